This is an optimization exercise on Yosys and OpenROAD, whose aim is small area and a short achievable clock period, not a production implementation.
Function was checked by simulation only, so behaviour that the tests miss may differ from the original.
Runs are listed by start time; runs that overlapped did not see each other's results, and the first one shown may already differ from the original design.
Some runs may be left out. An edit can pass the tests and still lose a function that they never use.
Power and IR drop assume default switching activity.

--- design/flow/design.v ---
module schoolbook(clk, rst, a, b, c);
input clk;
input rst;
input [282:0] a;
input [282:0] b;
output [565:0] c;
reg  [282:0] areg;
reg  [282:0] hi;
reg  [282:0] lo;
reg  [8:0]   count;
reg          first;
reg          done;
wire [282:0] addend = lo[0] ? areg : 283'd0;
wire [283:0] s      = {1'b0, hi} + {1'b0, addend};
wire [283:0] s0     = {1'b0, b[0] ? a : 283'd0};
wire [283:0] sn     = first ? s0 : s;
assign c = {hi, lo};
always @(posedge clk) begin
	areg <= a;
	if (rst == 1'b0) begin
		count <= 9'd0;
		first <= 1'b1;
		done  <= 1'b0;
	end
	else begin
		first <= 1'b0;
		if (!done) count <= count + 9'd1;
		if (count == 9'd282) done <= 1'b1;
	end
	if (!done) begin
		hi <= sn[283:1];
		lo <= first ? {sn[0], b[282:1]} : {sn[0], lo[282:1]};
	end
end
endmodule
--- design/flow/run.sh ---
#!/bin/bash
# synth_recipe.tcl (not shown) runs the flow's synth.tcl, then flattens the netlist and writes it again
# the make line also repeats each setting of config.mk as NAME=value (left out here)
make -C /OpenROAD-flow-scripts/flow DESIGN_CONFIG=/design/flow/config.mk WORK_HOME=/design/flow/orfs CLKGATE_MAP_FILE= SYNTH_SCRIPT=/design/flow/synth_recipe.tcl finish
--- design/flow/config.mk ---
export PLATFORM = sky130hd
export DESIGN_NAME = schoolbook
export DESIGN_NICKNAME = schoolbook
export VERILOG_FILES = /design/flow/design.v
export SDC_FILE = /design/flow/constraint.sdc
export NUM_CORES = 4
export LEC_CHECK = 0
export CAP_MARGIN = 20
export CORE_MARGIN = 2
export CORE_UTILIZATION = 25
export PLACE_DENSITY = 0.4
export SLEW_MARGIN = 20
--- design/flow/constraint.sdc ---
create_clock -name core_clock -period 14.0 [get_ports {clk}]
set_input_delay 2.8000 -clock core_clock [delete_from_list [all_inputs] [get_ports {clk}]]
set_output_delay 2.8000 -clock core_clock [all_outputs]
set_load 0.01 [all_outputs]
==> results of run 1 <==
==> placed cells by master (no fill, tap or decap), types with 107 or more instances in the layout <==
cell type and count:
and2_1 284, nand4_1 158, clkdlybuf4s50_1 1133, nand2_1 717
clkbuf_16 112, ha_1 285, xor2_1 108, mux2_2 282
a21oi_1 563, xnor2_1 173, inv_1 107, edfxtp_1 566
dfxtp_1 293, nor2_1 341, o21ai_0 617, a21o_1 126
==> per-layer routing <==
layer / GRT usage / up-vias
met4: 0.143 / 100
met3: 0.0668 / 507
met5: 0 / -
li1: - / 22400
met1: 0.290 / 23500
met2: 0.448 / 1576
==> power breakdown <==
group          switching (uW)  internal (uW)  leakage, uW  total, uW
Clock                    1270           1820      0.00188       3090
Combinational            2980           1930       0.0153       4910
Sequential                422           3240      0.00868       3660
Total                    4670           6990       0.0259      11700
==> sequential cells by signal, indices dropped and copies added, names as in the netlist <==
register / count
done: 1
count: 9
lo: 283
hi: 283
areg: 283
first: 1
==> metrics by stage <==
| step | std cells | hold slack [ns] |
|---|---|---|
| 2_1_floorplan | 5548 | 0.471 |
| 3_3_place_gp | 9161 | 0.499 |
| 3_5_place_dp | 9161 | 0.498 |
| 4_1_cts | 9372 | 0.516 |
| 5_1_grt | 9390 | 0.559 |
| 6_report | 9411 | 0.512 |
==> logic make-up (layout without fill, tap and decap cells) <==
logic type / after synthesis / after routing / synth area share
adders and majority gates: 286 / 286 / 0.0693
muxes: 284 / 284 / 0.0617
AOI/OAI and AO/OA: 1686 / 1686 / 0.190
and+or+nand+nor: 1780 / 1780 / 0.162
other: 0 / 39 / 0
DFF: 860 / 860 / 0.442
xor gates and xnor gates: 281 / 281 / 0.0476
buffers and inverters: 371 / 1491 / 0.0269
==> worst reg2reg max path: stages (launching register included) <==
cell       delay (ns)
edfxtp_1         0.32
buf_4            0.71
buf_4            0.81
buf_4            0.49
buf_4            0.59
and2_1           0.29
ha_1             0.30
nand2_1          0.11
nor2_1           0.27
nand2_1          0.19
nor4_1           0.58
nand3_1          0.18
a2111oi_1        0.68
nor3_1           0.28
o31ai_1          0.49
a21oi_1          0.20
o21ai_1          0.46
nand2_1          0.14
o21ai_0          0.22
xnor2_1          0.14
o21ai_0          0.08
==> area by class of cell <==
cell class / count / area, sq um / share of cell area
diodes: 39 / 97.6 / 0.00140
clock buffers: 166 / 3230 / 0.0462
clock inverters: 45 / 674 / 0.00966
inverters: 108 / 413 / 0.00591
multi-input cells: 4317 / 27500 / 0.394
flip-flops and latches: 860 / 22900 / 0.328
well taps: 2704 / 3380 / 0.0485
repair buffers: 1172 / 11700 / 0.167
==> final timing paths <==
kind	startpoint	to
worst max-delay path	lo[0]$_DFFE_PN_	hi[280]$_DFFE_PN_
worst min-delay path	count[8]$_SDFFE_PN0N_	count[8]$_SDFFE_PN0N_
worst max register to register	lo[0]$_DFFE_PN_	hi[280]$_DFFE_PN_
worst min register to register	count[8]$_SDFFE_PN0N_	count[8]$_SDFFE_PN0N_
==> summary.md, run 1 <==
| Metric | Value |
|---|---|
| Outcome | `complete, no violations` |
| Setup ws final | `6.15 ns` |
| Cell depth of the worst hold path | `2` |
| CP Capture Type | `flip-flop` |
| Ys flop type | `edfxtp_1` |
| Max_slew headroom | `0.200` |
| Final Instance Area | `69800 sq um` |
| Yosys cell types | `81` |
| First-pass GRT wire length | `389000 microns` |
| Final Core Density | `0.338` |
| Leak | `0.0259 uW` |
| Crit Path Max Fanout | `100` |
| Area Growth Syn to Fin | `34.9%` |
| Yosys warns | `1` |
| Worst Hold Class | `reg2reg` |
| CTS Sinks | `860` |
| Grt total ovfl | `0` |
| Cell area after synthesis | `51800 sq um` |
| Pwr dens | `167 nW/um^2` |
| Die span in y | `459 microns` |
| GRT Util Overall | `0.259` |
| DRC viols | `0` |
| Final GP Congestion | `0.978` |
| Arrival time worst endpoint | `8.33 ns` |
| Largest cells by area after synthesis | `edfxtp_1, dfxtp_1, ha_1, mux2_2, o21ai_0` |
| Largest net degree at the start of global routing | `148` |
| H-tree levels | `3` |
| NumNets Final | `7424` |
| CTS tree | `done` |
| Sequential share of the synthesized area | `0.442` |
| Setup TNS | `0 ns` |
| Initial antenna violation count | `110` |
| Post-synth EDFFs | `566` |
| Synthesized netlist cell count | `5548` |
| Via count | `48000` |
| Top layer in use | `met5` |
| Tot Pwr | `11700 uW` |
| Final setup vio count | `0` |
| Routed metal-1 wirelength | `109000 microns` |
| Crit path kind | `reg2reg` |
| Worst-path cell chain | `buf_4 > buf_4 > buf_4 > buf_4 > and2_1 > ha_1 > nand2_1 > nor2_1 > nand2_1 > nor4_1 > nand3_1 > a2111oi_1 > nor3_1 > o31ai_1 > a21oi_1 > o21ai_1 > nand2_1 > o21ai_0 > xnor2_1 > o21ai_0` |
| Worst VDD drop | `0.103 mV` |
| Met3 routed WL | `17800 microns` |
| Clk root buf | `clkbuf_16` |
| CP peak stage delay | `0.77 ns` |
| Slew @ Worst Pin | `1.20 ns` |
| DRT iter0 DRCs | `3566` |
| Area post-placement | `65800 sq um` |
| Clock skew | `0.0652 ns` |
| CTS Buf Count | `111` |
| Startpoint type of the worst setup path | `flip-flop` |
| Clk latency of the worst-skew pair | `0.81 ns` |
| FMAX | `127 MHz` |
| Post-DP HPWL | `236000 microns` |
| Pre-CTS setup slack | `5.95 ns` |
| Post-Route WL | `284000 microns` |
| Num rows | `167` |
| Layout cells sized above 1 | `0.0801` |
| Worst-case reg-to-reg path depth | `20` |
| CP required | `14.47 ns` |
| Post-DRT Antenna Nets | `0` |
| Setup Fix Bufs, Post-CTS | `0` |
| Placeable Area | `206000 sq um` |
| Synth top area share | `0.328` |
| Max-cap check violation count | `0` |
| Commonest cells in the netlist | `nand2_1, o21ai_0, edfxtp_1` |
| Vias in the first global route | `49200` |
| PortBufs | `1133` |
| DRT Pass-1 Iters | `6` |
| Buffers & Inverters on Critical Path | `4` |
| Initial Util | `0.251` |
| Async set-or-reset flop fraction in the synthesized netlist | `0` |
| Post-CTS Resized | `0` |
| Final period util | `0.561` |
| RSZ-0062 raised after global routing | `no` |
| Clk buf depth | `3` |
| Die area | `211000 sq um` |
| Fill count | `21500` |
| Drt wl/cell | `30.1 microns` |
| # hold bufs at CTS | `0` |
| Die X | `459 microns` |
| Most frequent cell after synthesis | `nand2_1` |
| Shortest period the worst path allows | `7.85 ns` |
| Average size of a mapped cell | `9.33 sq um` |
| Syn_nets | `6402` |
| Slowest CP cell | `buf_4` |
| FF-to-FF setup slack | `6.15 ns` |
| Via density per instance | `5.10` |
| Number of I/O pins | `1134` |
| Final Hold Viols | `0` |
| Max Slew Vio Count | `0` |
| Yosys top cell by area | `edfxtp_1` |
| WP depth | `20` |
| #FFs+latches synth | `860` |
| Clock slew at reported path FFs | `0.06 ns` |
| Top delay family on crit path | `buffers and inverters` |
| Critical path's most frequent cell | `buf_4` |
| Met2 wire length | `139000 microns` |
==> run 2, diff against run 1 <==
--- a/design/flow/design.v
+++ b/design/flow/design.v
@@ -6,3 +6,3 @@
 output [565:0] c;
-reg  [282:0] areg;
+reg  [282:0] am;
 reg  [282:0] hi;
@@ -12,9 +12,8 @@
 reg          done;
-wire [282:0] addend = lo[0] ? areg : 283'd0;
-wire [283:0] s      = {1'b0, hi} + {1'b0, addend};
-wire [283:0] s0     = {1'b0, b[0] ? a : 283'd0};
-wire [283:0] sn     = first ? s0 : s;
+wire         bn = first ? b[1] : lo[1];
+wire [283:0] s  = {1'b0, hi} + {1'b0, am};
+wire [283:0] sn = first ? {1'b0, b[0] ? a : 283'd0} : s;
 assign c = {hi, lo};
 always @(posedge clk) begin
-	areg <= a;
+	am <= bn ? a : 283'd0;
 	if (rst == 1'b0) begin
==> design/flow/flow/run.sh (new file) <==
#!/bin/bash
set -euo pipefail
bash standard.sh SETUP_SLACK_MARGIN=9 finish > standard.log 2>&1
==> design/flow/standard.sh (new file) <==
#!/bin/bash
# synth_recipe.tcl (not shown) runs the flow's synth.tcl, then flattens the netlist and writes it again
# the make line also repeats each setting of config.mk as NAME=value (left out here)
make -C /OpenROAD-flow-scripts/flow DESIGN_CONFIG=/design/flow/config.mk WORK_HOME=/design/flow/orfs CLKGATE_MAP_FILE= SYNTH_SCRIPT=/design/flow/synth_recipe.tcl "${@:-finish}"
--- a/design/flow/config.mk
+++ b/design/flow/config.mk
@@ -9,4 +9,4 @@
 export CORE_MARGIN = 2
-export CORE_UTILIZATION = 25
-export PLACE_DENSITY = 0.4
+export CORE_UTILIZATION = 50
+export PLACE_DENSITY = 0.6
 export SLEW_MARGIN = 20
removed: design/flow/run.sh
==> run 2 against run 1 <==
Against the previous run: sequential share of layout area up 0.14 points; fmax rose by 54%; non-clock buffer count increased by 46; via count grew 11%; setup slack better by 2.8 ns; die area shrank 49%.
==> summary.md, run 2 <==
| Metric | Value |
|---|---|
| Startpoint type of the worst setup path | `flip-flop` |
| Via count | `53100` |
| Worst Hold Class | `reg2reg` |
| Yosys top cell by area | `edfxtp_1` |
| Max-cap check violation count | `0` |
| FMAX | `197 MHz` |
| Shortest period the worst path allows | `5.09 ns` |
| Average size of a mapped cell | `9.31 sq um` |
| Fill count | `8320` |
| GRT Util Overall | `0.494` |
| # hold bufs at CTS | `0` |
| Pwr dens | `168 nW/um^2` |
| Leak | `0.0262 uW` |
| Drt wl/cell | `34.1 microns` |
| Ys flop type | `edfxtp_1` |
| Area post-placement | `64500 sq um` |
| Register area | `22900 sq um` |
| Initial Util | `0.505` |
| Synth Area in Compound Gates | `0.191` |
| NumNets Final | `7508` |
| CP endpoint | `hi[253]$_DFFE_PN_` |
| Most common cell after layout, fill and taps aside | `clkdlybuf4s50_1` |
| CP Capture Type | `flip-flop` |
| R2r startpoint | `hi[0]$_DFFE_PN_` |
| Hold slack | `0.507 ns` |
| Most frequent cell after synthesis | `nand2_1` |
| Yosys warns | `1` |
| Arrival time worst endpoint | `5.52 ns` |
| Commonest cells in the netlist | `nand2_1, o21ai_0, a21oi_1` |
| Final Instance Area | `69500 sq um` |
| CTS Sinks | `860` |
| CTS Buf Count | `93` |
| Post-synth EDFFs | `566` |
| Worst-case reg-to-reg path depth | `18` |
| Multi-input logic area | `29100 sq um` |
| Final setup vio count | `0` |
| Vias in the first global route | `49300` |
| Max_slew headroom | `0.192` |
| Clock slew at reported path FFs | `0.06 ns` |
| Clk latency of the worst-skew pair | `0.72 ns` |
| DRT Pass-1 Iters | `6` |
| Via density per instance | `6.52` |
| Die X | `328 microns` |
| Layout cells sized above 1 | `0.103` |
| Leading cell types in the layout, fill and taps excluded | `clkdlybuf4s50_1, nand2_1, o21ai_0` |
| Clk root buf | `clkbuf_16` |
| Largest cells by area after synthesis | `edfxtp_1, dfxtp_1, ha_1, mux2_2, o21ai_0` |
| Placeable Area | `104000 sq um` |
| Final GP Congestion | `1.19` |
| Syn_nets | `6477` |
| Biggest regs | `am (283), hi (283), lo (283)` |
| Final Hold Viols | `0` |
| Clock skew | `0.0338 ns` |
| Post-DP HPWL | `228000 microns` |
| Number of I/O pins | `1134` |
| CP required | `14.43 ns` |
| Slew @ Worst Pin | `1.21 ns` |
| Mux cell area share after synthesis | `0.0611` |
| Sequential share of the synthesized area | `0.437` |
| Area Growth Syn to Fin | `32.9%` |
| Synthesized netlist cell count | `5623` |
| Setup TNS | `0 ns` |
| Post-Synth Adder-Cell Area | `0.0685` |
| FF-to-FF setup slack | `8.91 ns` |
| First-pass GRT wire length | `374000 microns` |
| Worst r2r dst | `hi[253]$_DFFE_PN_` |
| Xor/xnor cell area share of the yosys netlist | `0.0464` |
| Crit path from | `hi[0]$_DFFE_PN_` |
| Grt total ovfl | `0` |
| Simple-Gate Fraction of Synth Area | `0.167` |
| Worst VDD drop | `0.120 mV` |
| Largest family of logic cells by synthesized area | `compound AO/OA/AOI/OAI gates` |
| DRC viols | `0` |
| Largest net degree at the start of global routing | `197` |
| Yosys cell types | `82` |
| CTS tree | `done` |
| Post-Route WL | `278000 microns` |
| H-tree levels | `3` |
| Crit path kind | `reg2reg` |
| Post-DRT Antenna Nets | `0` |
| Initial antenna violation count | `54` |
| Max Slew Vio Count | `0` |
| Async set-or-reset flop fraction in the synthesized netlist | `0` |
| Die area | `107000 sq um` |
| Num rows | `118` |
| RSZ-0062 raised after global routing | `yes` |
| Crit Path Max Fanout | `4` |
| Die span in y | `328 microns` |
| PortBufs | `1133` |
| Outcome | `complete, no violations` |
| #FFs+latches synth | `860` |
| Final period util | `0.363` |
| Clk buf depth | `3` |
| Cell area after synthesis | `52300 sq um` |
| DRT iter0 DRCs | `7375` |
| Synth top area share | `0.325` |
==> run 2: layout make-up <==
cell class	instances	area share
tap	1380	0.0248
multi-input combinational	4382	0.418
timing repair buffer	1218	0.173
clock inverter	47	0.00900
antenna	38	0.00137
inverter	99	0.00540
clock buffer	128	0.0387
sequential	860	0.329
==> run 2: logic make-up after synthesis <==
| group | after synthesis |
|---|---|
| multiplexers | 284 |
| adder cells (fa/ha/maj) | 286 |
| AND/OR/NAND/NOR | 1838 |
| flip-flops | 860 |
| buffers and inverters | 382 |
| XOR/XNOR | 277 |
| AO/OA/AOI/OAI | 1696 |
==> run 2: worst max-delay path: stages (launching register included) <==
cell       delay (ns)
edfxtp_1         0.39
ha_4             0.16
inv_1            0.05
fa_2             0.37
nor2b_4          0.18
o2111ai_4        0.16
a21o_1           0.27
a2111o_1         0.50
a311oi_4         0.46
nor3_4           0.08
o21ai_2          0.23
a31o_4           0.24
a41o_4           0.26
a41oi_4          0.17
o21a_4           0.31
o31a_1           0.29
o41ai_2          0.39
xnor2_1          0.19
o21ai_1          0.10
==> run 2: repair_timing <==
action,in CTS,in global routing
buffers inserted,17,43
endpoints found under the setup margin,213,160
gates resized for setup,94,111
cloned,1,0
pin swaps,17,39
endpoints found under the hold margin,0,0
==> run 2: metal layers <==
layer | share of wire | global-route usage
met4 | 0.089 | 0.350
met2 | 0.40 | 0.687
met5 | 0.0019 | 0.0169
met1 | 0.36 | 0.595
met3 | 0.16 | 0.239
==> run 2: worst min path at each step <==
stage                                     start                    end  slack [ns]  depth (start not counted)
after global placement    count[8]$_SDFFE_PN0N_  count[8]$_SDFFE_PN0N_        0.46                          2
after CTS                 count[8]$_SDFFE_PN0N_  count[8]$_SDFFE_PN0N_        0.51                          2
after floorplan           count[8]$_SDFFE_PN0N_  count[8]$_SDFFE_PN0N_        0.45                          2
final                     count[8]$_SDFFE_PN0N_  count[8]$_SDFFE_PN0N_        0.51                          2
after detailed placement  count[8]$_SDFFE_PN0N_  count[8]$_SDFFE_PN0N_        0.50                          2
after global routing      count[8]$_SDFFE_PN0N_  count[8]$_SDFFE_PN0N_        0.52                          2
==> run 2: per-stage QoR <==
stage | util | setup slack (ns) | cells | total power, uW
4_1_cts | 0.660 | 8.94 | 8071 | 11200
3_5_place_dp | 0.623 | 7.69 | 7878 | 8520
5_1_grt | 0.671 | 8.89 | 8146 | 11900
3_3_place_gp | 0.623 | 7.73 | 7878 | 8480
6_report | 0.671 | 8.91 | 8152 | 11700
2_1_floorplan | - | 4.50 | 5623 | 6090
==> run 2: power by group <==
part	switching, uW	leakage [uW]	total, uW	internal [uW]
combinational	3230	0.0160	5260	2040
clock	1150	0.00161	2680	1530
sequential	459	0.00865	3710	3260
--- run 3: outline of the changes from run 2 ---
design/flow/design.v: 34 -> 2543 lines; modules unchanged: 0
  schoolbook: edited, 34 -> 2543 lines, shown in part
==> module schoolbook, changes in run 3, first 50 of 2514 lines <==
@@ -13,3 +13,2512 @@
 wire         bn = first ? b[1] : lo[1];
-wire [283:0] s  = {1'b0, hi} + {1'b0, am};
+wire [282:0] g0 = hi & am;
+wire [282:0] p0 = hi ^ am;
+wire g1_1 = g0[1] | (p0[1] & g0[0]);
+wire p1_1 = p0[1] & p0[0];
+wire g1_3 = g0[3] | (p0[3] & g0[2]);
+wire p1_3 = p0[3] & p0[2];
+wire g1_5 = g0[5] | (p0[5] & g0[4]);
+wire p1_5 = p0[5] & p0[4];
+wire g1_7 = g0[7] | (p0[7] & g0[6]);
+wire p1_7 = p0[7] & p0[6];
+wire g1_9 = g0[9] | (p0[9] & g0[8]);
+wire p1_9 = p0[9] & p0[8];
+wire g1_11 = g0[11] | (p0[11] & g0[10]);
+wire p1_11 = p0[11] & p0[10];
+wire g1_13 = g0[13] | (p0[13] & g0[12]);
+wire p1_13 = p0[13] & p0[12];
+wire g1_15 = g0[15] | (p0[15] & g0[14]);
+wire p1_15 = p0[15] & p0[14];
+wire g1_17 = g0[17] | (p0[17] & g0[16]);
+wire p1_17 = p0[17] & p0[16];
+wire g1_19 = g0[19] | (p0[19] & g0[18]);
+wire p1_19 = p0[19] & p0[18];
+wire g1_21 = g0[21] | (p0[21] & g0[20]);
+wire p1_21 = p0[21] & p0[20];
+wire g1_23 = g0[23] | (p0[23] & g0[22]);
+wire p1_23 = p0[23] & p0[22];
+wire g1_25 = g0[25] | (p0[25] & g0[24]);
+wire p1_25 = p0[25] & p0[24];
+wire g1_27 = g0[27] | (p0[27] & g0[26]);
+wire p1_27 = p0[27] & p0[26];
+wire g1_29 = g0[29] | (p0[29] & g0[28]);
+wire p1_29 = p0[29] & p0[28];
+wire g1_31 = g0[31] | (p0[31] & g0[30]);
+wire p1_31 = p0[31] & p0[30];
+wire g1_33 = g0[33] | (p0[33] & g0[32]);
+wire p1_33 = p0[33] & p0[32];
+wire g1_35 = g0[35] | (p0[35] & g0[34]);
+wire p1_35 = p0[35] & p0[34];
+wire g1_37 = g0[37] | (p0[37] & g0[36]);
+wire p1_37 = p0[37] & p0[36];
+wire g1_39 = g0[39] | (p0[39] & g0[38]);
+wire p1_39 = p0[39] & p0[38];
+wire g1_41 = g0[41] | (p0[41] & g0[40]);
+wire p1_41 = p0[41] & p0[40];
+wire g1_43 = g0[43] | (p0[43] & g0[42]);
+wire p1_43 = p0[43] & p0[42];
+wire g1_45 = g0[45] | (p0[45] & g0[44]);
==> design/flow/flow/run.sh (replaced) <==
#!/bin/bash
set -euo pipefail
bash standard.sh SETUP_SLACK_MARGIN=9 BUFFER_PORTS_ARGS="-buffer_cell sky130_fd_sc_hd__buf_1" finish > standard.log 2>&1
--- a/design/flow/config.mk
+++ b/design/flow/config.mk
@@ -11,2 +11,2 @@
 export PLACE_DENSITY = 0.6
-export SLEW_MARGIN = 20
+export SLEW_MARGIN = 40
==> run 3 against run 2 <==
Against the previous run: the flow now stops in 3_2_place_iop; area after synthesis decreased by 19%; synthesized cell count decreased by 35%.
==> summary.md, run 3 <==
| Metric | Value |
|---|---|
| Commonest cells in the netlist | `edfxtp_1, nand2_1, o21ai_0` |
| First error | `[ERROR PPL-0024] Number of IO pins (1134) exceeds maximum number of available positions (1068). Increase the die perimeter from 1183.96um to 1542.24um.` |
| Sequential share of the synthesized area | `0.537` |
| Yosys cell types | `74` |
| Post-synth EDFFs | `566` |
| Synth top area share | `0.399` |
| Yosys warns | `1` |
| Synth Area in Compound Gates | `0.118` |
| Syn_nets | `4513` |
| Average size of a mapped cell | `11.7 sq um` |
| Ys flop type | `edfxtp_1` |
| Simple-Gate Fraction of Synth Area | `0.109` |
| Xor/xnor cell area share of the yosys netlist | `0.0559` |
| #FFs+latches synth | `860` |
| Synthesized netlist cell count | `3652` |
| Halt Stage | `3_2_place_iop` |
| Largest cells by area after synthesis | `edfxtp_1, dfxtp_1, ha_1, mux2_2, and2_1` |
| Num rows | `107` |
| Die X | `296 microns` |
| Post-Synth Adder-Cell Area | `0.0876` |
| Initial Util | `0.502` |
| Outcome | `stopped before the end` |
| Yosys top cell by area | `edfxtp_1` |
| Async set-or-reset flop fraction in the synthesized netlist | `0` |
| Die span in y | `296 microns` |
| Cell area after synthesis | `42600 sq um` |
| Most frequent cell after synthesis | `edfxtp_1` |
| Mux cell area share after synthesis | `0.0745` |
| Largest family of logic cells by synthesized area | `compound AO/OA/AOI/OAI gates` |
[run 3: cell count changes after synthesis, sizes merged, moves of 113 or more]
cell	before	now
o21ai	618	338
nor2	344	89
nand2	726	349
nand4	164	46
clkbuf	240	127
a21oi	569	202
[run 3: cell families after synthesis]
logic type / after synthesis
XOR/XNOR: 272
adder cells (fa/ha/maj): 293
flip-flops: 860
multiplexers: 282
AO/OA/AOI/OAI: 823
buffers and inverters: 204
AND/OR/NAND/NOR: 918
==> run 4, diff against run 3 <==
==> design/flow/design.v (replaced) <==
module schoolbook(clk, rst, a, b, c);
input clk;
input rst;
input [282:0] a;
input [282:0] b;
output [565:0] c;
reg  [282:0] am;
reg  [282:0] hi;
reg  [282:0] lo;
reg  [8:0]   count;
reg          first;
reg          done;
wire         bn = first ? b[1] : lo[1];
wire [282:0] g0 = hi & am;
wire [282:0] p0 = hi ^ am;
wire g1_1 = g0[1] | (p0[1] & g0[0]);
wire p1_1 = p0[1] & p0[0];
wire g1_3 = g0[3] | (p0[3] & g0[2]);
wire p1_3 = p0[3] & p0[2];
wire g1_5 = g0[5] | (p0[5] & g0[4]);
wire p1_5 = p0[5] & p0[4];
wire g1_7 = g0[7] | (p0[7] & g0[6]);
wire p1_7 = p0[7] & p0[6];
wire g1_9 = g0[9] | (p0[9] & g0[8]);
wire p1_9 = p0[9] & p0[8];
wire g1_11 = g0[11] | (p0[11] & g0[10]);
wire p1_11 = p0[11] & p0[10];
wire g1_13 = g0[13] | (p0[13] & g0[12]);
wire p1_13 = p0[13] & p0[12];
wire g1_15 = g0[15] | (p0[15] & g0[14]);
wire p1_15 = p0[15] & p0[14];
wire g1_17 = g0[17] | (p0[17] & g0[16]);
wire p1_17 = p0[17] & p0[16];
wire g1_19 = g0[19] | (p0[19] & g0[18]);
wire p1_19 = p0[19] & p0[18];
wire g1_21 = g0[21] | (p0[21] & g0[20]);
wire p1_21 = p0[21] & p0[20];
wire g1_23 = g0[23] | (p0[23] & g0[22]);
wire p1_23 = p0[23] & p0[22];
wire g1_25 = g0[25] | (p0[25] & g0[24]);
wire p1_25 = p0[25] & p0[24];
wire g1_27 = g0[27] | (p0[27] & g0[26]);
wire p1_27 = p0[27] & p0[26];
wire g1_29 = g0[29] | (p0[29] & g0[28]);
wire p1_29 = p0[29] & p0[28];
wire g1_31 = g0[31] | (p0[31] & g0[30]);
wire p1_31 = p0[31] & p0[30];
wire g1_33 = g0[33] | (p0[33] & g0[32]);
wire p1_33 = p0[33] & p0[32];
wire g1_35 = g0[35] | (p0[35] & g0[34]);
wire p1_35 = p0[35] & p0[34];
wire g1_37 = g0[37] | (p0[37] & g0[36]);
wire p1_37 = p0[37] & p0[36];
wire g1_39 = g0[39] | (p0[39] & g0[38]);
wire p1_39 = p0[39] & p0[38];
wire g1_41 = g0[41] | (p0[41] & g0[40]);
wire p1_41 = p0[41] & p0[40];
wire g1_43 = g0[43] | (p0[43] & g0[42]);
wire p1_43 = p0[43] & p0[42];
wire g1_45 = g0[45] | (p0[45] & g0[44]);
wire p1_45 = p0[45] & p0[44];
wire g1_47 = g0[47] | (p0[47] & g0[46]);
wire p1_47 = p0[47] & p0[46];
wire g1_49 = g0[49] | (p0[49] & g0[48]);
wire p1_49 = p0[49] & p0[48];
wire g1_51 = g0[51] | (p0[51] & g0[50]);
wire p1_51 = p0[51] & p0[50];
wire g1_53 = g0[53] | (p0[53] & g0[52]);
wire p1_53 = p0[53] & p0[52];
wire g1_55 = g0[55] | (p0[55] & g0[54]);
wire p1_55 = p0[55] & p0[54];
wire g1_57 = g0[57] | (p0[57] & g0[56]);
wire p1_57 = p0[57] & p0[56];
wire g1_59 = g0[59] | (p0[59] & g0[58]);
wire p1_59 = p0[59] & p0[58];
wire g1_61 = g0[61] | (p0[61] & g0[60]);
wire p1_61 = p0[61] & p0[60];
wire g1_63 = g0[63] | (p0[63] & g0[62]);
wire p1_63 = p0[63] & p0[62];
wire g1_65 = g0[65] | (p0[65] & g0[64]);
wire p1_65 = p0[65] & p0[64];
wire g1_67 = g0[67] | (p0[67] & g0[66]);
wire p1_67 = p0[67] & p0[66];
wire g1_69 = g0[69] | (p0[69] & g0[68]);
wire p1_69 = p0[69] & p0[68];
wire g1_71 = g0[71] | (p0[71] & g0[70]);
wire p1_71 = p0[71] & p0[70];
wire g1_73 = g0[73] | (p0[73] & g0[72]);
wire p1_73 = p0[73] & p0[72];
wire g1_75 = g0[75] | (p0[75] & g0[74]);
wire p1_75 = p0[75] & p0[74];
wire g1_77 = g0[77] | (p0[77] & g0[76]);
wire p1_77 = p0[77] & p0[76];
wire g1_79 = g0[79] | (p0[79] & g0[78]);
wire p1_79 = p0[79] & p0[78];
wire g1_81 = g0[81] | (p0[81] & g0[80]);
wire p1_81 = p0[81] & p0[80];
wire g1_83 = g0[83] | (p0[83] & g0[82]);
wire p1_83 = p0[83] & p0[82];
wire g1_85 = g0[85] | (p0[85] & g0[84]);
wire p1_85 = p0[85] & p0[84];
wire g1_87 = g0[87] | (p0[87] & g0[86]);
wire p1_87 = p0[87] & p0[86];
wire g1_89 = g0[89] | (p0[89] & g0[88]);
wire p1_89 = p0[89] & p0[88];
wire g1_91 = g0[91] | (p0[91] & g0[90]);
wire p1_91 = p0[91] & p0[90];
wire g1_93 = g0[93] | (p0[93] & g0[92]);
wire p1_93 = p0[93] & p0[92];
wire g1_95 = g0[95] | (p0[95] & g0[94]);
wire p1_95 = p0[95] & p0[94];
wire g1_97 = g0[97] | (p0[97] & g0[96]);
wire p1_97 = p0[97] & p0[96];
wire g1_99 = g0[99] | (p0[99] & g0[98]);
wire p1_99 = p0[99] & p0[98];
wire g1_101 = g0[101] | (p0[101] & g0[100]);
wire p1_101 = p0[101] & p0[100];
wire g1_103 = g0[103] | (p0[103] & g0[102]);
wire p1_103 = p0[103] & p0[102];
wire g1_105 = g0[105] | (p0[105] & g0[104]);
wire p1_105 = p0[105] & p0[104];
wire g1_107 = g0[107] | (p0[107] & g0[106]);
wire p1_107 = p0[107] & p0[106];
wire g1_109 = g0[109] | (p0[109] & g0[108]);
wire p1_109 = p0[109] & p0[108];
wire g1_111 = g0[111] | (p0[111] & g0[110]);
wire p1_111 = p0[111] & p0[110];
wire g1_113 = g0[113] | (p0[113] & g0[112]);
wire p1_113 = p0[113] & p0[112];
wire g1_115 = g0[115] | (p0[115] & g0[114]);
wire p1_115 = p0[115] & p0[114];
wire g1_117 = g0[117] | (p0[117] & g0[116]);
wire p1_117 = p0[117] & p0[116];
wire g1_119 = g0[119] | (p0[119] & g0[118]);
wire p1_119 = p0[119] & p0[118];
wire g1_121 = g0[121] | (p0[121] & g0[120]);
wire p1_121 = p0[121] & p0[120];
wire g1_123 = g0[123] | (p0[123] & g0[122]);
wire p1_123 = p0[123] & p0[122];
wire g1_125 = g0[125] | (p0[125] & g0[124]);
wire p1_125 = p0[125] & p0[124];
wire g1_127 = g0[127] | (p0[127] & g0[126]);
wire p1_127 = p0[127] & p0[126];
wire g1_129 = g0[129] | (p0[129] & g0[128]);
wire p1_129 = p0[129] & p0[128];
wire g1_131 = g0[131] | (p0[131] & g0[130]);
wire p1_131 = p0[131] & p0[130];
wire g1_133 = g0[133] | (p0[133] & g0[132]);
wire p1_133 = p0[133] & p0[132];
wire g1_135 = g0[135] | (p0[135] & g0[134]);
wire p1_135 = p0[135] & p0[134];
wire g1_137 = g0[137] | (p0[137] & g0[136]);
wire p1_137 = p0[137] & p0[136];
wire g1_139 = g0[139] | (p0[139] & g0[138]);
wire p1_139 = p0[139] & p0[138];
wire g1_141 = g0[141] | (p0[141] & g0[140]);
wire p1_141 = p0[141] & p0[140];
wire g1_143 = g0[143] | (p0[143] & g0[142]);
wire p1_143 = p0[143] & p0[142];
wire g1_145 = g0[145] | (p0[145] & g0[144]);
wire p1_145 = p0[145] & p0[144];
wire g1_147 = g0[147] | (p0[147] & g0[146]);
wire p1_147 = p0[147] & p0[146];
wire g1_149 = g0[149] | (p0[149] & g0[148]);
wire p1_149 = p0[149] & p0[148];
wire g1_151 = g0[151] | (p0[151] & g0[150]);
wire p1_151 = p0[151] & p0[150];
wire g1_153 = g0[153] | (p0[153] & g0[152]);
wire p1_153 = p0[153] & p0[152];
wire g1_155 = g0[155] | (p0[155] & g0[154]);
wire p1_155 = p0[155] & p0[154];
wire g1_157 = g0[157] | (p0[157] & g0[156]);
wire p1_157 = p0[157] & p0[156];
wire g1_159 = g0[159] | (p0[159] & g0[158]);
wire p1_159 = p0[159] & p0[158];
wire g1_161 = g0[161] | (p0[161] & g0[160]);
wire p1_161 = p0[161] & p0[160];
wire g1_163 = g0[163] | (p0[163] & g0[162]);
wire p1_163 = p0[163] & p0[162];
wire g1_165 = g0[165] | (p0[165] & g0[164]);
wire p1_165 = p0[165] & p0[164];
wire g1_167 = g0[167] | (p0[167] & g0[166]);
wire p1_167 = p0[167] & p0[166];
wire g1_169 = g0[169] | (p0[169] & g0[168]);
wire p1_169 = p0[169] & p0[168];
wire g1_171 = g0[171] | (p0[171] & g0[170]);
wire p1_171 = p0[171] & p0[170];
wire g1_173 = g0[173] | (p0[173] & g0[172]);
wire p1_173 = p0[173] & p0[172];
wire g1_175 = g0[175] | (p0[175] & g0[174]);
wire p1_175 = p0[175] & p0[174];
wire g1_177 = g0[177] | (p0[177] & g0[176]);
wire p1_177 = p0[177] & p0[176];
wire g1_179 = g0[179] | (p0[179] & g0[178]);
wire p1_179 = p0[179] & p0[178];
wire g1_181 = g0[181] | (p0[181] & g0[180]);
wire p1_181 = p0[181] & p0[180];
wire g1_183 = g0[183] | (p0[183] & g0[182]);
wire p1_183 = p0[183] & p0[182];
wire g1_185 = g0[185] | (p0[185] & g0[184]);
wire p1_185 = p0[185] & p0[184];
wire g1_187 = g0[187] | (p0[187] & g0[186]);
wire p1_187 = p0[187] & p0[186];
wire g1_189 = g0[189] | (p0[189] & g0[188]);
wire p1_189 = p0[189] & p0[188];
wire g1_191 = g0[191] | (p0[191] & g0[190]);
wire p1_191 = p0[191] & p0[190];
wire g1_193 = g0[193] | (p0[193] & g0[192]);
wire p1_193 = p0[193] & p0[192];
wire g1_195 = g0[195] | (p0[195] & g0[194]);
wire p1_195 = p0[195] & p0[194];
wire g1_197 = g0[197] | (p0[197] & g0[196]);
wire p1_197 = p0[197] & p0[196];
wire g1_199 = g0[199] | (p0[199] & g0[198]);
wire p1_199 = p0[199] & p0[198];
wire g1_201 = g0[201] | (p0[201] & g0[200]);
wire p1_201 = p0[201] & p0[200];
wire g1_203 = g0[203] | (p0[203] & g0[202]);
wire p1_203 = p0[203] & p0[202];
wire g1_205 = g0[205] | (p0[205] & g0[204]);
wire p1_205 = p0[205] & p0[204];
wire g1_207 = g0[207] | (p0[207] & g0[206]);
wire p1_207 = p0[207] & p0[206];
wire g1_209 = g0[209] | (p0[209] & g0[208]);
wire p1_209 = p0[209] & p0[208];
wire g1_211 = g0[211] | (p0[211] & g0[210]);
wire p1_211 = p0[211] & p0[210];
wire g1_213 = g0[213] | (p0[213] & g0[212]);
wire p1_213 = p0[213] & p0[212];
wire g1_215 = g0[215] | (p0[215] & g0[214]);
wire p1_215 = p0[215] & p0[214];
wire g1_217 = g0[217] | (p0[217] & g0[216]);
wire p1_217 = p0[217] & p0[216];
wire g1_219 = g0[219] | (p0[219] & g0[218]);
wire p1_219 = p0[219] & p0[218];
wire g1_221 = g0[221] | (p0[221] & g0[220]);
wire p1_221 = p0[221] & p0[220];
wire g1_223 = g0[223] | (p0[223] & g0[222]);
wire p1_223 = p0[223] & p0[222];
wire g1_225 = g0[225] | (p0[225] & g0[224]);
wire p1_225 = p0[225] & p0[224];
wire g1_227 = g0[227] | (p0[227] & g0[226]);
wire p1_227 = p0[227] & p0[226];
wire g1_229 = g0[229] | (p0[229] & g0[228]);
wire p1_229 = p0[229] & p0[228];
wire g1_231 = g0[231] | (p0[231] & g0[230]);
wire p1_231 = p0[231] & p0[230];
wire g1_233 = g0[233] | (p0[233] & g0[232]);
wire p1_233 = p0[233] & p0[232];
wire g1_235 = g0[235] | (p0[235] & g0[234]);
wire p1_235 = p0[235] & p0[234];
wire g1_237 = g0[237] | (p0[237] & g0[236]);
wire p1_237 = p0[237] & p0[236];
wire g1_239 = g0[239] | (p0[239] & g0[238]);
wire p1_239 = p0[239] & p0[238];
wire g1_241 = g0[241] | (p0[241] & g0[240]);
wire p1_241 = p0[241] & p0[240];
wire g1_243 = g0[243] | (p0[243] & g0[242]);
wire p1_243 = p0[243] & p0[242];
wire g1_245 = g0[245] | (p0[245] & g0[244]);
wire p1_245 = p0[245] & p0[244];
wire g1_247 = g0[247] | (p0[247] & g0[246]);
wire p1_247 = p0[247] & p0[246];
wire g1_249 = g0[249] | (p0[249] & g0[248]);
wire p1_249 = p0[249] & p0[248];
wire g1_251 = g0[251] | (p0[251] & g0[250]);
wire p1_251 = p0[251] & p0[250];
wire g1_253 = g0[253] | (p0[253] & g0[252]);
wire p1_253 = p0[253] & p0[252];
wire g1_255 = g0[255] | (p0[255] & g0[254]);
wire p1_255 = p0[255] & p0[254];
wire g1_257 = g0[257] | (p0[257] & g0[256]);
wire p1_257 = p0[257] & p0[256];
wire g1_259 = g0[259] | (p0[259] & g0[258]);
wire p1_259 = p0[259] & p0[258];
wire g1_261 = g0[261] | (p0[261] & g0[260]);
wire p1_261 = p0[261] & p0[260];
wire g1_263 = g0[263] | (p0[263] & g0[262]);
wire p1_263 = p0[263] & p0[262];
wire g1_265 = g0[265] | (p0[265] & g0[264]);
wire p1_265 = p0[265] & p0[264];
wire g1_267 = g0[267] | (p0[267] & g0[266]);
wire p1_267 = p0[267] & p0[266];
wire g1_269 = g0[269] | (p0[269] & g0[268]);
wire p1_269 = p0[269] & p0[268];
wire g1_271 = g0[271] | (p0[271] & g0[270]);
wire p1_271 = p0[271] & p0[270];
wire g1_273 = g0[273] | (p0[273] & g0[272]);
wire p1_273 = p0[273] & p0[272];
wire g1_275 = g0[275] | (p0[275] & g0[274]);
wire p1_275 = p0[275] & p0[274];
wire g1_277 = g0[277] | (p0[277] & g0[276]);
wire p1_277 = p0[277] & p0[276];
wire g1_279 = g0[279] | (p0[279] & g0[278]);
wire p1_279 = p0[279] & p0[278];
wire g1_281 = g0[281] | (p0[281] & g0[280]);
wire p1_281 = p0[281] & p0[280];
wire g2_3 = g1_3 | (p1_3 & g1_1);
wire p2_3 = p1_3 & p1_1;
wire g2_7 = g1_7 | (p1_7 & g1_5);
wire p2_7 = p1_7 & p1_5;
wire g2_11 = g1_11 | (p1_11 & g1_9);
wire p2_11 = p1_11 & p1_9;
wire g2_15 = g1_15 | (p1_15 & g1_13);
wire p2_15 = p1_15 & p1_13;
wire g2_19 = g1_19 | (p1_19 & g1_17);
wire p2_19 = p1_19 & p1_17;
wire g2_23 = g1_23 | (p1_23 & g1_21);
wire p2_23 = p1_23 & p1_21;
wire g2_27 = g1_27 | (p1_27 & g1_25);
wire p2_27 = p1_27 & p1_25;
wire g2_31 = g1_31 | (p1_31 & g1_29);
wire p2_31 = p1_31 & p1_29;
wire g2_35 = g1_35 | (p1_35 & g1_33);
wire p2_35 = p1_35 & p1_33;
wire g2_39 = g1_39 | (p1_39 & g1_37);
wire p2_39 = p1_39 & p1_37;
wire g2_43 = g1_43 | (p1_43 & g1_41);
wire p2_43 = p1_43 & p1_41;
wire g2_47 = g1_47 | (p1_47 & g1_45);
wire p2_47 = p1_47 & p1_45;
wire g2_51 = g1_51 | (p1_51 & g1_49);
wire p2_51 = p1_51 & p1_49;
wire g2_55 = g1_55 | (p1_55 & g1_53);
wire p2_55 = p1_55 & p1_53;
wire g2_59 = g1_59 | (p1_59 & g1_57);
wire p2_59 = p1_59 & p1_57;
wire g2_63 = g1_63 | (p1_63 & g1_61);
wire p2_63 = p1_63 & p1_61;
wire g2_67 = g1_67 | (p1_67 & g1_65);
wire p2_67 = p1_67 & p1_65;
wire g2_71 = g1_71 | (p1_71 & g1_69);
wire p2_71 = p1_71 & p1_69;
wire g2_75 = g1_75 | (p1_75 & g1_73);
wire p2_75 = p1_75 & p1_73;
wire g2_79 = g1_79 | (p1_79 & g1_77);
wire p2_79 = p1_79 & p1_77;
wire g2_83 = g1_83 | (p1_83 & g1_81);
wire p2_83 = p1_83 & p1_81;
wire g2_87 = g1_87 | (p1_87 & g1_85);
wire p2_87 = p1_87 & p1_85;
wire g2_91 = g1_91 | (p1_91 & g1_89);
wire p2_91 = p1_91 & p1_89;
wire g2_95 = g1_95 | (p1_95 & g1_93);
wire p2_95 = p1_95 & p1_93;
wire g2_99 = g1_99 | (p1_99 & g1_97);
wire p2_99 = p1_99 & p1_97;
wire g2_103 = g1_103 | (p1_103 & g1_101);
wire p2_103 = p1_103 & p1_101;
wire g2_107 = g1_107 | (p1_107 & g1_105);
wire p2_107 = p1_107 & p1_105;
wire g2_111 = g1_111 | (p1_111 & g1_109);
wire p2_111 = p1_111 & p1_109;
wire g2_115 = g1_115 | (p1_115 & g1_113);
wire p2_115 = p1_115 & p1_113;
wire g2_119 = g1_119 | (p1_119 & g1_117);
wire p2_119 = p1_119 & p1_117;
wire g2_123 = g1_123 | (p1_123 & g1_121);
wire p2_123 = p1_123 & p1_121;
wire g2_127 = g1_127 | (p1_127 & g1_125);
wire p2_127 = p1_127 & p1_125;
wire g2_131 = g1_131 | (p1_131 & g1_129);
wire p2_131 = p1_131 & p1_129;
wire g2_135 = g1_135 | (p1_135 & g1_133);
wire p2_135 = p1_135 & p1_133;
wire g2_139 = g1_139 | (p1_139 & g1_137);
wire p2_139 = p1_139 & p1_137;
wire g2_143 = g1_143 | (p1_143 & g1_141);
wire p2_143 = p1_143 & p1_141;
wire g2_147 = g1_147 | (p1_147 & g1_145);
wire p2_147 = p1_147 & p1_145;
wire g2_151 = g1_151 | (p1_151 & g1_149);
wire p2_151 = p1_151 & p1_149;
wire g2_155 = g1_155 | (p1_155 & g1_153);
wire p2_155 = p1_155 & p1_153;
wire g2_159 = g1_159 | (p1_159 & g1_157);
wire p2_159 = p1_159 & p1_157;
wire g2_163 = g1_163 | (p1_163 & g1_161);
wire p2_163 = p1_163 & p1_161;
wire g2_167 = g1_167 | (p1_167 & g1_165);
wire p2_167 = p1_167 & p1_165;
wire g2_171 = g1_171 | (p1_171 & g1_169);
wire p2_171 = p1_171 & p1_169;
wire g2_175 = g1_175 | (p1_175 & g1_173);
wire p2_175 = p1_175 & p1_173;
wire g2_179 = g1_179 | (p1_179 & g1_177);
wire p2_179 = p1_179 & p1_177;
wire g2_183 = g1_183 | (p1_183 & g1_181);
wire p2_183 = p1_183 & p1_181;
wire g2_187 = g1_187 | (p1_187 & g1_185);
wire p2_187 = p1_187 & p1_185;
wire g2_191 = g1_191 | (p1_191 & g1_189);
wire p2_191 = p1_191 & p1_189;
wire g2_195 = g1_195 | (p1_195 & g1_193);
wire p2_195 = p1_195 & p1_193;
wire g2_199 = g1_199 | (p1_199 & g1_197);
wire p2_199 = p1_199 & p1_197;
wire g2_203 = g1_203 | (p1_203 & g1_201);
wire p2_203 = p1_203 & p1_201;
wire g2_207 = g1_207 | (p1_207 & g1_205);
wire p2_207 = p1_207 & p1_205;
wire g2_211 = g1_211 | (p1_211 & g1_209);
wire p2_211 = p1_211 & p1_209;
wire g2_215 = g1_215 | (p1_215 & g1_213);
wire p2_215 = p1_215 & p1_213;
wire g2_219 = g1_219 | (p1_219 & g1_217);
wire p2_219 = p1_219 & p1_217;
wire g2_223 = g1_223 | (p1_223 & g1_221);
wire p2_223 = p1_223 & p1_221;
wire g2_227 = g1_227 | (p1_227 & g1_225);
wire p2_227 = p1_227 & p1_225;
wire g2_231 = g1_231 | (p1_231 & g1_229);
wire p2_231 = p1_231 & p1_229;
wire g2_235 = g1_235 | (p1_235 & g1_233);
wire p2_235 = p1_235 & p1_233;
wire g2_239 = g1_239 | (p1_239 & g1_237);
wire p2_239 = p1_239 & p1_237;
wire g2_243 = g1_243 | (p1_243 & g1_241);
wire p2_243 = p1_243 & p1_241;
wire g2_247 = g1_247 | (p1_247 & g1_245);
wire p2_247 = p1_247 & p1_245;
wire g2_251 = g1_251 | (p1_251 & g1_249);
wire p2_251 = p1_251 & p1_249;
wire g2_255 = g1_255 | (p1_255 & g1_253);
wire p2_255 = p1_255 & p1_253;
wire g2_259 = g1_259 | (p1_259 & g1_257);
wire p2_259 = p1_259 & p1_257;
wire g2_263 = g1_263 | (p1_263 & g1_261);
wire p2_263 = p1_263 & p1_261;
wire g2_267 = g1_267 | (p1_267 & g1_265);
wire p2_267 = p1_267 & p1_265;
wire g2_271 = g1_271 | (p1_271 & g1_269);
wire p2_271 = p1_271 & p1_269;
wire g2_275 = g1_275 | (p1_275 & g1_273);
wire p2_275 = p1_275 & p1_273;
wire g2_279 = g1_279 | (p1_279 & g1_277);
wire p2_279 = p1_279 & p1_277;
wire g3_7 = g2_7 | (p2_7 & g2_3);
wire p3_7 = p2_7 & p2_3;
wire g3_15 = g2_15 | (p2_15 & g2_11);
wire p3_15 = p2_15 & p2_11;
wire g3_23 = g2_23 | (p2_23 & g2_19);
wire p3_23 = p2_23 & p2_19;
wire g3_31 = g2_31 | (p2_31 & g2_27);
wire p3_31 = p2_31 & p2_27;
wire g3_39 = g2_39 | (p2_39 & g2_35);
wire p3_39 = p2_39 & p2_35;
wire g3_47 = g2_47 | (p2_47 & g2_43);
wire p3_47 = p2_47 & p2_43;
wire g3_55 = g2_55 | (p2_55 & g2_51);
wire p3_55 = p2_55 & p2_51;
wire g3_63 = g2_63 | (p2_63 & g2_59);
wire p3_63 = p2_63 & p2_59;
wire g3_71 = g2_71 | (p2_71 & g2_67);
wire p3_71 = p2_71 & p2_67;
wire g3_79 = g2_79 | (p2_79 & g2_75);
wire p3_79 = p2_79 & p2_75;
wire g3_87 = g2_87 | (p2_87 & g2_83);
wire p3_87 = p2_87 & p2_83;
wire g3_95 = g2_95 | (p2_95 & g2_91);
wire p3_95 = p2_95 & p2_91;
wire g3_103 = g2_103 | (p2_103 & g2_99);
wire p3_103 = p2_103 & p2_99;
wire g3_111 = g2_111 | (p2_111 & g2_107);
wire p3_111 = p2_111 & p2_107;
wire g3_119 = g2_119 | (p2_119 & g2_115);
wire p3_119 = p2_119 & p2_115;
wire g3_127 = g2_127 | (p2_127 & g2_123);
wire p3_127 = p2_127 & p2_123;
wire g3_135 = g2_135 | (p2_135 & g2_131);
wire p3_135 = p2_135 & p2_131;
wire g3_143 = g2_143 | (p2_143 & g2_139);
wire p3_143 = p2_143 & p2_139;
wire g3_151 = g2_151 | (p2_151 & g2_147);
wire p3_151 = p2_151 & p2_147;
wire g3_159 = g2_159 | (p2_159 & g2_155);
wire p3_159 = p2_159 & p2_155;
wire g3_167 = g2_167 | (p2_167 & g2_163);
wire p3_167 = p2_167 & p2_163;
wire g3_175 = g2_175 | (p2_175 & g2_171);
wire p3_175 = p2_175 & p2_171;
wire g3_183 = g2_183 | (p2_183 & g2_179);
wire p3_183 = p2_183 & p2_179;
wire g3_191 = g2_191 | (p2_191 & g2_187);
wire p3_191 = p2_191 & p2_187;
wire g3_199 = g2_199 | (p2_199 & g2_195);
wire p3_199 = p2_199 & p2_195;
wire g3_207 = g2_207 | (p2_207 & g2_203);
wire p3_207 = p2_207 & p2_203;
wire g3_215 = g2_215 | (p2_215 & g2_211);
wire p3_215 = p2_215 & p2_211;
wire g3_223 = g2_223 | (p2_223 & g2_219);
wire p3_223 = p2_223 & p2_219;
wire g3_231 = g2_231 | (p2_231 & g2_227);
wire p3_231 = p2_231 & p2_227;
wire g3_239 = g2_239 | (p2_239 & g2_235);
wire p3_239 = p2_239 & p2_235;
wire g3_247 = g2_247 | (p2_247 & g2_243);
wire p3_247 = p2_247 & p2_243;
wire g3_255 = g2_255 | (p2_255 & g2_251);
wire p3_255 = p2_255 & p2_251;
wire g3_263 = g2_263 | (p2_263 & g2_259);
wire p3_263 = p2_263 & p2_259;
wire g3_271 = g2_271 | (p2_271 & g2_267);
wire p3_271 = p2_271 & p2_267;
wire g3_279 = g2_279 | (p2_279 & g2_275);
wire p3_279 = p2_279 & p2_275;
wire g4_15 = g3_15 | (p3_15 & g3_7);
wire p4_15 = p3_15 & p3_7;
wire g4_31 = g3_31 | (p3_31 & g3_23);
wire p4_31 = p3_31 & p3_23;
wire g4_47 = g3_47 | (p3_47 & g3_39);
wire p4_47 = p3_47 & p3_39;
wire g4_63 = g3_63 | (p3_63 & g3_55);
wire p4_63 = p3_63 & p3_55;
wire g4_79 = g3_79 | (p3_79 & g3_71);
wire p4_79 = p3_79 & p3_71;
wire g4_95 = g3_95 | (p3_95 & g3_87);
wire p4_95 = p3_95 & p3_87;
wire g4_111 = g3_111 | (p3_111 & g3_103);
wire p4_111 = p3_111 & p3_103;
wire g4_127 = g3_127 | (p3_127 & g3_119);
wire p4_127 = p3_127 & p3_119;
wire g4_143 = g3_143 | (p3_143 & g3_135);
wire p4_143 = p3_143 & p3_135;
wire g4_159 = g3_159 | (p3_159 & g3_151);
wire p4_159 = p3_159 & p3_151;
wire g4_175 = g3_175 | (p3_175 & g3_167);
wire p4_175 = p3_175 & p3_167;
wire g4_191 = g3_191 | (p3_191 & g3_183);
wire p4_191 = p3_191 & p3_183;
wire g4_207 = g3_207 | (p3_207 & g3_199);
wire p4_207 = p3_207 & p3_199;
wire g4_223 = g3_223 | (p3_223 & g3_215);
wire p4_223 = p3_223 & p3_215;
wire g4_239 = g3_239 | (p3_239 & g3_231);
wire p4_239 = p3_239 & p3_231;
wire g4_255 = g3_255 | (p3_255 & g3_247);
wire p4_255 = p3_255 & p3_247;
wire g4_271 = g3_271 | (p3_271 & g3_263);
wire p4_271 = p3_271 & p3_263;
wire g5_31 = g4_31 | (p4_31 & g4_15);
wire p5_31 = p4_31 & p4_15;
wire g5_63 = g4_63 | (p4_63 & g4_47);
wire p5_63 = p4_63 & p4_47;
wire g5_95 = g4_95 | (p4_95 & g4_79);
wire p5_95 = p4_95 & p4_79;
wire g5_127 = g4_127 | (p4_127 & g4_111);
wire p5_127 = p4_127 & p4_111;
wire g5_159 = g4_159 | (p4_159 & g4_143);
wire p5_159 = p4_159 & p4_143;
wire g5_191 = g4_191 | (p4_191 & g4_175);
wire p5_191 = p4_191 & p4_175;
wire g5_223 = g4_223 | (p4_223 & g4_207);
wire p5_223 = p4_223 & p4_207;
wire g5_255 = g4_255 | (p4_255 & g4_239);
wire p5_255 = p4_255 & p4_239;
wire g6_63 = g5_63 | (p5_63 & g5_31);
wire p6_63 = p5_63 & p5_31;
wire g6_127 = g5_127 | (p5_127 & g5_95);
wire p6_127 = p5_127 & p5_95;
wire g6_191 = g5_191 | (p5_191 & g5_159);
wire p6_191 = p5_191 & p5_159;
wire g6_255 = g5_255 | (p5_255 & g5_223);
wire p6_255 = p5_255 & p5_223;
wire g7_127 = g6_127 | (p6_127 & g6_63);
wire p7_127 = p6_127 & p6_63;
wire g7_255 = g6_255 | (p6_255 & g6_191);
wire p7_255 = p6_255 & p6_191;
wire g8_255 = g7_255 | (p7_255 & g7_127);
wire p8_255 = p7_255 & p7_127;
wire g9_191 = g6_191 | (p6_191 & g7_127);
wire p9_191 = p6_191 & p7_127;
wire g10_95 = g5_95 | (p5_95 & g6_63);
wire p10_95 = p5_95 & p6_63;
wire g10_159 = g5_159 | (p5_159 & g7_127);
wire p10_159 = p5_159 & p7_127;
wire g10_223 = g5_223 | (p5_223 & g9_191);
wire p10_223 = p5_223 & p9_191;
wire g11_47 = g4_47 | (p4_47 & g5_31);
wire p11_47 = p4_47 & p5_31;
wire g11_79 = g4_79 | (p4_79 & g6_63);
wire p11_79 = p4_79 & p6_63;
wire g11_111 = g4_111 | (p4_111 & g10_95);
wire p11_111 = p4_111 & p10_95;
wire g11_143 = g4_143 | (p4_143 & g7_127);
wire p11_143 = p4_143 & p7_127;
wire g11_175 = g4_175 | (p4_175 & g10_159);
wire p11_175 = p4_175 & p10_159;
wire g11_207 = g4_207 | (p4_207 & g9_191);
wire p11_207 = p4_207 & p9_191;
wire g11_239 = g4_239 | (p4_239 & g10_223);
wire p11_239 = p4_239 & p10_223;
wire g11_271 = g4_271 | (p4_271 & g8_255);
wire p11_271 = p4_271 & p8_255;
wire g12_23 = g3_23 | (p3_23 & g4_15);
wire p12_23 = p3_23 & p4_15;
wire g12_39 = g3_39 | (p3_39 & g5_31);
wire p12_39 = p3_39 & p5_31;
wire g12_55 = g3_55 | (p3_55 & g11_47);
wire p12_55 = p3_55 & p11_47;
wire g12_71 = g3_71 | (p3_71 & g6_63);
wire p12_71 = p3_71 & p6_63;
wire g12_87 = g3_87 | (p3_87 & g11_79);
wire p12_87 = p3_87 & p11_79;
wire g12_103 = g3_103 | (p3_103 & g10_95);
wire p12_103 = p3_103 & p10_95;
wire g12_119 = g3_119 | (p3_119 & g11_111);
wire p12_119 = p3_119 & p11_111;
wire g12_135 = g3_135 | (p3_135 & g7_127);
wire p12_135 = p3_135 & p7_127;
wire g12_151 = g3_151 | (p3_151 & g11_143);
wire p12_151 = p3_151 & p11_143;
wire g12_167 = g3_167 | (p3_167 & g10_159);
wire p12_167 = p3_167 & p10_159;
wire g12_183 = g3_183 | (p3_183 & g11_175);
wire p12_183 = p3_183 & p11_175;
wire g12_199 = g3_199 | (p3_199 & g9_191);
wire p12_199 = p3_199 & p9_191;
wire g12_215 = g3_215 | (p3_215 & g11_207);
wire p12_215 = p3_215 & p11_207;
wire g12_231 = g3_231 | (p3_231 & g10_223);
wire p12_231 = p3_231 & p10_223;
wire g12_247 = g3_247 | (p3_247 & g11_239);
wire p12_247 = p3_247 & p11_239;
wire g12_263 = g3_263 | (p3_263 & g8_255);
wire p12_263 = p3_263 & p8_255;
wire g12_279 = g3_279 | (p3_279 & g11_271);
wire p12_279 = p3_279 & p11_271;
wire g13_11 = g2_11 | (p2_11 & g3_7);
wire p13_11 = p2_11 & p3_7;
wire g13_19 = g2_19 | (p2_19 & g4_15);
wire p13_19 = p2_19 & p4_15;
wire g13_27 = g2_27 | (p2_27 & g12_23);
wire p13_27 = p2_27 & p12_23;
wire g13_35 = g2_35 | (p2_35 & g5_31);
wire p13_35 = p2_35 & p5_31;
wire g13_43 = g2_43 | (p2_43 & g12_39);
wire p13_43 = p2_43 & p12_39;
wire g13_51 = g2_51 | (p2_51 & g11_47);
wire p13_51 = p2_51 & p11_47;
wire g13_59 = g2_59 | (p2_59 & g12_55);
wire p13_59 = p2_59 & p12_55;
wire g13_67 = g2_67 | (p2_67 & g6_63);
wire p13_67 = p2_67 & p6_63;
wire g13_75 = g2_75 | (p2_75 & g12_71);
wire p13_75 = p2_75 & p12_71;
wire g13_83 = g2_83 | (p2_83 & g11_79);
wire p13_83 = p2_83 & p11_79;
wire g13_91 = g2_91 | (p2_91 & g12_87);
wire p13_91 = p2_91 & p12_87;
wire g13_99 = g2_99 | (p2_99 & g10_95);
wire p13_99 = p2_99 & p10_95;
wire g13_107 = g2_107 | (p2_107 & g12_103);
wire p13_107 = p2_107 & p12_103;
wire g13_115 = g2_115 | (p2_115 & g11_111);
wire p13_115 = p2_115 & p11_111;
wire g13_123 = g2_123 | (p2_123 & g12_119);
wire p13_123 = p2_123 & p12_119;
wire g13_131 = g2_131 | (p2_131 & g7_127);
wire p13_131 = p2_131 & p7_127;
wire g13_139 = g2_139 | (p2_139 & g12_135);
wire p13_139 = p2_139 & p12_135;
wire g13_147 = g2_147 | (p2_147 & g11_143);
wire p13_147 = p2_147 & p11_143;
wire g13_155 = g2_155 | (p2_155 & g12_151);
wire p13_155 = p2_155 & p12_151;
wire g13_163 = g2_163 | (p2_163 & g10_159);
wire p13_163 = p2_163 & p10_159;
wire g13_171 = g2_171 | (p2_171 & g12_167);
wire p13_171 = p2_171 & p12_167;
wire g13_179 = g2_179 | (p2_179 & g11_175);
wire p13_179 = p2_179 & p11_175;
wire g13_187 = g2_187 | (p2_187 & g12_183);
wire p13_187 = p2_187 & p12_183;
wire g13_195 = g2_195 | (p2_195 & g9_191);
wire p13_195 = p2_195 & p9_191;
wire g13_203 = g2_203 | (p2_203 & g12_199);
wire p13_203 = p2_203 & p12_199;
wire g13_211 = g2_211 | (p2_211 & g11_207);
wire p13_211 = p2_211 & p11_207;
wire g13_219 = g2_219 | (p2_219 & g12_215);
wire p13_219 = p2_219 & p12_215;
wire g13_227 = g2_227 | (p2_227 & g10_223);
wire p13_227 = p2_227 & p10_223;
wire g13_235 = g2_235 | (p2_235 & g12_231);
wire p13_235 = p2_235 & p12_231;
wire g13_243 = g2_243 | (p2_243 & g11_239);
wire p13_243 = p2_243 & p11_239;
wire g13_251 = g2_251 | (p2_251 & g12_247);
wire p13_251 = p2_251 & p12_247;
wire g13_259 = g2_259 | (p2_259 & g8_255);
wire p13_259 = p2_259 & p8_255;
wire g13_267 = g2_267 | (p2_267 & g12_263);
wire p13_267 = p2_267 & p12_263;
wire g13_275 = g2_275 | (p2_275 & g11_271);
wire p13_275 = p2_275 & p11_271;
wire g14_5 = g1_5 | (p1_5 & g2_3);
wire p14_5 = p1_5 & p2_3;
wire g14_9 = g1_9 | (p1_9 & g3_7);
wire p14_9 = p1_9 & p3_7;
wire g14_13 = g1_13 | (p1_13 & g13_11);
wire p14_13 = p1_13 & p13_11;
wire g14_17 = g1_17 | (p1_17 & g4_15);
wire p14_17 = p1_17 & p4_15;
wire g14_21 = g1_21 | (p1_21 & g13_19);
wire p14_21 = p1_21 & p13_19;
wire g14_25 = g1_25 | (p1_25 & g12_23);
wire p14_25 = p1_25 & p12_23;
wire g14_29 = g1_29 | (p1_29 & g13_27);
wire p14_29 = p1_29 & p13_27;
wire g14_33 = g1_33 | (p1_33 & g5_31);
wire p14_33 = p1_33 & p5_31;
wire g14_37 = g1_37 | (p1_37 & g13_35);
wire p14_37 = p1_37 & p13_35;
wire g14_41 = g1_41 | (p1_41 & g12_39);
wire p14_41 = p1_41 & p12_39;
wire g14_45 = g1_45 | (p1_45 & g13_43);
wire p14_45 = p1_45 & p13_43;
wire g14_49 = g1_49 | (p1_49 & g11_47);
wire p14_49 = p1_49 & p11_47;
wire g14_53 = g1_53 | (p1_53 & g13_51);
wire p14_53 = p1_53 & p13_51;
wire g14_57 = g1_57 | (p1_57 & g12_55);
wire p14_57 = p1_57 & p12_55;
wire g14_61 = g1_61 | (p1_61 & g13_59);
wire p14_61 = p1_61 & p13_59;
wire g14_65 = g1_65 | (p1_65 & g6_63);
wire p14_65 = p1_65 & p6_63;
wire g14_69 = g1_69 | (p1_69 & g13_67);
wire p14_69 = p1_69 & p13_67;
wire g14_73 = g1_73 | (p1_73 & g12_71);
wire p14_73 = p1_73 & p12_71;
wire g14_77 = g1_77 | (p1_77 & g13_75);
wire p14_77 = p1_77 & p13_75;
wire g14_81 = g1_81 | (p1_81 & g11_79);
wire p14_81 = p1_81 & p11_79;
wire g14_85 = g1_85 | (p1_85 & g13_83);
wire p14_85 = p1_85 & p13_83;
wire g14_89 = g1_89 | (p1_89 & g12_87);
wire p14_89 = p1_89 & p12_87;
wire g14_93 = g1_93 | (p1_93 & g13_91);
wire p14_93 = p1_93 & p13_91;
wire g14_97 = g1_97 | (p1_97 & g10_95);
wire p14_97 = p1_97 & p10_95;
wire g14_101 = g1_101 | (p1_101 & g13_99);
wire p14_101 = p1_101 & p13_99;
wire g14_105 = g1_105 | (p1_105 & g12_103);
wire p14_105 = p1_105 & p12_103;
wire g14_109 = g1_109 | (p1_109 & g13_107);
wire p14_109 = p1_109 & p13_107;
wire g14_113 = g1_113 | (p1_113 & g11_111);
wire p14_113 = p1_113 & p11_111;
wire g14_117 = g1_117 | (p1_117 & g13_115);
wire p14_117 = p1_117 & p13_115;
wire g14_121 = g1_121 | (p1_121 & g12_119);
wire p14_121 = p1_121 & p12_119;
wire g14_125 = g1_125 | (p1_125 & g13_123);
wire p14_125 = p1_125 & p13_123;
wire g14_129 = g1_129 | (p1_129 & g7_127);
wire p14_129 = p1_129 & p7_127;
wire g14_133 = g1_133 | (p1_133 & g13_131);
wire p14_133 = p1_133 & p13_131;
wire g14_137 = g1_137 | (p1_137 & g12_135);
wire p14_137 = p1_137 & p12_135;
wire g14_141 = g1_141 | (p1_141 & g13_139);
wire p14_141 = p1_141 & p13_139;
wire g14_145 = g1_145 | (p1_145 & g11_143);
wire p14_145 = p1_145 & p11_143;
wire g14_149 = g1_149 | (p1_149 & g13_147);
wire p14_149 = p1_149 & p13_147;
wire g14_153 = g1_153 | (p1_153 & g12_151);
wire p14_153 = p1_153 & p12_151;
wire g14_157 = g1_157 | (p1_157 & g13_155);
wire p14_157 = p1_157 & p13_155;
wire g14_161 = g1_161 | (p1_161 & g10_159);
wire p14_161 = p1_161 & p10_159;
wire g14_165 = g1_165 | (p1_165 & g13_163);
wire p14_165 = p1_165 & p13_163;
wire g14_169 = g1_169 | (p1_169 & g12_167);
wire p14_169 = p1_169 & p12_167;
wire g14_173 = g1_173 | (p1_173 & g13_171);
wire p14_173 = p1_173 & p13_171;
wire g14_177 = g1_177 | (p1_177 & g11_175);
wire p14_177 = p1_177 & p11_175;
wire g14_181 = g1_181 | (p1_181 & g13_179);
wire p14_181 = p1_181 & p13_179;
wire g14_185 = g1_185 | (p1_185 & g12_183);
wire p14_185 = p1_185 & p12_183;
wire g14_189 = g1_189 | (p1_189 & g13_187);
wire p14_189 = p1_189 & p13_187;
wire g14_193 = g1_193 | (p1_193 & g9_191);
wire p14_193 = p1_193 & p9_191;
wire g14_197 = g1_197 | (p1_197 & g13_195);
wire p14_197 = p1_197 & p13_195;
wire g14_201 = g1_201 | (p1_201 & g12_199);
wire p14_201 = p1_201 & p12_199;
wire g14_205 = g1_205 | (p1_205 & g13_203);
wire p14_205 = p1_205 & p13_203;
wire g14_209 = g1_209 | (p1_209 & g11_207);
wire p14_209 = p1_209 & p11_207;
wire g14_213 = g1_213 | (p1_213 & g13_211);
wire p14_213 = p1_213 & p13_211;
wire g14_217 = g1_217 | (p1_217 & g12_215);
wire p14_217 = p1_217 & p12_215;
wire g14_221 = g1_221 | (p1_221 & g13_219);
wire p14_221 = p1_221 & p13_219;
wire g14_225 = g1_225 | (p1_225 & g10_223);
wire p14_225 = p1_225 & p10_223;
wire g14_229 = g1_229 | (p1_229 & g13_227);
wire p14_229 = p1_229 & p13_227;
wire g14_233 = g1_233 | (p1_233 & g12_231);
wire p14_233 = p1_233 & p12_231;
wire g14_237 = g1_237 | (p1_237 & g13_235);
wire p14_237 = p1_237 & p13_235;
wire g14_241 = g1_241 | (p1_241 & g11_239);
wire p14_241 = p1_241 & p11_239;
wire g14_245 = g1_245 | (p1_245 & g13_243);
wire p14_245 = p1_245 & p13_243;
wire g14_249 = g1_249 | (p1_249 & g12_247);
wire p14_249 = p1_249 & p12_247;
wire g14_253 = g1_253 | (p1_253 & g13_251);
wire p14_253 = p1_253 & p13_251;
wire g14_257 = g1_257 | (p1_257 & g8_255);
wire p14_257 = p1_257 & p8_255;
wire g14_261 = g1_261 | (p1_261 & g13_259);
wire p14_261 = p1_261 & p13_259;
wire g14_265 = g1_265 | (p1_265 & g12_263);
wire p14_265 = p1_265 & p12_263;
wire g14_269 = g1_269 | (p1_269 & g13_267);
wire p14_269 = p1_269 & p13_267;
wire g14_273 = g1_273 | (p1_273 & g11_271);
wire p14_273 = p1_273 & p11_271;
wire g14_277 = g1_277 | (p1_277 & g13_275);
wire p14_277 = p1_277 & p13_275;
wire g14_281 = g1_281 | (p1_281 & g12_279);
wire p14_281 = p1_281 & p12_279;
wire g15_2 = g0[2] | (p0[2] & g1_1);
wire p15_2 = p0[2] & p1_1;
wire g15_4 = g0[4] | (p0[4] & g2_3);
wire p15_4 = p0[4] & p2_3;
wire g15_6 = g0[6] | (p0[6] & g14_5);
wire p15_6 = p0[6] & p14_5;
wire g15_8 = g0[8] | (p0[8] & g3_7);
wire p15_8 = p0[8] & p3_7;
wire g15_10 = g0[10] | (p0[10] & g14_9);
wire p15_10 = p0[10] & p14_9;
wire g15_12 = g0[12] | (p0[12] & g13_11);
wire p15_12 = p0[12] & p13_11;
wire g15_14 = g0[14] | (p0[14] & g14_13);
wire p15_14 = p0[14] & p14_13;
wire g15_16 = g0[16] | (p0[16] & g4_15);
wire p15_16 = p0[16] & p4_15;
wire g15_18 = g0[18] | (p0[18] & g14_17);
wire p15_18 = p0[18] & p14_17;
wire g15_20 = g0[20] | (p0[20] & g13_19);
wire p15_20 = p0[20] & p13_19;
wire g15_22 = g0[22] | (p0[22] & g14_21);
wire p15_22 = p0[22] & p14_21;
wire g15_24 = g0[24] | (p0[24] & g12_23);
wire p15_24 = p0[24] & p12_23;
wire g15_26 = g0[26] | (p0[26] & g14_25);
wire p15_26 = p0[26] & p14_25;
wire g15_28 = g0[28] | (p0[28] & g13_27);
wire p15_28 = p0[28] & p13_27;
wire g15_30 = g0[30] | (p0[30] & g14_29);
wire p15_30 = p0[30] & p14_29;
wire g15_32 = g0[32] | (p0[32] & g5_31);
wire p15_32 = p0[32] & p5_31;
wire g15_34 = g0[34] | (p0[34] & g14_33);
wire p15_34 = p0[34] & p14_33;
wire g15_36 = g0[36] | (p0[36] & g13_35);
wire p15_36 = p0[36] & p13_35;
wire g15_38 = g0[38] | (p0[38] & g14_37);
wire p15_38 = p0[38] & p14_37;
wire g15_40 = g0[40] | (p0[40] & g12_39);
wire p15_40 = p0[40] & p12_39;
wire g15_42 = g0[42] | (p0[42] & g14_41);
wire p15_42 = p0[42] & p14_41;
wire g15_44 = g0[44] | (p0[44] & g13_43);
wire p15_44 = p0[44] & p13_43;
wire g15_46 = g0[46] | (p0[46] & g14_45);
wire p15_46 = p0[46] & p14_45;
wire g15_48 = g0[48] | (p0[48] & g11_47);
wire p15_48 = p0[48] & p11_47;
wire g15_50 = g0[50] | (p0[50] & g14_49);
wire p15_50 = p0[50] & p14_49;
wire g15_52 = g0[52] | (p0[52] & g13_51);
wire p15_52 = p0[52] & p13_51;
wire g15_54 = g0[54] | (p0[54] & g14_53);
wire p15_54 = p0[54] & p14_53;
wire g15_56 = g0[56] | (p0[56] & g12_55);
wire p15_56 = p0[56] & p12_55;
wire g15_58 = g0[58] | (p0[58] & g14_57);
wire p15_58 = p0[58] & p14_57;
wire g15_60 = g0[60] | (p0[60] & g13_59);
wire p15_60 = p0[60] & p13_59;
wire g15_62 = g0[62] | (p0[62] & g14_61);
wire p15_62 = p0[62] & p14_61;
wire g15_64 = g0[64] | (p0[64] & g6_63);
wire p15_64 = p0[64] & p6_63;
wire g15_66 = g0[66] | (p0[66] & g14_65);
wire p15_66 = p0[66] & p14_65;
wire g15_68 = g0[68] | (p0[68] & g13_67);
wire p15_68 = p0[68] & p13_67;
wire g15_70 = g0[70] | (p0[70] & g14_69);
wire p15_70 = p0[70] & p14_69;
wire g15_72 = g0[72] | (p0[72] & g12_71);
wire p15_72 = p0[72] & p12_71;
wire g15_74 = g0[74] | (p0[74] & g14_73);
wire p15_74 = p0[74] & p14_73;
wire g15_76 = g0[76] | (p0[76] & g13_75);
wire p15_76 = p0[76] & p13_75;
wire g15_78 = g0[78] | (p0[78] & g14_77);
wire p15_78 = p0[78] & p14_77;
wire g15_80 = g0[80] | (p0[80] & g11_79);
wire p15_80 = p0[80] & p11_79;
wire g15_82 = g0[82] | (p0[82] & g14_81);
wire p15_82 = p0[82] & p14_81;
wire g15_84 = g0[84] | (p0[84] & g13_83);
wire p15_84 = p0[84] & p13_83;
wire g15_86 = g0[86] | (p0[86] & g14_85);
wire p15_86 = p0[86] & p14_85;
wire g15_88 = g0[88] | (p0[88] & g12_87);
wire p15_88 = p0[88] & p12_87;
wire g15_90 = g0[90] | (p0[90] & g14_89);
wire p15_90 = p0[90] & p14_89;
wire g15_92 = g0[92] | (p0[92] & g13_91);
wire p15_92 = p0[92] & p13_91;
wire g15_94 = g0[94] | (p0[94] & g14_93);
wire p15_94 = p0[94] & p14_93;
wire g15_96 = g0[96] | (p0[96] & g10_95);
wire p15_96 = p0[96] & p10_95;
wire g15_98 = g0[98] | (p0[98] & g14_97);
wire p15_98 = p0[98] & p14_97;
wire g15_100 = g0[100] | (p0[100] & g13_99);
wire p15_100 = p0[100] & p13_99;
wire g15_102 = g0[102] | (p0[102] & g14_101);
wire p15_102 = p0[102] & p14_101;
wire g15_104 = g0[104] | (p0[104] & g12_103);
wire p15_104 = p0[104] & p12_103;
wire g15_106 = g0[106] | (p0[106] & g14_105);
wire p15_106 = p0[106] & p14_105;
wire g15_108 = g0[108] | (p0[108] & g13_107);
wire p15_108 = p0[108] & p13_107;
wire g15_110 = g0[110] | (p0[110] & g14_109);
wire p15_110 = p0[110] & p14_109;
wire g15_112 = g0[112] | (p0[112] & g11_111);
wire p15_112 = p0[112] & p11_111;
wire g15_114 = g0[114] | (p0[114] & g14_113);
wire p15_114 = p0[114] & p14_113;
wire g15_116 = g0[116] | (p0[116] & g13_115);
wire p15_116 = p0[116] & p13_115;
wire g15_118 = g0[118] | (p0[118] & g14_117);
wire p15_118 = p0[118] & p14_117;
wire g15_120 = g0[120] | (p0[120] & g12_119);
wire p15_120 = p0[120] & p12_119;
wire g15_122 = g0[122] | (p0[122] & g14_121);
wire p15_122 = p0[122] & p14_121;
wire g15_124 = g0[124] | (p0[124] & g13_123);
wire p15_124 = p0[124] & p13_123;
wire g15_126 = g0[126] | (p0[126] & g14_125);
wire p15_126 = p0[126] & p14_125;
wire g15_128 = g0[128] | (p0[128] & g7_127);
wire p15_128 = p0[128] & p7_127;
wire g15_130 = g0[130] | (p0[130] & g14_129);
wire p15_130 = p0[130] & p14_129;
wire g15_132 = g0[132] | (p0[132] & g13_131);
wire p15_132 = p0[132] & p13_131;
wire g15_134 = g0[134] | (p0[134] & g14_133);
wire p15_134 = p0[134] & p14_133;
wire g15_136 = g0[136] | (p0[136] & g12_135);
wire p15_136 = p0[136] & p12_135;
wire g15_138 = g0[138] | (p0[138] & g14_137);
wire p15_138 = p0[138] & p14_137;
wire g15_140 = g0[140] | (p0[140] & g13_139);
wire p15_140 = p0[140] & p13_139;
wire g15_142 = g0[142] | (p0[142] & g14_141);
wire p15_142 = p0[142] & p14_141;
wire g15_144 = g0[144] | (p0[144] & g11_143);
wire p15_144 = p0[144] & p11_143;
wire g15_146 = g0[146] | (p0[146] & g14_145);
wire p15_146 = p0[146] & p14_145;
wire g15_148 = g0[148] | (p0[148] & g13_147);
wire p15_148 = p0[148] & p13_147;
wire g15_150 = g0[150] | (p0[150] & g14_149);
wire p15_150 = p0[150] & p14_149;
wire g15_152 = g0[152] | (p0[152] & g12_151);
wire p15_152 = p0[152] & p12_151;
wire g15_154 = g0[154] | (p0[154] & g14_153);
wire p15_154 = p0[154] & p14_153;
wire g15_156 = g0[156] | (p0[156] & g13_155);
wire p15_156 = p0[156] & p13_155;
wire g15_158 = g0[158] | (p0[158] & g14_157);
wire p15_158 = p0[158] & p14_157;
wire g15_160 = g0[160] | (p0[160] & g10_159);
wire p15_160 = p0[160] & p10_159;
wire g15_162 = g0[162] | (p0[162] & g14_161);
wire p15_162 = p0[162] & p14_161;
wire g15_164 = g0[164] | (p0[164] & g13_163);
wire p15_164 = p0[164] & p13_163;
wire g15_166 = g0[166] | (p0[166] & g14_165);
wire p15_166 = p0[166] & p14_165;
wire g15_168 = g0[168] | (p0[168] & g12_167);
wire p15_168 = p0[168] & p12_167;
wire g15_170 = g0[170] | (p0[170] & g14_169);
wire p15_170 = p0[170] & p14_169;
wire g15_172 = g0[172] | (p0[172] & g13_171);
wire p15_172 = p0[172] & p13_171;
wire g15_174 = g0[174] | (p0[174] & g14_173);
wire p15_174 = p0[174] & p14_173;
wire g15_176 = g0[176] | (p0[176] & g11_175);
wire p15_176 = p0[176] & p11_175;
wire g15_178 = g0[178] | (p0[178] & g14_177);
wire p15_178 = p0[178] & p14_177;
wire g15_180 = g0[180] | (p0[180] & g13_179);
wire p15_180 = p0[180] & p13_179;
wire g15_182 = g0[182] | (p0[182] & g14_181);
wire p15_182 = p0[182] & p14_181;
wire g15_184 = g0[184] | (p0[184] & g12_183);
wire p15_184 = p0[184] & p12_183;
wire g15_186 = g0[186] | (p0[186] & g14_185);
wire p15_186 = p0[186] & p14_185;
wire g15_188 = g0[188] | (p0[188] & g13_187);
wire p15_188 = p0[188] & p13_187;
wire g15_190 = g0[190] | (p0[190] & g14_189);
wire p15_190 = p0[190] & p14_189;
wire g15_192 = g0[192] | (p0[192] & g9_191);
wire p15_192 = p0[192] & p9_191;
wire g15_194 = g0[194] | (p0[194] & g14_193);
wire p15_194 = p0[194] & p14_193;
wire g15_196 = g0[196] | (p0[196] & g13_195);
wire p15_196 = p0[196] & p13_195;
wire g15_198 = g0[198] | (p0[198] & g14_197);
wire p15_198 = p0[198] & p14_197;
wire g15_200 = g0[200] | (p0[200] & g12_199);
wire p15_200 = p0[200] & p12_199;
wire g15_202 = g0[202] | (p0[202] & g14_201);
wire p15_202 = p0[202] & p14_201;
wire g15_204 = g0[204] | (p0[204] & g13_203);
wire p15_204 = p0[204] & p13_203;
wire g15_206 = g0[206] | (p0[206] & g14_205);
wire p15_206 = p0[206] & p14_205;
wire g15_208 = g0[208] | (p0[208] & g11_207);
wire p15_208 = p0[208] & p11_207;
wire g15_210 = g0[210] | (p0[210] & g14_209);
wire p15_210 = p0[210] & p14_209;
wire g15_212 = g0[212] | (p0[212] & g13_211);
wire p15_212 = p0[212] & p13_211;
wire g15_214 = g0[214] | (p0[214] & g14_213);
wire p15_214 = p0[214] & p14_213;
wire g15_216 = g0[216] | (p0[216] & g12_215);
wire p15_216 = p0[216] & p12_215;
wire g15_218 = g0[218] | (p0[218] & g14_217);
wire p15_218 = p0[218] & p14_217;
wire g15_220 = g0[220] | (p0[220] & g13_219);
wire p15_220 = p0[220] & p13_219;
wire g15_222 = g0[222] | (p0[222] & g14_221);
wire p15_222 = p0[222] & p14_221;
wire g15_224 = g0[224] | (p0[224] & g10_223);
wire p15_224 = p0[224] & p10_223;
wire g15_226 = g0[226] | (p0[226] & g14_225);
wire p15_226 = p0[226] & p14_225;
wire g15_228 = g0[228] | (p0[228] & g13_227);
wire p15_228 = p0[228] & p13_227;
wire g15_230 = g0[230] | (p0[230] & g14_229);
wire p15_230 = p0[230] & p14_229;
wire g15_232 = g0[232] | (p0[232] & g12_231);
wire p15_232 = p0[232] & p12_231;
wire g15_234 = g0[234] | (p0[234] & g14_233);
wire p15_234 = p0[234] & p14_233;
wire g15_236 = g0[236] | (p0[236] & g13_235);
wire p15_236 = p0[236] & p13_235;
wire g15_238 = g0[238] | (p0[238] & g14_237);
wire p15_238 = p0[238] & p14_237;
wire g15_240 = g0[240] | (p0[240] & g11_239);
wire p15_240 = p0[240] & p11_239;
wire g15_242 = g0[242] | (p0[242] & g14_241);
wire p15_242 = p0[242] & p14_241;
wire g15_244 = g0[244] | (p0[244] & g13_243);
wire p15_244 = p0[244] & p13_243;
wire g15_246 = g0[246] | (p0[246] & g14_245);
wire p15_246 = p0[246] & p14_245;
wire g15_248 = g0[248] | (p0[248] & g12_247);
wire p15_248 = p0[248] & p12_247;
wire g15_250 = g0[250] | (p0[250] & g14_249);
wire p15_250 = p0[250] & p14_249;
wire g15_252 = g0[252] | (p0[252] & g13_251);
wire p15_252 = p0[252] & p13_251;
wire g15_254 = g0[254] | (p0[254] & g14_253);
wire p15_254 = p0[254] & p14_253;
wire g15_256 = g0[256] | (p0[256] & g8_255);
wire p15_256 = p0[256] & p8_255;
wire g15_258 = g0[258] | (p0[258] & g14_257);
wire p15_258 = p0[258] & p14_257;
wire g15_260 = g0[260] | (p0[260] & g13_259);
wire p15_260 = p0[260] & p13_259;
wire g15_262 = g0[262] | (p0[262] & g14_261);
wire p15_262 = p0[262] & p14_261;
wire g15_264 = g0[264] | (p0[264] & g12_263);
wire p15_264 = p0[264] & p12_263;
wire g15_266 = g0[266] | (p0[266] & g14_265);
wire p15_266 = p0[266] & p14_265;
wire g15_268 = g0[268] | (p0[268] & g13_267);
wire p15_268 = p0[268] & p13_267;
wire g15_270 = g0[270] | (p0[270] & g14_269);
wire p15_270 = p0[270] & p14_269;
wire g15_272 = g0[272] | (p0[272] & g11_271);
wire p15_272 = p0[272] & p11_271;
wire g15_274 = g0[274] | (p0[274] & g14_273);
wire p15_274 = p0[274] & p14_273;
wire g15_276 = g0[276] | (p0[276] & g13_275);
wire p15_276 = p0[276] & p13_275;
wire g15_278 = g0[278] | (p0[278] & g14_277);
wire p15_278 = p0[278] & p14_277;
wire g15_280 = g0[280] | (p0[280] & g12_279);
wire p15_280 = p0[280] & p12_279;
wire g15_282 = g0[282] | (p0[282] & g14_281);
wire p15_282 = p0[282] & p14_281;
wire [283:0] cy;
assign cy[0] = 1'b0;
assign cy[1] = g0[0];
assign cy[2] = g1_1;
assign cy[3] = g15_2;
assign cy[4] = g2_3;
assign cy[5] = g15_4;
assign cy[6] = g14_5;
assign cy[7] = g15_6;
assign cy[8] = g3_7;
assign cy[9] = g15_8;
assign cy[10] = g14_9;
assign cy[11] = g15_10;
assign cy[12] = g13_11;
assign cy[13] = g15_12;
assign cy[14] = g14_13;
assign cy[15] = g15_14;
assign cy[16] = g4_15;
assign cy[17] = g15_16;
assign cy[18] = g14_17;
assign cy[19] = g15_18;
assign cy[20] = g13_19;
assign cy[21] = g15_20;
assign cy[22] = g14_21;
assign cy[23] = g15_22;
assign cy[24] = g12_23;
assign cy[25] = g15_24;
assign cy[26] = g14_25;
assign cy[27] = g15_26;
assign cy[28] = g13_27;
assign cy[29] = g15_28;
assign cy[30] = g14_29;
assign cy[31] = g15_30;
assign cy[32] = g5_31;
assign cy[33] = g15_32;
assign cy[34] = g14_33;
assign cy[35] = g15_34;
assign cy[36] = g13_35;
assign cy[37] = g15_36;
assign cy[38] = g14_37;
assign cy[39] = g15_38;
assign cy[40] = g12_39;
assign cy[41] = g15_40;
assign cy[42] = g14_41;
assign cy[43] = g15_42;
assign cy[44] = g13_43;
assign cy[45] = g15_44;
assign cy[46] = g14_45;
assign cy[47] = g15_46;
assign cy[48] = g11_47;
assign cy[49] = g15_48;
assign cy[50] = g14_49;
assign cy[51] = g15_50;
assign cy[52] = g13_51;
assign cy[53] = g15_52;
assign cy[54] = g14_53;
assign cy[55] = g15_54;
assign cy[56] = g12_55;
assign cy[57] = g15_56;
assign cy[58] = g14_57;
assign cy[59] = g15_58;
assign cy[60] = g13_59;
assign cy[61] = g15_60;
assign cy[62] = g14_61;
assign cy[63] = g15_62;
assign cy[64] = g6_63;
assign cy[65] = g15_64;
assign cy[66] = g14_65;
assign cy[67] = g15_66;
assign cy[68] = g13_67;
assign cy[69] = g15_68;
assign cy[70] = g14_69;
assign cy[71] = g15_70;
assign cy[72] = g12_71;
assign cy[73] = g15_72;
assign cy[74] = g14_73;
assign cy[75] = g15_74;
assign cy[76] = g13_75;
assign cy[77] = g15_76;
assign cy[78] = g14_77;
assign cy[79] = g15_78;
assign cy[80] = g11_79;
assign cy[81] = g15_80;
assign cy[82] = g14_81;
assign cy[83] = g15_82;
assign cy[84] = g13_83;
assign cy[85] = g15_84;
assign cy[86] = g14_85;
assign cy[87] = g15_86;
assign cy[88] = g12_87;
assign cy[89] = g15_88;
assign cy[90] = g14_89;
assign cy[91] = g15_90;
assign cy[92] = g13_91;
assign cy[93] = g15_92;
assign cy[94] = g14_93;
assign cy[95] = g15_94;
assign cy[96] = g10_95;
assign cy[97] = g15_96;
assign cy[98] = g14_97;
assign cy[99] = g15_98;
assign cy[100] = g13_99;
assign cy[101] = g15_100;
assign cy[102] = g14_101;
assign cy[103] = g15_102;
assign cy[104] = g12_103;
assign cy[105] = g15_104;
assign cy[106] = g14_105;
assign cy[107] = g15_106;
assign cy[108] = g13_107;
assign cy[109] = g15_108;
assign cy[110] = g14_109;
assign cy[111] = g15_110;
assign cy[112] = g11_111;
assign cy[113] = g15_112;
assign cy[114] = g14_113;
assign cy[115] = g15_114;
assign cy[116] = g13_115;
assign cy[117] = g15_116;
assign cy[118] = g14_117;
assign cy[119] = g15_118;
assign cy[120] = g12_119;
assign cy[121] = g15_120;
assign cy[122] = g14_121;
assign cy[123] = g15_122;
assign cy[124] = g13_123;
assign cy[125] = g15_124;
assign cy[126] = g14_125;
assign cy[127] = g15_126;
assign cy[128] = g7_127;
assign cy[129] = g15_128;
assign cy[130] = g14_129;
assign cy[131] = g15_130;
assign cy[132] = g13_131;
assign cy[133] = g15_132;
assign cy[134] = g14_133;
assign cy[135] = g15_134;
assign cy[136] = g12_135;
assign cy[137] = g15_136;
assign cy[138] = g14_137;
assign cy[139] = g15_138;
assign cy[140] = g13_139;
assign cy[141] = g15_140;
assign cy[142] = g14_141;
assign cy[143] = g15_142;
assign cy[144] = g11_143;
assign cy[145] = g15_144;
assign cy[146] = g14_145;
assign cy[147] = g15_146;
assign cy[148] = g13_147;
assign cy[149] = g15_148;
assign cy[150] = g14_149;
assign cy[151] = g15_150;
assign cy[152] = g12_151;
assign cy[153] = g15_152;
assign cy[154] = g14_153;
assign cy[155] = g15_154;
assign cy[156] = g13_155;
assign cy[157] = g15_156;
assign cy[158] = g14_157;
assign cy[159] = g15_158;
assign cy[160] = g10_159;
assign cy[161] = g15_160;
assign cy[162] = g14_161;
assign cy[163] = g15_162;
assign cy[164] = g13_163;
assign cy[165] = g15_164;
assign cy[166] = g14_165;
assign cy[167] = g15_166;
assign cy[168] = g12_167;
assign cy[169] = g15_168;
assign cy[170] = g14_169;
assign cy[171] = g15_170;
assign cy[172] = g13_171;
assign cy[173] = g15_172;
assign cy[174] = g14_173;
assign cy[175] = g15_174;
assign cy[176] = g11_175;
assign cy[177] = g15_176;
assign cy[178] = g14_177;
assign cy[179] = g15_178;
assign cy[180] = g13_179;
assign cy[181] = g15_180;
assign cy[182] = g14_181;
assign cy[183] = g15_182;
assign cy[184] = g12_183;
assign cy[185] = g15_184;
assign cy[186] = g14_185;
assign cy[187] = g15_186;
assign cy[188] = g13_187;
assign cy[189] = g15_188;
assign cy[190] = g14_189;
assign cy[191] = g15_190;
assign cy[192] = g9_191;
assign cy[193] = g15_192;
assign cy[194] = g14_193;
assign cy[195] = g15_194;
assign cy[196] = g13_195;
assign cy[197] = g15_196;
assign cy[198] = g14_197;
assign cy[199] = g15_198;
assign cy[200] = g12_199;
assign cy[201] = g15_200;
assign cy[202] = g14_201;
assign cy[203] = g15_202;
assign cy[204] = g13_203;
assign cy[205] = g15_204;
assign cy[206] = g14_205;
assign cy[207] = g15_206;
assign cy[208] = g11_207;
assign cy[209] = g15_208;
assign cy[210] = g14_209;
assign cy[211] = g15_210;
assign cy[212] = g13_211;
assign cy[213] = g15_212;
assign cy[214] = g14_213;
assign cy[215] = g15_214;
assign cy[216] = g12_215;
assign cy[217] = g15_216;
assign cy[218] = g14_217;
assign cy[219] = g15_218;
assign cy[220] = g13_219;
assign cy[221] = g15_220;
assign cy[222] = g14_221;
assign cy[223] = g15_222;
assign cy[224] = g10_223;
assign cy[225] = g15_224;
assign cy[226] = g14_225;
assign cy[227] = g15_226;
assign cy[228] = g13_227;
assign cy[229] = g15_228;
assign cy[230] = g14_229;
assign cy[231] = g15_230;
assign cy[232] = g12_231;
assign cy[233] = g15_232;
assign cy[234] = g14_233;
assign cy[235] = g15_234;
assign cy[236] = g13_235;
assign cy[237] = g15_236;
assign cy[238] = g14_237;
assign cy[239] = g15_238;
assign cy[240] = g11_239;
assign cy[241] = g15_240;
assign cy[242] = g14_241;
assign cy[243] = g15_242;
assign cy[244] = g13_243;
assign cy[245] = g15_244;
assign cy[246] = g14_245;
assign cy[247] = g15_246;
assign cy[248] = g12_247;
assign cy[249] = g15_248;
assign cy[250] = g14_249;
assign cy[251] = g15_250;
assign cy[252] = g13_251;
assign cy[253] = g15_252;
assign cy[254] = g14_253;
assign cy[255] = g15_254;
assign cy[256] = g8_255;
assign cy[257] = g15_256;
assign cy[258] = g14_257;
assign cy[259] = g15_258;
assign cy[260] = g13_259;
assign cy[261] = g15_260;
assign cy[262] = g14_261;
assign cy[263] = g15_262;
assign cy[264] = g12_263;
assign cy[265] = g15_264;
assign cy[266] = g14_265;
assign cy[267] = g15_266;
assign cy[268] = g13_267;
assign cy[269] = g15_268;
assign cy[270] = g14_269;
assign cy[271] = g15_270;
assign cy[272] = g11_271;
assign cy[273] = g15_272;
assign cy[274] = g14_273;
assign cy[275] = g15_274;
assign cy[276] = g13_275;
assign cy[277] = g15_276;
assign cy[278] = g14_277;
assign cy[279] = g15_278;
assign cy[280] = g12_279;
assign cy[281] = g15_280;
assign cy[282] = g14_281;
assign cy[283] = g15_282;
wire [283:0] s = {cy[283], p0 ^ cy[282:0]};
wire [283:0] sn = first ? {1'b0, b[0] ? a : 283'd0} : s;
assign c = {hi, lo};
always @(posedge clk) begin
	am <= bn ? a : 283'd0;
	if (rst == 1'b0) begin
		count <= 9'd0;
		first <= 1'b1;
		done  <= 1'b0;
	end
	else begin
		first <= 1'b0;
		if (!done) count <= count + 9'd1;
		if (count == 9'd282) done <= 1'b1;
	end
	if (!done) begin
		hi <= sn[283:1];
		lo <= first ? {sn[0], b[282:1]} : {sn[0], lo[282:1]};
	end
end
endmodule
==> run 4 against run 3 <==
Against the previous run: the flow again stops in 3_2_place_iop; synthesized cell count rose by 0.14%; area after synthesis rose by 2.4%.
==> summary.md, run 4 <==
| Metric | Value |
|---|---|
| Outcome | `stopped before the end` |
| Halt Stage | `3_2_place_iop` |
| First error | `[ERROR PPL-0024] Number of IO pins (1134) exceeds maximum number of available positions (1080). Increase the die perimeter from 1198.08um to 1542.24um.` |
| Sequential share of the synthesized area | `0.524` |
| Initial Util | `0.504` |
| Yosys top cell by area | `edfxtp_1` |
| Synth Area in Compound Gates | `0.0962` |
| Xor/xnor cell area share of the yosys netlist | `0.0291` |
| Mux cell area share after synthesis | `0.0727` |
| Ys flop type | `edfxtp_1` |
| Simple-Gate Fraction of Synth Area | `0.101` |
| #FFs+latches synth | `860` |
| Die X | `300 microns` |
| Average size of a mapped cell | `11.9 sq um` |
| Num rows | `108` |
| Largest family of logic cells by synthesized area | `adder cells` |
| Async set-or-reset flop fraction in the synthesized netlist | `0` |
| Post-synth EDFFs | `566` |
| Synth top area share | `0.389` |
| Cell area after synthesis | `43700 sq um` |
| Yosys warns | `1` |
| Syn_nets | `4650` |
| Synthesized netlist cell count | `3657` |
| Yosys cell types | `70` |
| Die span in y | `300 microns` |
| Largest cells by area after synthesis | `edfxtp_1, dfxtp_1, ha_1, mux2_2, fa_1` |
| Commonest cells in the netlist | `edfxtp_1, nand2_1, o21ai_0` |
| Most frequent cell after synthesis | `edfxtp_1` |
| Post-Synth Adder-Cell Area | `0.146` |
[run 4: cell families after synthesis]
kind of cell               after synthesis
and+or+nand+nor                        879
DFF                                    860
AOI/OAI and AO/OA                      704
adders and majority gates              425
buffers and inverters                  362
muxes                                  282
xor gates and xnor gates               145
==> run 5, diff against run 4 <==
==> design/flow/design.v: back to that of run 3 <==
--- a/design/flow/config.mk
+++ b/design/flow/config.mk
@@ -8,4 +8,4 @@
 export CAP_MARGIN = 20
-export CORE_MARGIN = 2
-export CORE_UTILIZATION = 50
+export CORE_AREA = 5 5 395 395
+export DIE_AREA = 0 0 400 400
 export PLACE_DENSITY = 0.6
==> run 5 against run 4 <==
Against the previous run: now clean on timing, DRC and antenna; area after synthesis is 2.4% lower; synthesized cell count is 0.14% lower.
==> summary.md, run 5 <==
| Metric | Value |
|---|---|
| Largest cells by area after synthesis | `edfxtp_1, dfxtp_1, ha_1, mux2_2, and2_1` |
| Biggest regs | `am (283), hi (283), lo (283)` |
| Tot Pwr | `9100 uW` |
| Cell total after placement | `6707` |
| Worst VDD drop | `0.117 mV` |
| Setup TNS | `0 ns` |
| Clk root buf | `clkbuf_16` |
| Clock skew | `0.0856 ns` |
| Routed metal-1 wirelength | `72600 microns` |
| Max-cap check violation count | `0` |
| First-pass GRT wire length | `264000 microns` |
| Clock slew at reported path FFs | `0.06 ns` |
| Worst-path cell chain | `buf_1` |
| Largest net degree at the start of global routing | `155` |
| Leak | `0.0206 uW` |
| Vias in the first global route | `33600` |
| NumNets Final | `5644` |
| Ys flop type | `edfxtp_1` |
| Slew @ Worst Pin | `1.02 ns` |
| Most frequent cell after synthesis | `edfxtp_1` |
| Yosys warns | `1` |
| H-tree levels | `3` |
| Worst Hold Class | `reg2reg` |
| Die X | `400 microns` |
| Crit Path Max Fanout | `2` |
| Grt total ovfl | `0` |
| Sequential share of the synthesized area | `0.537` |
| CTS Buf Count | `101` |
| Post-Route WL | `199000 microns` |
| Layout cells sized above 1 | `0.104` |
| CTS tree | `done` |
| Die span in y | `400 microns` |
| Via count | `34700` |
| Drt wl/cell | `28.7 microns` |
| GRT Util Overall | `0.236` |
| Pwr dens | `172 nW/um^2` |
| DRC viols | `0` |
| Initial Util | `0.281` |
| Yosys cell types | `74` |
| Clk buf depth | `3` |
| #FFs+latches synth | `860` |
| Yosys top cell by area | `edfxtp_1` |
| Most common cell after layout, fill and taps aside | `buf_1` |
| Non-filler cells, final | `6956` |
| Final period util | `0.337` |
| Average size of a mapped cell | `11.7 sq um` |
| Cell area after synthesis | `42600 sq um` |
| Commonest cells in the netlist | `edfxtp_1, nand2_1, o21ai_0` |
| CTS Sinks | `860` |
| CP required | `11.20 ns` |
| Num rows | `143` |
| Clk latency of the worst-skew pair | `0.73 ns` |
| Final GP Congestion | `0.982` |
| PortBufs | `1133` |
| CP Capture Type | `primary output` |
| Top delay family on crit path | `buffers and inverters` |
| Shortest period the worst path allows | `4.71 ns` |
| Post-synth EDFFs | `566` |
| RSZ-0062 raised after global routing | `no` |
| Max Slew Vio Count | `0` |
| Buffers & Inverters on Critical Path | `1` |
| Top layer in use | `met5` |
| Via density per instance | `4.98` |
| Async set-or-reset flop fraction in the synthesized netlist | `0` |
| Placeable Area | `152000 sq um` |
| Area Growth Syn to Fin | `24.3%` |
| Number of I/O pins | `1134` |
| Post-DP HPWL | `161000 microns` |
| Crit path kind | `reg2out` |
| Arrival time worst endpoint | `1.91 ns` |
| Synth top area share | `0.399` |
| Final Hold Viols | `0` |
| Startpoint type of the worst setup path | `flip-flop` |
| Die area | `160000 sq um` |
| Synthesized netlist cell count | `3652` |
| FMAX | `212 MHz` |
| Slowest CP cell | `buf_1` |
| Max_slew headroom | `0.320` |
| CP peak stage delay | `0.69 ns` |
| Outcome | `complete, no violations` |
| DRT Pass-1 Iters | `6` |
| Leading cell types in the layout, fill and taps excluded | `buf_1, edfxtp_1, nand2_1` |
| Final setup vio count | `0` |
| Initial antenna violation count | `86` |
| Syn_nets | `4513` |
| Post-DRT Antenna Nets | `0` |
| Met3 routed WL | `24900 microns` |
| DRT iter0 DRCs | `3121` |
| Met2 wire length | `88700 microns` |
[run 5: cell families (layout without fill, tap and decap cells)]
family                   after synthesis  count (layout)  synth area share
AO/OA/AOI/OAI                        823             823             0.118
buffers and inverters                204            1424            0.0180
flip-flops                           860             860             0.537
multiplexers                         282             282            0.0745
XOR/XNOR                             272             272            0.0559
other                                  0              54                 0
AND/OR/NAND/NOR                      918             918             0.109
adder cells (fa/ha/maj)              293             293            0.0876
[run 5: worst paths after layout]
check | cells after the start | start | slack, ns | endpoint
min reg2reg | 2 | count[8]$_SDFFE_PN0N_ | 0.51 | count[8]$_SDFFE_PN0N_
min | 2 | count[8]$_SDFFE_PN0N_ | 0.51 | count[8]$_SDFFE_PN0N_
max reg2reg | 15 | hi[110]$_DFFE_PN_ | 9.29 | hi[174]$_DFFE_PN_
max | 1 | lo[2]$_DFFE_PN_ | 9.29 | c[2]
[run 5: area by class of cell]
cell class,count,area [sq um]
fillers,15500,98600
flip-flops and latches,860,22900
multi-input cells,2588,19000
repair buffers,1156,4630
clock buffers,136,2890
well taps,2030,2540
clock inverters,56,577
inverters,76,292
diodes,54,135
[run 5: worst register-to-register path, stage by stage, from the launching register on]
cell and delay (ns):
edfxtp_1 0.40, ha_1 0.39, nand4_1 0.19, nor4_2 0.67
nand2_1 0.11, a21oi_1 0.44, o2111ai_1 0.20, o211ai_1 0.13
buf_4 0.22, nor2_2 0.13, o31ai_2 0.57, a21o_1 0.28
a221o_1 0.26, a41oi_1 0.15, xor2_1 0.16, o21ai_0 0.09
[run 5: what timing repair did]
action | CTS | global route
setup endpoints to repair | 54 | 18
pin swaps | 1 | 0
resized for setup | 3 | 6
setup buffers | 1 | 0
hold buffers | 0 | 0
[run 5: stage by stage]
stage / area [sq um] / worst slack, ns / utilization / hold WS [ns]
after floorplan: 42600 / 4.72 / - / 0.453
after global placement: 49200 / 8.48 / 0.324 / 0.468
after detailed placement: 49300 / 8.60 / 0.325 / 0.504
after CTS: 52800 / 9.14 / 0.348 / 0.512
after global routing: 52900 / 9.02 / 0.349 / 0.555
final: 53000 / 9.29 / 0.350 / 0.512
[run 5: where the power goes]
part,leakage [uW],internal (uW),switching [uW]
Clock,0.00171,1610,1170
Sequential,0.00865,3240,357
Combinational,0.0102,1040,1690
[run 5: per-layer routing]
metal / track usage / up-vias
li1: - / 15700
met5: 0.0385 / -
met1: 0.259 / 16900
met3: 0.122 / 444
met2: 0.361 / 1606
met4: 0.136 / 64
==> run 6, diff against run 5 <==
==> design/flow/design.v: back to that of run 4 <==
==> run 6 against run 5 <==
Against the previous run: die area stayed put; flip-flop and latch count did not move; total power decreased by 0.87%; critical endpoint is now hi[166]$_DFFE_PN_; utilization increased by 0.80 points; clock skew down 0.029 ns; largest cell class unchanged; register-to-register slack got worse by 0.06 ns; setup slack got worse by 0.056 ns; via count fell by 2.7%; first-iteration DRC count is 22% lower.
==> summary.md, run 6 <==
| Metric | Value |
|---|---|
| NumNets Final | `5793` |
| Placeable Area | `152000 sq um` |
| CP peak stage delay | `0.44 ns` |
| Final Hold Viols | `0` |
| Worst Hold Class | `reg2reg` |
| Yosys warns | `1` |
| H-tree levels | `3` |
| Initial antenna violation count | `62` |
| Max-cap check violation count | `0` |
| Die area | `160000 sq um` |
| Arrival time worst endpoint | `5.19 ns` |
| Commonest cells in the netlist | `edfxtp_1, nand2_1, o21ai_0` |
| Average size of a mapped cell | `11.9 sq um` |
| Final setup vio count | `0` |
| Yosys cell types | `70` |
| FMAX | `210 MHz` |
| Clk root buf | `clkbuf_16` |
| PortBufs | `1133` |
| Worst-path cell chain | `ha_1 > fa_1 > a211oi_2 > o211a_1 > or4b_1 > nand3_2 > o2111ai_4 > a2111oi_4 > buf_4 > buf_4 > o21a_2 > a21oi_1 > o21bai_1 > a31o_2 > fa_1 > xnor2_1 > o21ai_0` |
| GR Util met2 | `0.374` |
| Clk buf depth | `3` |
| WP depth | `17` |
| Ys flop type | `edfxtp_1` |
| Most frequent cell after synthesis | `edfxtp_1` |
| Async set-or-reset flop fraction in the synthesized netlist | `0` |
| Largest cells by area after synthesis | `edfxtp_1, dfxtp_1, ha_1, mux2_2, fa_1` |
| FF-to-FF setup slack | `9.23 ns` |
| Vias in the first global route | `33600` |
| CTS Sinks | `860` |
| Clock slew at reported path FFs | `0.06 ns` |
| Crit Path Max Fanout | `6` |
| CP required | `14.42 ns` |
| Via count | `33700` |
| CTS Buf Count | `104` |
| #FFs+latches synth | `860` |
| Leading cell types in the layout, fill and taps excluded | `buf_1, edfxtp_1, nand2_1` |
| Synth Area in Compound Gates | `0.0962` |
| Final period util | `0.341` |
| Post-synth EDFFs | `566` |
| Number of I/O pins | `1134` |
| Startpoint type of the worst setup path | `flip-flop` |
| Sequential share of the synthesized area | `0.524` |
| First-pass GRT wire length | `248000 microns` |
| DRT Pass-1 Iters | `9` |
| Largest family of logic cells by synthesized area | `adder cells` |
| Slew @ Worst Pin | `1.06 ns` |
| # hold bufs at CTS | `0` |
| Final GP Congestion | `0.926` |
| Initial Util | `0.288` |
| Max Slew Vio Count | `0` |
| DRC viols | `0` |
| Top delay family on crit path | `compound AO/OA/AOI/OAI gates` |
| Cell area after synthesis | `43700 sq um` |
| Pwr dens | `166 nW/um^2` |
| Worst-case reg-to-reg path depth | `17` |
| Post-Route WL | `182000 microns` |
| Crit path kind | `reg2reg` |
| GRT Util Overall | `0.216` |
| Shortest period the worst path allows | `4.77 ns` |
| Leak | `0.0213 uW` |
| Met3 usage | `0.0864` |
| Most common cell after layout, fill and taps aside | `buf_1` |
| Largest net degree at the start of global routing | `149` |
| Num rows | `143` |
| Clock skew | `0.0566 ns` |
| Grt total ovfl | `0` |
| Synthesized netlist cell count | `3657` |
| Die X | `400 microns` |
| Post-Synth Adder-Cell Area | `0.146` |
| Slowest CP cell | `fa_1` |
| GR peak layer | `met2` |
| Mux cell area share after synthesis | `0.0727` |
| Post-DRT Antenna Nets | `0` |
| Outcome | `complete, no violations` |
| Setup TNS | `0 ns` |
| Cell depth of the worst hold path | `2` |
| DRT iter0 DRCs | `2426` |
| CP Capture Type | `flip-flop` |
| Die span in y | `400 microns` |
| Post-DP HPWL | `146000 microns` |
| CTS tree | `done` |
| Drt wl/cell | `26.1 microns` |
| Area Growth Syn to Fin | `24.1%` |
| Worst VDD drop | `0.124 mV` |
| Xor/xnor cell area share of the yosys netlist | `0.0291` |
| Synth top area share | `0.389` |
| Grt met1 use | `0.232` |
| Buffers & Inverters on Critical Path | `2` |
| Via density per instance | `4.85` |
| Tot Pwr | `9020 uW` |
| Yosys top cell by area | `edfxtp_1` |
| Layout cells sized above 1 | `0.106` |
| Simple-Gate Fraction of Synth Area | `0.101` |
| Clk latency of the worst-skew pair | `0.73 ns` |
| Biggest regs | `am (283), hi (283), lo (283)` |
| Syn_nets | `4650` |
| RSZ-0062 raised after global routing | `no` |
| Max_slew headroom | `0.297` |
-- run 6: cell count changes in the layout (fill, tap and decap cells not counted), moves of 16 or more --
cell / previous run / this run
nand3_1: 44 / 24
fa_1: 9 / 142
nor2_1: 87 / 64
inv_1: 74 / 233
diode_2: 54 / 37
xnor2_1: 149 / 92
a21oi_1: 198 / 129
nand2_1: 349 / 377
xor2_1: 123 / 53
a22o_1: 24 / 0
o21ai_0: 332 / 348
-- run 6: repair_timing --
| action | in CTS | in global routing |
|---|---|---|
| resized for setup | 6 | 18 |
| pin swaps | 2 | 2 |
| gates cloned | 0 | 0 |
| setup buffers | 5 | 4 |
| endpoints found under the setup margin | 49 | 71 |
-- run 6: area by class of cell --
cell class,instances,area [sq um]
sequential,860,22900
clock inverter,50,626
fill,15300,97300
clock buffer,142,2930
inverter,235,886
antenna,37,92.6
timing repair buffer,1164,4650
multi-input combinational,2435,19600
tap,2030,2540
-- run 6: logic make-up after synthesis --
group | after synthesis
simple gates | 879
mux | 282
fa+ha+maj | 425
compound gates | 704
flops | 860
xor+xnor | 145
buf+inv | 362
-- run 6: per-stage QoR --
step | cells | worst slack [ns] | hold WS (ns) | instance area (sq um) | util
final | 6953 | 9.23 | 0.487 | 54200 | 0.358
after global routing | 6926 | 9.02 | 0.534 | 54100 | 0.357
after CTS | 6911 | 9.04 | 0.487 | 53900 | 0.356
after detailed placement | 6714 | 8.44 | 0.479 | 50300 | 0.332
after global placement | 6712 | 8.49 | 0.475 | 50200 | 0.331
after floorplan | 3657 | 4.72 | 0.458 | 43700 | -
-- run 6: worst min-delay path, stage by stage, from the launching register on --
cell	delay (ns)
dfxtp_1	0.31
o21ai_0	0.07
a21oi_1	0.06
-- run 6: final timing paths --
path,start,endpoint
worst min register to register,count[8]$_SDFFE_PN0N_,count[8]$_SDFFE_PN0N_
worst max-delay path,hi[0]$_DFFE_PN_,hi[166]$_DFFE_PN_
worst min-delay path,count[8]$_SDFFE_PN0N_,count[8]$_SDFFE_PN0N_
worst max register to register,hi[0]$_DFFE_PN_,hi[166]$_DFFE_PN_
-- run 6: per-layer routing --
layer / routed length [microns] / share of wire
met4: 9420 / 0.052
met2: 89600 / 0.49
met5: 313 / 0.0017
met3: 18000 / 0.099
met1: 64400 / 0.35
-- run 6: power by group --
group          internal (uW)  leakage [uW]  switching [uW]
Sequential              3240       0.00865             378
Combinational            991        0.0110            1590
Clock                   1660       0.00172            1160
==> run 7, diff against run 6 <==
==> design/flow/design.v: back to that of run 3 <==
==> design/flow/flow/run.sh (replaced) <==
#!/bin/bash
set -euo pipefail
bash standard.sh SETUP_SLACK_MARGIN=10 BUFFER_PORTS_ARGS="-buffer_cell sky130_fd_sc_hd__buf_1" finish > standard.log 2>&1
==> run 7 against run 6 <==
Against the previous run: non-clock buffer count is 482 higher; still clean; combinational power is 48% higher; clock power is 3% lower; critical path type is now reg2out; via count is 9.3% higher.
==> summary.md, run 7 <==
| Metric | Value |
|---|---|
| Outcome | `complete, no violations` |
| Commonest cells in the netlist | `edfxtp_1, nand2_1, o21ai_0` |
| CP Capture Type | `primary output` |
| Num rows | `143` |
| Post-Route WL | `206000 microns` |
| Hold slack | `0.487 ns` |
| Slew @ Worst Pin | `1.02 ns` |
| Yosys cell types | `74` |
| Area Growth Syn to Fin | `44.4%` |
| CTS Buf Count | `102` |
| Crit Path Max Fanout | `2` |
| DRT Pass-1 Iters | `8` |
| Drt wl/cell | `27.6 microns` |
| CTS tree | `done` |
| Final setup vio count | `0` |
| Worst r2r dst | `hi[281]$_DFFE_PN_` |
| Syn_nets | `4513` |
| First-pass GRT wire length | `268000 microns` |
| Number of I/O pins | `1134` |
| Clk root buf | `clkbuf_16` |
| Clock slew at reported path FFs | `0.06 ns` |
| Initial Util | `0.281` |
| Area post-placement | `49300 sq um` |
| Worst-case reg-to-reg path depth | `14` |
| Async set-or-reset flop fraction in the synthesized netlist | `0` |
| Worst VDD drop | `0.110 mV` |
| Grt total ovfl | `0` |
| Slowest CP cell | `edfxtp_1` |
| Max-cap check violation count | `0` |
| Post-synth EDFFs | `566` |
| Clock skew | `0.0530 ns` |
| Arrival time worst endpoint | `1.55 ns` |
| Largest net degree at the start of global routing | `159` |
| #FFs+latches synth | `860` |
| Pwr dens | `165 nW/um^2` |
| Post-DP HPWL | `159000 microns` |
| Clk latency of the worst-skew pair | `0.73 ns` |
| Tot Pwr | `10200 uW` |
| Worst-path cell chain | `clkbuf_2` |
| Buffers & Inverters on Critical Path | `1` |
| Leading cell types in the layout, fill and taps excluded | `buf_1, edfxtp_1, buf_4` |
| WP depth | `1` |
| Max_slew headroom | `0.318` |
| Leak | `0.0256 uW` |
| Max Slew Vio Count | `0` |
| Final Hold Viols | `0` |
| Startpoint type of the worst setup path | `flip-flop` |
| Clk buf depth | `3` |
| FF-to-FF setup slack | `9.77 ns` |
| Most frequent cell after synthesis | `edfxtp_1` |
| Top delay family on crit path | `flip-flops` |
| Most common cell after layout, fill and taps aside | `buf_1` |
| Initial antenna violation count | `84` |
| DRT iter0 DRCs | `3273` |
| Placeable Area | `152000 sq um` |
| NumNets Final | `6137` |
| Vias in the first global route | `35000` |
| Die area | `160000 sq um` |
| Yosys warns | `1` |
| Hold path start | `count[8]$_SDFFE_PN0N_` |
| Setup TNS | `0 ns` |
| Layout cells sized above 1 | `0.333` |
| Final GP Congestion | `1.01` |
| R2r startpoint | `hi[210]$_DFFE_PN_` |
| Average size of a mapped cell | `11.7 sq um` |
| Shortest period the worst path allows | `4.35 ns` |
| Die X | `400 microns` |
| Cell area after synthesis | `42600 sq um` |
| Post-DRT Antenna Nets | `0` |
| GRT Util Overall | `0.238` |
| RSZ-0062 raised after global routing | `yes` |
| WHS Endpoint | `count[8]$_SDFFE_PN0N_` |
| DRC viols | `0` |
| Biggest regs | `am (283), hi (283), lo (283)` |
| Via count | `36900` |
| Worst Hold Class | `reg2reg` |
| H-tree levels | `3` |
| Synth top area share | `0.399` |
| Via density per instance | `4.95` |
| # hold bufs at CTS | `0` |
| Final Instance Area | `61500 sq um` |
| Cell depth of the worst hold path | `2` |
| Largest cells by area after synthesis | `edfxtp_1, dfxtp_1, ha_1, mux2_2, and2_1` |
| PortBufs | `1133` |
| Crit path kind | `reg2out` |
| FMAX | `230 MHz` |
| CTS Sinks | `860` |
| Final period util | `0.311` |
| CP peak stage delay | `0.59 ns` |
| Synthesized netlist cell count | `3652` |
| CP required | `11.20 ns` |
| Ys flop type | `edfxtp_1` |
| Yosys top cell by area | `edfxtp_1` |
| Die span in y | `400 microns` |
| Sequential share of the synthesized area | `0.537` |
run 7: per-stage QoR:
| step | setup WS (ns) | util | std cells |
|---|---|---|---|
| floorplan | 4.72 | - | 3652 |
| global placement | 8.47 | 0.324 | 6706 |
| detailed placement | 8.51 | 0.325 | 6711 |
| CTS | 9.61 | 0.382 | 7226 |
| global route | 9.65 | 0.406 | 7428 |
| finish | 9.65 | 0.406 | 7453 |
run 7: repair_timing:
action / 4_1_cts / 5_1_grt
buffers inserted: 318 / 169
resized for setup: 1033 / 653
cloned: 3 / 0
setup endpoints to repair: 828 / 737
pin swaps: 29 / 215
run 7: power breakdown:
part | switching (uW) | total [uW] | leakage [uW] | internal, uW
sequential | 363 | 3600 | 0.00865 | 3240
combinational | 1970 | 3830 | 0.0153 | 1850
clock | 1180 | 2730 | 0.00166 | 1560
total | 3510 | 10200 | 0.0256 | 6650
run 7: worst max path at each step:
stage                 startpoint                 to  slack, ns
6_report       lo[256]$_DFFE_PN_             c[256]       9.65
5_1_grt         hi[15]$_DFFE_PN_  hi[254]$_DFFE_PN_       9.65
4_1_cts        lo[233]$_DFFE_PN_             c[233]       9.61
3_5_place_dp     hi[0]$_DFFE_PN_  hi[266]$_DFFE_PN_       8.51
3_3_place_gp     hi[0]$_DFFE_PN_  hi[266]$_DFFE_PN_       8.47
2_1_floorplan  done$_SDFFE_PN0N_    hi[0]$_DFFE_PN_       4.72
run 7: logic make-up after synthesis:
kind of cell	share of synthesized area
xor gates and xnor gates	0.0559
and+or+nand+nor	0.109
buffers and inverters	0.0180
adders and majority gates	0.0876
muxes	0.0745
AOI/OAI and AO/OA	0.118
DFF	0.537
run 7: area by class of cell:
type / instances / area [sq um]
timing repair buffer: 1646 / 11300
antenna: 57 / 143
inverter: 76 / 292
clock buffer: 138 / 2830
multi-input combinational: 2590 / 21000
fill: 14600 / 90000
sequential: 860 / 22900
tap: 2030 / 2540
clock inverter: 56 / 562
run 7: per-layer routing:
layer	vias up	global-route usage	wire length [microns]
met3	467	0.115	25000
met1	17900	0.260	72600
li1	16700	-	-
met2	1702	0.369	92700
met4	66	0.144	14100
met5	-	0.0406	1330
==> run 8, diff against run 7 <==
--- a/design/flow/config.mk
+++ b/design/flow/config.mk
@@ -9,2 +9,4 @@
 export CORE_AREA = 5 5 395 395
+export CTS_CLUSTER_DIAMETER = 60
+export CTS_CLUSTER_SIZE = 30
 export DIE_AREA = 0 0 400 400
==> run 8 against run 7 <==
Against the previous run: sequential power about the same; worst hold slack about the same; cell count decreased by 0.11%; clock skew increased by 0.0054 ns; final area decreased by 0.18%; utilization decreased by 0.074 points; clock power hardly changed; total power decreased by 0.12%; critical endpoint is now c[233].
==> summary.md, run 8 <==
| Metric | Value |
|---|---|
| Outcome | `complete, no violations` |
| Ys flop type | `edfxtp_1` |
| Biggest regs | `am (283), hi (283), lo (283)` |
| Leak | `0.0256 uW` |
| CTS tree | `done` |
| Startpoint type of the worst setup path | `flip-flop` |
| Shortest period the worst path allows | `4.45 ns` |
| Drt wl/cell | `27.5 microns` |
| Yosys warns | `1` |
| Yosys cell types | `74` |
| Cell area after synthesis | `42600 sq um` |
| CTS Buf Count | `96` |
| Placeable Area | `152000 sq um` |
| Leading cell types in the layout, fill and taps excluded | `buf_1, edfxtp_1, buf_4` |
| # hold bufs at CTS | `0` |
| Clock slew at reported path FFs | `0.08 ns` |
| CTS Sinks | `860` |
| Number of I/O pins | `1134` |
| Via density per instance | `4.99` |
| Post-DP HPWL | `159000 microns` |
| Synth top area share | `0.399` |
| Largest net degree at the start of global routing | `159` |
| Non-filler cells, final | `7445` |
| WP depth | `1` |
| #FFs+latches synth | `860` |
| CP peak stage delay | `0.67 ns` |
| Pre-CTS setup slack | `8.51 ns` |
| Async set-or-reset flop fraction in the synthesized netlist | `0` |
| Most common cell after layout, fill and taps aside | `buf_1` |
| Max Slew Vio Count | `0` |
| Final GP Congestion | `1.01` |
| Sequential share of the synthesized area | `0.537` |
| Die area | `160000 sq um` |
| Worst-case reg-to-reg path depth | `19` |
| Commonest cells in the netlist | `edfxtp_1, nand2_1, o21ai_0` |
| Cell depth of the worst hold path | `2` |
| Synthesized netlist cell count | `3652` |
| Final setup vio count | `0` |
| Arrival time worst endpoint | `1.65 ns` |
| Worst Hold Class | `reg2reg` |
| DRT Pass-1 Iters | `6` |
| Top delay family on crit path | `flip-flops` |
| FF-to-FF setup slack | `9.72 ns` |
| Average size of a mapped cell | `11.7 sq um` |
| Crit Path Max Fanout | `2` |
| Slowest CP cell | `edfxtp_1` |
| Initial antenna violation count | `85` |
| Cell total after placement | `6711` |
| FMAX | `225 MHz` |
| Post-synth EDFFs | `566` |
| Worst-path cell chain | `buf_2` |
| Clk latency of the worst-skew pair | `0.75 ns` |
| Crit path kind | `reg2out` |
| Syn_nets | `4513` |
| Max-cap check violation count | `0` |
| Layout cells sized above 1 | `0.337` |
| Slew @ Worst Pin | `1.17 ns` |
| RSZ-0062 raised after global routing | `yes` |
| Worst VDD drop | `0.109 mV` |
| Yosys top cell by area | `edfxtp_1` |
| Initial Util | `0.281` |
| Vias in the first global route | `35000` |
| Clock skew | `0.0584 ns` |
| Clk root buf | `clkbuf_16` |
| Pwr dens | `165 nW/um^2` |
| Via count | `37100` |
| Die span in y | `400 microns` |
| Grt total ovfl | `0` |
| Die X | `400 microns` |
| GRT Util Overall | `0.237` |
| Post-DRT Antenna Nets | `0` |
| Final Hold Viols | `0` |
| Area Growth Syn to Fin | `44.1%` |
| Most frequent cell after synthesis | `edfxtp_1` |
| Num rows | `143` |
| CP Capture Type | `primary output` |
| CP required | `11.20 ns` |
| Setup TNS | `0 ns` |
| H-tree levels | `3` |
| DRT iter0 DRCs | `3325` |
| Final period util | `0.318` |
| Buffers & Inverters on Critical Path | `1` |
| Max_slew headroom | `0.218` |
| First-pass GRT wire length | `267000 microns` |
| Post-Route WL | `205000 microns` |
| NumNets Final | `6127` |
| Clk buf depth | `3` |
| PortBufs | `1133` |
| Largest cells by area after synthesis | `edfxtp_1, dfxtp_1, ha_1, mux2_2, and2_1` |
| DRC viols | `0` |
| Setup ws final | `9.55 ns` |
[run 8: cell counts after synthesis]
No cell type changed its count.
[run 8: layout make-up]
type                            count  area (sq um)
Inverter                           76           292
Timing Repair Buffer             1641         11200
Fill cell                       14500         90100
Antenna cell                       65           163
Tap cell                         2030          2540
Clock buffer                      104          2520
Sequential cell                   860         22900
Multi-Input combinational cell   2591         20900
Clock inverter                     78           933
[run 8: timing repair]
| item | 4_1_cts | 5_1_grt |
|---|---|---|
| pin swaps | 46 | 196 |
| setup buffers | 322 | 160 |
| endpoints found under the setup margin | 828 | 755 |
| resized for setup | 1035 | 644 |
| gates cloned | 4 | 0 |
| endpoints found under the hold margin | 0 | 0 |
[run 8: logic make-up (layout without fill, tap and decap cells)]
logic type | Yosys count | after routing | synth area share
AND/OR/NAND/NOR | 918 | 920 | 0.109
other | 0 | 65 | 0
adder cells (fa/ha/maj) | 293 | 293 | 0.0876
multiplexers | 282 | 282 | 0.0745
AO/OA/AOI/OAI | 823 | 824 | 0.118
buffers and inverters | 204 | 1899 | 0.0180
XOR/XNOR | 272 | 272 | 0.0559
flip-flops | 860 | 860 | 0.537
[run 8: layer usage]
metal	global-route usage	vias up	share of wire	routed length, microns
met5	0.0409	-	0.0048	977
met4	0.141	64	0.066	13600
met3	0.113	470	0.12	24100
met2	0.370	1756	0.45	93300
met1	0.260	18200	0.36	73100
li1	-	16700	-	-
[run 8: stage by stage]
stage | utilization | total power (uW) | area (sq um) | hold slack [ns]
finish | 0.405 | 10100 | 61400 | 0.487
global route | 0.405 | 10600 | 61400 | 0.534
CTS | 0.383 | 9710 | 58000 | 0.489
detailed placement | 0.325 | 6310 | 49300 | 0.476
global placement | 0.324 | 6270 | 49200 | 0.466
floorplan | - | 5200 | 42600 | 0.453
[run 8: power breakdown]
part	total, uW	switching [uW]	leakage (uW)	internal (uW)
logic	3800	1980	0.0153	1820
registers	3590	356	0.00865	3240
clock network	2750	1290	0.00165	1460
total	10100	3630	0.0256	6520
[run 8: path summary, 6_finish.rpt]
| path | startpoint | to |
|---|---|---|
| worst min-delay path | count[8]$_SDFFE_PN0N_ | count[8]$_SDFFE_PN0N_ |
| worst min register to register | count[8]$_SDFFE_PN0N_ | count[8]$_SDFFE_PN0N_ |
| worst max-delay path | lo[233]$_DFFE_PN_ | c[233] |
| worst max register to register | hi[11]$_DFFE_PN_ | hi[225]$_DFFE_PN_ |
==> run 9, diff against run 8 <==
==> design/flow/flow/run.sh (replaced) <==
#!/bin/bash
set -euo pipefail
bash standard.sh SETUP_SLACK_MARGIN=9.5 BUFFER_PORTS_ARGS="-buffer_cell sky130_fd_sc_hd__buf_1" finish > standard.log 2>&1
--- a/design/flow/config.mk
+++ b/design/flow/config.mk
@@ -9,4 +9,2 @@
 export CORE_AREA = 5 5 395 395
-export CTS_CLUSTER_DIAMETER = 60
-export CTS_CLUSTER_SIZE = 30
 export DIE_AREA = 0 0 400 400
==> run 9 against run 8 <==
Against the previous run: register-to-register slack worse by 0.20 ns; non-clock buffer count is 471 lower; critical path type unchanged; synthesized cell count stayed put.
==> summary.md, run 9 <==
| Metric | Value |
|---|---|
| Outcome | `complete, no violations` |
| FF-to-FF setup slack | `9.52 ns` |
| Setup ws final | `9.49 ns` |
| DRC viols | `0` |
| Post-DP HPWL | `161000 microns` |
| Layout cells sized above 1 | `0.117` |
| Vias in the first global route | `33700` |
| Yosys cell types | `74` |
| Final GP Congestion | `0.982` |
| First-pass GRT wire length | `265000 microns` |
| Clock skew | `0.0861 ns` |
| Hold slack | `0.505 ns` |
| Logic pwr share | `0.303` |
| Leading cell types in the layout, fill and taps excluded | `buf_1, edfxtp_1, nand2_1` |
| #FFs+latches synth | `860` |
| Clk latency of the worst-skew pair | `0.73 ns` |
| Drt wl/cell | `28.7 microns` |
| Setup TNS | `0 ns` |
| Yosys top cell by area | `edfxtp_1` |
| Clk root buf | `clkbuf_16` |
| CP Capture Type | `primary output` |
| Multi-input logic area | `19300 sq um` |
| Most frequent cell after synthesis | `edfxtp_1` |
| Leak | `0.0208 uW` |
| Number of I/O pins | `1134` |
| Internal power | `5900 uW` |
| DRT Pass-1 Iters | `7` |
| Average size of a mapped cell | `11.7 sq um` |
| Crit Path Max Fanout | `2` |
| Commonest cells in the netlist | `edfxtp_1, nand2_1, o21ai_0` |
| Async set-or-reset flop fraction in the synthesized netlist | `0` |
| Crit path kind | `reg2out` |
| Register area | `22900 sq um` |
| Area Growth Syn to Fin | `25.2%` |
| Worst-path cell chain | `buf_1` |
| Power share of the sequential group | `0.393` |
| Clock slew at reported path FFs | `0.07 ns` |
| CTS Sinks | `860` |
| Crit path from | `lo[207]$_DFFE_PN_` |
| CP required | `11.20 ns` |
| Arrival time worst endpoint | `1.71 ns` |
| Max Slew Vio Count | `0` |
| Initial Util | `0.281` |
| Top delay family on crit path | `buffers and inverters` |
| Cell area after synthesis | `42600 sq um` |
| R2r startpoint | `hi[139]$_DFFE_PN_` |
| Syn_nets | `4513` |
| Die span in y | `400 microns` |
| Initial antenna violation count | `86` |
| Final period util | `0.322` |
| Cell depth of the worst hold path | `2` |
| GRT Util Overall | `0.236` |
| Buffers & Inverters on Critical Path | `1` |
| Clock power frac | `0.304` |
| Worst r2r dst | `hi[281]$_DFFE_PN_` |
| Die X | `400 microns` |
| Grt total ovfl | `0` |
| Synthesized netlist cell count | `3652` |
| Synth top area share | `0.399` |
| Largest cells by area after synthesis | `edfxtp_1, dfxtp_1, ha_1, mux2_2, and2_1` |
| Num rows | `143` |
| Final Hold Viols | `0` |
| RSZ-0062 raised after global routing | `yes` |
| Max_slew headroom | `0.339` |
| Post-synth EDFFs | `566` |
| Biggest regs | `am (283), hi (283), lo (283)` |
| Via density per instance | `5.03` |
| CTS Buf Count | `101` |
| Via count | `35000` |
| Pwr dens | `171 nW/um^2` |
| Tot Pwr | `9140 uW` |
| Fill count | `15400` |
| Max-cap check violation count | `0` |
| Clk buf depth | `3` |
| Final setup vio count | `0` |
| Net Switching | `3240 uW` |
| Shortest period the worst path allows | `4.51 ns` |
| Hold path start | `count[8]$_SDFFE_PN0N_` |
| # hold bufs at CTS | `0` |
| WHS Endpoint | `count[8]$_SDFFE_PN0N_` |
| Sequential share of the synthesized area | `0.537` |
| Post-DRT Antenna Nets | `0` |
| Startpoint type of the worst setup path | `flip-flop` |
| NumNets Final | `5659` |
| Largest net degree at the start of global routing | `155` |
| DRT iter0 DRCs | `3132` |
| Yosys warns | `1` |
| Worst VDD drop | `0.116 mV` |
| CTS tree | `done` |
| PortBufs | `1133` |
| FMAX | `222 MHz` |
| H-tree levels | `3` |
| Worst Hold Class | `reg2reg` |
| Pre-CTS setup slack | `8.60 ns` |
| CP peak stage delay | `0.63 ns` |
| Post-Route WL | `200000 microns` |
| Switching Fraction | `0.355` |
| Placeable Area | `152000 sq um` |
| Ys flop type | `edfxtp_1` |
| Die area | `160000 sq um` |
| Most common cell after layout, fill and taps aside | `buf_1` |
| Slew @ Worst Pin | `0.992 ns` |
| Slowest CP cell | `buf_1` |
| Final Core Density | `0.352` |
| Worst-case reg-to-reg path depth | `14` |
## run 9: worst max-delay path by stage
stage	end	slack [ns]	depth (start not counted)
after global routing	hi[174]$_DFFE_PN_	9.40	16
after global placement	hi[253]$_DFFE_PN_	8.48	14
final	c[207]	9.49	1
after detailed placement	hi[266]$_DFFE_PN_	8.60	15
after CTS	hi[245]$_DFFE_PN_	9.43	17
after floorplan	hi[0]$_DFFE_PN_	4.72	1
## run 9: layer usage
metal | global-route usage | part of all wire
met5 | 0.0311 | 0.0058
met1 | 0.262 | 0.36
met4 | 0.129 | 0.062
met2 | 0.366 | 0.45
met3 | 0.118 | 0.13
## run 9: through the flow
step,std cells,area (sq um)
final,6965,53400
after global routing,6934,53300
after CTS,6906,52900
after detailed placement,6707,49300
after global placement,6704,49200
after floorplan,3652,42600
## run 9: what timing repair did
action                     in CTS  in global routing
setup endpoints to repair     160                 82
pin swaps                       5                 10
setup buffers                   7                  8
gates cloned                    0                  1
gates resized for setup        49                 35
## run 9: power by group through the flow
| stage | Sequential, uW | Clock, uW | Combinational, uW |
|---|---|---|---|
| CTS | 3580 | 2820 | 2730 |
| global route | 3620 | 2930 | 3010 |
| floorplan | 3660 | 0 | 1530 |
| detailed placement | 3630 | 0 | 2700 |
| global placement | 3620 | 0 | 2660 |
| finish | 3590 | 2780 | 2770 |
## run 9: cells by family (layout without fill, tap and decap cells)
family	Yosys count	in the layout	synth area share
AO/OA/AOI/OAI	823	824	0.118
XOR/XNOR	272	272	0.0559
adder cells (fa/ha/maj)	293	293	0.0876
buffers and inverters	204	1438	0.0180
flip-flops	860	860	0.537
multiplexers	282	282	0.0745
other	0	48	0
AND/OR/NAND/NOR	918	918	0.109
## run 9: final cells by class
class | instances | share of cell area
Tap cell | 2030 | 0.0476
Inverter | 76 | 0.00546
Clock inverter | 56 | 0.0108
Clock buffer | 136 | 0.0542
Timing Repair Buffer | 1170 | 0.0897
Multi-Input combinational cell | 2589 | 0.361
Sequential cell | 860 | 0.429
Antenna cell | 48 | 0.00225
==> run 10, diff against run 9 <==
==> design/flow/flow/run.sh (replaced) <==
#!/bin/bash
set -euo pipefail
bash standard.sh SETUP_SLACK_MARGIN=9.75 BUFFER_PORTS_ARGS="-buffer_cell sky130_fd_sc_hd__buf_1" finish > standard.log 2>&1
==> run 10 against run 9 <==
Against the previous run: clock power hardly changed; clock skew is 0.0013 ns lower; register-to-register slack better by 0.29 ns; total power is 2.3% higher; worst hold slack better by 0.0058 ns; flip-flop and latch count stayed put; critical path type unchanged; largest cell class unchanged; largest power group unchanged.
==> summary.md, run 10 <==
| Metric | Value |
|---|---|
| R2r startpoint | `hi[167]$_DFFE_PN_` |
| DRC viols | `0` |
| Yosys top cell by area | `edfxtp_1` |
| Die span in y | `400 microns` |
| #FFs+latches synth | `860` |
| Final period util | `0.313` |
| CP required | `11.20 ns` |
| Vias in the first global route | `34000` |
| Commonest cells in the netlist | `edfxtp_1, nand2_1, o21ai_0` |
| FF-to-FF setup slack | `9.81 ns` |
| Initial Util | `0.281` |
| Final setup vio count | `0` |
| Yosys cell types | `74` |
| Met3 usage | `0.123` |
| GR Util met2 | `0.366` |
| Cell area after synthesis | `42600 sq um` |
| DRT iter0 DRCs | `2985` |
| Sequential share of the synthesized area | `0.537` |
| RSZ-0062 raised after global routing | `yes` |
| Clock skew | `0.0848 ns` |
| CTS Sinks | `860` |
| GR peak layer | `met2` |
| Setup TNS | `0 ns` |
| Die area | `160000 sq um` |
| CTS tree | `done` |
| Worst-case reg-to-reg path depth | `14` |
| Non-filler cells, final | `7048` |
| GRT Util Overall | `0.237` |
| Top delay family on crit path | `flip-flops` |
| Multi-input logic area | `19800 sq um` |
| Final Core Density | `0.363` |
| Worst-path cell chain | `buf_2` |
| Cell total after placement | `6707` |
| Grt met1 use | `0.261` |
| Largest cells by area after synthesis | `edfxtp_1, dfxtp_1, ha_1, mux2_2, and2_1` |
| Drt wl/cell | `28.7 microns` |
| First-pass GRT wire length | `266000 microns` |
| Tot Pwr | `9350 uW` |
| Die X | `400 microns` |
| Synthesized netlist cell count | `3652` |
| Post-DP HPWL | `161000 microns` |
| Worst Hold Class | `reg2reg` |
| WHS Endpoint | `count[8]$_SDFFE_PN0N_` |
| CTS Buf Count | `101` |
| Worst VDD drop | `0.116 mV` |
| Most frequent cell after synthesis | `edfxtp_1` |
| Most common cell after layout, fill and taps aside | `buf_1` |
| Area Growth Syn to Fin | `29.1%` |
| Final GP Congestion | `0.982` |
| Fill count | `15300` |
| Syn_nets | `4513` |
| Clk latency of the worst-skew pair | `0.73 ns` |
| # hold bufs at CTS | `0` |
| Max Slew Vio Count | `0` |
| Crit Path Max Fanout | `2` |
| Via density per instance | `5.00` |
| Clk buf depth | `3` |
| Worst r2r dst | `hi[281]$_DFFE_PN_` |
| Initial antenna violation count | `86` |
| CP peak stage delay | `0.62 ns` |
| Placeable Area | `152000 sq um` |
| Leak | `0.0218 uW` |
| Shortest period the worst path allows | `4.38 ns` |
| NumNets Final | `5745` |
| Clock slew at reported path FFs | `0.06 ns` |
| PortBufs | `1133` |
| Async set-or-reset flop fraction in the synthesized netlist | `0` |
| Clk root buf | `clkbuf_16` |
| CP Capture Type | `primary output` |
| Startpoint type of the worst setup path | `flip-flop` |
| Number of I/O pins | `1134` |
| DRT Pass-1 Iters | `6` |
| Max_slew headroom | `0.357` |
| Max-cap check violation count | `0` |
| Grt total ovfl | `0` |
| Post-Route WL | `202000 microns` |
| Synth top area share | `0.399` |
| Largest net degree at the start of global routing | `155` |
| Pwr dens | `170 nW/um^2` |
| Yosys warns | `1` |
| Post-DRT Antenna Nets | `0` |
| Outcome | `complete, no violations` |
| Num rows | `143` |
| Via count | `35300` |
| Average size of a mapped cell | `11.7 sq um` |
| Buffers & Inverters on Critical Path | `1` |
| Hold path start | `count[8]$_SDFFE_PN0N_` |
| Crit path kind | `reg2out` |
| Post-synth EDFFs | `566` |
| Register area | `22900 sq um` |
| H-tree levels | `3` |
| Cell depth of the worst hold path | `2` |
| Final Hold Viols | `0` |
| Biggest regs | `am (283), hi (283), lo (283)` |
| Arrival time worst endpoint | `1.58 ns` |
| Slowest CP cell | `edfxtp_1` |
| Leading cell types in the layout, fill and taps excluded | `buf_1, edfxtp_1, nand2_1` |
| Slew @ Worst Pin | `0.964 ns` |
| Layout cells sized above 1 | `0.175` |
| Ys flop type | `edfxtp_1` |
| FMAX | `228 MHz` |
==> run 10: cell counts after synthesis <==
No cell type changed its count.
==> run 10: per-layer routing <==
metal  up-vias  part of all wire
li1      15900                 -
met1     17200              0.36
met2      1640              0.45
met3       451              0.13
met4        70             0.063
met5         -            0.0060
==> run 10: final cells by class <==
type	count	area share
Antenna cell	45	0.00205
Timing Repair Buffer	1255	0.108
Clock buffer	136	0.0526
Tap cell	2030	0.0462
Clock inverter	56	0.0105
Inverter	76	0.00530
Sequential cell	860	0.416
Multi-Input combinational cell	2590	0.360
==> run 10: through the flow <==
stage          worst slack (ns)  hold WS (ns)  area, sq um
6_report                   9.62         0.511        55000
5_1_grt                    9.65         0.555        55000
4_1_cts                    9.65         0.512        54000
3_5_place_dp               8.60         0.504        49300
3_3_place_gp               8.48         0.468        49200
2_1_floorplan              4.72         0.453        42600
==> run 10: how the worst max path moves through the flow <==
stage | from | to | slack, ns | cells after the start
3_5_place_dp | hi[0]$_DFFE_PN_ | hi[266]$_DFFE_PN_ | 8.60 | 15
2_1_floorplan | done$_SDFFE_PN0N_ | hi[0]$_DFFE_PN_ | 4.72 | 1
6_report | lo[244]$_DFFE_PN_ | c[244] | 9.62 | 1
5_1_grt | hi[109]$_DFFE_PN_ | hi[250]$_DFFE_PN_ | 9.65 | 17
4_1_cts | lo[280]$_DFFE_PN_ | c[280] | 9.65 | 1
3_3_place_gp | hi[110]$_DFFE_PN_ | hi[253]$_DFFE_PN_ | 8.48 | 14
==> run 10: cell families after synthesis <==
logic type,share of synthesized area
AO/OA/AOI/OAI,0.118
XOR/XNOR,0.0559
adder cells (fa/ha/maj),0.0876
buffers and inverters,0.0180
flip-flops,0.537
multiplexers,0.0745
AND/OR/NAND/NOR,0.109
==> run 10: where the power goes <==
part           switching, uW  internal (uW)
logic                   1780           1210
registers                341           3240
clock network           1170           1610
==> run 10: timing repair <==
| item | in CTS | in global routing |
|---|---|---|
| endpoints found under the hold margin | 0 | 0 |
| pin swaps | 17 | 61 |
| gates cloned | 1 | 2 |
| endpoints found under the setup margin | 364 | 167 |
| gates resized for setup | 296 | 124 |
| setup buffers | 65 | 34 |
==> run 11, diff against run 10 <==
==> design/flow/flow/run.sh (replaced) <==
#!/bin/bash
set -euo pipefail
bash standard.sh SETUP_SLACK_MARGIN=9.5 BUFFER_PORTS_ARGS="-buffer_cell sky130_fd_sc_hd__buf_1" finish > standard.log 2>&1
--- a/design/flow/config.mk
+++ b/design/flow/config.mk
@@ -9,2 +9,3 @@
 export CORE_AREA = 5 5 395 395
+export CTS_BUF_LIST = sky130_fd_sc_hd__clkbuf_8
 export DIE_AREA = 0 0 400 400
==> run 11 against run 10 <==
Against the previous run: clock power shrank 8.6%; die area did not move; setup slack lost 0.16 ns; combinational power shrank 3%; non-clock buffer count shrank 39; critical path depth did not move; register-to-register slack got worse by 0.25 ns; sequential share of layout area grew 0.71 points; area after synthesis unchanged; sequential power hardly changed; utilization is 0.61 points lower; critical path type unchanged; largest power group unchanged; highest routed layer unchanged.
==> summary.md, run 11 <==
| Metric | Value |
|---|---|
| Sequential share of the synthesized area | `0.537` |
| Commonest cells in the netlist | `edfxtp_1, nand2_1, o21ai_0` |
| Via density per instance | `4.98` |
| Via count | `35500` |
| Clk root buf | `clkbuf_8` |
| Worst VDD drop | `0.0886 mV` |
| Most common cell after layout, fill and taps aside | `buf_1` |
| Number of I/O pins | `1134` |
| Slew @ Worst Pin | `1.06 ns` |
| Final period util | `0.324` |
| R2r startpoint | `hi[81]$_DFFE_PN_` |
| Synthesized netlist cell count | `3652` |
| Top delay family on crit path | `flip-flops` |
| Crit path kind | `reg2out` |
| H-tree levels | `4` |
| CTS tree | `done` |
| Clock skew | `0.0620 ns` |
| CTS Buf Count | `162` |
| Setup ws final | `9.47 ns` |
| Die area | `160000 sq um` |
| Initial antenna violation count | `87` |
| Leak | `0.0216 uW` |
| Worst r2r dst | `hi[281]$_DFFE_PN_` |
| CP required | `11.20 ns` |
| Synth top area share | `0.399` |
| Layout cells sized above 1 | `0.159` |
| Most frequent cell after synthesis | `edfxtp_1` |
| CP Capture Type | `primary output` |
| First-pass GRT wire length | `266000 microns` |
| Shortest period the worst path allows | `4.53 ns` |
| DRT iter0 DRCs | `3000` |
| Outcome | `complete, no violations` |
| Initial Util | `0.281` |
| DRT Pass-1 Iters | `8` |
| Clk latency of the worst-skew pair | `0.90 ns` |
| Arrival time worst endpoint | `1.73 ns` |
| Ys flop type | `edfxtp_1` |
| DRC viols | `0` |
| PortBufs | `1133` |
| Syn_nets | `4513` |
| Die span in y | `400 microns` |
| Hold path start | `count[8]$_SDFFE_PN0N_` |
| Clock slew at reported path FFs | `0.06 ns` |
| Clk buf depth | `3` |
| Vias in the first global route | `34300` |
| GRT Util Overall | `0.238` |
| #FFs+latches synth | `860` |
| Yosys top cell by area | `edfxtp_1` |
| Buffers & Inverters on Critical Path | `1` |
| Post-DP HPWL | `161000 microns` |
| Area Growth Syn to Fin | `26.9%` |
| Placeable Area | `152000 sq um` |
| Startpoint type of the worst setup path | `flip-flop` |
| Average size of a mapped cell | `11.7 sq um` |
| Biggest regs | `am (283), hi (283), lo (283)` |
| Post-DRT Antenna Nets | `0` |
| Worst Hold Class | `reg2reg` |
| Final setup vio count | `0` |
| Max-cap check violation count | `0` |
| Pwr dens | `167 nW/um^2` |
| Final Hold Viols | `0` |
| Crit Path Max Fanout | `2` |
| CP peak stage delay | `0.63 ns` |
| Leading cell types in the layout, fill and taps excluded | `buf_1, edfxtp_1, nand2_1` |
| Worst-path cell chain | `buf_2` |
| Post-Route WL | `202000 microns` |
| Cell area after synthesis | `42600 sq um` |
| Async set-or-reset flop fraction in the synthesized netlist | `0` |
| Max Slew Vio Count | `0` |
| Grt total ovfl | `0` |
| Die X | `400 microns` |
| Drt wl/cell | `28.3 microns` |
| Largest net degree at the start of global routing | `155` |
| RSZ-0062 raised after global routing | `yes` |
| Post-synth EDFFs | `566` |
| Yosys cell types | `74` |
| Cell depth of the worst hold path | `2` |
| Num rows | `143` |
| Final GP Congestion | `0.982` |
| Max_slew headroom | `0.295` |
| WHS Endpoint | `count[8]$_SDFFE_PN0N_` |
| Yosys warns | `1` |
| FF-to-FF setup slack | `9.56 ns` |
| Largest cells by area after synthesis | `edfxtp_1, dfxtp_1, ha_1, mux2_2, and2_1` |
| NumNets Final | `5765` |
| Setup TNS | `0 ns` |
| Pre-CTS setup slack | `8.60 ns` |
| CTS Sinks | `860` |
| Tot Pwr | `9020 uW` |
| Slowest CP cell | `edfxtp_1` |
| FMAX | `221 MHz` |
| Worst-case reg-to-reg path depth | `17` |
==> run 11: logic make-up after synthesis <==
kind of cell | synth area share
XOR/XNOR | 0.0559
buffers and inverters | 0.0180
multiplexers | 0.0745
AO/OA/AOI/OAI | 0.118
adder cells (fa/ha/maj) | 0.0876
AND/OR/NAND/NOR | 0.109
flip-flops | 0.537
==> run 11: tightest hold or removal path: cells and delay by family, from the launching register on <==
family             cells  cell delay [ns]
AOI/OAI and AO/OA      2             0.13
DFF                    1             0.32
==> run 11: what timing repair did <==
| item | CTS | global route |
|---|---|---|
| resized for setup | 190 | 73 |
| hold buffers | 0 | 0 |
| endpoints found under the setup margin | 255 | 83 |
| cloned | 0 | 0 |
| buffers inserted | 43 | 17 |
| pin swaps | 10 | 23 |
==> run 11: worst max path at each step <==
| stage | from | to | slack, ns | depth (start not counted) |
|---|---|---|---|---|
| after floorplan | done$_SDFFE_PN0N_ | hi[0]$_DFFE_PN_ | 4.72 | 1 |
| after CTS | lo[2]$_DFFE_PN_ | c[2] | 9.41 | 1 |
| after detailed placement | hi[0]$_DFFE_PN_ | hi[266]$_DFFE_PN_ | 8.60 | 15 |
| final | lo[280]$_DFFE_PN_ | c[280] | 9.47 | 1 |
| after global routing | lo[280]$_DFFE_PN_ | c[280] | 9.39 | 1 |
| after global placement | hi[110]$_DFFE_PN_ | hi[253]$_DFFE_PN_ | 8.48 | 14 |
==> run 11: final cells by class <==
class,instances,area [sq um]
inverter,76,292
timing repair buffer,1216,5410
sequential,860,22900
multi-input combinational,2588,19500
fill,15400,97500
antenna,61,153
clock buffer,189,2600
tap,2030,2540
clock inverter,111,683
==> run 11: metrics by stage <==
step,hold slack [ns],cells,area (sq um),utilization
global route,0.555,7101,54000,0.356
global placement,0.468,6704,49200,0.324
detailed placement,0.504,6707,49300,0.325
finish,0.509,7131,54100,0.357
CTS,0.512,7050,53300,0.352
floorplan,0.453,3652,42600,-
==> run 11: power by group <==
| part | total [uW] | leakage (uW) | switching (uW) | internal, uW |
|---|---|---|---|---|
| logic | 2900 | 0.0110 | 1760 | 1140 |
| registers | 3580 | 0.00865 | 337 | 3240 |
| clock network | 2540 | 0.00195 | 1200 | 1350 |
| total | 9020 | 0.0216 | 3290 | 5730 |
==> run 11: metal layers <==
metal / part of all wire / track usage / vias to the layer above
met3: 0.13 / 0.130 / 451
met4: 0.062 / 0.131 / 64
met1: 0.36 / 0.260 / 17300
li1: - / - / 16000
met5: 0.0056 / 0.0357 / -
met2: 0.45 / 0.365 / 1725
==> run 12, diff against run 11 <==
==> design/flow/flow/run.sh (replaced) <==
#!/bin/bash
set -euo pipefail
bash standard.sh SETUP_SLACK_MARGIN=9.75 BUFFER_PORTS_ARGS="-buffer_cell sky130_fd_sc_hd__buf_1" finish > standard.log 2>&1
--- a/design/flow/config.mk
+++ b/design/flow/config.mk
@@ -9,5 +9,4 @@
 export CORE_AREA = 5 5 395 395
-export CTS_BUF_LIST = sky130_fd_sc_hd__clkbuf_8
 export DIE_AREA = 0 0 400 400
-export PLACE_DENSITY = 0.6
+export PLACE_DENSITY = 0.35
 export SLEW_MARGIN = 40
==> run 12 against run 11 <==
Against the previous run: utilization rose by 0.47 points; cell count is 1.3% lower; clock skew decreased by 0.043 ns; combinational power up 3%; clock power rose by 7%; still clean; fmax up 6.2%; non-clock buffer count is 25 higher; sequential power about the same.
==> summary.md, run 12 <==
| Metric | Value |
|---|---|
| Met3 usage | `0.0923` |
| Clock skew | `0.0188 ns` |
| Crit path kind | `reg2out` |
| Yosys cell types | `74` |
| Setup TNS | `0 ns` |
| Grt total ovfl | `0` |
| CP peak stage delay | `0.55 ns` |
| Post-DP HPWL | `160000 microns` |
| Hold slack | `0.490 ns` |
| Clk latency of the worst-skew pair | `0.71 ns` |
| Pwr dens | `169 nW/um^2` |
| CTS Buf Count | `109` |
| Leading cell types in the layout, fill and taps excluded | `buf_1, edfxtp_1, nand2_1` |
| CTS tree | `done` |
| DRT Pass-1 Iters | `5` |
| Final period util | `0.305` |
| Final Hold Viols | `0` |
| Drt wl/cell | `28.8 microns` |
| Top delay family on crit path | `flip-flops` |
| Slew @ Worst Pin | `0.846 ns` |
| Die area | `160000 sq um` |
| #FFs+latches synth | `860` |
| Num rows | `143` |
| Initial Util | `0.281` |
| Startpoint type of the worst setup path | `flip-flop` |
| Most frequent cell after synthesis | `edfxtp_1` |
| Async set-or-reset flop fraction in the synthesized netlist | `0` |
| Post-Route WL | `203000 microns` |
| First-pass GRT wire length | `270000 microns` |
| DRT iter0 DRCs | `2102` |
| Worst VDD drop | `0.0916 mV` |
| Worst-path cell chain | `buf_6` |
| Post-DRT Antenna Nets | `0` |
| Layout cells sized above 1 | `0.174` |
| Clk root buf | `clkbuf_16` |
| Die span in y | `400 microns` |
| CP required | `11.20 ns` |
| Buffers & Inverters on Critical Path | `1` |
| Slowest CP cell | `edfxtp_1` |
| # hold bufs at CTS | `0` |
| Final setup vio count | `0` |
| Synth top area share | `0.399` |
| Max Slew Vio Count | `0` |
| Area Growth Syn to Fin | `28.6%` |
| Largest cells by area after synthesis | `edfxtp_1, dfxtp_1, ha_1, mux2_2, and2_1` |
| Worst Hold Class | `reg2reg` |
| GR peak layer | `met2` |
| Sequential share of the synthesized area | `0.537` |
| Max-cap check violation count | `0` |
| Ys flop type | `edfxtp_1` |
| Synthesized netlist cell count | `3652` |
| DRC viols | `0` |
| Cell area after synthesis | `42600 sq um` |
| Via density per instance | `4.79` |
| Placeable Area | `152000 sq um` |
| PortBufs | `1133` |
| H-tree levels | `3` |
| Shortest period the worst path allows | `4.27 ns` |
| Outcome | `complete, no violations` |
| Average size of a mapped cell | `11.7 sq um` |
| Number of I/O pins | `1134` |
| Grt met1 use | `0.277` |
| Yosys top cell by area | `edfxtp_1` |
| Max_slew headroom | `0.436` |
| Crit Path Max Fanout | `2` |
| Via count | `33700` |
| Syn_nets | `4513` |
| Clock slew at reported path FFs | `0.06 ns` |
| RSZ-0062 raised after global routing | `yes` |
| CTS Sinks | `860` |
| CP Capture Type | `primary output` |
| Initial antenna violation count | `105` |
| Post-synth EDFFs | `566` |
| Vias in the first global route | `34100` |
| GRT Util Overall | `0.240` |
| GR Util met2 | `0.404` |
| Commonest cells in the netlist | `edfxtp_1, nand2_1, o21ai_0` |
| Biggest regs | `am (283), hi (283), lo (283)` |
| Final GP Congestion | `0.911` |
| Yosys warns | `1` |
| Largest net degree at the start of global routing | `121` |
| NumNets Final | `5739` |
| Die X | `400 microns` |
| Clk buf depth | `3` |
| Arrival time worst endpoint | `1.47 ns` |
| Leak | `0.0217 uW` |
| FMAX | `234 MHz` |
| Most common cell after layout, fill and taps aside | `buf_1` |
-- run 12: cell count changes in the layout (fill, tap and decap cells not counted), sizes merged --
cell      change
and2          +2
buf          +19
bufinv        -4
clkbuf       -13
clkinv        -1
clkinvlp      -2
diode        -19
inv          -75
-- run 12: layer usage --
layer  wire length (microns)  up-vias
met5                     362        -
met3                   17400      323
met2                   97200     1074
met4                    8970       54
met1                   78900    16400
li1                        -    15900
-- run 12: power by group --
part / internal, uW / switching, uW
Clock: 1540 / 1180
Sequential: 3240 / 322
Combinational: 1210 / 1770
Total: 5990 / 3280
-- run 12: path summary, 6_finish.rpt --
kind / startpoint / endpoint / slack, ns / cells past startpoint
worst max-delay path: hi[244]$_DFFE_PN_ / c[527] / 9.73 / 1
worst min-delay path: count[8]$_SDFFE_PN0N_ / count[8]$_SDFFE_PN0N_ / 0.49 / 2
worst max register to register: hi[58]$_DFFE_PN_ / hi[281]$_DFFE_PN_ / 9.86 / 15
worst min register to register: count[8]$_SDFFE_PN0N_ / count[8]$_SDFFE_PN0N_ / 0.49 / 2
-- run 12: stage by stage --
step	total power (uW)	std cells	utilization	instance area, sq um	setup WS (ns)
floorplan	5200	3652	-	42600	4.72
global placement	6400	6709	0.325	49200	8.68
detailed placement	6380	6716	0.326	49400	8.58
CTS	9300	6958	0.355	53900	9.65
global route	9790	7004	0.361	54700	9.66
finish	9270	7038	0.362	54800	9.73
-- run 12: repair_timing --
item	CTS	global route
endpoints found under the setup margin	427	175
pin swaps	27	46
gates resized for setup	325	97
gates cloned	0	2
buffers inserted	43	35
-- run 12: logic make-up after synthesis --
family | after synthesis | synth area share
fa+ha+maj | 293 | 0.0876
flops | 860 | 0.537
simple gates | 918 | 0.109
xor+xnor | 272 | 0.0559
compound gates | 823 | 0.118
mux | 282 | 0.0745
buf+inv | 204 | 0.0180
-- run 12: worst reg2reg max path, delay by kind of cell (launching register included) --
kind | cells | cell delay, ns
DFF | 1 | 0.43
buffers and inverters | 1 | 0.14
and+or+nand+nor | 3 | 0.79
AOI/OAI and AO/OA | 10 | 2.24
adders and majority gates | 1 | 0.28
-- run 12: cell type report --
type                       count  area [sq um]
sequential                   860         22900
inverter                      76           289
antenna                       42           105
clock buffer                 170          3080
timing repair buffer        1241          5770
fill                       15600         96700
multi-input combinational   2590         19900
clock inverter                29           244
tap                         2030          2540
==> run 13, diff against run 12 <==
--- a/design/flow/config.mk
+++ b/design/flow/config.mk
@@ -10,3 +10,3 @@
 export DIE_AREA = 0 0 400 400
-export PLACE_DENSITY = 0.35
+export PLACE_DENSITY = 0.45
 export SLEW_MARGIN = 40
==> run 13 against run 12 <==
Against the previous run: area after synthesis is the same; total power grew 2.5%; flip-flop and latch count is the same; worst hold slack gained 0.0022 ns; critical endpoint is now c[528]; cell count is essentially flat; non-clock buffer count grew 19; largest cell class unchanged.
==> summary.md, run 13 <==
| Metric | Value |
|---|---|
| Outcome | `complete, no violations` |
| Max-cap check violation count | `0` |
| H-tree levels | `3` |
| Post-Synth Adder-Cell Area | `0.0876` |
| Routed metal-1 wirelength | `78900 microns` |
| FF-to-FF setup slack | `9.77 ns` |
| Non-filler cells, final | `7042` |
| Yosys cell types | `74` |
| Layout cells sized above 1 | `0.188` |
| Crit path kind | `reg2out` |
| #FFs+latches synth | `860` |
| Sequential share of the synthesized area | `0.537` |
| GRT Util Overall | `0.234` |
| Buffers & Inverters on Critical Path | `1` |
| Met3 routed WL | `15000 microns` |
| RSZ-0062 raised after global routing | `yes` |
| Leading cell types in the layout, fill and taps excluded | `buf_1, edfxtp_1, nand2_1` |
| Async set-or-reset flop fraction in the synthesized netlist | `0` |
| CP endpoint | `c[528]` |
| Most frequent cell after synthesis | `edfxtp_1` |
| Post-DP HPWL | `157000 microns` |
| Synth top area share | `0.399` |
| CP peak stage delay | `0.55 ns` |
| DRC viols | `0` |
| Top delay family on crit path | `flip-flops` |
| Simple-Gate Fraction of Synth Area | `0.109` |
| Post-DRT Antenna Nets | `0` |
| Synthesized netlist cell count | `3652` |
| Placeable Area | `152000 sq um` |
| Drt wl/cell | `28.2 microns` |
| Worst-path cell chain | `buf_6` |
| Crit Path Max Fanout | `2` |
| DRT Pass-1 Iters | `7` |
| Leak | `0.0221 uW` |
| Num rows | `143` |
| Via density per instance | `4.87` |
| Worst VDD drop | `0.105 mV` |
| NumNets Final | `5756` |
| Arrival time worst endpoint | `1.48 ns` |
| Worst-case reg-to-reg path depth | `14` |
| Area Growth Syn to Fin | `30.4%` |
| Largest family of logic cells by synthesized area | `compound AO/OA/AOI/OAI gates` |
| Die span in y | `400 microns` |
| First-pass GRT wire length | `265000 microns` |
| Most common cell after layout, fill and taps aside | `buf_1` |
| Final period util | `0.306` |
| Slowest CP cell | `edfxtp_1` |
| Shortest period the worst path allows | `4.28 ns` |
| Average size of a mapped cell | `11.7 sq um` |
| Syn_nets | `4513` |
| Yosys top cell by area | `edfxtp_1` |
| Post-Route WL | `198000 microns` |
| CTS Sinks | `860` |
| CP required | `11.20 ns` |
| Initial antenna violation count | `72` |
| DRT iter0 DRCs | `2333` |
| Clk buf depth | `3` |
| WP depth | `1` |
| Die X | `400 microns` |
| Clock skew | `0.0518 ns` |
| Mux cell area share after synthesis | `0.0745` |
| Slew @ Worst Pin | `0.817 ns` |
| Ys flop type | `edfxtp_1` |
| CTS tree | `done` |
| CP Capture Type | `primary output` |
| Final Hold Viols | `0` |
| Final GP Congestion | `0.922` |
| Final setup vio count | `0` |
| Clock slew at reported path FFs | `0.06 ns` |
| Xor/xnor cell area share of the yosys netlist | `0.0559` |
| CTS Buf Count | `107` |
| Clk root buf | `clkbuf_16` |
| Final Core Density | `0.367` |
| Met2 wire length | `94100 microns` |
| Largest net degree at the start of global routing | `166` |
| PortBufs | `1133` |
| Synth Area in Compound Gates | `0.118` |
| Max_slew headroom | `0.455` |
| Worst Hold Class | `reg2reg` |
| Post-synth EDFFs | `566` |
| Startpoint type of the worst setup path | `flip-flop` |
| Setup TNS | `0 ns` |
| Die area | `160000 sq um` |
| Number of I/O pins | `1134` |
| Cell depth of the worst hold path | `2` |
| Top layer in use | `met5` |
| Grt total ovfl | `0` |
| Max Slew Vio Count | `0` |
| Pwr dens | `171 nW/um^2` |
| Cell total after placement | `6712` |
| Biggest regs | `am (283), hi (283), lo (283)` |
| Initial Util | `0.281` |
| Clk latency of the worst-skew pair | `0.74 ns` |
| Vias in the first global route | `33900` |
| Largest cells by area after synthesis | `edfxtp_1, dfxtp_1, ha_1, mux2_2, and2_1` |
| R2r startpoint | `hi[213]$_DFFE_PN_` |
| Cell area after synthesis | `42600 sq um` |
| Commonest cells in the netlist | `edfxtp_1, nand2_1, o21ai_0` |
| Yosys warns | `1` |
| FMAX | `234 MHz` |
| Crit path from | `hi[245]$_DFFE_PN_` |
| Worst r2r dst | `hi[281]$_DFFE_PN_` |
| Via count | `34300` |
[run 13: cell counts after synthesis]
Identical to the previous run, type by type.
[run 13: kinds of logic after synthesis]
family / after synthesis
compound gates: 823
xor+xnor: 272
fa+ha+maj: 293
buf+inv: 204
flops: 860
mux: 282
simple gates: 918
[run 13: where the power goes]
group,switching (uW),internal (uW)
Sequential,349,3240
Combinational,1770,1250
Clock,1190,1710
[run 13: routing by layer]
layer | vias to the layer above | global-route usage
met3 | 330 | 0.0696
li1 | 15900 | -
met4 | 48 | 0.108
met2 | 1132 | 0.386
met1 | 16900 | 0.281
met5 | - | 0
[run 13: worst reg2reg max path, stage by stage (launching register included)]
cell and delay, ns:
edfxtp_1 0.46, ha_4 0.27, and3_1 0.19, and2_1 0.18, a221o_1 0.37, a221o_1 0.36, a221oi_4 0.38, nand3_2 0.17
nand3b_1 0.29, a31oi_4 0.27, buf_12 0.13, o21ai_4 0.05, o311a_1 0.30, or3_1 0.32, a32o_1 0.25
[run 13: area by class of cell]
type | count | area [sq um]
Clock inverter | 57 | 672
Antenna cell | 27 | 67.6
Multi-Input combinational cell | 2590 | 19900
Inverter | 76 | 292
Timing Repair Buffer | 1260 | 6190
Tap cell | 2030 | 2540
Fill cell | 15500 | 96000
Clock buffer | 142 | 3000
Sequential cell | 860 | 22900
[run 13: worst min-delay path by stage]
stage	start	end	slack, ns
after detailed placement	count[8]$_SDFFE_PN0N_	count[8]$_SDFFE_PN0N_	0.48
final	count[8]$_SDFFE_PN0N_	count[8]$_SDFFE_PN0N_	0.49
after global placement	count[8]$_SDFFE_PN0N_	count[8]$_SDFFE_PN0N_	0.47
after CTS	count[8]$_SDFFE_PN0N_	count[8]$_SDFFE_PN0N_	0.50
after floorplan	count[8]$_SDFFE_PN0N_	count[8]$_SDFFE_PN0N_	0.45
after global routing	count[7]$_SDFFE_PN0N_	count[7]$_SDFFE_PN0N_	0.56
[run 13: metrics by stage]
step                      hold slack (ns)  area [sq um]  total power, uW  setup slack [ns]
after floorplan                     0.453         42600             5200              4.72
after global placement              0.472         49200             6350              8.58
after detailed placement            0.481         49300             6350              8.52
after CTS                           0.496         54700             9490              9.65
after global routing                0.555         55500             9970              9.64
final                               0.493         55600             9500              9.72
[run 13: repair_timing]
action | in CTS | in global routing
gates cloned | 2 | 0
resized for setup | 381 | 121
endpoints found under the hold margin | 0 | 0
setup buffers | 74 | 26
hold buffers | 0 | 0
pin swaps | 29 | 41
setup endpoints to repair | 489 | 184
==> run 14, diff against run 13 <==
--- a/design/flow/config.mk
+++ b/design/flow/config.mk
@@ -10,3 +10,3 @@
 export DIE_AREA = 0 0 400 400
-export PLACE_DENSITY = 0.45
+export PLACE_DENSITY = 0.28
 export SLEW_MARGIN = 40
==> run 14 against run 13 <==
Against the previous run: global-route usage is 0.47 points higher; critical path depth is 1 higher; clock-buffer cell count is 23 higher; total power is 1.1% lower; highest routed layer unchanged; clock power hardly changed; first-iteration DRC count is 24% lower; fmax is 0.22% higher; final area is 1.2% lower; setup slack better by 0.0093 ns; cell count stayed put.
==> summary.md, run 14 <==
| Metric | Value |
|---|---|
| Outcome | `complete, no violations` |
| Clock skew | `0.0386 ns` |
| Most frequent cell after synthesis | `edfxtp_1` |
| First-pass GRT wire length | `268000 microns` |
| Shortest period the worst path allows | `4.27 ns` |
| Via density per instance | `4.76` |
| Worst r2r dst | `hi[281]$_DFFE_PN_` |
| Top delay family on crit path | `flip-flops` |
| Hold path start | `count[8]$_SDFFE_PN0N_` |
| DRC viols | `0` |
| Final setup vio count | `0` |
| Post-DRT Antenna Nets | `0` |
| Max_slew headroom | `0.429` |
| Post-DP HPWL | `158000 microns` |
| Ys flop type | `edfxtp_1` |
| Internal power | `6100 uW` |
| Slowest CP cell | `edfxtp_1` |
| Area Growth Syn to Fin | `28.8%` |
| DRT Pass-1 Iters | `5` |
| Yosys warns | `1` |
| GRT Util Overall | `0.239` |
| Final Hold Viols | `0` |
| CTS tree | `done` |
| #FFs+latches synth | `860` |
| R2r startpoint | `hi[217]$_DFFE_PN_` |
| Leak | `0.0219 uW` |
| Worst-case reg-to-reg path depth | `15` |
| Routed metal-1 wirelength | `78100 microns` |
| Sequential share of the synthesized area | `0.537` |
| Largest net degree at the start of global routing | `132` |
| Power share of the sequential group | `0.375` |
| Worst-path cell chain | `buf_6 > buf_6` |
| DRT iter0 DRCs | `1784` |
| Clk root buf | `clkbuf_16` |
| Worst VDD drop | `0.104 mV` |
| Hold slack | `0.496 ns` |
| Drt wl/cell | `28.6 microns` |
| Yosys cell types | `74` |
| Pre-CTS setup slack | `8.42 ns` |
| Net Switching | `3300 uW` |
| Leading cell types in the layout, fill and taps excluded | `buf_1, edfxtp_1, nand2_1` |
| Met2 wire length | `99600 microns` |
| Die span in y | `400 microns` |
| PortBufs | `1133` |
| Post-synth EDFFs | `566` |
| Worst Hold Class | `reg2reg` |
| WHS Endpoint | `count[8]$_SDFFE_PN0N_` |
| Top layer in use | `met5` |
| Average size of a mapped cell | `11.7 sq um` |
| Startpoint type of the worst setup path | `flip-flop` |
| Vias in the first global route | `34000` |
| Cell depth of the worst hold path | `2` |
| Initial antenna violation count | `114` |
| Max Slew Vio Count | `0` |
| Commonest cells in the netlist | `edfxtp_1, nand2_1, o21ai_0` |
| Met3 routed WL | `16100 microns` |
| FMAX | `234 MHz` |
| Multi-input logic area | `19700 sq um` |
| Clock slew at reported path FFs | `0.06 ns` |
| Clk buf depth | `3` |
| CP peak stage delay | `0.48 ns` |
| Clock power frac | `0.308` |
| Largest cells by area after synthesis | `edfxtp_1, dfxtp_1, ha_1, mux2_2, and2_1` |
| Pwr dens | `171 nW/um^2` |
| Register area | `22900 sq um` |
| Setup ws final | `9.73 ns` |
| CP Capture Type | `primary output` |
| Synth top area share | `0.399` |
| Placeable Area | `152000 sq um` |
| Post-Route WL | `202000 microns` |
| Cell area after synthesis | `42600 sq um` |
| Arrival time worst endpoint | `1.47 ns` |
| Num rows | `143` |
| Fill count | `15700` |
| NumNets Final | `5746` |
| Synthesized netlist cell count | `3652` |
| Max-cap check violation count | `0` |
| Setup TNS | `0 ns` |
| Clk latency of the worst-skew pair | `0.74 ns` |
| Syn_nets | `4513` |
| Grt total ovfl | `0` |
| Slew @ Worst Pin | `0.857 ns` |
| H-tree levels | `3` |
| Layout cells sized above 1 | `0.178` |
| RSZ-0062 raised after global routing | `yes` |
| CTS Buf Count | `113` |
| Buffers & Inverters on Critical Path | `2` |
| Die area | `160000 sq um` |
| FF-to-FF setup slack | `9.78 ns` |
| Crit path kind | `reg2out` |
| CP required | `11.20 ns` |
| CTS Sinks | `860` |
| Async set-or-reset flop fraction in the synthesized netlist | `0` |
| Yosys top cell by area | `edfxtp_1` |
| Most common cell after layout, fill and taps aside | `buf_1` |
| Switching Fraction | `0.351` |
| Initial Util | `0.281` |
| Final period util | `0.305` |
| Die X | `400 microns` |
| Biggest regs | `am (283), hi (283), lo (283)` |
| Final GP Congestion | `0.846` |
| Number of I/O pins | `1134` |
| Via count | `33500` |
| Logic pwr share | `0.317` |
| Crit Path Max Fanout | `2` |
| Critical path's most frequent cell | `buf_6` |
==> run 14: cell counts after synthesis <==
Identical to the previous run, type by type.
==> run 14: power groups by stage <==
stage / Sequential, uW / Clock (uW) / Combinational (uW)
CTS: 3540 / 2990 / 2960
finish: 3530 / 2900 / 2980
global route: 3580 / 3090 / 3270
detailed placement: 3590 / 0 / 2780
global placement: 3590 / 0 / 2810
floorplan: 3660 / 0 / 1530
==> run 14: how the worst max path moves through the flow <==
stage                      start                 to  depth (start not counted)
2_1_floorplan  done$_SDFFE_PN0N_    hi[0]$_DFFE_PN_                          1
3_3_place_gp                b[0]  hi[237]$_DFFE_PN_                          5
3_5_place_dp    hi[17]$_DFFE_PN_  hi[266]$_DFFE_PN_                         14
4_1_cts        hi[214]$_DFFE_PN_             c[497]                          2
5_1_grt        hi[165]$_DFFE_PN_  hi[281]$_DFFE_PN_                         14
6_report       hi[214]$_DFFE_PN_             c[497]                          2
==> run 14: cells by family after synthesis <==
| logic type | Yosys count | share of synthesized area |
|---|---|---|
| compound gates | 823 | 0.118 |
| mux | 282 | 0.0745 |
| buf+inv | 204 | 0.0180 |
| xor+xnor | 272 | 0.0559 |
| flops | 860 | 0.537 |
| simple gates | 918 | 0.109 |
| fa+ha+maj | 293 | 0.0876 |
==> run 14: worst register-to-register path: cells and delay by family (launching register included) <==
family	cells	cell delay (ns)
DFF	1	0.46
and+or+nand+nor	3	0.75
AOI/OAI and AO/OA	10	2.30
buffers and inverters	1	0.18
adders and majority gates	1	0.29
==> run 14: final cells by class <==
cell class                      count  area share
Tap cell                         2030      0.0462
Multi-Input combinational cell   2591       0.359
Clock buffer                      165      0.0580
Antenna cell                       29     0.00132
Inverter                           76     0.00526
Sequential cell                   860       0.417
Clock inverter                     48     0.00806
Timing Repair Buffer             1243       0.105
==> run 14: per-stage QoR <==
step | cells | util | power [uW] | instance area [sq um]
floorplan | 3652 | - | 5200 | 42600
global placement | 6711 | 0.324 | 6400 | 49200
detailed placement | 6715 | 0.325 | 6370 | 49300
CTS | 6979 | 0.359 | 9500 | 54300
global route | 7020 | 0.362 | 9940 | 54900
finish | 7042 | 0.362 | 9400 | 54900
==> run 14: timing repair <==
item / CTS / global route
hold buffers: 0 / 0
setup buffers: 51 / 31
cloned: 0 / 3
resized for setup: 353 / 85
endpoints found under the setup margin: 464 / 155
pin swaps: 30 / 34
==> run 14: layer usage <==
metal,vias to the layer above,GRT usage
li1,15900,-
met1,16200,0.275
met2,999,0.418
met3,363,0.0825
met4,56,0.0724
met5,-,0
==> run 15, diff against run 14 <==
==> design/flow/flow/run.sh (replaced) <==
#!/bin/bash
set -euo pipefail
bash standard.sh SETUP_SLACK_MARGIN=9.75 BUFFER_PORTS_ARGS="-buffer_cell sky130_fd_sc_hd__buf_1" CTS_ARGS="-sink_clustering_enable -repair_clock_nets -dont_use_dummy_load" finish > standard.log 2>&1
--- a/design/flow/config.mk
+++ b/design/flow/config.mk
@@ -10,3 +10,3 @@
 export DIE_AREA = 0 0 400 400
-export PLACE_DENSITY = 0.28
+export PLACE_DENSITY = 0.35
 export SLEW_MARGIN = 40
==> run 15 against run 14 <==
Against the previous run: still clean on timing, DRC and antenna; flip-flop and latch count is the same; total power decreased by 5.1%; via count shrank 0.47%; sequential share of layout area increased by 0.86 points; clock power fell by 16%; clock skew grew 0.0039 ns; die area stayed put; sequential power about the same; global-route usage grew 0.20 points.
==> summary.md, run 15 <==
| Metric | Value |
|---|---|
| Max Slew Vio Count | `0` |
| Clock slew at reported path FFs | `0.06 ns` |
| DRC viols | `0` |
| Num rows | `143` |
| Post-DRT Antenna Nets | `0` |
| Commonest cells in the netlist | `edfxtp_1, nand2_1, o21ai_0` |
| Grt total ovfl | `0` |
| Synth top area share | `0.399` |
| Post-Route WL | `202000 microns` |
| PortBufs | `1133` |
| Die span in y | `400 microns` |
| Worst Hold Class | `reg2reg` |
| Crit path kind | `reg2out` |
| Max_slew headroom | `0.425` |
| Largest net degree at the start of global routing | `121` |
| Drt wl/cell | `29.2 microns` |
| Post-synth EDFFs | `566` |
| Final Hold Viols | `0` |
| Syn_nets | `4513` |
| Initial Util | `0.281` |
| Setup TNS | `0 ns` |
| RSZ-0062 raised after global routing | `yes` |
| Die X | `400 microns` |
| DRT Pass-1 Iters | `5` |
| First-pass GRT wire length | `270000 microns` |
| Final setup vio count | `0` |
| Clk buf depth | `3` |
| # hold bufs at CTS | `0` |
| CTS Sinks | `860` |
| Slowest CP cell | `edfxtp_1` |
| Final GP Congestion | `0.911` |
| Cell area after synthesis | `42600 sq um` |
| Vias in the first global route | `33900` |
| Biggest regs | `am (283), hi (283), lo (283)` |
| Layout cells sized above 1 | `0.159` |
| Yosys top cell by area | `edfxtp_1` |
| Pwr dens | `166 nW/um^2` |
| Final Core Density | `0.355` |
| Yosys warns | `1` |
| Via density per instance | `4.82` |
| Worst-path cell chain | `buf_4 > buf_2` |
| Clk latency of the worst-skew pair | `0.72 ns` |
| Average size of a mapped cell | `11.7 sq um` |
| Leading cell types in the layout, fill and taps excluded | `buf_1, edfxtp_1, nand2_1` |
| Via count | `33400` |
| Yosys cell types | `74` |
| Die area | `160000 sq um` |
| Post-DP HPWL | `160000 microns` |
| NumNets Final | `5721` |
| Async set-or-reset flop fraction in the synthesized netlist | `0` |
| CP Capture Type | `primary output` |
| FMAX | `235 MHz` |
| Crit Path Max Fanout | `2` |
| Sequential share of the synthesized area | `0.537` |
| CTS tree | `done` |
| Final period util | `0.303` |
| DRT iter0 DRCs | `1955` |
| Largest cells by area after synthesis | `edfxtp_1, dfxtp_1, ha_1, mux2_2, and2_1` |
| Ys flop type | `edfxtp_1` |
| Final Instance Area | `53800 sq um` |
| Most common cell after layout, fill and taps aside | `buf_1` |
| Arrival time worst endpoint | `1.45 ns` |
| H-tree levels | `3` |
| Outcome | `complete, no violations` |
| Area Growth Syn to Fin | `26.2%` |
| Clock skew | `0.0425 ns` |
| Max-cap check violation count | `0` |
| CP peak stage delay | `0.44 ns` |
| Slew @ Worst Pin | `0.862 ns` |
| Most frequent cell after synthesis | `edfxtp_1` |
| CTS Buf Count | `109` |
| #FFs+latches synth | `860` |
| Synthesized netlist cell count | `3652` |
| CP required | `11.20 ns` |
| Startpoint type of the worst setup path | `flip-flop` |
| Shortest period the worst path allows | `4.25 ns` |
| Clk root buf | `clkbuf_16` |
| Leak | `0.0212 uW` |
| Initial antenna violation count | `101` |
| Worst VDD drop | `0.0914 mV` |
| Area post-placement | `49400 sq um` |
| GRT Util Overall | `0.241` |
| Placeable Area | `152000 sq um` |
| Number of I/O pins | `1134` |
-- run 15: changes by cell type in the layout (fill, tap and decap cells not counted), moves of 14 or more --
cell,before,now
clkbuf_8,14,0
clkbuf_1,37,0
buf_2,158,137
clkinv_2,17,0
buf_1,910,954
clkinv_1,18,0
buf_4,101,83
-- run 15: final timing paths --
check                             start                     to  slack, ns  depth (start not counted)
hold / removal    count[8]$_SDFFE_PN0N_  count[8]$_SDFFE_PN0N_       0.49                          2
hold reg to reg   count[8]$_SDFFE_PN0N_  count[8]$_SDFFE_PN0N_       0.49                          2
setup / recovery      hi[115]$_DFFE_PN_                 c[398]       9.75                          2
setup reg to reg      hi[117]$_DFFE_PN_      hi[281]$_DFFE_PN_       9.87                         14
-- run 15: timing repair --
item	in CTS	in global routing
gates cloned	2	0
setup buffers	33	27
gates resized for setup	277	79
pin swaps	20	37
setup endpoints to repair	412	154
-- run 15: worst max-delay path, delay by kind of cell, from the launching register on --
family,cells,cell delay (ns)
flops,1,0.44
buf+inv,2,0.33
-- run 15: cell type report --
cell class | instances | area [sq um]
diodes | 37 | 92.6
clock buffers | 109 | 2730
fillers | 15600 | 97700
inverters | 76 | 289
multi-input cells | 2590 | 19800
flip-flops and latches | 860 | 22900
well taps | 2030 | 2540
repair buffers | 1223 | 5530
-- run 15: cell families after synthesis --
family                   count (synthesis)  synth area share
AND/OR/NAND/NOR                        918             0.109
flip-flops                             860             0.537
AO/OA/AOI/OAI                          823             0.118
adder cells (fa/ha/maj)                293            0.0876
multiplexers                           282            0.0745
XOR/XNOR                               272            0.0559
buffers and inverters                  204            0.0180
-- run 15: layer usage --
layer | wire, microns | vias to the layer above | GRT usage
met4 | 9210 | 52 | 0.0934
met2 | 96500 | 1023 | 0.404
met1 | 79200 | 16200 | 0.282
met5 | 361 | - | 0
met3 | 16900 | 320 | 0.0866
li1 | - | 15700 | -
-- run 15: report_power, final --
| group | leakage, uW | internal [uW] | total (uW) | switching [uW] |
|---|---|---|---|---|
| sequential | 0.00865 | 3240 | 3560 | 319 |
| combinational | 0.0112 | 1170 | 2940 | 1760 |
| clock | 0.00134 | 1350 | 2430 | 1080 |
| total | 0.0212 | 5760 | 8930 | 3160 |
-- run 15: stage by stage --
stage / hold slack [ns] / setup WS, ns / total power, uW / std cells
final: 0.489 / 9.75 / 8930 / 6925
after global routing: 0.546 / 9.66 / 9430 / 6894
after CTS: 0.486 / 9.67 / 8980 / 6860
after detailed placement: 0.479 / 8.58 / 6380 / 6716
after global placement: 0.474 / 8.68 / 6400 / 6709
after floorplan: 0.453 / 4.72 / 5200 / 3652
## Run 16: large edit since run 15, in outline
design/flow/design.v: 2543 -> 2631 lines; modules unchanged: 0
  schoolbook: edited, 2543 -> 2631 lines, shown in part
==> module schoolbook, changes in run 16, first 53 of 4122 lines <==
@@ -297,1942 +297,2030 @@
 wire p1_281 = p0[281] & p0[280];
-wire g2_2 = g0[2] | (p0[2] & g1_1);
-wire p2_2 = p0[2] & p1_1;
 wire g2_3 = g1_3 | (p1_3 & g1_1);
 wire p2_3 = p1_3 & p1_1;
-wire g2_6 = g0[6] | (p0[6] & g1_5);
-wire p2_6 = p0[6] & p1_5;
+wire g2_5 = g1_5 | (p1_5 & g1_3);
+wire p2_5 = p1_5 & p1_3;
 wire g2_7 = g1_7 | (p1_7 & g1_5);
 wire p2_7 = p1_7 & p1_5;
-wire g2_10 = g0[10] | (p0[10] & g1_9);
-wire p2_10 = p0[10] & p1_9;
+wire g2_9 = g1_9 | (p1_9 & g1_7);
+wire p2_9 = p1_9 & p1_7;
 wire g2_11 = g1_11 | (p1_11 & g1_9);
 wire p2_11 = p1_11 & p1_9;
-wire g2_14 = g0[14] | (p0[14] & g1_13);
-wire p2_14 = p0[14] & p1_13;
+wire g2_13 = g1_13 | (p1_13 & g1_11);
+wire p2_13 = p1_13 & p1_11;
 wire g2_15 = g1_15 | (p1_15 & g1_13);
 wire p2_15 = p1_15 & p1_13;
-wire g2_18 = g0[18] | (p0[18] & g1_17);
-wire p2_18 = p0[18] & p1_17;
+wire g2_17 = g1_17 | (p1_17 & g1_15);
+wire p2_17 = p1_17 & p1_15;
 wire g2_19 = g1_19 | (p1_19 & g1_17);
 wire p2_19 = p1_19 & p1_17;
-wire g2_22 = g0[22] | (p0[22] & g1_21);
-wire p2_22 = p0[22] & p1_21;
+wire g2_21 = g1_21 | (p1_21 & g1_19);
+wire p2_21 = p1_21 & p1_19;
 wire g2_23 = g1_23 | (p1_23 & g1_21);
 wire p2_23 = p1_23 & p1_21;
-wire g2_26 = g0[26] | (p0[26] & g1_25);
-wire p2_26 = p0[26] & p1_25;
+wire g2_25 = g1_25 | (p1_25 & g1_23);
+wire p2_25 = p1_25 & p1_23;
 wire g2_27 = g1_27 | (p1_27 & g1_25);
 wire p2_27 = p1_27 & p1_25;
-wire g2_30 = g0[30] | (p0[30] & g1_29);
-wire p2_30 = p0[30] & p1_29;
+wire g2_29 = g1_29 | (p1_29 & g1_27);
+wire p2_29 = p1_29 & p1_27;
 wire g2_31 = g1_31 | (p1_31 & g1_29);
 wire p2_31 = p1_31 & p1_29;
-wire g2_34 = g0[34] | (p0[34] & g1_33);
-wire p2_34 = p0[34] & p1_33;
+wire g2_33 = g1_33 | (p1_33 & g1_31);
+wire p2_33 = p1_33 & p1_31;
 wire g2_35 = g1_35 | (p1_35 & g1_33);
==> design/flow/flow/run.sh (replaced) <==
#!/bin/bash
set -euo pipefail
bash standard.sh SETUP_SLACK_MARGIN=9.75 BUFFER_PORTS_ARGS="-buffer_cell sky130_fd_sc_hd__buf_1" finish > standard.log 2>&1
==> run 16 against run 15 <==
Against the previous run: first-iteration DRC count up 24%; still clean on timing, DRC and antenna; highest routed layer unchanged; sequential power up 1%; cell count up 12%; critical path depth up 17; critical endpoint is now hi[279]$_DFFE_PN_; worst hold slack better by 0.019 ns; sequential share of layout area down 5.0 points.
==> summary.md, run 16 <==
| Metric | Value |
|---|---|
| Outcome | `complete, no violations` |
| Largest family of logic cells by synthesized area | `adder cells` |
| Tot Pwr | `9990 uW` |
| Post-DRT Antenna Nets | `0` |
| Worst Hold Class | `reg2reg` |
| Synth top area share | `0.363` |
| #FFs+latches synth | `860` |
| Xor/xnor cell area share of the yosys netlist | `0.0277` |
| WHS Endpoint | `count[8]$_SDFFE_PN0N_` |
| Crit path kind | `reg2reg` |
| Async set-or-reset flop fraction in the synthesized netlist | `0` |
| Initial Util | `0.309` |
| DRC viols | `0` |
| Shortest period the worst path allows | `4.49 ns` |
| Synth Area in Compound Gates | `0.119` |
| Clk buf depth | `3` |
| Post-Route WL | `218000 microns` |
| DRT iter0 DRCs | `2425` |
| Cell total after placement | `7381` |
| Max-cap check violation count | `0` |
| Post-DP HPWL | `173000 microns` |
| Grt met1 use | `0.326` |
| CP required | `14.44 ns` |
| RSZ-0062 raised after global routing | `yes` |
| Largest net degree at the start of global routing | `130` |
| Yosys top cell by area | `edfxtp_1` |
| Simple-Gate Fraction of Synth Area | `0.127` |
| Via count | `38600` |
| CTS Buf Count | `111` |
| H-tree levels | `3` |
| Setup TNS | `0 ns` |
| NumNets Final | `6631` |
| PortBufs | `1133` |
| First-pass GRT wire length | `298000 microns` |
| Yosys cell types | `76` |
| Startpoint type of the worst setup path | `flip-flop` |
| Layout cells sized above 1 | `0.202` |
| Syn_nets | `5312` |
| Worst-case reg-to-reg path depth | `19` |
| GR Util met2 | `0.437` |
| Leading cell types in the layout, fill and taps excluded | `buf_1, edfxtp_1, nand2_1` |
| Post-synth EDFFs | `566` |
| Fill count | `15300` |
| Max_slew headroom | `0.413` |
| Slew @ Worst Pin | `0.874 ns` |
| Max Slew Vio Count | `0` |
| Final Hold Viols | `0` |
| Num rows | `143` |
| Die area | `160000 sq um` |
| Hold slack | `0.509 ns` |
| Final GP Congestion | `0.872` |
| Die X | `400 microns` |
| Clock skew | `0.0204 ns` |
| DRT Pass-1 Iters | `5` |
| FF-to-FF setup slack | `9.51 ns` |
| Area post-placement | `53600 sq um` |
| Arrival time worst endpoint | `4.93 ns` |
| Leak | `0.0236 uW` |
| Clk root buf | `clkbuf_16` |
| Cell depth of the worst hold path | `2` |
| GR peak layer | `met2` |
| Met3 usage | `0.0743` |
| Yosys warns | `1` |
| GRT Util Overall | `0.261` |
| FMAX | `223 MHz` |
| Final setup vio count | `0` |
| Placeable Area | `152000 sq um` |
| Non-filler cells, final | `7788` |
| Register area | `22900 sq um` |
| Final Instance Area | `60900 sq um` |
| Synthesized netlist cell count | `4319` |
| Area Growth Syn to Fin | `30.0%` |
| Multi-input logic area | `24300 sq um` |
| Biggest regs | `am (283), hi (283), lo (283)` |
| Worst r2r dst | `hi[279]$_DFFE_PN_` |
| Most common cell after layout, fill and taps aside | `buf_1` |
| Die span in y | `400 microns` |
| Pwr dens | `164 nW/um^2` |
| Worst VDD drop | `0.107 mV` |
| Hold path start | `count[8]$_SDFFE_PN0N_` |
| Vias in the first global route | `39300` |
| Clk latency of the worst-skew pair | `0.73 ns` |
| R2r startpoint | `hi[0]$_DFFE_PN_` |
| Post-Synth Adder-Cell Area | `0.136` |
| Clock slew at reported path FFs | `0.06 ns` |
| Sequential share of the synthesized area | `0.488` |
| Initial antenna violation count | `96` |
| Final period util | `0.321` |
| Cell area after synthesis | `46800 sq um` |
| Largest cells by area after synthesis | `edfxtp_1, dfxtp_1, ha_1, mux2_2, fa_1` |
| # hold bufs at CTS | `0` |
| Grt total ovfl | `0` |
| Commonest cells in the netlist | `edfxtp_1, nand2_1, o21ai_0` |
| Crit Path Max Fanout | `3` |
| CTS tree | `done` |
| Mux cell area share after synthesis | `0.0678` |
| CP Capture Type | `flip-flop` |
| Most frequent cell after synthesis | `edfxtp_1` |
| Drt wl/cell | `28.0 microns` |
| Via density per instance | `4.95` |
| Average size of a mapped cell | `10.8 sq um` |
| Ys flop type | `edfxtp_1` |
| CTS Sinks | `860` |
| Number of I/O pins | `1134` |
==> run 16: repair_timing <==
item / CTS / global route
gates resized for setup: 500 / 247
pin swaps: 112 / 100
setup endpoints to repair: 368 / 177
buffers inserted: 116 / 57
==> run 16: worst max-delay path, stage by stage, from the launching register on <==
cell       delay, ns
edfxtp_1        0.35
ha_2            0.18
inv_2           0.04
fa_2            0.33
nand2b_4        0.15
a21o_1          0.22
a311o_2         0.41
a2111oi_4       0.35
buf_4           0.18
o311ai_4        0.11
a21oi_2         0.17
buf_6           0.14
o2111ai_4       0.18
o21ai_4         0.15
a31oi_4         0.14
a211oi_4        0.33
a221o_1         0.21
fa_1            0.40
inv_1           0.05
o21ai_0         0.07
==> run 16: layer usage <==
metal	wire length (microns)	vias to the layer above
met5	375	-
met1	89400	18900
li1	-	18100
met4	7840	56
met2	104000	1176
met3	16300	376
==> run 16: worst max-delay path by stage <==
stage                            from           endpoint  slack [ns]  cells past startpoint
finish                hi[0]$_DFFE_PN_  hi[279]$_DFFE_PN_        9.51                     19
global route          hi[0]$_DFFE_PN_  hi[211]$_DFFE_PN_        9.32                     21
CTS                   hi[0]$_DFFE_PN_  hi[275]$_DFFE_PN_        9.47                     20
detailed placement   hi[69]$_DFFE_PN_  hi[275]$_DFFE_PN_        8.49                     15
global placement                 b[1]  am[58]$_SDFF_PN0_        8.13                      5
floorplan           done$_SDFFE_PN0N_    hi[0]$_DFFE_PN_        4.73                      1
==> run 16: final cells by class <==
cell class / count / share of cell area
multi-input cells: 3043 / 0.399
flip-flops and latches: 860 / 0.376
repair buffers: 1336 / 0.108
clock buffers: 164 / 0.0502
well taps: 2030 / 0.0417
inverters: 286 / 0.0178
clock inverters: 45 / 0.00692
diodes: 24 / 0.000986
==> run 16: kinds of logic after synthesis <==
| kind of cell | after synthesis |
|---|---|
| AND/OR/NAND/NOR | 1231 |
| AO/OA/AOI/OAI | 957 |
| flip-flops | 860 |
| adder cells (fa/ha/maj) | 425 |
| buffers and inverters | 416 |
| multiplexers | 282 |
| XOR/XNOR | 148 |
==> run 16: metrics by stage <==
step	worst slack, ns	utilization
global route	9.32	0.402
detailed placement	8.49	0.353
finish	9.51	0.402
global placement	8.13	0.352
CTS	9.47	0.393
floorplan	4.73	-
==> run 16: report_power, final <==
part / leakage, uW / internal (uW) / total (uW) / switching (uW)
clock network: 0.00168 / 1620 / 2850 / 1230
registers: 0.00865 / 3240 / 3600 / 355
logic: 0.0132 / 1380 / 3550 / 2170
==> run 17: too many edits to list; what changed since run 16 <==
design/flow/design.v: 2631 -> 4393 lines; modules unchanged: 0
  schoolbook: edited, 2631 -> 4393 lines, shown in part
==> module schoolbook, changes in run 17, first 51 of 4780 lines <==
@@ -17,2310 +17,4072 @@
 wire p1_1 = p0[1] & p0[0];
+wire g1_2 = g0[2] | (p0[2] & g0[1]);
+wire p1_2 = p0[2] & p0[1];
 wire g1_3 = g0[3] | (p0[3] & g0[2]);
 wire p1_3 = p0[3] & p0[2];
+wire g1_4 = g0[4] | (p0[4] & g0[3]);
+wire p1_4 = p0[4] & p0[3];
 wire g1_5 = g0[5] | (p0[5] & g0[4]);
 wire p1_5 = p0[5] & p0[4];
+wire g1_6 = g0[6] | (p0[6] & g0[5]);
+wire p1_6 = p0[6] & p0[5];
 wire g1_7 = g0[7] | (p0[7] & g0[6]);
 wire p1_7 = p0[7] & p0[6];
+wire g1_8 = g0[8] | (p0[8] & g0[7]);
+wire p1_8 = p0[8] & p0[7];
 wire g1_9 = g0[9] | (p0[9] & g0[8]);
 wire p1_9 = p0[9] & p0[8];
+wire g1_10 = g0[10] | (p0[10] & g0[9]);
+wire p1_10 = p0[10] & p0[9];
 wire g1_11 = g0[11] | (p0[11] & g0[10]);
 wire p1_11 = p0[11] & p0[10];
+wire g1_12 = g0[12] | (p0[12] & g0[11]);
+wire p1_12 = p0[12] & p0[11];
 wire g1_13 = g0[13] | (p0[13] & g0[12]);
 wire p1_13 = p0[13] & p0[12];
+wire g1_14 = g0[14] | (p0[14] & g0[13]);
+wire p1_14 = p0[14] & p0[13];
 wire g1_15 = g0[15] | (p0[15] & g0[14]);
 wire p1_15 = p0[15] & p0[14];
+wire g1_16 = g0[16] | (p0[16] & g0[15]);
+wire p1_16 = p0[16] & p0[15];
 wire g1_17 = g0[17] | (p0[17] & g0[16]);
 wire p1_17 = p0[17] & p0[16];
+wire g1_18 = g0[18] | (p0[18] & g0[17]);
+wire p1_18 = p0[18] & p0[17];
 wire g1_19 = g0[19] | (p0[19] & g0[18]);
 wire p1_19 = p0[19] & p0[18];
+wire g1_20 = g0[20] | (p0[20] & g0[19]);
+wire p1_20 = p0[20] & p0[19];
 wire g1_21 = g0[21] | (p0[21] & g0[20]);
 wire p1_21 = p0[21] & p0[20];
+wire g1_22 = g0[22] | (p0[22] & g0[21]);
+wire p1_22 = p0[22] & p0[21];
 wire g1_23 = g0[23] | (p0[23] & g0[22]);
 wire p1_23 = p0[23] & p0[22];
+wire g1_24 = g0[24] | (p0[24] & g0[23]);
+wire p1_24 = p0[24] & p0[23];
 wire g1_25 = g0[25] | (p0[25] & g0[24]);
 wire p1_25 = p0[25] & p0[24];
+wire g1_26 = g0[26] | (p0[26] & g0[25]);
==> design/flow/flow/run.sh (replaced) <==
#!/bin/bash
set -euo pipefail
bash standard.sh SETUP_SLACK_MARGIN=9.75 BUFFER_PORTS_ARGS="-buffer_cell sky130_fd_sc_hd__buf_1" CTS_ARGS="-sink_clustering_enable -repair_clock_nets -dont_use_dummy_load" finish > standard.log 2>&1
==> run 17 against run 16 <==
Against the previous run: area after synthesis is 13% higher; worst hold slack better by 0.0043 ns; critical endpoint is now hi[229]$_DFFE_PN_; fmax is 2.2% higher; critical path type unchanged; clock power is 18% lower; flip-flop and latch count stayed put.
==> summary.md, run 17 <==
| Metric | Value |
|---|---|
| Outcome | `complete, no violations` |
| Shortest period the worst path allows | `4.40 ns` |
| Via density per instance | `5.73` |
| Layout cells sized above 1 | `0.184` |
| Pre-CTS setup slack | `8.10 ns` |
| Yosys cell types | `86` |
| Initial Util | `0.348` |
| Crit Path Max Fanout | `7` |
| Worst VDD drop | `0.104 mV` |
| Average size of a mapped cell | `9.26 sq um` |
| Worst Hold Class | `reg2reg` |
| CTS Sinks | `860` |
| Clock slew at reported path FFs | `0.06 ns` |
| Async set-or-reset flop fraction in the synthesized netlist | `0` |
| Cell total after placement | `8599` |
| Largest net degree at the start of global routing | `156` |
| Post-synth EDFFs | `566` |
| Die area | `160000 sq um` |
| Xor/xnor cell area share of the yosys netlist | `0.0465` |
| DRT iter0 DRCs | `4917` |
| Clock skew | `0.117 ns` |
| Max-cap check violation count | `0` |
| # hold bufs at CTS | `0` |
| Largest cells by area after synthesis | `edfxtp_1, dfxtp_1, ha_1, mux2_2, o21ai_0` |
| Clk buf depth | `3` |
| Pwr dens | `166 nW/um^2` |
| H-tree levels | `3` |
| Ys flop type | `edfxtp_1` |
| Slowest CP cell | `a311o_2` |
| Simple-Gate Fraction of Synth Area | `0.170` |
| Initial antenna violation count | `68` |
| NumNets Final | `7743` |
| CTS Buf Count | `104` |
| CP Capture Type | `flip-flop` |
| Syn_nets | `6550` |
| Final period util | `0.314` |
| Post-Route WL | `295000 microns` |
| Clk latency of the worst-skew pair | `0.76 ns` |
| Die X | `400 microns` |
| Final GP Congestion | `1.02` |
| Max Slew Vio Count | `0` |
| Mux cell area share after synthesis | `0.0606` |
| Arrival time worst endpoint | `4.80 ns` |
| Most frequent cell after synthesis | `nand2_1` |
| Cell area after synthesis | `52800 sq um` |
| GRT Util Overall | `0.349` |
| Post-DP HPWL | `244000 microns` |
| FMAX | `228 MHz` |
| Vias in the first global route | `50000` |
| Post-DRT Antenna Nets | `0` |
| DRT Pass-1 Iters | `8` |
| Leading cell types in the layout, fill and taps excluded | `buf_1, nand2_1, edfxtp_1` |
| Yosys top cell by area | `edfxtp_1` |
| Leak | `0.0245 uW` |
| Final setup vio count | `0` |
| Setup TNS | `0 ns` |
| CTS tree | `done` |
| Setup ws final | `9.60 ns` |
| Via count | `51200` |
| Num rows | `143` |
| Area Growth Syn to Fin | `26.5%` |
| Number of I/O pins | `1134` |
| Crit path kind | `reg2reg` |
| Worst-path cell chain | `ha_1 > nand4_1 > nor2_2 > nand2_1 > nor3_2 > o211ai_1 > buf_4 > a311o_2 > nand2_4 > a21oi_4 > buf_8 > buf_6 > o41ai_4 > a21oi_2 > xor2_1 > o21ai_1` |
| Biggest regs | `am (283), hi (283), lo (283)` |
| Tot Pwr | `11100 uW` |
| Placeable Area | `152000 sq um` |
| Max_slew headroom | `0.370` |
| CP required | `14.41 ns` |
| Top delay family on crit path | `compound AO/OA/AOI/OAI gates` |
| Sequential share of the synthesized area | `0.434` |
| Non-filler cells, final | `8935` |
| DRC viols | `0` |
| RSZ-0062 raised after global routing | `yes` |
| Slew @ Worst Pin | `0.936 ns` |
| Grt total ovfl | `0` |
| Post-Synth Adder-Cell Area | `0.0680` |
| Final Hold Viols | `0` |
| Commonest cells in the netlist | `nand2_1, o21ai_0, a21oi_1` |
| First-pass GRT wire length | `396000 microns` |
| Synth Area in Compound Gates | `0.191` |
| Largest family of logic cells by synthesized area | `compound AO/OA/AOI/OAI gates` |
| Synth top area share | `0.322` |
| PortBufs | `1133` |
| Yosys warns | `1` |
| #FFs+latches synth | `860` |
| Most common cell after layout, fill and taps aside | `buf_1` |
| CP peak stage delay | `0.50 ns` |
| Drt wl/cell | `33.0 microns` |
| Synthesized netlist cell count | `5696` |
| Clk root buf | `clkbuf_16` |
| Startpoint type of the worst setup path | `flip-flop` |
| Die span in y | `400 microns` |
| Buffers & Inverters on Critical Path | `3` |
==> run 17: final timing paths <==
check | startpoint | end | slack [ns] | depth (start not counted)
setup / recovery | hi[91]$_DFFE_PN_ | hi[229]$_DFFE_PN_ | 9.60 | 16
hold / removal | count[8]$_SDFFE_PN0N_ | count[8]$_SDFFE_PN0N_ | 0.51 | 2
setup reg to reg | hi[91]$_DFFE_PN_ | hi[229]$_DFFE_PN_ | 9.60 | 16
hold reg to reg | count[8]$_SDFFE_PN0N_ | count[8]$_SDFFE_PN0N_ | 0.51 | 2
==> run 17: report_power, final <==
group	internal [uW]	switching (uW)
Sequential	3260	342
Clock	1290	1050
Combinational	1790	3360
Total	6330	4750
==> run 17: what timing repair did <==
action,in CTS,in global routing
endpoints found under the hold margin,0,0
pin swaps,112,122
buffers inserted,148,65
gates resized for setup,665,256
cloned,0,0
setup endpoints to repair,454,233
==> run 17: stage by stage <==
| stage | hold WS (ns) | utilization | area [sq um] |
|---|---|---|---|
| floorplan | 0.471 | - | 52800 |
| global placement | 0.495 | 0.387 | 58700 |
| detailed placement | 0.505 | 0.389 | 58900 |
| CTS | 0.520 | 0.429 | 65100 |
| global route | 0.539 | 0.440 | 66700 |
| finish | 0.513 | 0.440 | 66700 |
==> run 17: cells by family after synthesis <==
kind of cell,Yosys count
compound gates,1716
xor+xnor,280
fa+ha+maj,286
buf+inv,405
flops,860
mux,284
simple gates,1865
==> run 17: worst register-to-register path: stages, from the launching register on <==
cell and delay, ns:
edfxtp_1 0.40, ha_1 0.47, nand4_1 0.31, nor2_2 0.32, nand2_1 0.14, nor3_2 0.34, o211ai_1 0.14, buf_4 0.19
a311o_2 0.50, nand2_4 0.15, a21oi_4 0.07, buf_8 0.17, buf_6 0.13, o41ai_4 0.38, a21oi_2 0.14, xor2_1 0.19
o21ai_1 0.07
==> run 17: final cells by class <==
| cell class | count | area, sq um |
|---|---|---|
| diodes | 18 | 45.0 |
| clock buffers | 104 | 2600 |
| repair buffers | 1385 | 7140 |
| fillers | 15500 | 84800 |
| inverters | 107 | 405 |
| well taps | 2030 | 2540 |
| multi-input cells | 4431 | 31100 |
| flip-flops and latches | 860 | 22900 |
==> run 17: per-layer routing <==
| metal | track usage | vias up | routed length (microns) | part of all wire |
|---|---|---|---|---|
| li1 | - | 23200 | - | - |
| met1 | 0.453 | 25200 | 121000 | 0.41 |
| met2 | 0.545 | 2200 | 130000 | 0.44 |
| met3 | 0.106 | 483 | 28500 | 0.097 |
| met4 | 0.136 | 44 | 14300 | 0.049 |
| met5 | 0 | - | 266 | 0.00090 |
==> run 18, diff against run 17 <==
==> design/flow/design.v: back to that of run 3 <==
==> design/flow/flow/run.sh (replaced) <==
#!/bin/bash
set -euo pipefail
bash standard.sh SETUP_SLACK_MARGIN=9.85 BUFFER_PORTS_ARGS="-buffer_cell sky130_fd_sc_hd__buf_1" CTS_ARGS="-sink_clustering_enable -repair_clock_nets -dont_use_dummy_load" finish > standard.log 2>&1
==> run 18 against run 17 <==
Against the previous run: first-iteration DRC count fell by 59%; fmax rose by 3.4%; highest routed layer unchanged; flip-flop and latch count did not move; non-clock buffer count rose by 4; still clean.
==> summary.md, run 18 <==
| Metric | Value |
|---|---|
| Outcome | `complete, no violations` |
| Most common cell after layout, fill and taps aside | `buf_1` |
| H-tree levels | `3` |
| Final Core Density | `0.375` |
| Max_slew headroom | `0.386` |
| Crit Path Max Fanout | `2` |
| Leak | `0.0231 uW` |
| Number of I/O pins | `1134` |
| Top delay family on crit path | `flip-flops` |
| Worst Hold Class | `reg2reg` |
| Buffers & Inverters on Critical Path | `1` |
| Num rows | `143` |
| Setup TNS | `0 ns` |
| Worst VDD drop | `0.0915 mV` |
| Biggest regs | `am (283), hi (283), lo (283)` |
| Commonest cells in the netlist | `edfxtp_1, nand2_1, o21ai_0` |
| Die span in y | `400 microns` |
| Slew @ Worst Pin | `0.913 ns` |
| Largest cells by area after synthesis | `edfxtp_1, dfxtp_1, ha_1, mux2_2, and2_1` |
| Clk root buf | `clkbuf_16` |
| Synth top area share | `0.399` |
| Post-DP HPWL | `160000 microns` |
| Met3 usage | `0.0853` |
| CP peak stage delay | `0.54 ns` |
| Crit path kind | `reg2out` |
| First-pass GRT wire length | `272000 microns` |
| Yosys top cell by area | `edfxtp_1` |
| GR peak layer | `met2` |
| Worst-case reg-to-reg path depth | `14` |
| Synthesized netlist cell count | `3652` |
| Grt met1 use | `0.282` |
| Placeable Area | `152000 sq um` |
| PortBufs | `1133` |
| Initial antenna violation count | `101` |
| WHS Endpoint | `count[8]$_SDFFE_PN0N_` |
| Clock skew | `0.0396 ns` |
| Via density per instance | `4.79` |
| Grt total ovfl | `0` |
| GRT Util Overall | `0.242` |
| Startpoint type of the worst setup path | `flip-flop` |
| R2r startpoint | `hi[217]$_DFFE_PN_` |
| Layout cells sized above 1 | `0.233` |
| Clk buf depth | `3` |
| CP required | `11.20 ns` |
| Area post-placement | `49400 sq um` |
| DRT iter0 DRCs | `1994` |
| Vias in the first global route | `34500` |
| Final period util | `0.304` |
| Average size of a mapped cell | `11.7 sq um` |
| Final GP Congestion | `0.911` |
| Post-DRT Antenna Nets | `0` |
| Pwr dens | `163 nW/um^2` |
| Initial Util | `0.281` |
| DRC viols | `0` |
| RSZ-0062 raised after global routing | `yes` |
| Largest net degree at the start of global routing | `121` |
| Clock slew at reported path FFs | `0.05 ns` |
| CTS tree | `done` |
| CP Capture Type | `primary output` |
| Via count | `34000` |
| Area Growth Syn to Fin | `33.4%` |
| Tot Pwr | `9280 uW` |
| Max Slew Vio Count | `0` |
| Post-Route WL | `203000 microns` |
| Drt wl/cell | `28.6 microns` |
| GR Util met2 | `0.401` |
| Sequential share of the synthesized area | `0.537` |
| Shortest period the worst path allows | `4.25 ns` |
| Final Instance Area | `56900 sq um` |
| Worst r2r dst | `hi[281]$_DFFE_PN_` |
| Worst-path cell chain | `buf_6` |
| Cell area after synthesis | `42600 sq um` |
| Syn_nets | `4513` |
| Ys flop type | `edfxtp_1` |
| Most frequent cell after synthesis | `edfxtp_1` |
| Post-synth EDFFs | `566` |
| DRT Pass-1 Iters | `5` |
| Die area | `160000 sq um` |
| Arrival time worst endpoint | `1.45 ns` |
| Hold path start | `count[8]$_SDFFE_PN0N_` |
| Clk latency of the worst-skew pair | `0.72 ns` |
| FF-to-FF setup slack | `9.86 ns` |
| NumNets Final | `5887` |
| Max-cap check violation count | `0` |
| Final Hold Viols | `0` |
| Async set-or-reset flop fraction in the synthesized netlist | `0` |
| Yosys warns | `1` |
| CTS Buf Count | `109` |
| Final setup vio count | `0` |
| FMAX | `235 MHz` |
| #FFs+latches synth | `860` |
| Cell depth of the worst hold path | `2` |
| Die X | `400 microns` |
| Slowest CP cell | `edfxtp_1` |
| Leading cell types in the layout, fill and taps excluded | `buf_1, edfxtp_1, nand2_1` |
| Yosys cell types | `74` |
| CTS Sinks | `860` |
==> run 18: cell types whose count changed in the layout (fill, tap and decap cells not counted), moves of 37 or more <==
cell	before	now
nor2_1	321	81
o21bai_1	95	33
buf_1	938	762
nand4_1	197	46
clkbuf_2	9	48
nor3_1	61	12
o21a_1	45	8
ha_1	185	245
buf_6	74	225
a21oi_1	536	183
ha_2	56	8
nand2_1	696	348
o21ai_0	542	302
==> run 18: cell families (layout without fill, tap and decap cells) <==
family | count (synthesis) | after routing | synth area share
fa+ha+maj | 293 | 293 | 0.0876
mux | 282 | 282 | 0.0745
flops | 860 | 860 | 0.537
simple gates | 918 | 920 | 0.109
other cells | 0 | 45 | 0
compound gates | 823 | 823 | 0.118
xor+xnor | 272 | 272 | 0.0559
buf+inv | 204 | 1574 | 0.0180
==> run 18: worst max-delay path by stage <==
stage / start / endpoint / depth (start not counted)
2_1_floorplan: done$_SDFFE_PN0N_ / hi[0]$_DFFE_PN_ / 1
3_3_place_gp: hi[0]$_DFFE_PN_ / hi[266]$_DFFE_PN_ / 15
3_5_place_dp: hi[0]$_DFFE_PN_ / hi[266]$_DFFE_PN_ / 15
4_1_cts: hi[245]$_DFFE_PN_ / c[528] / 1
5_1_grt: hi[244]$_DFFE_PN_ / c[527] / 1
6_report: hi[249]$_DFFE_PN_ / c[532] / 1
==> run 18: power by group <==
group / switching [uW] / internal, uW / leakage (uW)
Combinational: 1830 / 1460 / 0.0131
Sequential: 324 / 3240 / 0.00865
Clock: 1090 / 1350 / 0.00134
Total: 3240 / 6050 / 0.0231
==> run 18: layout make-up <==
cell class / instances / area [sq um]
inverter: 76 / 289
fill: 15400 / 94700
clock buffer: 109 / 2730
multi-input combinational: 2590 / 20100
antenna: 45 / 113
timing repair buffer: 1389 / 8250
tap: 2030 / 2540
sequential: 860 / 22900
==> run 18: through the flow <==
step	cells	worst slack (ns)	hold WS (ns)
after floorplan	3652	4.72	0.453
after global placement	6709	8.68	0.474
after detailed placement	6716	8.58	0.479
after CTS	6980	9.67	0.486
after global routing	7074	9.68	0.546
final	7099	9.75	0.489
==> run 18: layer usage <==
metal,vias to the layer above,routed length [microns]
li1,16100,-
met1,16500,79200
met2,1052,96400
met3,332,17000
met4,50,10400
met5,-,343
==> run 18: worst min-delay path, delay by kind of cell, from the launching register on <==
family          cells  cell delay, ns
compound gates      2            0.13
flops               1            0.31
==> run 18: repair_timing <==
action                                  in CTS  in global routing
cloned                                       2                  0
endpoints found under the hold margin        0                  0
pin swaps                                   28                 57
hold buffers                                 0                  0
gates resized for setup                    773                221
endpoints found under the setup margin     629                348
setup buffers                              153                 72
==> run 19, diff against run 18 <==
==> design/flow/flow/run.sh (replaced) <==
#!/bin/bash
set -euo pipefail
bash standard.sh SETUP_SLACK_MARGIN=9.75 BUFFER_PORTS_ARGS="-buffer_cell sky130_fd_sc_hd__buf_1" CTS_ARGS="-sink_clustering_enable -repair_clock_nets -dont_use_dummy_load" finish > standard.log 2>&1
--- a/design/flow/config.mk
+++ b/design/flow/config.mk
@@ -11,2 +11,2 @@
 export PLACE_DENSITY = 0.35
-export SLEW_MARGIN = 40
+export SLEW_MARGIN = 20
==> run 19 against run 18 <==
Against the previous run: still clean on timing, DRC and antenna; fmax rose by 0.10%; critical path depth unchanged; register-to-register slack worse by 0.09 ns; global-route usage is 0.17 points lower; area after synthesis unchanged; worst hold slack lost 0.0019 ns; sequential share of layout area is 2.4 points higher; non-clock buffer count down 166; clock-buffer cell count rose by 1; flip-flop and latch count did not move; synthesized cell count unchanged; cell count is 2.4% lower.
==> summary.md, run 19 <==
| Metric | Value |
|---|---|
| WHS Endpoint | `count[8]$_SDFFE_PN0N_` |
| Synthesized netlist cell count | `3652` |
| Cell area after synthesis | `42600 sq um` |
| Die X | `400 microns` |
| DRT Pass-1 Iters | `6` |
| Pre-CTS setup slack | `8.62 ns` |
| Via density per instance | `4.82` |
| DRC viols | `0` |
| Hold path start | `count[8]$_SDFFE_PN0N_` |
| Final GP Congestion | `0.911` |
| RSZ-0062 raised after global routing | `yes` |
| Async set-or-reset flop fraction in the synthesized netlist | `0` |
| Grt total ovfl | `0` |
| Clk buf depth | `3` |
| Layout cells sized above 1 | `0.158` |
| Post-DRT Antenna Nets | `0` |
| Worst VDD drop | `0.109 mV` |
| Vias in the first global route | `33700` |
| Area Growth Syn to Fin | `25.8%` |
| CTS Sinks | `860` |
| Post-DP HPWL | `159000 microns` |
| Yosys cell types | `74` |
| Arrival time worst endpoint | `1.45 ns` |
| Yosys top cell by area | `edfxtp_1` |
| Clk root buf | `clkbuf_16` |
| CTS Buf Count | `110` |
| Leak | `0.0212 uW` |
| Synth top area share | `0.399` |
| PortBufs | `1133` |
| Max Slew Vio Count | `0` |
| Biggest regs | `am (283), hi (283), lo (283)` |
| Sequential share of the synthesized area | `0.537` |
| Final period util | `0.303` |
| Buffers & Inverters on Critical Path | `1` |
| CP required | `11.20 ns` |
| Top delay family on crit path | `flip-flops` |
| First-pass GRT wire length | `270000 microns` |
| Crit path kind | `reg2out` |
| Average size of a mapped cell | `11.7 sq um` |
| Post-synth EDFFs | `566` |
| Setup ws final | `9.75 ns` |
| FMAX | `236 MHz` |
| Worst r2r dst | `hi[281]$_DFFE_PN_` |
| Initial Util | `0.281` |
| CP peak stage delay | `0.54 ns` |
| Initial antenna violation count | `92` |
| Clock skew | `0.0512 ns` |
| Largest net degree at the start of global routing | `182` |
| R2r startpoint | `hi[19]$_DFFE_PN_` |
| Worst-case reg-to-reg path depth | `15` |
| Pwr dens | `166 nW/um^2` |
| Num rows | `143` |
| FF-to-FF setup slack | `9.77 ns` |
| H-tree levels | `3` |
| Syn_nets | `4513` |
| Max_slew headroom | `0.274` |
| Final Hold Viols | `0` |
| Worst Hold Class | `reg2reg` |
| Ys flop type | `edfxtp_1` |
| Clock slew at reported path FFs | `0.05 ns` |
| Outcome | `complete, no violations` |
| Worst-path cell chain | `buf_6` |
| Crit Path Max Fanout | `2` |
| Largest cells by area after synthesis | `edfxtp_1, dfxtp_1, ha_1, mux2_2, and2_1` |
| Setup TNS | `0 ns` |
| Most frequent cell after synthesis | `edfxtp_1` |
| Cell depth of the worst hold path | `2` |
| CP Capture Type | `primary output` |
| Startpoint type of the worst setup path | `flip-flop` |
| Slew @ Worst Pin | `1.09 ns` |
| CTS tree | `done` |
| Die area | `160000 sq um` |
| GRT Util Overall | `0.240` |
| Number of I/O pins | `1134` |
| Placeable Area | `152000 sq um` |
| Register area | `22900 sq um` |
| Clk latency of the worst-skew pair | `0.73 ns` |
| Leading cell types in the layout, fill and taps excluded | `buf_1, edfxtp_1, nand2_1` |
| Slowest CP cell | `edfxtp_1` |
| Shortest period the worst path allows | `4.25 ns` |
| Final setup vio count | `0` |
| DRT iter0 DRCs | `1951` |
| Multi-input logic area | `19700 sq um` |
| Drt wl/cell | `29.2 microns` |
| Via count | `33400` |
| # hold bufs at CTS | `0` |
| Yosys warns | `1` |
| #FFs+latches synth | `860` |
| Die span in y | `400 microns` |
| NumNets Final | `5722` |
| Most common cell after layout, fill and taps aside | `buf_1` |
| Commonest cells in the netlist | `edfxtp_1, nand2_1, o21ai_0` |
| Fill count | `15600` |
| Max-cap check violation count | `0` |
| Post-Route WL | `202000 microns` |
-- run 19: cell counts after synthesis --
No cell type changed its count.
-- run 19: cells by family (layout without fill, tap and decap cells) --
family | after synthesis | count (layout) | synth area share
muxes | 282 | 282 | 0.0745
AOI/OAI and AO/OA | 823 | 823 | 0.118
and+or+nand+nor | 918 | 920 | 0.109
xor gates and xnor gates | 272 | 272 | 0.0559
DFF | 860 | 860 | 0.537
other | 0 | 38 | 0
adders and majority gates | 293 | 293 | 0.0876
buffers and inverters | 204 | 1409 | 0.0180
-- run 19: metrics by stage --
| step | power, uW | cells | cell area, sq um | hold slack [ns] | utilization |
|---|---|---|---|---|---|
| global route | 9430 | 6895 | 53600 | 0.545 | 0.353 |
| CTS | 8980 | 6857 | 52900 | 0.487 | 0.349 |
| floorplan | 5200 | 3652 | 42600 | 0.453 | - |
| global placement | 6400 | 6709 | 49200 | 0.474 | 0.325 |
| detailed placement | 6380 | 6709 | 49200 | 0.481 | 0.325 |
| finish | 8920 | 6927 | 53600 | 0.487 | 0.354 |
-- run 19: power by group --
part	total (uW)	switching, uW	internal (uW)
sequential	3550	310	3240
clock	2440	1080	1360
combinational	2930	1760	1170
total	8920	3150	5770
-- run 19: timing repair --
action                     in CTS  in global routing
cloned                          1                  2
setup endpoints to repair     424                167
pin swaps                      19                 39
gates resized for setup       280                 73
setup buffers                  37                 29
-- run 19: area by class of cell --
class,instances,area share
flip-flops and latches,860,0.427
multi-input cells,2590,0.366
repair buffers,1223,0.101
clock buffers,110,0.0513
well taps,2030,0.0473
inverters,76,0.00539
diodes,38,0.00177
-- run 19: worst max path at each step --
| stage | start | endpoint | slack, ns | cells after the start |
|---|---|---|---|---|
| 2_1_floorplan | done$_SDFFE_PN0N_ | hi[0]$_DFFE_PN_ | 4.72 | 1 |
| 3_3_place_gp | hi[0]$_DFFE_PN_ | hi[266]$_DFFE_PN_ | 8.68 | 15 |
| 3_5_place_dp | hi[0]$_DFFE_PN_ | hi[266]$_DFFE_PN_ | 8.62 | 15 |
| 4_1_cts | hi[249]$_DFFE_PN_ | c[532] | 9.68 | 1 |
| 5_1_grt | hi[12]$_DFFE_PN_ | hi[110]$_DFFE_PN_ | 9.64 | 16 |
| 6_report | hi[249]$_DFFE_PN_ | c[532] | 9.75 | 1 |
-- run 19: routing by layer --
layer / routed length [microns] / vias up / global-route usage
met3: 17400 / 345 / 0.0945
met5: 512 / - / 0.0111
li1: - / 15700 / -
met1: 78600 / 16300 / 0.274
met2: 96900 / 997 / 0.405
met4: 8750 / 58 / 0.0903
==> run 20, diff against run 19 <==
--- a/design/flow/config.mk
+++ b/design/flow/config.mk
@@ -11,2 +11,3 @@
 export PLACE_DENSITY = 0.35
-export SLEW_MARGIN = 20
+export SLEW_MARGIN = 40
+export TNS_END_PERCENT = 30
==> run 20 against run 19 <==
Against the previous run: still clean on timing, DRC and antenna; clock power about the same; cell count fell by 0.22%; routed wire length is 0.15% lower; die area stayed put; sequential share of layout area up 0.24 points; register-to-register slack better by 0.02 ns; largest power group unchanged.
==> summary.md, run 20 <==
| Metric | Value |
|---|---|
| Internal power | `5710 uW` |
| Clk buf depth | `3` |
| Via count | `33300` |
| Cell area after synthesis | `42600 sq um` |
| Final GP Congestion | `0.911` |
| Final setup vio count | `0` |
| Slew @ Worst Pin | `0.858 ns` |
| H-tree levels | `3` |
| Largest cells by area after synthesis | `edfxtp_1, dfxtp_1, ha_1, mux2_2, and2_1` |
| CP peak stage delay | `0.45 ns` |
| Net Switching | `3150 uW` |
| Cell depth of the worst hold path | `2` |
| Outcome | `complete, no violations` |
| Via density per instance | `4.82` |
| #FFs+latches synth | `860` |
| Tot Pwr | `8860 uW` |
| CTS Buf Count | `109` |
| Placeable Area | `152000 sq um` |
| Clock slew at reported path FFs | `0.05 ns` |
| WHS Endpoint | `count[8]$_SDFFE_PN0N_` |
| WP depth | `1` |
| Post-DP HPWL | `160000 microns` |
| Leading cell types in the layout, fill and taps excluded | `buf_1, edfxtp_1, nand2_1` |
| Crit path from | `lo[226]$_DFFE_PN_` |
| Synthesized netlist cell count | `3652` |
| DRT iter0 DRCs | `1972` |
| Area Growth Syn to Fin | `25.2%` |
| CTS tree | `done` |
| PortBufs | `1133` |
| Logic pwr share | `0.324` |
| Die span in y | `400 microns` |
| R2r startpoint | `hi[13]$_DFFE_PN_` |
| Largest net degree at the start of global routing | `121` |
| Average size of a mapped cell | `11.7 sq um` |
| Drt wl/cell | `29.2 microns` |
| Ys flop type | `edfxtp_1` |
| DRC viols | `0` |
| Post-DRT Antenna Nets | `0` |
| Vias in the first global route | `33800` |
| Grt total ovfl | `0` |
| Power share of the sequential group | `0.402` |
| FF-to-FF setup slack | `9.79 ns` |
| Area post-placement | `49400 sq um` |
| Die X | `400 microns` |
| Worst-case reg-to-reg path depth | `15` |
| Pwr dens | `166 nW/um^2` |
| Hold path start | `count[8]$_SDFFE_PN0N_` |
| Yosys cell types | `74` |
| Post-synth EDFFs | `566` |
| Number of I/O pins | `1134` |
| NumNets Final | `5710` |
| Worst r2r dst | `hi[281]$_DFFE_PN_` |
| FMAX | `230 MHz` |
| Max Slew Vio Count | `0` |
| Biggest regs | `am (283), hi (283), lo (283)` |
| Worst Hold Class | `reg2reg` |
| First-pass GRT wire length | `270000 microns` |
| Setup ws final | `9.66 ns` |
| Clock skew | `0.0415 ns` |
| RSZ-0062 raised after global routing | `yes` |
| Pre-CTS setup slack | `8.58 ns` |
| Initial Util | `0.281` |
| Async set-or-reset flop fraction in the synthesized netlist | `0` |
| Slowest CP cell | `buf_1` |
| Switching Fraction | `0.356` |
| Fill count | `15700` |
| CTS Sinks | `860` |
| Yosys warns | `1` |
| Final Hold Viols | `0` |
| Top delay family on crit path | `buffers and inverters` |
| Clock power frac | `0.274` |
| DRT Pass-1 Iters | `5` |
| Leak | `0.0207 uW` |
| Layout cells sized above 1 | `0.126` |
| Die area | `160000 sq um` |
| Startpoint type of the worst setup path | `flip-flop` |
| Syn_nets | `4513` |
| Arrival time worst endpoint | `1.54 ns` |
| Synth top area share | `0.399` |
| Clk root buf | `clkbuf_16` |
| Buffers & Inverters on Critical Path | `1` |
| Yosys top cell by area | `edfxtp_1` |
| Crit path kind | `reg2out` |
| Max-cap check violation count | `0` |
| Final period util | `0.310` |
| Initial antenna violation count | `100` |
| Worst VDD drop | `0.0906 mV` |
| Most frequent cell after synthesis | `edfxtp_1` |
| CP required | `11.20 ns` |
| Num rows | `143` |
| Setup TNS | `0 ns` |
| Most common cell after layout, fill and taps aside | `buf_1` |
| CP Capture Type | `primary output` |
| Crit Path Max Fanout | `2` |
| Worst-path cell chain | `buf_1` |
| Sequential share of the synthesized area | `0.537` |
| Shortest period the worst path allows | `4.34 ns` |
| GRT Util Overall | `0.241` |
| Post-Route WL | `202000 microns` |
| Commonest cells in the netlist | `edfxtp_1, nand2_1, o21ai_0` |
| Clk latency of the worst-skew pair | `0.70 ns` |
| Max_slew headroom | `0.428` |
| Final Instance Area | `53400 sq um` |
==> run 20: metal layers <==
metal | vias to the layer above | global-route usage | wire length [microns]
met5 | - | 0 | 358
met4 | 50 | 0.0917 | 9510
met3 | 320 | 0.0868 | 17000
met2 | 1073 | 0.404 | 96100
met1 | 16200 | 0.281 | 78900
li1 | 15700 | - | -
==> run 20: what timing repair did <==
action | CTS | global route
setup endpoints to repair | 412 | 289
setup buffers | 13 | 36
hold buffers | 0 | 0
gates cloned | 2 | 0
pin swaps | 18 | 29
resized for setup | 69 | 136
endpoints found under the hold margin | 0 | 0
==> run 20: cells by family after synthesis <==
| group | count (synthesis) | synth area share |
|---|---|---|
| DFF | 860 | 0.537 |
| muxes | 282 | 0.0745 |
| buffers and inverters | 204 | 0.0180 |
| adders and majority gates | 293 | 0.0876 |
| and+or+nand+nor | 918 | 0.109 |
| AOI/OAI and AO/OA | 823 | 0.118 |
| xor gates and xnor gates | 272 | 0.0559 |
==> run 20: worst max-delay path by stage <==
stage | end | slack [ns]
final | c[226] | 9.66
after floorplan | hi[0]$_DFFE_PN_ | 4.72
after detailed placement | hi[266]$_DFFE_PN_ | 8.58
after CTS | c[99] | 9.50
after global routing | hi[281]$_DFFE_PN_ | 9.58
after global placement | hi[266]$_DFFE_PN_ | 8.68
==> run 20: power by group through the flow <==
stage               combinational, uW  clock [uW]  sequential, uW
detailed placement               2770           0            3610
CTS                              2830        2520            3570
global placement                 2790           0            3610
floorplan                        1530           0            3660
finish                           2870        2430            3560
global route                     3150        2610            3600
==> run 20: through the flow <==
step / util / cells / hold slack [ns]
after floorplan: - / 3652 / 0.453
after CTS: 0.347 / 6840 / 0.486
final: 0.352 / 6912 / 0.489
after detailed placement: 0.326 / 6716 / 0.479
after global placement: 0.325 / 6709 / 0.474
after global routing: 0.352 / 6882 / 0.546
==> run 20: final cells by class <==
class,count,area [sq um],share of cell area
multi-input combinational,2590,19600,0.367
clock buffer,109,2730,0.0511
timing repair buffer,1212,5220,0.0978
antenna,35,87.6,0.00164
inverter,76,289,0.00542
tap,2030,2540,0.0476
sequential,860,22900,0.429
==> run 21, diff against run 20 <==
--- a/design/flow/config.mk
+++ b/design/flow/config.mk
@@ -10,4 +10,4 @@
 export DIE_AREA = 0 0 400 400
+export GPL_ROUTABILITY_DRIVEN = 0
 export PLACE_DENSITY = 0.35
 export SLEW_MARGIN = 40
-export TNS_END_PERCENT = 30
==> run 21 against run 20 <==
Against the previous run: clock-buffer cell count is 1 higher; utilization is 0.27 points higher; global-route usage hardly changed; flip-flop and latch count stayed put; via count hardly changed; total power is 0.70% higher; clock skew is 0.025 ns higher; worst hold slack worse by 0.0014 ns; sequential share of layout area is 0.33 points lower; combinational power is 2% higher; critical path type unchanged; critical endpoint is now c[528].
==> summary.md, run 21 <==
| Metric | Value |
|---|---|
| Outcome | `complete, no violations` |
| Async set-or-reset flop fraction in the synthesized netlist | `0` |
| Worst Hold Class | `reg2reg` |
| Max-cap check violation count | `0` |
| Leak | `0.0212 uW` |
| Post-synth EDFFs | `566` |
| Power share of the sequential group | `0.399` |
| Largest net degree at the start of global routing | `133` |
| Clock slew at reported path FFs | `0.06 ns` |
| Die span in y | `400 microns` |
| DRT Pass-1 Iters | `5` |
| Cell area after synthesis | `42600 sq um` |
| Worst-path cell chain | `buf_6` |
| Slew @ Worst Pin | `0.860 ns` |
| Hold path start | `count[8]$_SDFFE_PN0N_` |
| Slowest CP cell | `edfxtp_1` |
| H-tree levels | `3` |
| Leading cell types in the layout, fill and taps excluded | `buf_1, edfxtp_1, nand2_1` |
| Die area | `160000 sq um` |
| Ys flop type | `edfxtp_1` |
| WHS Endpoint | `count[8]$_SDFFE_PN0N_` |
| Clock skew | `0.0664 ns` |
| Biggest regs | `am (283), hi (283), lo (283)` |
| Internal power | `5770 uW` |
| Yosys cell types | `74` |
| Post-Route WL | `201000 microns` |
| Commonest cells in the netlist | `edfxtp_1, nand2_1, o21ai_0` |
| Max Slew Vio Count | `0` |
| Cell total after placement | `6714` |
| FMAX | `235 MHz` |
| Yosys top cell by area | `edfxtp_1` |
| CTS tree | `done` |
| Area Growth Syn to Fin | `26.1%` |
| Average size of a mapped cell | `11.7 sq um` |
| Top delay family on crit path | `flip-flops` |
| Grt total ovfl | `0` |
| R2r startpoint | `hi[0]$_DFFE_PN_` |
| Switching Fraction | `0.354` |
| CTS Sinks | `860` |
| DRT iter0 DRCs | `1850` |
| CP required | `11.20 ns` |
| WP depth | `1` |
| Crit Path Max Fanout | `3` |
| Clock power frac | `0.274` |
| PortBufs | `1133` |
| Via count | `33300` |
| CP peak stage delay | `0.55 ns` |
| Non-filler cells, final | `6917` |
| CTS Buf Count | `110` |
| Final period util | `0.304` |
| Clk root buf | `clkbuf_16` |
| Number of I/O pins | `1134` |
| Vias in the first global route | `33900` |
| Startpoint type of the worst setup path | `flip-flop` |
| Yosys warns | `1` |
| Pwr dens | `166 nW/um^2` |
| FF-to-FF setup slack | `9.77 ns` |
| Worst-case reg-to-reg path depth | `16` |
| Layout cells sized above 1 | `0.157` |
| Syn_nets | `4513` |
| Post-DRT Antenna Nets | `0` |
| Crit path from | `hi[245]$_DFFE_PN_` |
| Clk latency of the worst-skew pair | `0.73 ns` |
| Drt wl/cell | `29.1 microns` |
| Final setup vio count | `0` |
| Net Switching | `3160 uW` |
| Synthesized netlist cell count | `3652` |
| Setup TNS | `0 ns` |
| Initial antenna violation count | `102` |
| Post-DP HPWL | `159000 microns` |
| Die X | `400 microns` |
| DRC viols | `0` |
| Logic pwr share | `0.327` |
| Max_slew headroom | `0.421` |
| Arrival time worst endpoint | `1.45 ns` |
| Most frequent cell after synthesis | `edfxtp_1` |
| Synth top area share | `0.399` |
| Crit path kind | `reg2out` |
| #FFs+latches synth | `860` |
| Num rows | `143` |
| RSZ-0062 raised after global routing | `yes` |
| Shortest period the worst path allows | `4.25 ns` |
| CP Capture Type | `primary output` |
| NumNets Final | `5710` |
| GRT Util Overall | `0.241` |
| Via density per instance | `4.81` |
| Buffers & Inverters on Critical Path | `1` |
| Most common cell after layout, fill and taps aside | `buf_1` |
| Clk buf depth | `3` |
| Placeable Area | `152000 sq um` |
| Cell depth of the worst hold path | `2` |
| Worst r2r dst | `hi[281]$_DFFE_PN_` |
| Sequential share of the synthesized area | `0.537` |
| Initial Util | `0.281` |
| Largest cells by area after synthesis | `edfxtp_1, dfxtp_1, ha_1, mux2_2, and2_1` |
| Worst VDD drop | `0.0905 mV` |
| Final Hold Viols | `0` |
| First-pass GRT wire length | `270000 microns` |
-- run 21: cell types whose count changed in the layout (fill, tap and decap cells not counted), sizes merged --
cell / delta
and2: -1
buf: +6
clkbuf: -5
diode: +5
-- run 21: per-layer routing --
metal | share of wire | up-vias | global-route usage
met2 | 0.48 | 1053 | 0.403
met5 | 0.0020 | - | 0.00677
met4 | 0.049 | 60 | 0.103
met3 | 0.088 | 336 | 0.0949
li1 | - | 15700 | -
met1 | 0.38 | 16100 | 0.273
-- run 21: stage by stage --
stage / cell area (sq um) / util / total power, uW / worst slack, ns / hold WS (ns)
finish: 53800 / 0.355 / 8920 / 9.75 / 0.487
global route: 53700 / 0.354 / 9440 / 9.61 / 0.537
CTS: 53000 / 0.350 / 8980 / 9.59 / 0.487
detailed placement: 49400 / 0.326 / 6380 / 8.64 / 0.476
global placement: 49200 / 0.324 / 6400 / 8.70 / 0.475
floorplan: 42600 / - / 5200 / 4.72 / 0.453
-- run 21: worst max-delay path by stage --
stage	to	slack [ns]
3_3_place_gp	hi[245]$_DFFE_PN_	8.70
4_1_cts	hi[281]$_DFFE_PN_	9.59
5_1_grt	hi[281]$_DFFE_PN_	9.61
6_report	c[528]	9.75
3_5_place_dp	hi[266]$_DFFE_PN_	8.64
2_1_floorplan	hi[0]$_DFFE_PN_	4.72
-- run 21: cell families after synthesis --
| family | after synthesis | share of synthesized area |
|---|---|---|
| AO/OA/AOI/OAI | 823 | 0.118 |
| buffers and inverters | 204 | 0.0180 |
| adder cells (fa/ha/maj) | 293 | 0.0876 |
| flip-flops | 860 | 0.537 |
| XOR/XNOR | 272 | 0.0559 |
| AND/OR/NAND/NOR | 918 | 0.109 |
| multiplexers | 282 | 0.0745 |
-- run 21: timing repair --
action,CTS,global route
pin swaps,9,39
endpoints found under the setup margin,443,158
hold buffers,0,0
gates resized for setup,271,86
cloned,1,0
setup buffers,29,22
-- run 21: layout make-up --
cell class                 instances  area, sq um
multi-input combinational       2589        19700
sequential                       860        22900
fill                           15600        97800
tap                             2030         2540
antenna                           40          100
inverter                          76          289
clock buffer                     110         2750
timing repair buffer            1212         5520
-- run 21: power groups by stage --
stage | Combinational [uW] | Clock [uW] | Sequential, uW
finish | 2920 | 2450 | 3560
global route | 3210 | 2620 | 3600
CTS | 2890 | 2540 | 3560
detailed placement | 2770 | 0 | 3610
global placement | 2790 | 0 | 3610
floorplan | 1530 | 0 | 3660
==> run 22, diff against run 21 <==
--- a/design/flow/design.v
+++ b/design/flow/design.v
@@ -11,3 +11,4 @@
 reg          first;
-reg          done;
+reg          done;    
+reg          hold;    
 wire         bn = first ? b[1] : lo[1];
@@ -2526,3 +2527,3 @@
 always @(posedge clk) begin
-	am <= bn ? a : 283'd0;
+	am <= hold ? s[283:1] : (bn ? a : 283'd0);
 	if (rst == 1'b0) begin
@@ -2531,2 +2532,3 @@
 		done  <= 1'b0;
+		hold  <= 1'b0;
 	end
@@ -2536,7 +2538,7 @@
 		if (count == 9'd282) done <= 1'b1;
+		if (count == 9'd281) hold <= 1'b1;
 	end
-	if (!done) begin
-		hi <= sn[283:1];
+	hi <= sn[283:1];
+	if (!done)
 		lo <= first ? {sn[0], b[282:1]} : {sn[0], lo[282:1]};
-	end
 end
--- a/design/flow/config.mk
+++ b/design/flow/config.mk
@@ -10,3 +10,2 @@
 export DIE_AREA = 0 0 400 400
-export GPL_ROUTABILITY_DRIVEN = 0
 export PLACE_DENSITY = 0.35
==> run 22 against run 21 <==
Against the previous run: routed wire length fell by 1.0%; critical path depth rose by 18; worst hold slack improved by 0.026 ns; flip-flop and latch count rose by 1; critical path type is now reg2reg; critical endpoint is now hi[185]$_DFF_P_; largest power group unchanged; highest routed layer unchanged.
==> summary.md, run 22 <==
| Metric | Value |
|---|---|
| Via density per instance | `4.98` |
| Final GP Congestion | `0.850` |
| Ys flop type | `dfxtp_1` |
| GRT Util Overall | `0.236` |
| Clk buf depth | `3` |
| Syn_nets | `4988` |
| Simple-Gate Fraction of Synth Area | `0.110` |
| Setup TNS | `0 ns` |
| Arrival time worst endpoint | `4.89 ns` |
| Worst VDD drop | `0.0965 mV` |
| Worst r2r dst | `hi[185]$_DFF_P_` |
| Sequential share of the synthesized area | `0.475` |
| Die area | `160000 sq um` |
| Most common cell after layout, fill and taps aside | `buf_1` |
| Worst Hold Class | `reg2reg` |
| Crit Path Max Fanout | `4` |
| Post-DP HPWL | `153000 microns` |
| Worst-path cell chain | `ha_4 > fa_2 > a21o_1 > nand4_1 > a31o_1 > a211o_4 > a2111oi_4 > buf_4 > buf_6 > o21ai_4 > and2_4 > a21o_4 > buf_4 > a2111oi_4 > buf_4 > o21a_4 > o21a_1 > o21ai_2 > a32o_1` |
| Initial antenna violation count | `99` |
| Largest family of logic cells by synthesized area | `compound AO/OA/AOI/OAI gates` |
| Vias in the first global route | `36500` |
| Clock skew | `0.0501 ns` |
| Cell total after placement | `7128` |
| Worst-case reg-to-reg path depth | `19` |
| NumNets Final | `6146` |
| DRC viols | `0` |
| DRT iter0 DRCs | `1854` |
| Hold path start | `count[8]$_SDFFE_PN0N_` |
| #FFs+latches synth | `861` |
| Post-Synth Adder-Cell Area | `0.0886` |
| Pre-CTS setup slack | `8.14 ns` |
| First-pass GRT wire length | `274000 microns` |
| Non-filler cells, final | `7342` |
| CP Capture Type | `flip-flop` |
| Largest cells by area after synthesis | `dfxtp_1, edfxtp_1, ha_1, mux2_2, nand2_1` |
| Yosys top cell by area | `dfxtp_1` |
| Slew @ Worst Pin | `0.847 ns` |
| CP peak stage delay | `0.43 ns` |
| Max-cap check violation count | `0` |
| CP required | `14.61 ns` |
| Leading cell types in the layout, fill and taps excluded | `buf_1, nand2_1, dfxtp_1` |
| Synth Area in Compound Gates | `0.175` |
| Drt wl/cell | `27.2 microns` |
| Clk latency of the worst-skew pair | `0.73 ns` |
| FF-to-FF setup slack | `9.72 ns` |
| Synthesized netlist cell count | `4126` |
| H-tree levels | `3` |
| Post-synth EDFFs | `283` |
| Critical path's most frequent cell | `buf_4` |
| Clock slew at reported path FFs | `0.05 ns` |
| WHS Endpoint | `count[8]$_SDFFE_PN0N_` |
| Clk root buf | `clkbuf_16` |
| Number of I/O pins | `1134` |
| Num rows | `143` |
| Max Slew Vio Count | `0` |
| Startpoint type of the worst setup path | `flip-flop` |
| Pwr dens | `170 nW/um^2` |
| R2r startpoint | `hi[0]$_DFF_P_` |
| Top delay family on crit path | `compound AO/OA/AOI/OAI gates` |
| Average size of a mapped cell | `10.2 sq um` |
| Grt total ovfl | `0` |
| Crit path kind | `reg2reg` |
| Cell depth of the worst hold path | `2` |
| Yosys warns | `1` |
| Crit path from | `hi[0]$_DFF_P_` |
| Largest net degree at the start of global routing | `165` |
| Buffers & Inverters on Critical Path | `4` |
| Yosys cell types | `90` |
| Die X | `400 microns` |
| PortBufs | `1133` |
| Leak | `0.0213 uW` |
| Area Growth Syn to Fin | `26.1%` |
| Setup ws final | `9.72 ns` |
| Shortest period the worst path allows | `4.28 ns` |
| Slowest CP cell | `a2111oi_4` |
| Synth top area share | `0.274` |
| CTS tree | `done` |
| Final setup vio count | `0` |
| Via count | `36500` |
| Post-Route WL | `199000 microns` |
| RSZ-0062 raised after global routing | `yes` |
| Max_slew headroom | `0.430` |
| Commonest cells in the netlist | `nand2_1, dfxtp_1, o21ai_0` |
| Die span in y | `400 microns` |
| Biggest regs | `am (283), hi (283), lo (283)` |
| Post-DRT Antenna Nets | `0` |
| Xor/xnor cell area share of the yosys netlist | `0.0479` |
| DRT Pass-1 Iters | `5` |
| Most frequent cell after synthesis | `nand2_1` |
| Layout cells sized above 1 | `0.142` |
| CTS Sinks | `861` |
| Cell area after synthesis | `42300 sq um` |
| Placeable Area | `152000 sq um` |
| Mux cell area share after synthesis | `0.0777` |
| FMAX | `234 MHz` |
| Initial Util | `0.279` |
| Async set-or-reset flop fraction in the synthesized netlist | `0` |
| Final Hold Viols | `0` |
| Outcome | `complete, no violations` |
| Final period util | `0.306` |
| CTS Buf Count | `112` |
run 22: kinds of logic (layout without fill, tap and decap cells):
| kind of cell | Yosys count | count (layout) |
|---|---|---|
| XOR/XNOR | 231 | 231 |
| flip-flops | 861 | 861 |
| other | 0 | 30 |
| AO/OA/AOI/OAI | 1122 | 1122 |
| buffers and inverters | 290 | 1445 |
| AND/OR/NAND/NOR | 1036 | 1037 |
| adder cells (fa/ha/maj) | 294 | 294 |
| multiplexers | 292 | 292 |
run 22: how the worst max path moves through the flow:
stage,to,depth (start not counted),slack [ns]
after floorplan,lo[0]$_DFFE_PN_,1,9.00
after global placement,hi[233]$_DFF_P_,7,7.68
after detailed placement,hi[233]$_DFF_P_,7,8.14
after CTS,c[81],2,9.68
after global routing,hi[182]$_DFF_P_,17,9.50
final,hi[185]$_DFF_P_,19,9.72
run 22: metal layers:
layer	global-route usage	vias up	wire (microns)
met5	0	-	430
met4	0.0639	68	5990
met3	0.0772	329	15200
met2	0.415	1007	98200
met1	0.277	17600	79500
li1	-	17500	-
run 22: per-stage QoR:
step | power, uW | utilization | cell area [sq um] | hold slack, ns
2_1_floorplan | 5300 | - | 42300 | 0.470
3_3_place_gp | 6560 | 0.321 | 48600 | 0.499
3_5_place_dp | 6530 | 0.321 | 48700 | 0.498
4_1_cts | 9120 | 0.345 | 52300 | 0.511
5_1_grt | 9630 | 0.351 | 53200 | 0.545
6_report | 9080 | 0.352 | 53300 | 0.514
run 22: final cells by class:
type,count,area (sq um)
timing repair buffer,1234,5510
inverter,99,395
sequential,861,20100
fill,15900,98200
antenna,30,75.1
tap,2030,2540
multi-input combinational,2976,21900
clock buffer,112,2800
run 22: what timing repair did:
action / in CTS / in global routing
gates cloned: 1 / 0
hold buffers: 0 / 0
pin swaps: 22 / 47
setup endpoints to repair: 558 / 238
gates resized for setup: 185 / 120
setup buffers: 29 / 40
run 22: worst min-delay path, stage by stage, from the launching register on:
cell and delay [ns]:
dfxtp_1 0.33, xor2_1 0.07, nor2_1 0.07
run 22: report_power, final:
part | total, uW | internal [uW] | switching, uW
Combinational | 3270 | 1270 | 2000
Clock | 2470 | 1380 | 1090
Sequential | 3340 | 3050 | 297
==> run 23, diff against run 22 <==
--- a/design/flow/design.v
+++ b/design/flow/design.v
@@ -11,4 +11,3 @@
 reg          first;
-reg          done;    
-reg          hold;    
+reg          done;
 wire         bn = first ? b[1] : lo[1];
@@ -2527,3 +2526,3 @@
 always @(posedge clk) begin
-	am <= hold ? s[283:1] : (bn ? a : 283'd0);
+	am <= bn ? a : 283'd0;
 	if (rst == 1'b0) begin
@@ -2532,3 +2531,2 @@
 		done  <= 1'b0;
-		hold  <= 1'b0;
 	end
@@ -2538,7 +2536,7 @@
 		if (count == 9'd282) done <= 1'b1;
-		if (count == 9'd281) hold <= 1'b1;
 	end
-	hi <= sn[283:1];
-	if (!done)
+	if (!done) begin
+		hi <= sn[283:1];
 		lo <= first ? {sn[0], b[282:1]} : {sn[0], lo[282:1]};
+	end
 end
==> design/flow/run.sh (new file) <==
#!/bin/bash
# synth_recipe.tcl (not shown) runs the flow's synth.tcl, then flattens the netlist and writes it again
# the make line also repeats each setting of config.mk as NAME=value (left out here)
make -C /OpenROAD-flow-scripts/flow DESIGN_CONFIG=/design/flow/config.mk WORK_HOME=/design/flow/orfs CLKGATE_MAP_FILE= SYNTH_SCRIPT=/design/flow/synth_recipe.tcl finish
--- a/design/flow/config.mk
+++ b/design/flow/config.mk
@@ -11,2 +11,3 @@
 export PLACE_DENSITY = 0.35
+export SETUP_SLACK_MARGIN = 5
 export SLEW_MARGIN = 40
removed: design/flow/flow/run.sh
removed: design/flow/standard.sh
==> run 23 against run 22 <==
Against the previous run: routed wire length grew 4.0%; area after synthesis increased by 0.86%; sequential share of layout area rose by 0.48 points; final area rose by 13%; sequential power is 6.3% higher; setup slack lost 1.1 ns; via count fell by 9.5%; clock power increased by 12%; synthesized cell count is 11% lower; clock-buffer cell count rose by 44; cell count down 5.3%; largest cell class is now sequential cells.
==> summary.md, run 23 <==
| Metric | Value |
|---|---|
| H-tree levels | `3` |
| GRT Util Overall | `0.248` |
| Yosys warns | `1` |
| Die X | `400 microns` |
| NumNets Final | `5653` |
| Initial antenna violation count | `104` |
| Multi-input logic area | `19000 sq um` |
| Final Instance Area | `60000 sq um` |
| Clock skew | `0.0398 ns` |
| R2r startpoint | `hi[17]$_DFFE_PN_` |
| Synth top area share | `0.399` |
| Layout cells sized above 1 | `0.0996` |
| CTS tree | `done` |
| Largest cells by area after synthesis | `edfxtp_1, dfxtp_1, ha_1, mux2_2, and2_1` |
| Via density per instance | `4.75` |
| Shortest period the worst path allows | `5.36 ns` |
| Max-cap check violation count | `0` |
| Synthesized netlist cell count | `3652` |
| CP Capture Type | `flip-flop` |
| Arrival time worst endpoint | `5.80 ns` |
| Pwr dens | `160 nW/um^2` |
| Fill count | `14900` |
| Via count | `33100` |
| Syn_nets | `4513` |
| Pre-CTS setup slack | `8.60 ns` |
| Async set-or-reset flop fraction in the synthesized netlist | `0` |
| Placeable Area | `152000 sq um` |
| Largest net degree at the start of global routing | `168` |
| Die span in y | `400 microns` |
| Final Hold Viols | `0` |
| Most common cell after layout, fill and taps aside | `clkdlybuf4s50_1` |
| Logic pwr share | `0.343` |
| Hold slack | `0.488 ns` |
| Area post-placement | `56400 sq um` |
| Clk root buf | `clkbuf_16` |
| Commonest cells in the netlist | `edfxtp_1, nand2_1, o21ai_0` |
| Vias in the first global route | `33900` |
| Final Core Density | `0.396` |
| Power share of the sequential group | `0.369` |
| CTS Buf Count | `109` |
| Average size of a mapped cell | `11.7 sq um` |
| Leak | `0.0236 uW` |
| Register area | `22900 sq um` |
| Clock power frac | `0.288` |
| Crit path kind | `reg2reg` |
| Final GP Congestion | `0.890` |
| Setup Fix Bufs, Post-CTS | `0` |
| CTS Sinks | `860` |
| # hold bufs at CTS | `0` |
| Post-Route WL | `207000 microns` |
| Biggest regs | `am (283), hi (283), lo (283)` |
| Max_slew headroom | `0.439` |
| Yosys cell types | `74` |
| RSZ-0062 raised after global routing | `no` |
| Final setup vio count | `0` |
| Ys flop type | `edfxtp_1` |
| Crit Path Max Fanout | `9` |
| Num rows | `143` |
| Net Switching | `3230 uW` |
| Leading cell types in the layout, fill and taps excluded | `clkdlybuf4s50_1, edfxtp_1, nand2_1` |
| Post-DP HPWL | `164000 microns` |
| Area Growth Syn to Fin | `40.7%` |
| Post-CTS Resized | `0` |
| Hold path start | `count[8]$_SDFFE_PN0N_` |
| Die area | `160000 sq um` |
| Setup ws final | `8.64 ns` |
| Final period util | `0.383` |
| CP required | `14.44 ns` |
| PortBufs | `1133` |
| Sequential share of the synthesized area | `0.537` |
| Startpoint type of the worst setup path | `flip-flop` |
| First-pass GRT wire length | `277000 microns` |
| Internal power | `6390 uW` |
| Worst Hold Class | `reg2reg` |
| Outcome | `complete, no violations` |
| Clk latency of the worst-skew pair | `0.72 ns` |
| Drt wl/cell | `29.8 microns` |
| Grt total ovfl | `0` |
| Setup TNS | `0 ns` |
| Crit path from | `hi[17]$_DFFE_PN_` |
| DRT iter0 DRCs | `1890` |
| #FFs+latches synth | `860` |
| DRC viols | `0` |
| Clock slew at reported path FFs | `0.06 ns` |
| Post-DRT Antenna Nets | `0` |
| DRT Pass-1 Iters | `5` |
| Most frequent cell after synthesis | `edfxtp_1` |
| Cell area after synthesis | `42600 sq um` |
| Slew @ Worst Pin | `0.841 ns` |
| FMAX | `186 MHz` |
| Post-synth EDFFs | `566` |
| Number of I/O pins | `1134` |
| Max Slew Vio Count | `0` |
| Switching Fraction | `0.336` |
| Initial Util | `0.281` |
| Yosys top cell by area | `edfxtp_1` |
| Clk buf depth | `3` |
| Worst VDD drop | `0.106 mV` |
-- run 23: kinds of logic after synthesis --
family / Yosys count / synth area share
simple gates: 918 / 0.109
xor+xnor: 272 / 0.0559
buf+inv: 204 / 0.0180
flops: 860 / 0.537
mux: 282 / 0.0745
compound gates: 823 / 0.118
fa+ha+maj: 293 / 0.0876
-- run 23: worst max-delay path, stage by stage (launching register included) --
cell and delay [ns]:
edfxtp_1 0.39, ha_1 0.36, a21oi_1 0.16, o21ai_0 0.11, a221oi_1 0.48, o221ai_1 0.31, nor2_1 0.57, o211ai_1 0.39
o21ai_1 0.58, nand2_1 0.34, a21oi_2 0.57, o22ai_1 0.28, a41oi_1 0.31, xor2_1 0.16, o21ai_0 0.08
-- run 23: cell type report --
cell class                      count  area share
Sequential cell                   860       0.382
Tap cell                         2030      0.0423
Clock inverter                     51     0.00551
Timing Repair Buffer             1157       0.196
Clock buffer                      156      0.0513
Inverter                           76     0.00486
Antenna cell                       37     0.00154
Multi-Input combinational cell   2588       0.317
-- run 23: per-stage QoR --
step	cells	power, uW
6_report	6955	9630
5_1_grt	6927	10100
4_1_cts	6915	9770
3_5_place_dp	6708	6930
3_3_place_gp	6703	6960
2_1_floorplan	3652	5200
-- run 23: power by group through the flow --
stage	clock [uW]	combinational (uW)	sequential [uW]
finish	2770	3300	3550
CTS	2850	3350	3560
global placement	0	3350	3610
global route	2950	3580	3600
detailed placement	0	3320	3610
floorplan	0	1530	3660
-- run 23: worst paths after layout --
path | depth (start not counted) | slack [ns] | end
setup / recovery | 14 | 8.64 | hi[266]$_DFFE_PN_
hold / removal | 2 | 0.49 | count[8]$_SDFFE_PN0N_
setup reg to reg | 14 | 8.64 | hi[266]$_DFFE_PN_
hold reg to reg | 2 | 0.49 | count[8]$_SDFFE_PN0N_
-- run 23: layer usage --
layer	vias to the layer above	part of all wire	track usage
met3	316	0.090	0.0988
met5	-	0.0020	0
met1	16100	0.38	0.276
met2	946	0.49	0.433
met4	62	0.034	0.0765
li1	15700	-	-
==> run 24, diff against run 23 <==
==> design/flow/flow/run.sh (new file) <==
#!/bin/bash
set -euo pipefail
bash standard.sh SETUP_SLACK_MARGIN=9.75 BUFFER_PORTS_ARGS="-buffer_cell sky130_fd_sc_hd__buf_1" CTS_ARGS="-sink_clustering_enable -repair_clock_nets -dont_use_dummy_load -sink_clustering_size 30 -sink_clustering_max_diameter 100" finish > standard.log 2>&1
==> design/flow/standard.sh (new file) <==
#!/bin/bash
# synth_recipe.tcl (not shown) runs the flow's synth.tcl, then flattens the netlist and writes it again
# the make line also repeats each setting of config.mk as NAME=value (left out here)
make -C /OpenROAD-flow-scripts/flow DESIGN_CONFIG=/design/flow/config.mk WORK_HOME=/design/flow/orfs CLKGATE_MAP_FILE= SYNTH_SCRIPT=/design/flow/synth_recipe.tcl "${@:-finish}"
--- a/design/flow/config.mk
+++ b/design/flow/config.mk
@@ -11,3 +11,2 @@
 export PLACE_DENSITY = 0.35
-export SETUP_SLACK_MARGIN = 5
 export SLEW_MARGIN = 40
removed: design/flow/run.sh
==> run 24 against run 23 <==
Against the previous run: cell count down 1.4%; register-to-register slack improved by 1.2 ns; setup slack gained 1.1 ns; total power down 17%; critical path type is now reg2out; worst hold slack gained 0.0081 ns; still clean on timing, DRC and antenna; highest routed layer unchanged; utilization is 5.1 points lower; critical path depth fell by 12; clock-buffer cell count down 108.
==> summary.md, run 24 <==
| Metric | Value |
|---|---|
| # hold bufs at CTS | `0` |
| Buffers & Inverters on Critical Path | `2` |
| Clk buf depth | `3` |
| Initial antenna violation count | `105` |
| Average size of a mapped cell | `11.7 sq um` |
| Sequential share of the synthesized area | `0.537` |
| Hold path start | `count[8]$_SDFFE_PN0N_` |
| GRT Util Overall | `0.238` |
| Crit path from | `hi[99]$_DFFE_PN_` |
| DRT Pass-1 Iters | `5` |
| Final period util | `0.304` |
| Max_slew headroom | `0.389` |
| Num rows | `143` |
| Most frequent cell after synthesis | `edfxtp_1` |
| Slew @ Worst Pin | `0.917 ns` |
| CTS tree | `done` |
| CP Capture Type | `primary output` |
| Placeable Area | `152000 sq um` |
| Via density per instance | `4.81` |
| Die X | `400 microns` |
| Clock slew at reported path FFs | `0.09 ns` |
| Shortest period the worst path allows | `4.25 ns` |
| Worst Hold Class | `reg2reg` |
| Pwr dens | `153 nW/um^2` |
| Leak | `0.0204 uW` |
| Area post-placement | `49400 sq um` |
| CP peak stage delay | `0.48 ns` |
| Clk root buf | `clkbuf_16` |
| Via count | `33000` |
| Die span in y | `400 microns` |
| Crit path kind | `reg2out` |
| Post-synth EDFFs | `566` |
| Clk latency of the worst-skew pair | `0.69 ns` |
| Async set-or-reset flop fraction in the synthesized netlist | `0` |
| Pre-CTS setup slack | `8.58 ns` |
| Post-Route WL | `201000 microns` |
| Initial Util | `0.281` |
| Crit Path Max Fanout | `2` |
| H-tree levels | `2` |
| RSZ-0062 raised after global routing | `yes` |
| Max Slew Vio Count | `0` |
| Largest net degree at the start of global routing | `121` |
| Yosys top cell by area | `edfxtp_1` |
| Synthesized netlist cell count | `3652` |
| NumNets Final | `5656` |
| CTS Sinks | `860` |
| Worst VDD drop | `0.0987 mV` |
| PortBufs | `1133` |
| Clock skew | `0.0971 ns` |
| Worst-case reg-to-reg path depth | `15` |
| #FFs+latches synth | `860` |
| Post-DP HPWL | `160000 microns` |
| Top delay family on crit path | `flip-flops` |
| CTS Buf Count | `48` |
| Yosys cell types | `74` |
| WP depth | `2` |
| Yosys warns | `1` |
| Most common cell after layout, fill and taps aside | `buf_1` |
| Area Growth Syn to Fin | `22.5%` |
| Cell depth of the worst hold path | `2` |
| Grt total ovfl | `0` |
| Final setup vio count | `0` |
| Final Instance Area | `52200 sq um` |
| Post-DRT Antenna Nets | `0` |
| Number of I/O pins | `1134` |
| Ys flop type | `edfxtp_1` |
| Largest cells by area after synthesis | `edfxtp_1, dfxtp_1, ha_1, mux2_2, and2_1` |
| First-pass GRT wire length | `268000 microns` |
| Drt wl/cell | `29.3 microns` |
| Final GP Congestion | `0.911` |
| Slowest CP cell | `edfxtp_1` |
| DRT iter0 DRCs | `2196` |
| Syn_nets | `4513` |
| Synth top area share | `0.399` |
| Startpoint type of the worst setup path | `flip-flop` |
| Die area | `160000 sq um` |
| Critical path's most frequent cell | `buf_6` |
| FMAX | `235 MHz` |
| Final Hold Viols | `0` |
| R2r startpoint | `hi[113]$_DFFE_PN_` |
| Worst-path cell chain | `buf_6 > buf_6` |
| Layout cells sized above 1 | `0.145` |
| Cell area after synthesis | `42600 sq um` |
| Setup TNS | `0 ns` |
| Setup ws final | `9.75 ns` |
| CP required | `11.20 ns` |
| DRC viols | `0` |
| Arrival time worst endpoint | `1.45 ns` |
| Outcome | `complete, no violations` |
| Max-cap check violation count | `0` |
| Biggest regs | `am (283), hi (283), lo (283)` |
| Vias in the first global route | `33400` |
| Commonest cells in the netlist | `edfxtp_1, nand2_1, o21ai_0` |
| Leading cell types in the layout, fill and taps excluded | `buf_1, edfxtp_1, nand2_1` |
run 24: cell count changes in the layout (fill, tap and decap cells not counted), moves of 15 or more:
cell / delta
buf_1: +966
ha_4: +21
buf_2: +140
o21ai_0: -15
buf_4: +60
clkinv_1: -23
clkinv_2: -19
clkbuf_16: -64
clkdlybuf4s50_1: -1133
ha_1: -22
clkbuf_1: -33
buf_6: +15
run 24: cell families after synthesis:
| kind of cell | after synthesis | synth area share |
|---|---|---|
| muxes | 282 | 0.0745 |
| adders and majority gates | 293 | 0.0876 |
| DFF | 860 | 0.537 |
| xor gates and xnor gates | 272 | 0.0559 |
| buffers and inverters | 204 | 0.0180 |
| and+or+nand+nor | 918 | 0.109 |
| AOI/OAI and AO/OA | 823 | 0.118 |
run 24: routing by layer:
metal / vias to the layer above / routed length [microns] / track usage
met1: 16100 / 78600 / 0.278
met2: 988 / 95500 / 0.400
li1: 15600 / - / -
met3: 295 / 16900 / 0.0829
met5: - / 414 / 0
met4: 62 / 9450 / 0.0956
run 24: report_power, final:
group	switching, uW	internal, uW	leakage (uW)
sequential	319	3230	0.00865
combinational	1760	1170	0.0112
clock	918	612	0.000592
run 24: through the flow:
stage               hold WS [ns]  total power [uW]  instances  utilization
finish                     0.496              8010       6856        0.345
detailed placement         0.479              6380       6716        0.326
global route               0.553              8480       6832        0.344
global placement           0.474              6400       6709        0.325
floorplan                  0.453              5200       3652            -
CTS                        0.493              8050       6801        0.340
run 24: worst paths after layout:
check / slack [ns] / end
max: 9.75 / c[382]
min: 0.50 / count[8]$_SDFFE_PN0N_
max reg2reg: 9.87 / hi[281]$_DFFE_PN_
min reg2reg: 0.50 / count[8]$_SDFFE_PN0N_
run 24: layout make-up:
| type | instances | area, sq um |
|---|---|---|
| Inverter | 76 | 289 |
| Multi-Input combinational cell | 2590 | 19700 |
| Clock buffer | 48 | 1200 |
| Fill cell | 15800 | 99300 |
| Timing Repair Buffer | 1219 | 5480 |
| Sequential cell | 860 | 22900 |
| Tap cell | 2030 | 2540 |
| Antenna cell | 33 | 82.6 |
run 24: repair_timing:
item                       CTS  global route
cloned                       2             0
resized for setup          243            80
setup endpoints to repair  404           123
buffers inserted            35            19
pin swaps                   21            37
run 24: worst min-delay path, stage by stage (launching register included):
cell and delay (ns):
dfxtp_1 0.33, o21ai_0 0.07, a21oi_1 0.06
==> run 25, diff against run 24 <==
==> design/flow/flow/run.sh (replaced) <==
#!/bin/bash
set -euo pipefail
bash standard.sh SETUP_SLACK_MARGIN=9.75 BUFFER_PORTS_ARGS="-buffer_cell sky130_fd_sc_hd__buf_1" CTS_ARGS="-sink_clustering_enable -repair_clock_nets -dont_use_dummy_load -sink_clustering_size 25 -sink_clustering_max_diameter 100" finish > standard.log 2>&1
==> run 25 against run 24 <==
Against the previous run: still clean; clock-buffer cell count did not move; area after synthesis did not move; combinational power barely moved; die area did not move; critical path type unchanged; critical endpoint unchanged; largest cell class unchanged.
==> summary.md, run 25 <==
| Metric | Value |
|---|---|
| Num rows | `143` |
| RSZ-0062 raised after global routing | `yes` |
| Clock skew | `0.101 ns` |
| WHS Endpoint | `count[8]$_SDFFE_PN0N_` |
| Post-synth EDFFs | `566` |
| Largest cells by area after synthesis | `edfxtp_1, dfxtp_1, ha_1, mux2_2, and2_1` |
| Yosys warns | `1` |
| Startpoint type of the worst setup path | `flip-flop` |
| First-pass GRT wire length | `268000 microns` |
| Commonest cells in the netlist | `edfxtp_1, nand2_1, o21ai_0` |
| #FFs+latches synth | `860` |
| Slowest CP cell | `edfxtp_1` |
| Non-filler cells, final | `6853` |
| Cell area after synthesis | `42600 sq um` |
| DRT iter0 DRCs | `2129` |
| Ys flop type | `edfxtp_1` |
| Buffers & Inverters on Critical Path | `2` |
| R2r startpoint | `hi[225]$_DFFE_PN_` |
| Worst r2r dst | `hi[281]$_DFFE_PN_` |
| Tot Pwr | `7980 uW` |
| Crit path kind | `reg2out` |
| Outcome | `complete, no violations` |
| Max_slew headroom | `0.341` |
| Critical path's most frequent cell | `buf_4` |
| Pwr dens | `154 nW/um^2` |
| CP required | `11.20 ns` |
| Drt wl/cell | `29.3 microns` |
| DRT Pass-1 Iters | `5` |
| Number of I/O pins | `1134` |
| Sequential share of the synthesized area | `0.537` |
| Via density per instance | `4.80` |
| H-tree levels | `2` |
| Clk root buf | `clkbuf_16` |
| Clock slew at reported path FFs | `0.09 ns` |
| Area Growth Syn to Fin | `21.9%` |
| Worst VDD drop | `0.102 mV` |
| Synth top area share | `0.399` |
| WP depth | `2` |
| Clk buf depth | `3` |
| Max-cap check violation count | `0` |
| Net Switching | `2990 uW` |
| Clock power frac | `0.192` |
| Most common cell after layout, fill and taps aside | `buf_1` |
| Vias in the first global route | `33400` |
| CTS Buf Count | `48` |
| DRC viols | `0` |
| Layout cells sized above 1 | `0.139` |
| Post-Synth Adder-Cell Area | `0.0876` |
| Max Slew Vio Count | `0` |
| CP peak stage delay | `0.46 ns` |
| Async set-or-reset flop fraction in the synthesized netlist | `0` |
| Worst-path cell chain | `buf_4 > buf_4` |
| Hold path start | `count[8]$_SDFFE_PN0N_` |
| Fill count | `15800` |
| Leading cell types in the layout, fill and taps excluded | `buf_1, edfxtp_1, nand2_1` |
| Die X | `400 microns` |
| Setup TNS | `0 ns` |
| Die span in y | `400 microns` |
| Die area | `160000 sq um` |
| GRT Util Overall | `0.238` |
| Initial antenna violation count | `103` |
| Yosys cell types | `74` |
| Worst-case reg-to-reg path depth | `14` |
| Top delay family on crit path | `flip-flops` |
| Largest family of logic cells by synthesized area | `compound AO/OA/AOI/OAI gates` |
| Mux cell area share after synthesis | `0.0745` |
| Simple-Gate Fraction of Synth Area | `0.109` |
| Crit Path Max Fanout | `2` |
| Area post-placement | `49400 sq um` |
| CTS tree | `done` |
| CTS Sinks | `860` |
| Average size of a mapped cell | `11.7 sq um` |
| Placeable Area | `152000 sq um` |
| Arrival time worst endpoint | `1.49 ns` |
| Internal power | `4990 uW` |
| FMAX | `233 MHz` |
| Power share of the sequential group | `0.444` |
| Final Instance Area | `52000 sq um` |
| Post-DRT Antenna Nets | `0` |
| Largest net degree at the start of global routing | `121` |
| Clk latency of the worst-skew pair | `0.71 ns` |
| Grt total ovfl | `0` |
| Final setup vio count | `0` |
| Biggest regs | `am (283), hi (283), lo (283)` |
| Via count | `32900` |
| Synth Area in Compound Gates | `0.118` |
| # hold bufs at CTS | `0` |
| Syn_nets | `4513` |
| CP Capture Type | `primary output` |
| Xor/xnor cell area share of the yosys netlist | `0.0559` |
| Yosys top cell by area | `edfxtp_1` |
| NumNets Final | `5651` |
| Post-DP HPWL | `160000 microns` |
| Switching Fraction | `0.375` |
| Final period util | `0.307` |
| Most frequent cell after synthesis | `edfxtp_1` |
| Leak | `0.0203 uW` |
| Final GP Congestion | `0.911` |
| Post-Route WL | `201000 microns` |
| Final Hold Viols | `0` |
| Worst Hold Class | `reg2reg` |
| Synthesized netlist cell count | `3652` |
| Shortest period the worst path allows | `4.29 ns` |
| Slew @ Worst Pin | `0.979 ns` |
| Cell depth of the worst hold path | `2` |
| Final Core Density | `0.343` |
| PortBufs | `1133` |
| FF-to-FF setup slack | `9.80 ns` |
| Logic pwr share | `0.363` |
| Initial Util | `0.281` |
| Cell total after placement | `6716` |
[run 25: cell counts after synthesis]
Identical to the previous run, type by type.
[run 25: layer usage]
layer	vias up	global-route usage	routed length [microns]
li1	15600	-	-
met1	16000	0.279	78700
met2	946	0.400	95600
met3	300	0.0820	16400
met4	58	0.0949	9600
met5	-	0	390
[run 25: worst min-delay path: stages (launching register included)]
cell     delay (ns)
dfxtp_1        0.33
o21ai_0        0.07
a21oi_1        0.06
[run 25: final cells by class]
class                   count  area, sq um  area share
inverters                  76          289     0.00556
multi-input cells        2590        19600       0.377
well taps                2030         2540      0.0489
clock buffers              48         1200      0.0231
flip-flops and latches    860        22900       0.440
diodes                     35         87.6     0.00169
repair buffers           1214         5370       0.103
[run 25: kinds of logic after synthesis]
| logic type | Yosys count |
|---|---|
| adders and majority gates | 293 |
| buffers and inverters | 204 |
| muxes | 282 |
| DFF | 860 |
| AOI/OAI and AO/OA | 823 |
| and+or+nand+nor | 918 |
| xor gates and xnor gates | 272 |
[run 25: repair_timing]
action | 4_1_cts | 5_1_grt
cloned | 2 | 0
resized for setup | 234 | 60
setup buffers | 33 | 17
pin swaps | 23 | 33
setup endpoints to repair | 393 | 138
[run 25: power groups by stage]
stage	clock [uW]	combinational (uW)	sequential, uW
after floorplan	0	1530	3660
after global placement	0	2790	3610
after detailed placement	0	2770	3610
after CTS	1610	2900	3550
after global routing	1680	3180	3590
final	1530	2900	3550
[run 25: worst max-delay path by stage]
stage | startpoint | to | slack [ns]
after detailed placement | hi[0]$_DFFE_PN_ | hi[266]$_DFFE_PN_ | 8.58
after global placement | hi[0]$_DFFE_PN_ | hi[266]$_DFFE_PN_ | 8.68
after global routing | hi[99]$_DFFE_PN_ | c[382] | 9.63
after CTS | hi[245]$_DFFE_PN_ | c[528] | 9.71
final | hi[99]$_DFFE_PN_ | c[382] | 9.71
after floorplan | done$_SDFFE_PN0N_ | hi[0]$_DFFE_PN_ | 4.72
[run 25: through the flow]
step | setup WS, ns | hold slack, ns
finish | 9.71 | 0.496
global route | 9.63 | 0.553
CTS | 9.71 | 0.493
detailed placement | 8.58 | 0.479
global placement | 8.68 | 0.474
floorplan | 4.72 | 0.453
==> run 26, diff against run 25 <==
==> design/flow/flow/run.sh (replaced) <==
#!/bin/bash
set -euo pipefail
bash standard.sh SETUP_SLACK_MARGIN=9.75 BUFFER_PORTS_ARGS="-buffer_cell sky130_fd_sc_hd__buf_1" CTS_ARGS="-sink_clustering_enable -repair_clock_nets -dont_use_dummy_load -sink_clustering_size 30 -sink_clustering_max_diameter 80" finish > standard.log 2>&1
==> run 26 against run 25 <==
Against the previous run: combinational power about the same; critical path depth decreased by 1; fmax increased by 0.31%; non-clock buffer count increased by 9; synthesized cell count unchanged; first-iteration DRC count decreased by 0.56%; sequential power about the same; flip-flop and latch count unchanged; clock power increased by 25%; utilization increased by 0.57 points; global-route usage increased by 0.16 points.
==> summary.md, run 26 <==
| Metric | Value |
|---|---|
| Post-DRT Antenna Nets | `0` |
| Leading cell types in the layout, fill and taps excluded | `buf_1, edfxtp_1, nand2_1` |
| Via count | `33100` |
| Post-DP HPWL | `160000 microns` |
| Net Switching | `3080 uW` |
| Initial Util | `0.281` |
| FMAX | `234 MHz` |
| Final period util | `0.306` |
| Yosys cell types | `74` |
| Clk latency of the worst-skew pair | `0.69 ns` |
| Internal power | `5320 uW` |
| RSZ-0062 raised after global routing | `yes` |
| Met3 usage | `0.0843` |
| Clock skew | `0.0644 ns` |
| Max-cap check violation count | `0` |
| Num rows | `143` |
| H-tree levels | `3` |
| Area post-placement | `49400 sq um` |
| Synth top area share | `0.399` |
| Clk root buf | `clkbuf_16` |
| Slew @ Worst Pin | `1.14 ns` |
| Ys flop type | `edfxtp_1` |
| Syn_nets | `4513` |
| Die span in y | `400 microns` |
| Fill count | `15700` |
| DRC viols | `0` |
| Buffers & Inverters on Critical Path | `1` |
| Biggest regs | `am (283), hi (283), lo (283)` |
| Die area | `160000 sq um` |
| Clk buf depth | `3` |
| GR Util met2 | `0.405` |
| CTS Sinks | `860` |
| Yosys top cell by area | `edfxtp_1` |
| Crit Path Max Fanout | `2` |
| Drt wl/cell | `29.3 microns` |
| Via density per instance | `4.81` |
| Worst-path cell chain | `buf_6` |
| Clock power frac | `0.228` |
| WHS Endpoint | `count[8]$_SDFFE_PN0N_` |
| PortBufs | `1133` |
| Average size of a mapped cell | `11.7 sq um` |
| Post-synth EDFFs | `566` |
| Final Instance Area | `52800 sq um` |
| DRT Pass-1 Iters | `5` |
| Worst Hold Class | `reg2reg` |
| Worst r2r dst | `hi[281]$_DFFE_PN_` |
| R2r startpoint | `hi[217]$_DFFE_PN_` |
| Leak | `0.0206 uW` |
| First-pass GRT wire length | `269000 microns` |
| Slowest CP cell | `edfxtp_1` |
| Final setup vio count | `0` |
| Area Growth Syn to Fin | `23.9%` |
| Number of I/O pins | `1134` |
| Top delay family on crit path | `flip-flops` |
| Max_slew headroom | `0.232` |
| Power share of the sequential group | `0.423` |
| Crit path kind | `reg2out` |
| CP required | `11.20 ns` |
| Sequential share of the synthesized area | `0.537` |
| GR peak layer | `met2` |
| Max Slew Vio Count | `0` |
| FF-to-FF setup slack | `9.85 ns` |
| CP Capture Type | `primary output` |
| DRT iter0 DRCs | `2117` |
| Pwr dens | `159 nW/um^2` |
| Async set-or-reset flop fraction in the synthesized netlist | `0` |
| Cell depth of the worst hold path | `2` |
| Largest net degree at the start of global routing | `121` |
| Largest cells by area after synthesis | `edfxtp_1, dfxtp_1, ha_1, mux2_2, and2_1` |
| #FFs+latches synth | `860` |
| CTS Buf Count | `73` |
| GRT Util Overall | `0.240` |
| Arrival time worst endpoint | `1.48 ns` |
| Startpoint type of the worst setup path | `flip-flop` |
| Synthesized netlist cell count | `3652` |
| Most common cell after layout, fill and taps aside | `buf_1` |
| Commonest cells in the netlist | `edfxtp_1, nand2_1, o21ai_0` |
| Die X | `400 microns` |
| Cell area after synthesis | `42600 sq um` |
| Final Hold Viols | `0` |
| Vias in the first global route | `33500` |
| Worst VDD drop | `0.0750 mV` |
| Yosys warns | `1` |
| NumNets Final | `5685` |
| Outcome | `complete, no violations` |
| Most frequent cell after synthesis | `edfxtp_1` |
| Grt total ovfl | `0` |
| CTS tree | `done` |
| Final GP Congestion | `0.911` |
| Worst-case reg-to-reg path depth | `14` |
| Hold slack | `0.492 ns` |
| Layout cells sized above 1 | `0.148` |
| Shortest period the worst path allows | `4.28 ns` |
| Hold path start | `count[8]$_SDFFE_PN0N_` |
| Setup TNS | `0 ns` |
| Clock slew at reported path FFs | `0.09 ns` |
| Logic pwr share | `0.349` |
| CP peak stage delay | `0.58 ns` |
| Grt met1 use | `0.281` |
| Initial antenna violation count | `100` |
| Post-Route WL | `202000 microns` |
| Placeable Area | `152000 sq um` |
| Switching Fraction | `0.367` |
[run 26: cell counts after synthesis]
Identical to the previous run, type by type.
[run 26: area by class of cell]
| type | count | area, sq um | area share |
|---|---|---|---|
| Inverter | 76 | 289 | 0.00547 |
| Tap cell | 2030 | 2540 | 0.0481 |
| Multi-Input combinational cell | 2590 | 19800 | 0.374 |
| Timing Repair Buffer | 1223 | 5420 | 0.103 |
| Sequential cell | 860 | 22900 | 0.433 |
| Clock buffer | 73 | 1830 | 0.0346 |
| Antenna cell | 35 | 87.6 | 0.00166 |
[run 26: kinds of logic after synthesis]
kind of cell | count (synthesis) | synth area share
mux | 282 | 0.0745
compound gates | 823 | 0.118
flops | 860 | 0.537
xor+xnor | 272 | 0.0559
buf+inv | 204 | 0.0180
simple gates | 918 | 0.109
fa+ha+maj | 293 | 0.0876
[run 26: repair_timing]
action	in CTS	in global routing
pin swaps	20	39
resized for setup	222	90
hold buffers	0	0
buffers inserted	27	33
gates cloned	2	0
setup endpoints to repair	379	145
[run 26: how the worst max path moves through the flow]
stage	from	end	slack, ns	depth (start not counted)
floorplan	done$_SDFFE_PN0N_	hi[0]$_DFFE_PN_	4.72	1
global placement	hi[0]$_DFFE_PN_	hi[266]$_DFFE_PN_	8.68	15
detailed placement	hi[0]$_DFFE_PN_	hi[266]$_DFFE_PN_	8.58	15
CTS	hi[245]$_DFFE_PN_	c[528]	9.68	1
global route	hi[115]$_DFFE_PN_	hi[281]$_DFFE_PN_	9.67	15
finish	hi[244]$_DFFE_PN_	c[527]	9.72	1
[run 26: power by group through the flow]
stage | combinational [uW] | clock (uW) | sequential, uW
2_1_floorplan | 1530 | 0 | 3660
4_1_cts | 2880 | 2000 | 3550
5_1_grt | 3210 | 2070 | 3600
3_5_place_dp | 2770 | 0 | 3610
6_report | 2930 | 1910 | 3550
3_3_place_gp | 2790 | 0 | 3610
[run 26: stage by stage]
stage               utilization  instances  power [uW]  worst slack (ns)
finish                    0.349       6887        8400              9.72
detailed placement        0.326       6716        6380              8.58
floorplan                     -       3652        5200              4.72
global route              0.348       6859        8880              9.67
global placement          0.325       6709        6400              8.68
CTS                       0.343       6818        8430              9.68
[run 26: metal layers]
metal / wire, microns / share of wire
met1: 79600 / 0.39
met2: 96900 / 0.48
met3: 16200 / 0.080
met4: 8790 / 0.044
met5: 356 / 0.0018

-- separate check: timing with driven ports --
How much do the figures lean on ideal ports? The routed layouts below were timed once more, with nothing changed but the port constraints. Step 1 sets driving cells, clkbuf_16 on the clock port and buf_2 on the other inputs (assumed; they add their load-dependent delay and slew). Step 2 times the ports against the registers' clock, not the clock port: input delays grow and output delays shrink by t, the midpoint of the rising clock arrivals with the driver on. a / b / c = ideal / step 1 / step 2; a / b = the first two.
run | t, ns | setup WS [ns] | worst setup path at the end | slew at the worst register clock pin (ns) | cell pins on the clock port's net
run 1 | 0.867 | 6.145 / 6.145 / 6.145 | register to register | 0.07 / 0.07 | 1
run 2 | 0.790 | 8.911 / 8.911 / 8.287 | input to register | 0.07 / 0.07 | 1
run 5 | 0.756 | 9.289 / 9.217 / 8.824 | input to register | 0.07 / 0.07 | 1
run 6 | 0.782 | 9.233 / 9.213 / 9.047 | input to register | 0.07 / 0.07 | 1
run 7 | 0.787 | 9.646 / 9.571 / 9.346 | input to register | 0.07 / 0.07 | 1
run 8 | 0.781 | 9.553 / 9.483 / 9.359 | input to register | 0.09 / 0.09 | 1
run 9 | 0.763 | 9.494 / 9.418 / 8.815 | input to register | 0.07 / 0.07 | 1
run 10 | 0.760 | 9.620 / 9.545 / 9.188 | input to register | 0.07 / 0.07 | 1
run 11 | 0.950 | 9.465 / 9.386 / 8.748 | input to register | 0.07 / 0.07 | 1
run 12 | 0.792 | 9.730 / 9.645 / 9.236 | input to register | 0.06 / 0.06 | 1
run 13 | 0.793 | 9.721 / 9.639 / 9.216 | input to register | 0.06 / 0.06 | 1
run 14 | 0.805 | 9.730 / 9.645 / 9.031 | input to register | 0.06 / 0.06 | 1
run 15 | 0.770 | 9.753 / 9.670 / 9.210 | input to register | 0.06 / 0.06 | 1
run 16 | 0.793 | 9.509 / 9.509 / 9.219 | input to register | 0.06 / 0.06 | 1
run 17 | 0.761 | 9.605 / 9.605 / 9.049 | input to register | 0.07 / 0.07 | 1
run 18 | 0.776 | 9.750 / 9.666 / 9.218 | input to register | 0.06 / 0.06 | 1
run 19 | 0.774 | 9.754 / 9.672 / 9.114 | input to register | 0.06 / 0.06 | 1
run 20 | 0.770 | 9.659 / 9.575 / 9.252 | input to register | 0.06 / 0.06 | 1
run 21 | 0.783 | 9.751 / 9.667 / 9.150 | input to register | 0.06 / 0.06 | 1
run 22 | 0.787 | 9.721 / 9.665 / 9.115 | input to register | 0.06 / 0.06 | 1
run 23 | 0.788 | 8.635 / 8.635 / 8.635 | register to register | 0.06 / 0.06 | 1
run 24 | 0.731 | 9.749 / 9.663 / 9.322 | input to register | 0.12 / 0.12 | 1
run 25 | 0.744 | 9.708 / 9.623 / 9.220 | input to register | 0.12 / 0.12 | 1
run 26 | 0.747 | 9.721 / 9.636 / 9.222 | input to register | 0.10 / 0.10 | 1
After both steps every run listed still meets setup and hold. The setup slack of run 11, which loses most, moves by -0.079 ns with the drivers and by -0.717 ns with both steps.
